This is an optimization exercise on Yosys and OpenROAD, whose aim is small area, not a production implementation. Function was checked by simulation only, so behaviour that the tests miss may differ from the original. The runs stand in the order in which they began. Some may have run side by side, so a run need not build on the results above it, and the first need not be the original design. Some runs may be left out. An edit can pass the tests and still lose a function that they never use. In runs 12 to 20 the design's own scripts or RTL, not TritonCTS, make the clock network. The flow treats the clock pin as an ideal source. Dropping or thinning the clock tree relies on that and would not hold on a real chip. No activity file was given, so power comes from the tool's default toggle rates.

## config.mk

```make
export PLATFORM = sky130hd
export DESIGN_NAME = top_czcjj
export DESIGN_NICKNAME = top_czcjj
export VERILOG_FILES = /design/flow/design.v
export SDC_FILE = /design/flow/constraint.sdc
export NUM_CORES = 4
export LEC_CHECK = 0
export CAP_MARGIN = 20
export CORE_MARGIN = 2
export CORE_UTILIZATION = 40
export PLACE_DENSITY = 0.6
export SLEW_MARGIN = 20
```

## constraint.sdc

```tcl
create_clock -name core_clock -period 14.0 [get_ports {sys_clk}]
set_input_delay 2.8000 -clock core_clock [delete_from_list [all_inputs] [get_ports {sys_clk}]]
set_output_delay 2.8000 -clock core_clock [all_outputs]
set_load 0.01 [all_outputs]
```

## run.sh

```bash
#!/bin/bash
# synth_recipe.tcl (not shown) runs the flow's synth.tcl, then flattens the netlist and writes it again
# the make line also repeats each setting of config.mk as NAME=value (left out here)
make -C /OpenROAD-flow-scripts/flow DESIGN_CONFIG=/design/flow/config.mk WORK_HOME=/design/flow/orfs CLKGATE_MAP_FILE= SYNTH_SCRIPT=/design/flow/synth_recipe.tcl finish
```

## design.v

```verilog
module key
(
	input                   clk,        
	input                reset_n,
	input   	[2:0]           key,
	output   				change_dis,
	output					add_km,
	output					stop,
	output    sys_reset_n
);
reg[2:0] D_ff_1;           
reg[2:0] D_ff_2;     
reg[2:0] D_ff_3;   
reg D_ff_1_reset_n;
reg D_ff_2_reset_n;
reg D_ff_3_reset_n;
always@(posedge clk )
begin
	D_ff_1 <= ~key;  
   D_ff_1_reset_n<=~reset_n;	
end
always@(posedge clk )
begin
	D_ff_2 <= D_ff_1;     
	D_ff_2_reset_n<=D_ff_1_reset_n;
end
always@(posedge clk)
begin
	D_ff_3_reset_n<=D_ff_2_reset_n;
	D_ff_3 <= D_ff_2;      
end
assign change_dis = D_ff_1[2]&D_ff_2[2]&D_ff_3[2];
assign add_km	=	D_ff_1[1]&D_ff_2[1]&D_ff_3[1];
assign stop = D_ff_1[0]&D_ff_2[0]&D_ff_3[0];
assign sys_reset_n=~(D_ff_1_reset_n&D_ff_2_reset_n&D_ff_3_reset_n);
endmodule
module count_1s
(
	input clk,
	input sys_reset_n,
	input EN,
	output reg [7:0] data_s,
	output reg [7:0] data_m,
	output [3:0] point
);
parameter time_60=8'd60;
parameter MAX_NUM=5'd24;
reg [4:0] cnt;   
reg   clk_1s;   
wire  tick_s;   
assign point=4'b0100;
assign tick_s = EN && !(cnt<MAX_NUM) && clk_1s;
always @(posedge clk)
	begin
		if(!sys_reset_n)
			begin
				cnt<=1'b0;
				clk_1s<=1'b0;
		end
		else if(!EN)
			begin
				cnt<=cnt;
				clk_1s<=clk_1s;
			end
		else if(cnt<MAX_NUM)
			begin
				cnt<=cnt+1'b1;
			end
		else
			begin
				cnt<=0;
				clk_1s<=~clk_1s;
			end
	end
always @(posedge clk)	
	begin
		if(!sys_reset_n)
			begin
				data_s<=0;
			end
		else if(!tick_s)
			begin
				data_s<=data_s;
			end
		else if(data_s < time_60-1)
			begin
				data_s<=data_s+1'b1;		
			end
		else
			begin
				data_s<=0;
			end			
	end
always @(posedge clk)	
	begin
		if(!sys_reset_n)
			begin
				data_m<=0;
			end
		else if(!(tick_s && !(data_s < time_60-1)))
			begin
				data_m<=data_m;
			end
		else  
			begin
				if(data_m<time_60-1)
					begin
						data_m<=data_m+1'b1;
					end
				else
					begin
						data_m<=0;
					end
			end
	end
endmodule
module count_km(
	input clk,
	input key_dri,
	input sys_reset_n,
	input EN,
	output reg [15:0] data_km,
	output [3:0] point
);
parameter max_km=16'd9999; 
assign point=4'b0010;
reg key_dri_q;    
always @(posedge clk)
	key_dri_q<=key_dri;
always @(posedge clk)
	begin
		if(!sys_reset_n)
			begin
				data_km<=16'b0;
			end
		else if(!EN)
			data_km<=data_km;
		else if(key_dri_q && !key_dri)
			begin
				if(data_km<max_km)
					begin
						data_km<=data_km+1'b1;
					end
				else
					begin
						data_km<=16'd0;
					end
			end
	end
endmodule
module count_money(
	input [7:0] data_m,
	input [15:0] data_km,
	input sys_reset_n,
	input clk,
	output reg [15:0] data_price,
	output [3:0] point
);
assign point=4'b0010;
reg [15:0] price_km;
reg [15:0] price_time;
always @(posedge clk)
	begin
		if(!sys_reset_n)
			begin
				price_km<=16'd30;
			end
		else if(data_km < 16'd10)
			price_km<=16'd30;
		else if(data_km < 16'd15)
			price_km<=16'd40;
		else if(data_km < 16'd20)
			price_km<=16'd50;
		else if(data_km < 16'd25)
			price_km<=16'd60;
		else if(data_km < 16'd30)
			price_km<=16'd70;
		else
			begin
			price_km<=16'd80+((data_km-16'd30)/5)*4'd7;
			end			
	end
always @(posedge clk)
	begin
		if(!sys_reset_n)
			begin
				price_time<=16'd0;
			end
		else
			begin
				price_time<=(data_m/3)*4'd7;
			end
	end
always @(posedge clk)
	begin
		data_price<=price_km+price_time;
	end
endmodule
module stop_car(
	input  clk,
	input  stop_key,
	input  sys_reset_n,
	output reg  en_time,
	output reg 	en_km
);
reg stop_key_q;    
always @(posedge clk)
	stop_key_q<=stop_key;
always @(posedge clk)
	begin
		if(!sys_reset_n)
			begin
				en_time<=1'b0;
				en_km<=1'b1;
			end
		else if(stop_key && !stop_key_q)
			begin
				en_time<=~en_time;
				en_km<=~en_km;
			end
	end
endmodule
module mux(
	input             clk,
	input             key_dri,
	input 				sys_reset_n,
	input [15:0] 		data_1_kilometer,
	input [3:0]			data_1_point,
	input [15:0] 		data_2_time,
	input [3:0] 		data_2_point,
	input [15:0] 		data_3_price,
	input  [3:0]			data_3_point,
	output reg [15:0]	   dis_data,
	output reg [3:0]		dis_point
);
reg [1:0] cnt;
reg key_dri_q;    
always @(posedge clk)
	key_dri_q<=key_dri;
always @(posedge clk)
	begin
		if(!sys_reset_n)
			begin
				cnt<=0;
			end
		else if(!(key_dri && !key_dri_q))
			begin
				cnt<=cnt;
			end
		else if(cnt < 2'd2)
			begin
				cnt<=cnt +1'b1;
			end
		else
			begin
				cnt <= 0;
			end
	end
always @(*)
	begin
		case(cnt)
			2'd0: 
				begin
					dis_data = data_1_kilometer;
					dis_point = data_1_point;
				end
			2'd1:
				begin
					dis_data = data_2_time;
					dis_point = data_2_point;
				end
			default:
				begin
					dis_data = data_3_price;
					dis_point = data_3_point;
				end
		endcase
	end
endmodule
module seg
(
	input clk,   
	input sys_reset,
	input  [15:0] data,  
	input 	[3:0] point,   
	output reg [3:0] seg_sel,
	output reg [7:0] seg_led
);
localparam  CLK_DIVIDE = 4'd10     ;
localparam  MAX_NUM    = 3'd4      ;
reg [3:0] clk_cnt;
reg  dri_clk;
wire dri_en;        
reg [15:0] num;   
reg [2:0]       cnt0;
reg               flag;   
reg [4:0] num_disp;
reg  point_disp;
reg [1:0]    cnt_sel;   
wire [3:0] data0;
wire [3:0] data1;
wire [3:0] data2;
wire [3:0] data3;
assign  data0 = data % 4'd10;
assign  data1 = data /4'd10 % 4'd10;
assign  data2 = data /7'd100%4'd10;
assign  data3 = data /10'd1000%4'd10;
assign  dri_en = (clk_cnt == CLK_DIVIDE/2 - 1'd1) && !dri_clk;
always @(posedge clk) 
	begin
   if(!sys_reset) 
		begin
       clk_cnt <= 4'd0;
       dri_clk <= 1'b1;
		end
   else if(clk_cnt == CLK_DIVIDE/2 - 1'd1) 
		begin
       clk_cnt <= 4'd0;
       dri_clk <= ~dri_clk;
		end
   else 
		begin
       clk_cnt <= clk_cnt + 1'b1;
       dri_clk <= dri_clk;
		end
end
always @(posedge clk)
	begin
		if(!sys_reset)
		begin
			num<=16'd0;
		end
		else if(dri_en)
		begin
		num[15:12]<=data3;
		num[11:8]<=data2;
		num[7:4]<=data1;
		num[3:0]<=data0;
		end
	end
always @(posedge clk)
	begin
		if(!sys_reset)
			begin
			cnt0<=3'b0;
			flag<=1'b0;
			end
		else if(!dri_en)
			begin
			cnt0<=cnt0;
			flag<=flag;
			end
		else if (cnt0 < MAX_NUM - 1'b1) 
			begin
        cnt0 <= cnt0 + 1'b1;
        flag <= 1'b0;
			end
		else 
		begin
        cnt0 <= 3'b0;
        flag <= 1'b1;
		end
	end
always @(posedge clk)
	begin
		if(!sys_reset)
			begin
			 cnt_sel<=2'b0;
			end 
		else	if(dri_en && flag)
			begin
				if(cnt_sel==2'b11)
					begin
						cnt_sel<=2'b00;
					end
				else
					begin
						cnt_sel<=cnt_sel+1'b1;
					end
			end
		else
			begin
				cnt_sel<=cnt_sel;
			end
	end
always @(posedge clk)
	begin
		if(!sys_reset)
			begin
			 seg_sel<=4'b1111;
			 num_disp<=5'b00000;   
			 point_disp<=1'b1;
			end 
		else if(dri_en)
			begin
				case (cnt_sel)
					2'd0:
					begin
						seg_sel  <= 4'b1110;
						num_disp <= {1'b0,num[3:0]};
						point_disp <= ~point[0];
					end
					2'd1:
					begin
						seg_sel  <= 4'b1101;   
						num_disp <= {1'b0,num[7:4]};
						point_disp <= ~point[1];
					end
					2'd2:
					begin
						seg_sel  <= 4'b1011;
						num_disp <= {1'b0,num[11:8]} ;
						point_disp <= ~point[2];
					end
					2'd3:
					begin
						seg_sel  <= 4'b0111;
						num_disp <= {1'b0,num[15:12]} ;
						point_disp <= ~point[3];
					end
				endcase
		end
	end
always @(posedge clk)
	begin
		if(!sys_reset)
			begin
				seg_led <= 8'b1111_1111;
			end
		else if(dri_en)
			begin
				case (num_disp)
					5'd0 : seg_led <= {point_disp,7'b1000000};   
					5'd1 : seg_led <= {point_disp,7'b1111001};   
					5'd2 : seg_led <= {point_disp,7'b0100100};   
					5'd3 : seg_led <= {point_disp,7'b0110000};   
					5'd4 : seg_led <= {point_disp,7'b0011001};   
					5'd5 : seg_led <= {point_disp,7'b0010010};   
					5'd6 : seg_led <= {point_disp,7'b0000010};   
					5'd7 : seg_led <= {point_disp,7'b1111000};   
					5'd8 : seg_led <= {point_disp,7'b0000000};   
					5'd9 : seg_led <= {point_disp,7'b0010000};   
					default : seg_led <= seg_led;
				endcase
			end
	end
endmodule
module top_czcjj(
	input sys_clk,
	input reset_n,
	input   [2:0]    key,   
	output [3:0] seg_sel,
	output [7:0] seg_led
);
wire sys_reset_n;
wire [7:0] data_s;
wire [7:0] data_m;
wire [3:0] second_point;
wire [15:0] dis_data;
wire [3:0] dis_point;
wire change_dis;
wire add_km;
wire [15:0] data_km;
wire [3:0]	point_km;
wire [15:0]	data_price;
wire [3:0] point_price;
wire stop_key;
wire en_time;
wire en_km;
wire [15:0] data_time;
assign data_time = data_m*7'd100+data_s;
key u_key(
	.clk          			(sys_clk),
	.reset_n    		   (reset_n),
	.key 			         (key),
	.change_dis      		(change_dis),
	.add_km					(add_km),
	.stop						(stop_key),
	.sys_reset_n  			(sys_reset_n)
);
count_1s u_count_1(
	.clk						(sys_clk),
	.sys_reset_n			(sys_reset_n),
	.EN                  (en_time),
	.data_s					(data_s),
	.data_m					(data_m),
	.point               (second_point)
);
seg u_seg(
	.clk						(sys_clk),
	.sys_reset				(sys_reset_n),
	.data						(dis_data),
	.point					(dis_point),
	.seg_sel					(seg_sel),
	.seg_led					(seg_led)
);
mux u_mux(
	.clk						(sys_clk),
	.key_dri					(change_dis),
	.sys_reset_n 			(sys_reset_n),
	.data_1_kilometer		(data_km),
	.data_1_point			(point_km),
	.data_2_time			(data_time),
	.data_2_point			(second_point),
	.data_3_price			(data_price),
	.data_3_point			(point_price),
	.dis_data				(dis_data),
	.dis_point				(dis_point)
);
count_km u_count_km(
	.clk						(sys_clk),
	.key_dri					(add_km),
	.sys_reset_n			(sys_reset_n),
	.EN						(en_km),
	.data_km					(data_km),
	.point					(point_km)
);
count_money u_price(
	.data_m					(data_m),
	.data_km					(data_km),
	.sys_reset_n			(sys_reset_n),
	.clk						(sys_clk),
	.data_price				(data_price),
	.point					(point_price)
);
stop_car u_stop(
	.clk						(sys_clk),
	.stop_key				(stop_key),
	.sys_reset_n			(sys_reset_n),
	.en_time					(en_time),
	.en_km					(en_km)
);
endmodule
```

==> results of run 1 <==
worst max-delay path: cells and delay by family, from the launching register on:
kind	cells	cell delay, ns
flops	1	0.64
compound gates	15	3.85
fa+ha+maj	5	1.76
simple gates	17	4.62
xor+xnor	1	0.15
mux	2	0.74
buf+inv	5	0.90
cell type report:
class	instances	area share, %
Timing Repair Buffer	42	2.004
Inverter	133	2.816
Sequential cell	143	16.15
Multi-Input combinational cell	1860	71.67
Clock buffer	17	2.399
Clock inverter	15	1.207
Tap cell	532	3.754
worst max-delay path by stage:
| stage | slack [ns] | cells past startpoint | end |
|---|---|---|---|
| floorplan | 2.49 | 52 | u_price.price_km[15] |
| global placement | 1.12 | 50 | u_price.price_km[15] |
| detailed placement | 0.62 | 50 | u_price.price_km[15] |
| CTS | 0.54 | 50 | u_price.price_km[15] |
| global route | 0.11 | 50 | u_price.price_km[15] |
| finish | 1.25 | 45 | u_seg.num[13] |
cells in the final DEF (no fill, tap or decap), types with 19 or more instances in the layout:
cell type / count
o31ai_1: 22
a31oi_1: 40
fa_1: 24
o211ai_1: 25
nand2_1: 218
a21oi_1: 163
nand4_1: 22
nor3_1: 56
o22ai_1: 22
buf_4: 26
and2_1: 20
a21o_1: 28
inv_1: 129
a211oi_1: 23
ha_1: 136
nand3_1: 87
and3_1: 29
dfxtp_1: 143
xnor2_1: 120
nand2b_1: 19
o21a_1: 20
nor2_1: 240
xor2_1: 42
o21ai_0: 120
mux2i_1: 30
routing by layer:
metal  GRT usage [%]  routed length, um
met5               0                  0
met1           27.24              20890
met2           34.47              21040
met3           1.316               1864
met4           5.542                743
logic make-up after synthesis:
| group | count (synthesis) | synth area share (%) |
|---|---|---|
| DFF | 143 | 17.31 |
| other | 1 | 0.02268 |
| buffers and inverters | 248 | 5.992 |
| AOI/OAI and AO/OA | 689 | 28.71 |
| adders and majority gates | 171 | 13.86 |
| and+or+nand+nor | 790 | 22.52 |
| xor gates and xnor gates | 163 | 8.678 |
| muxes | 46 | 2.913 |
registers in the layout (all words and copies together) (netlist names), 4 cells and up:
signal	cells
u_count_km.data_km	16
u_price.data_price	16
u_price.price_km	16
u_seg.num	16
u_price.price_time	10
u_count_1.data_m	8
u_count_1.data_s	8
u_seg.seg_led	8
u_count_1.cnt	5
u_seg.clk_cnt	4
u_seg.num_disp	4
u_seg.seg_sel	4
per-stage QoR:
stage	instances	utilization [%]	instance area [um^2]	setup slack [ns]	hold WS, ns
2_1_floorplan	2251	-	16540	2.485	0.3231
3_3_place_gp	2708	41.79	17060	1.122	0.3304
3_5_place_dp	2708	41.79	17060	0.6168	0.3322
4_1_cts	2740	43.35	17700	0.5392	0.3440
5_1_grt	2742	43.42	17730	0.1068	0.3453
6_report	2742	43.42	17730	1.251	0.3429
timing repair:
action,4_1_cts,5_1_grt
setup endpoints to repair,0,5
buffers inserted,0,2
resized for setup,0,3
==> out/metrics.cfg, run 1 <==
[status]
outcome = no timing/DRC/antenna violations

[setup_path]
end_kind = flop
cp.arrival_ns = 13.11
critPathMaxStageDelay_ns = 0.78
slowest_stage = a22oi_1
crit_type = flop to flop
startpoint = u_count_1.data_m[3]
crit_required_ns = 14.36
startpoint_type = flop
r2r_slack_ns = 1.25
r2r_start = u_count_1.data_m[3]
cp_max_fo = 16
reg2reg_depth = 45
rr_endpoint = u_seg.num[13]

[global_route]
grt_pass1_vias = 15134
track_usage_pct = 20.10
antenna_found_initial = 0
grt_pass1_wl_um = 74310
gr-total-overflow = 0
grt_max_degree = 47

[detailed_routing]
ant_nets = 0
post-route-drc-count = 0
wl_um = 44540
wl_per_cell_um = 16.24
firstDrtPassIters = 7
dr.first_iter.drc_count = 1287
viasPerCell = 5.923
vias = 16241

[timing]
slew_viol_final = 0
rsz0062_at_grt = false
max_freq_mhz = 78.44
period_minus_slack_ns = 12.75
finClkSkew_ns = 0.01580
finalSetupTns_ns = 0
hold_viol = 0
worst_slew_pin_slew_ns = 0.9702
finalSetupViolCount = 0
slew_headroom_pct = 35.32
fin_crit_sh_pct = 91.06

[place]
io_buffer_count = 16
dp_hpwl_um = 33910
place_congestion = 0.9220

[cts]
clock_sinks = 143
cts-root-buf = clkbuf_16
cts_tree = yes
numCtsBuffers = 17
cts_max_path_buffers = 2
clkTransAtPathRegs_ns = 0.07
holdBufCountCts = 0
clk_latency_ns = 0.42
h-tree-depth = 4

[layout]
synthToLayoutAreaGrowth_pct = 7.210
nNetsFinal = 2362
regArea_um2 = 2863
layout-drive-gt1-share_pct = 6.425
multi_input_area_um2 = 12710
num_antenna_cells = 0
num-fill-cells = 4104

[yosys]
syn_area_um2 = 16540
ys_warn_count = 7
yosysSeqAreaShare_pct = 17.31
syn_avg_cell_area_um2 = 7.347
synthTopCellsByCount = nor2_1, nand2_1, a21oi_1
netlist.area_leader.share_pct = 17.31
synth-seq-cells = 143
synth-edff-count = 0
async_reset_ff_share_pct = 0
synth_top_cell_by_area = dfxtp_1
ys.flop_type = dfxtp_1
ys_types = 114
postSynthCellCount = 2251
synth_nets = 2416
post_synth_main_area_contributors = dfxtp_1, ha_1, xnor2_1
synth_most_common_cell = nor2_1

[hold_path]
hp-class = flop to flop
hp-start = u_key.D_ff_2[2]
whs_path_depth = 0
hold_end = u_key.D_ff_3[2]

[floorplanning]
die_x_um = 207.3
die_area_um2 = 42990
initial_core_util_pct = 40.50
die_y_um = 207.3
io_pins = 17
core_area_um2 = 40830
fp-row-count = 74

[job]
drv_cap = 0

Power of run 1 is not shown: the default activity estimate is doubtful for this run.
==> inputs of run 2 (changes only) <==
==> design.v (replaced) <==
module top_czcjj(
	input sys_clk,
	input reset_n,
	input   [2:0]    key,
	output [3:0] seg_sel,
	output [7:0] seg_led
);
reg [2:0] r_ff;                  
reg [2:0] k0_ff, k1_ff, k2_ff;   
reg k0_q, k1_q, k2_q;            
always @(posedge sys_clk) begin
	r_ff  <= {r_ff[1:0],  ~reset_n};
	k0_ff <= {k0_ff[1:0], ~key[0]};
	k1_ff <= {k1_ff[1:0], ~key[1]};
	k2_ff <= {k2_ff[1:0], ~key[2]};
end
wire rst  = &r_ff;
wire stop = &k0_ff;
wire addk = &k1_ff;
wire chd  = &k2_ff;
always @(posedge sys_clk) begin
	k0_q <= stop;
	k1_q <= addk;
	k2_q <= chd;
end
wire stop_ev = stop & ~k0_q;
wire add_ev  = k1_q & ~addk;
wire chd_ev  = chd & ~k2_q;
reg waiting;         
reg [1:0] mode;      
always @(posedge sys_clk) begin
	if (rst) waiting <= 1'b0;
	else if (stop_ev) waiting <= ~waiting;
end
always @(posedge sys_clk) begin
	if (rst) mode <= 2'd0;
	else if (chd_ev) mode <= mode[1] ? 2'd0 : mode + 2'd1;
end
reg [5:0] pre;        
wire tick = waiting & (&pre);
always @(posedge sys_clk) begin
	if (rst) pre <= 6'd14;
	else if (waiting) pre <= (&pre) ? 6'd14 : pre + 6'd1;
end
reg [2:0] s_t; reg [3:0] s_o;
reg [2:0] m_t; reg [3:0] m_o;
wire s_o9  = (s_o == 4'd9);
wire s_59  = s_o9 & (s_t == 3'd5);
wire m_o9  = (m_o == 4'd9);
wire m_59  = m_o9 & (m_t == 3'd5);
wire m_ev  = tick & s_59;
always @(posedge sys_clk) begin
	if (rst) begin
		s_o <= 4'd0; s_t <= 3'd0;
	end else if (tick) begin
		s_o <= s_o9 ? 4'd0 : s_o + 4'd1;
		if (s_o9) s_t <= (s_t == 3'd5) ? 3'd0 : s_t + 3'd1;
	end
end
always @(posedge sys_clk) begin
	if (rst) begin
		m_o <= 4'd0; m_t <= 3'd0;
	end else if (m_ev) begin
		m_o <= m_o9 ? 4'd0 : m_o + 4'd1;
		if (m_o9) m_t <= (m_t == 3'd5) ? 3'd0 : m_t + 3'd1;
	end
end
reg [15:0] km;
wire k_ev = ~waiting & add_ev;
wire [3:0] c9;
assign c9[0] = (km[3:0] == 4'd9);
assign c9[1] = c9[0] & (km[7:4] == 4'd9);
assign c9[2] = c9[1] & (km[11:8] == 4'd9);
assign c9[3] = c9[2] & (km[15:12] == 4'd9);
always @(posedge sys_clk) begin
	if (rst) km <= 16'd0;
	else if (k_ev) begin
		km[3:0]   <= c9[0] ? 4'd0 : km[3:0] + 4'd1;
		if (c9[0]) km[7:4]   <= c9[1] ? 4'd0 : km[7:4] + 4'd1;
		if (c9[1]) km[11:8]  <= c9[2] ? 4'd0 : km[11:8] + 4'd1;
		if (c9[2]) km[15:12] <= c9[3] ? 4'd0 : km[15:12] + 4'd1;
	end
end
reg kd1, kd2, md1, md2;
always @(posedge sys_clk) begin
	kd1 <= k_ev & ~rst;
	kd2 <= kd1 & ~rst;
	md1 <= m_ev & ~rst;
	md2 <= md1 & ~rst;
end
wire km_hi0   = (km[15:8] == 8'd0);
wire k_mul5   = (km[3:0] == 4'd0) | (km[3:0] == 4'd5);
wire k_zero   = km_hi0 & (km[7:0] == 8'd0);
wire k_five   = km_hi0 & (km[7:0] == 8'h05);
wire k_ten    = km_hi0 & ((km[7:4] == 4'd1) | (km[7:4] == 4'd2) | (km[7:0] == 8'h30));
wire m_zero   = (m_t == 3'd0) & (m_o == 4'd0);
wire [3:0] m_sum = {1'b0, m_t} + m_o;    
wire m_mul3   = (m_sum == 4'd0) | (m_sum == 4'd3) | (m_sum == 4'd6) | (m_sum == 4'd9) | (m_sum == 4'd12);
reg [15:0] delta;
always @(*) begin
	delta = 16'h0000;
	if (kd2) begin
		if (k_zero)                 delta = 16'h5999;
		else if (k_mul5 & ~k_five)  delta = k_ten ? 16'h0010 : 16'h0007;
	end else if (md2) begin
		if (m_zero)      delta = 16'h9867;
		else if (m_mul3) delta = 16'h0007;
	end
end
reg [15:0] fare;
reg [15:0] fare_n;
reg [4:0] dsum;
reg cy;
integer i;
always @(*) begin
	cy = 1'b0;
	for (i = 0; i < 4; i = i + 1) begin
		dsum = fare[4*i +: 4] + delta[4*i +: 4] + cy;
		if (dsum > 5'd9) begin
			fare_n[4*i +: 4] = dsum - 5'd10;
			cy = 1'b1;
		end else begin
			fare_n[4*i +: 4] = dsum[3:0];
			cy = 1'b0;
		end
	end
end
always @(posedge sys_clk) begin
	if (rst) fare <= 16'h0030;
	else fare <= fare_n;
end
reg [3:0] q;           
wire dri_en = &q;
always @(posedge sys_clk) begin
	if (rst) q <= 4'd6;
	else q <= dri_en ? 4'd6 : q + 4'd1;
end
reg [3:0] v;           
reg b;                 
always @(posedge sys_clk) begin
	if (rst) begin
		v <= 4'd0; b <= 1'b1;
	end else if (dri_en) begin
		v <= v + 4'd1;
		if (v[0]) b <= 1'b0;
	end
end
wire [3:0] vm1 = v - 4'd1;
wire [1:0] cs  = b ? 2'd0 : vm1[3:2];
reg [3:0] dig;
always @(*) begin
	case (mode)
		2'd0: case (v[3:2])
			2'd0: dig = km[3:0];
			2'd1: dig = km[7:4];
			2'd2: dig = km[11:8];
			default: dig = km[15:12];
		endcase
		2'd1: case (v[3:2])
			2'd0: dig = s_o;
			2'd1: dig = {1'b0, s_t};
			2'd2: dig = m_o;
			default: dig = {1'b0, m_t};
		endcase
		default: case (v[3:2])
			2'd0: dig = fare[3:0];
			2'd1: dig = fare[7:4];
			2'd2: dig = fare[11:8];
			default: dig = fare[15:12];
		endcase
	endcase
end
wire pt = (mode == 2'd1) ? (cs == 2'd2) : (cs == 2'd1);
reg [3:0] s0, nd, od;
reg pd, odp;
always @(posedge sys_clk) begin
	if (rst) begin
		s0 <= 4'd0; nd <= 4'd0; pd <= 1'b1; od <= 4'd15; odp <= 1'b1;
	end else if (dri_en) begin
		s0 <= dig;
		nd <= s0;
		pd <= ~pt;
		od <= nd;
		odp <= pd;
	end
end
wire [3:0] vm2 = v - 4'd2;
wire [1:0] ss = vm2[3:2];
assign seg_sel = b ? (v[0] ? 4'b1110 : 4'b1111) : ~(4'b0001 << ss);
wire [6:0] seg7 =
	(od == 4'd0) ? 7'b1000000 :
	(od == 4'd1) ? 7'b1111001 :
	(od == 4'd2) ? 7'b0100100 :
	(od == 4'd3) ? 7'b0110000 :
	(od == 4'd4) ? 7'b0011001 :
	(od == 4'd5) ? 7'b0010010 :
	(od == 4'd6) ? 7'b0000010 :
	(od == 4'd7) ? 7'b1111000 :
	(od == 4'd8) ? 7'b0000000 :
	(od == 4'd9) ? 7'b0010000 : 7'b1111111;
assign seg_led = {odp, seg7};
endmodule
==> out/metrics.cfg, run 2 <==
[timing]
max_freq_mhz = 109.5  ; +40%
fin_ws_ns = 4.868  ; +3.617 ns
worst_slew_pin_slew_ns = 0.8579  ; -0.1123 ns
period_minus_slack_ns = 9.132  ; -3.617 ns
rsz0062_at_grt = false
slew_headroom_pct = 42.68  ; +7.4 points
timing.hold.ws_ns = 0.3492  ; +0.006332 ns
slew_viol_final = 0  ; unchanged
finalSetupViolCount = 0  ; unchanged
hold_viol = 0  ; unchanged
finClkSkew_ns = 0.007461  ; -0.008342 ns
fin_crit_sh_pct = 65.23  ; -26 points
finalSetupTns_ns = 0  ; unchanged

[power_and_ir_drop]
p_seq_share_pct = 40.4
p_sw_w = 0.0003491
switching_share_pct = 34.54
p_int_w = 0.0006615
p_per_area_nw_per_um2 = 169.6
irDropWorstVdd_mv = 0.05932
pwr-share-comb_pct = 35.9
clockPowerShare_pct = 23.7
power.leakage_nw = 2.475

[layout]
layout-drive-gt1-share_pct = 6.525  ; +0.10 points
reg_top3 = fare: 16 flops, km: 16 flops, pre: 6 flops
regArea_um2 = 1943  ; -32%
final_cell_mix = dfxtp_1, nand2_1, nor2_1
num_antenna_cells = 0  ; unchanged
multi_input_area_um2 = 3256  ; -74%
utilization_pct = 45.18  ; +1.8 points
layout_commonest_cell = dfxtp_1
nNetsFinal = 659  ; -72%
synthToLayoutAreaGrowth_pct = 10.64
num-fill-cells = 1281  ; -69%
fin_area_um2 = 5959  ; -66%

[global_route]
track_usage_pct = 15.85  ; -4.3 points
grt_max_degree = 55  ; +17%
gr-total-overflow = 0  ; unchanged
grt_pass1_vias = 3962  ; -74%
antenna_found_initial = 0  ; unchanged
grt_pass1_wl_um = 18350  ; -75%

[cts]
holdBufCountCts = 0  ; unchanged
numCtsBuffers = 9  ; -8
clk_latency_ns = 0.35  ; -0.07 ns
cts_setup_buffers = 0  ; unchanged
cts-root-buf = clkbuf_16
clkTransAtPathRegs_ns = 0.06  ; about the same
cts-resized-gates = 0  ; unchanged
clock_sinks = 97  ; -32%
cts_tree = yes
cts_max_path_buffers = 2  ; unchanged
h-tree-depth = 3  ; -1

[yosys]
postSynthCellCount = 607  ; -73%
post_synth_main_area_contributors = dfxtp_1, ha_1, a21oi_1
syn_area_um2 = 5386  ; -67%
synthTopCellsByCount = dfxtp_1, nand2_1, nor2_1
synth-edff-count = 0  ; unchanged
yosysSeqAreaShare_pct = 36.05  ; +19 points
ys.flop_type = dfxtp_1
synth_top_cell_by_area = dfxtp_1
ys_types = 60  ; -47%
synth_most_common_cell = dfxtp_1
synth-seq-cells = 97  ; -32%
syn_avg_cell_area_um2 = 8.874  ; +21%
netlist.area_leader.share_pct = 36.05  ; +19 points
synth_nets = 657  ; -73%
ys_warn_count = 1  ; -6
async_reset_ff_share_pct = 0  ; unchanged

[setup_path]
crit_type = flop to flop
startpoint_type = flop
critPathTopFamily = adder cells
crit_required_ns = 14.26  ; -0.10 ns
path_depth = 33  ; -27%
cpMostUsedCell = ha_1
slowest_stage = nor4b_1
reg2reg_depth = 33  ; -27%
cp.arrival_ns = 9.39  ; -3.72 ns
critPathMaxStageDelay_ns = 0.64  ; -0.14 ns
r2r_slack_ns = 4.87  ; +3.62 ns
cp_max_fo = 5  ; -11
critPathBufInv = 0  ; -5
end_kind = flop

[floorplanning]
io_pins = 17  ; unchanged
initial_core_util_pct = 40.84  ; +0.34 points
core_area_um2 = 13190  ; -68%
die_area_um2 = 14410  ; -66%
fp-row-count = 42  ; -43%
die_y_um = 120.0  ; -42%
die_x_um = 120.0  ; -42%

[place]
post-place-ws_ns = 4.928  ; +4.311 ns
place_area_um2 = 5664  ; -67%
io_buffer_count = 16  ; unchanged
place_congestion = 0.8330  ; -9.7%
dp_hpwl_um = 7709  ; -77%

[hold_path]
whs_path_depth = 0  ; unchanged
hp-class = flop to flop

[detailed_routing]
dr.first_iter.drc_count = 234  ; -82%
post-route-drc-count = 0  ; unchanged
wl_um = 10620  ; -76%
ant_nets = 0  ; unchanged
firstDrtPassIters = 4  ; -3
wl_per_cell_um = 13.47  ; -17%
viasPerCell = 5.276  ; -11%
vias = 4163  ; -74%

[job]
drv_cap = 0  ; unchanged

[status]
outcome = no timing/DRC/antenna violations

[run 2: cell count changes after synthesis, moves of 94 or more]
cell     previous run  this run
inv_1             129        25
nand2_1           218        58
xnor2_1           120        20
o21ai_0           122        28
a21oi_1           163        44
ha_1              136        39
nor2_1            241        52
[run 2: logic make-up (layout without fill, tap and decap cells)]
logic type	Yosys count	count (layout)	synth area share [%]
and+or+nand+nor	227	227	22.32
muxes	26	26	6.132
AOI/OAI and AO/OA	122	122	14.01
adders and majority gates	45	45	11.29
DFF	97	97	36.05
xor gates and xnor gates	40	40	6.504
buffers and inverters	50	56	3.693
[run 2: worst register-to-register path, delay by kind of cell (launching register included)]
kind / cells / cell delay (ns)
XOR/XNOR: 6 / 1.60
AO/OA/AOI/OAI: 10 / 2.02
flip-flops: 1 / 0.35
AND/OR/NAND/NOR: 4 / 0.94
adder cells (fa/ha/maj): 13 / 4.15
[run 2: stage by stage]
stage,cells,total power (W)
after CTS,789,0.001024
after global routing,789,0.001088
after detailed placement,774,0.0007773
final,789,0.001011
after global placement,774,0.0007583
after floorplan,607,0.0006792
[run 2: area by class of cell]
type                       count  area share (%)
multi-input combinational    460           54.63
tap                          176           3.695
inverter                      25           1.575
sequential                    97           32.61
clock buffer                  11           3.905
timing repair buffer          16           2.687
clock inverter                 4          0.9028
[run 2: power by group through the flow]
| stage | clock [W] | sequential (W) | combinational [W] |
|---|---|---|---|
| after floorplan | 0 | 0.000381 | 0.000298 |
| after global placement | 0 | 0.000413 | 0.000345 |
| after detailed placement | 0 | 0.000414 | 0.000363 |
| after CTS | 0.000250 | 0.000408 | 0.000366 |
| after global routing | 0.000257 | 0.000419 | 0.000412 |
| final | 0.000240 | 0.000408 | 0.000363 |
[run 2: final timing paths]
| path | startpoint | end |
|---|---|---|
| setup reg to reg | m_t[0] | fare[14] |
| setup / recovery | m_t[0] | fare[14] |
| hold / removal | k0_ff[1] | k0_ff[2] |
| hold reg to reg | k0_ff[1] | k0_ff[2] |
[run 2: per-layer routing]
metal / up-vias / global-route usage, % / routed length, um
met4: 0 / 4.779 / 128
met1: 1966 / 19.96 / 5082
met2: 53 / 26.07 / 4966
li1: 2135 / - / -
met5: - / 0 / 0
met3: 9 / 4.800 / 447
==> inputs of run 3 (changes only) <==
==> flow/run.sh (new file) <==
#!/bin/bash
# Own layout flow: the standard flow (standard.sh) with an area-oriented synthesis
# (own_synth.tcl) and plain buf_1 cells as the port buffers.
set -euo pipefail
W=$(pwd)
F=$W/flow
export OWN_ABC_SCRIPT=$F/abc_area_min.script
bash "$W/standard.sh" "SYNTH_SCRIPT=$F/own_synth.tcl" "ADDER_MAP_FILE=" \
  "BUFFER_PORTS_ARGS=-buffer_cell sky130_fd_sc_hd__buf_1" finish > "$W/own_flow_make.log" 2>&1
==> flow/abc_area_min.script (new file) <==
strash
&get -n
&fraig -x
&put
dc2
strash
&get -n
&dch -f
&nf -R 1000 -a
&put
==> flow/own_synth.tcl (new file) <==
# Standard synthesis (synth_recipe.tcl) with two changes for area: full/half adder
# extraction is skipped, and ABC maps with an area-only script (no buffering or upsizing).
proc synth {args} { yosys synth -nofsm -noshare {*}$args }
proc extract_fa {args} { puts "own flow: extract_fa skipped" }
proc abc {args} {
  set out {}
  set skip 0
  foreach a $args {
    if { $skip } { set skip 0; continue }
    if { $a eq "-script" || $a eq "-constr" || $a eq "-D" } { set skip 1; continue }
    lappend out $a
  }
  puts "own flow: abc -script $::env(OWN_ABC_SCRIPT) $out"
  yosys abc -script $::env(OWN_ABC_SCRIPT) {*}$out
}
source $::env(SCRIPTS_DIR)/synth.tcl
# left out here: clear keep_hierarchy, flatten, clean up, hide names made inside functions, write 1_2_yosys.v
==> standard.sh (new file) <==
#!/bin/bash
# synth_recipe.tcl (not shown) runs the flow's synth.tcl, then flattens the netlist and writes it again
# the make line also repeats each setting of config.mk as NAME=value (left out here)
make -C /OpenROAD-flow-scripts/flow DESIGN_CONFIG=/design/flow/config.mk WORK_HOME=/design/flow/orfs CLKGATE_MAP_FILE= SYNTH_SCRIPT=/design/flow/synth_recipe.tcl "${@:-finish}"
removed: run.sh
==> out/metrics.cfg, run 3 <==
[status]
outcome = no timing/DRC/antenna violations

[place]
io_buffer_count = 16  ; unchanged
dp_hpwl_um = 6792  ; -12%
post-place-ws_ns = 6.591  ; +1.664 ns
place_area_um2 = 4599  ; -19%
place_congestion = 0.7701  ; -7.6%

[timing]
period_minus_slack_ns = 7.489  ; -1.643 ns
fin_crit_sh_pct = 53.49  ; -12 points
rsz0062_at_grt = false
hold_viol = 0  ; unchanged
finalSetupViolCount = 0  ; unchanged
max_freq_mhz = 133.5  ; +22%
finalSetupTns_ns = 0  ; unchanged
timing.hold.ws_ns = 0.3473  ; -0.001929 ns
slew_headroom_pct = 47.73  ; +5.0 points
slew_viol_final = 0  ; unchanged
finClkSkew_ns = 0.005083  ; -0.002378 ns
worst_slew_pin_slew_ns = 0.7812  ; -0.07669 ns
fin_ws_ns = 6.511  ; +1.643 ns

[setup_path]
r2r_slack_ns = 6.51  ; +1.64 ns
end_kind = flop
critPathMaxStageDelay_ns = 0.49  ; -0.15 ns
cp.arrival_ns = 7.74  ; -1.65 ns
startpoint_type = flop
slowest_stage = dfxtp_1
rr_endpoint = fare[14]
crit_type = flop to flop
cpMostUsedCell = o21ai_0
startpoint = m_o[0]
cp_max_fo = 9  ; +4
reg2reg_depth = 38  ; +15%
r2r_start = m_o[0]
crit_required_ns = 14.26  ; about the same

[cts]
clock_sinks = 97  ; unchanged
cts-resized-gates = 0  ; unchanged
numCtsBuffers = 9  ; unchanged
holdBufCountCts = 0  ; unchanged
cts_tree = yes
cts-root-buf = clkbuf_8
cts_max_path_buffers = 2  ; unchanged
clk_latency_ns = 0.36  ; about the same
clkTransAtPathRegs_ns = 0.09  ; +0.03 ns
h-tree-depth = 3  ; unchanged
cts_setup_buffers = 0  ; unchanged

[yosys]
synthTopCellsByCount = dfxtp_1, nand2_1, a21oi_1
synth-seq-cells = 97  ; unchanged
synth_most_common_cell = dfxtp_1
synth_top_cell_by_area = dfxtp_1
netlist.area_leader.share_pct = 44.65  ; +8.6 points
yosysSeqAreaShare_pct = 44.65  ; +8.6 points
synth_nets = 526  ; -20%
syn_area_um2 = 4349  ; -19%
ys.flop_type = dfxtp_1
ys_types = 39  ; -35%
async_reset_ff_share_pct = 0  ; unchanged
synth-edff-count = 0  ; unchanged
ys_warn_count = 1  ; unchanged
syn_avg_cell_area_um2 = 8.348  ; -5.9%
postSynthCellCount = 521  ; -14%
post_synth_main_area_contributors = dfxtp_1, a21oi_1, o21ai_0

[detailed_routing]
firstDrtPassIters = 5  ; +1
dr.first_iter.drc_count = 203  ; -13%
wl_per_cell_um = 13.74  ; +2.0%
post-route-drc-count = 0  ; unchanged
viasPerCell = 5.424  ; +2.8%
wl_um = 9547  ; -10%
ant_nets = 0  ; unchanged
vias = 3770  ; -9.4%

[hold_path]
hold_end = k2_ff[1]
hp-start = k2_ff[0]
whs_path_depth = 0  ; unchanged
hp-class = flop to flop

[layout]
layout-drive-gt1-share_pct = 3.423  ; -3.1 points
num_antenna_cells = 0  ; unchanged
final_cell_mix = dfxtp_1, nand2_1, a21oi_1
reg_top3 = fare: 16 flops, km: 16 flops, pre: 6 flops
fin_area_um2 = 4778  ; -20%
nNetsFinal = 555  ; -16%
synthToLayoutAreaGrowth_pct = 9.868
layout_commonest_cell = dfxtp_1

[floorplanning]
core_area_um2 = 10750  ; -19%
die_x_um = 108.3  ; -9.8%
die_area_um2 = 11720  ; -19%
initial_core_util_pct = 40.48  ; -0.36 points
io_pins = 17  ; unchanged
fp-row-count = 38  ; -9.5%
die_y_um = 108.3  ; -9.8%

[global_route]
gr-total-overflow = 0  ; unchanged
grt_max_degree = 42  ; -24%
grt_pass1_vias = 3412  ; -14%
grt_pass1_wl_um = 16030  ; -13%
track_usage_pct = 17.35  ; +1.5 points
antenna_found_initial = 0  ; unchanged

[power_and_ir_drop]
p_seq_share_pct = 49.8  ; +9.4 points
irDropWorstVdd_mv = 0.07231  ; +22%
p_int_w = 0.0005104  ; -23%
p_sw_w = 0.0002903  ; -17%
clockPowerShare_pct = 20.8  ; -2.9 points
switching_share_pct = 36.25  ; +1.7 points
p_per_area_nw_per_um2 = 167.6  ; -1.2%
power.leakage_nw = 1.813  ; -27%
pwr-share-comb_pct = 29.4  ; -6.5 points

[job]
drv_cap = 0  ; unchanged

[run 3: cell type report]
class / count / area, um^2
multi-input cells: 412 / 2359
well taps: 140 / 175.2
clock buffers: 10 / 137.6
inverters: 11 / 41.29
clock inverters: 6 / 41.29
flip-flops and latches: 97 / 1942
repair buffers: 19 / 82.58
fillers: 1095 / 5967
[run 3: cell families (layout without fill, tap and decap cells)]
kind of cell    count (synthesis)  count (layout)  synth area share (%)
compound gates                153             153                 21.03
xor+xnor                       44              44                 8.861
fa+ha+maj                       4               4                0.9206
buf+inv                        12              46                 1.122
flops                          97              97                 44.65
simple gates                  211             211                 23.42
[run 3: how the worst max path moves through the flow]
stage               endpoint  slack, ns  cells after the start
detailed placement  fare[14]       6.59                     38
global route        fare[14]       5.79                     38
CTS                 fare[14]       6.54                     38
floorplan           fare[14]       7.42                     38
global placement    fare[14]       7.01                     38
finish              fare[14]       6.51                     38
[run 3: critical path: cells and delay by family (launching register included)]
kind	cells	cell delay (ns)
AOI/OAI and AO/OA	13	2.70
and+or+nand+nor	16	2.23
xor gates and xnor gates	7	1.28
adders and majority gates	2	0.66
DFF	1	0.49
[run 3: power by group through the flow]
stage	logic, W	registers [W]	clock network [W]
2_1_floorplan	0.000192	0.000385	0
3_3_place_gp	0.000227	0.000401	0
3_5_place_dp	0.000236	0.000403	0
4_1_cts	0.000236	0.000398	0.000173
5_1_grt	0.000269	0.000407	0.000187
6_report	0.000235	0.000399	0.000167
[run 3: per-layer routing]
layer	vias to the layer above	routed length (um)	GRT usage, %
met2	60	4534	29.07
met3	14	333	4.219
li1	1931	-	-
met1	1765	4546	21.77
met4	0	132	6.136
met5	-	0	0
[run 3: through the flow]
stage	utilization [%]	std cells	power, W
2_1_floorplan	-	521	0.0005769
3_3_place_gp	42.80	679	0.0006283
3_5_place_dp	42.80	679	0.0006390
4_1_cts	44.47	695	0.0008072
5_1_grt	44.47	695	0.0008634
6_report	44.47	695	0.0008007
==> inputs of run 4 (changes only) <==
--- a/design.v
+++ b/design.v
@@ -1 +1,14 @@
+module bcd_inc(input [3:0] d, input c, output [3:0] o, output co);
+	assign co   = c & d[3] & d[0];
+	assign o[0] = d[0] ^ c;
+	assign o[1] = d[1] ^ (c & d[0] & ~d[3]);
+	assign o[2] = d[2] ^ (c & d[0] & d[1]);
+	assign o[3] = d[3] ^ (c & d[0] & (d[3] | (d[1] & d[2])));
+endmodule
+module six_inc(input [2:0] d, input c, output [2:0] o, output co);
+	assign co   = c & d[2] & d[0];
+	assign o[0] = d[0] ^ c;
+	assign o[1] = d[1] ^ (c & d[0] & ~d[2]);
+	assign o[2] = d[2] ^ (c & d[0] & (d[1] | d[2]));
+endmodule
 module top_czcjj(
@@ -7,23 +20,14 @@
 );
-reg [2:0] r_ff;                  
-reg [2:0] k0_ff, k1_ff, k2_ff;   
-reg k0_q, k1_q, k2_q;            
+reg [2:0] r_ff;
+reg [3:0] k0_ff, k1_ff, k2_ff;
 always @(posedge sys_clk) begin
 	r_ff  <= {r_ff[1:0],  ~reset_n};
-	k0_ff <= {k0_ff[1:0], ~key[0]};
-	k1_ff <= {k1_ff[1:0], ~key[1]};
-	k2_ff <= {k2_ff[1:0], ~key[2]};
+	k0_ff <= {k0_ff[2:0], ~key[0]};
+	k1_ff <= {k1_ff[2:0], ~key[1]};
+	k2_ff <= {k2_ff[2:0], ~key[2]};
 end
-wire rst  = &r_ff;
-wire stop = &k0_ff;
-wire addk = &k1_ff;
-wire chd  = &k2_ff;
-always @(posedge sys_clk) begin
-	k0_q <= stop;
-	k1_q <= addk;
-	k2_q <= chd;
-end
-wire stop_ev = stop & ~k0_q;
-wire add_ev  = k1_q & ~addk;
-wire chd_ev  = chd & ~k2_q;
+wire rst     = &r_ff;
+wire stop_ev = (&k0_ff[2:0]) & ~k0_ff[3];           
+wire add_ev  = (&k1_ff[3:1]) & ~k1_ff[0];           
+wire chd_ev  = (&k2_ff[2:0]) & ~k2_ff[3];           
 reg waiting;         
@@ -36,5 +40,6 @@
 	if (rst) mode <= 2'd0;
-	else if (chd_ev) mode <= mode[1] ? 2'd0 : mode + 2'd1;
+	else if (chd_ev) mode <= {mode[0], ~mode[1] & ~mode[0]};
 end
 reg [5:0] pre;        
+wire [5:0] pre_c = {&pre[4:0], &pre[3:0], &pre[2:0], &pre[1:0], pre[0], 1'b1};
 wire tick = waiting & (&pre);
@@ -42,25 +47,18 @@
 	if (rst) pre <= 6'd14;
-	else if (waiting) pre <= (&pre) ? 6'd14 : pre + 6'd1;
+	else if (waiting) pre <= (pre ^ pre_c) | {2'b00, {3{&pre}}, 1'b0};
 end
-reg [2:0] s_t; reg [3:0] s_o;
-reg [2:0] m_t; reg [3:0] m_o;
-wire s_o9  = (s_o == 4'd9);
-wire s_59  = s_o9 & (s_t == 3'd5);
-wire m_o9  = (m_o == 4'd9);
-wire m_59  = m_o9 & (m_t == 3'd5);
-wire m_ev  = tick & s_59;
+reg [3:0] s_o; reg [2:0] s_t;
+reg [3:0] m_o; reg [2:0] m_t;
+wire [3:0] s_o_n, m_o_n; wire [2:0] s_t_n, m_t_n;
+wire c_so, c_st, c_mo, c_mt;
+bcd_inc u_so(.d(s_o), .c(tick), .o(s_o_n), .co(c_so));
+six_inc u_st(.d(s_t), .c(c_so), .o(s_t_n), .co(c_st));
+bcd_inc u_mo(.d(m_o), .c(c_st), .o(m_o_n), .co(c_mo));
+six_inc u_mt(.d(m_t), .c(c_mo), .o(m_t_n), .co(c_mt));
+wire m_ev = c_st;
 always @(posedge sys_clk) begin
 	if (rst) begin
-		s_o <= 4'd0; s_t <= 3'd0;
-	end else if (tick) begin
-		s_o <= s_o9 ? 4'd0 : s_o + 4'd1;
-		if (s_o9) s_t <= (s_t == 3'd5) ? 3'd0 : s_t + 3'd1;
-	end
-end
-always @(posedge sys_clk) begin
-	if (rst) begin
-		m_o <= 4'd0; m_t <= 3'd0;
-	end else if (m_ev) begin
-		m_o <= m_o9 ? 4'd0 : m_o + 4'd1;
-		if (m_o9) m_t <= (m_t == 3'd5) ? 3'd0 : m_t + 3'd1;
+		s_o <= 4'd0; s_t <= 3'd0; m_o <= 4'd0; m_t <= 3'd0;
+	end else begin
+		s_o <= s_o_n; s_t <= s_t_n; m_o <= m_o_n; m_t <= m_t_n;
 	end
@@ -68,16 +66,12 @@
 reg [15:0] km;
+wire [15:0] km_n;
 wire k_ev = ~waiting & add_ev;
-wire [3:0] c9;
-assign c9[0] = (km[3:0] == 4'd9);
-assign c9[1] = c9[0] & (km[7:4] == 4'd9);
-assign c9[2] = c9[1] & (km[11:8] == 4'd9);
-assign c9[3] = c9[2] & (km[15:12] == 4'd9);
+wire ck0, ck1, ck2, ck3;
+bcd_inc u_k0(.d(km[3:0]),   .c(k_ev), .o(km_n[3:0]),   .co(ck0));
+bcd_inc u_k1(.d(km[7:4]),   .c(ck0),  .o(km_n[7:4]),   .co(ck1));
+bcd_inc u_k2(.d(km[11:8]),  .c(ck1),  .o(km_n[11:8]),  .co(ck2));
+bcd_inc u_k3(.d(km[15:12]), .c(ck2),  .o(km_n[15:12]), .co(ck3));
 always @(posedge sys_clk) begin
 	if (rst) km <= 16'd0;
-	else if (k_ev) begin
-		km[3:0]   <= c9[0] ? 4'd0 : km[3:0] + 4'd1;
-		if (c9[0]) km[7:4]   <= c9[1] ? 4'd0 : km[7:4] + 4'd1;
-		if (c9[1]) km[11:8]  <= c9[2] ? 4'd0 : km[11:8] + 4'd1;
-		if (c9[2]) km[15:12] <= c9[3] ? 4'd0 : km[15:12] + 4'd1;
-	end
+	else km <= km_n;
 end
@@ -90,8 +84,8 @@
 end
-wire km_hi0   = (km[15:8] == 8'd0);
-wire k_mul5   = (km[3:0] == 4'd0) | (km[3:0] == 4'd5);
-wire k_zero   = km_hi0 & (km[7:0] == 8'd0);
-wire k_five   = km_hi0 & (km[7:0] == 8'h05);
-wire k_ten    = km_hi0 & ((km[7:4] == 4'd1) | (km[7:4] == 4'd2) | (km[7:0] == 8'h30));
-wire m_zero   = (m_t == 3'd0) & (m_o == 4'd0);
+wire km_hi0   = ~(|km[15:8]);
+wire k_mul5   = ~km[3] & ~km[1] & (km[2] ~^ km[0]);    
+wire k_zero   = km_hi0 & ~(|km[7:0]);
+wire k_five   = km_hi0 & ~(|km[7:4]) & km[2];
+wire k_ten    = km_hi0 & ((km[7:4] == 4'd1) | (km[7:4] == 4'd2) | ((km[7:4] == 4'd3) & ~km[2]));
+wire m_zero   = ~(|m_t) & ~(|m_o);
 wire [3:0] m_sum = {1'b0, m_t} + m_o;    
@@ -135,3 +129,3 @@
 	if (rst) q <= 4'd6;
-	else q <= dri_en ? 4'd6 : q + 4'd1;
+	else q <= (q + 4'd1) | {1'b0, dri_en, dri_en, 1'b0};
 end
@@ -147,4 +141,3 @@
 end
-wire [3:0] vm1 = v - 4'd1;
-wire [1:0] cs  = b ? 2'd0 : vm1[3:2];
+wire [1:0] cs = b ? 2'd0 : (v[3:2] - {1'b0, ~|v[1:0]});
 reg [3:0] dig;
@@ -172,3 +165,3 @@
 end
-wire pt = (mode == 2'd1) ? (cs == 2'd2) : (cs == 2'd1);
+wire pt = mode[0] ? (cs == 2'd2) : (cs == 2'd1);
 reg [3:0] s0, nd, od;
@@ -186,5 +179,4 @@
 end
-wire [3:0] vm2 = v - 4'd2;
-wire [1:0] ss = vm2[3:2];
-assign seg_sel = b ? (v[0] ? 4'b1110 : 4'b1111) : ~(4'b0001 << ss);
+wire [1:0] ss = v[3:2] - {1'b0, ~v[1]};
+assign seg_sel = b ? {3'b111, ~v[0]} : ~(4'b0001 << ss);
 wire [6:0] seg7 =
==> out/metrics.cfg, run 4 <==
[status]
outcome = no timing/DRC/antenna violations

[timing]
rsz0062_at_grt = false
fin_crit_sh_pct = 55.01  ; +1.5 points
finClkSkew_ns = 0.01632  ; +0.01124 ns
slew_headroom_pct = 42.49  ; -5.2 points
finalSetupTns_ns = 0  ; unchanged
finalSetupViolCount = 0  ; unchanged
worst_slew_pin_slew_ns = 0.8609  ; +0.07971 ns
hold_viol = 0  ; unchanged
slew_viol_final = 0  ; unchanged
period_minus_slack_ns = 7.702  ; +0.2127 ns
max_freq_mhz = 129.8  ; -2.8%

[floorplanning]
die_x_um = 106.8  ; -1.4%
die_y_um = 106.8  ; -1.4%
fp-row-count = 37  ; -2.6%
initial_core_util_pct = 41.10  ; +0.63 points
core_area_um2 = 10280  ; -4.4%
io_pins = 17  ; unchanged
die_area_um2 = 11400  ; -2.8%

[yosys]
async_reset_ff_share_pct = 0  ; unchanged
netlist.area_leader.share_pct = 45.97  ; +1.3 points
synth_compound_area_share_pct = 22.13  ; +1.1 points
synth_top_family_by_area = simple AND/OR/NAND/NOR gates
yosysSeqAreaShare_pct = 45.97  ; +1.3 points
postSynthCellCount = 496  ; -4.8%
synth_mux_area_share_pct = 0.2370  ; +0.24 points
post_synth_main_area_contributors = dfxtp_1, a21oi_1, o21ai_0
syn_area_um2 = 4224  ; -2.9%
synth-seq-cells = 97  ; unchanged
synthTopCellsByCount = dfxtp_1, a21oi_1, nor2_1
synth_adder_area_share_pct = 1.422  ; +0.50 points
ys_warn_count = 1  ; unchanged
synth_top_cell_by_area = dfxtp_1
ys.flop_type = dfxtp_1
synth_most_common_cell = dfxtp_1
synth_nets = 501  ; -4.8%
ys_types = 39  ; unchanged
synth_xor_area_share_pct = 7.257  ; -1.6 points
syn_avg_cell_area_um2 = 8.516  ; +2.0%
synth-simple-area-share_pct = 22.19  ; -1.2 points
synth-edff-count = 0  ; unchanged

[hold_path]
hp-class = flop to flop

[global_route]
grt_pass1_wl_um = 15680  ; -2.2%
grt_pass1_vias = 3305  ; -3.1%
gr-total-overflow = 0  ; unchanged
grt_max_degree = 42  ; unchanged
antenna_found_initial = 0  ; unchanged
track_usage_pct = 17.08  ; -0.27 points

[layout]
layout-drive-gt1-share_pct = 3.214  ; -0.21 points
reg_top3 = fare: 16 flops, km: 16 flops, pre: 6 flops
synthToLayoutAreaGrowth_pct = 10.63
num_antenna_cells = 0  ; unchanged
num-fill-cells = 1056  ; -3.6%
regArea_um2 = 1942  ; unchanged
nNetsFinal = 529  ; -4.7%
final_cell_mix = dfxtp_1, a21oi_1, nor2_1
fin_area_um2 = 4673  ; -2.2%
layout_commonest_cell = dfxtp_1
multi_input_area_um2 = 2248  ; -4.7%

[detailed_routing]
viasPerCell = 5.379  ; -0.84%
dr.first_iter.drc_count = 189  ; -6.9%
ant_nets = 0  ; unchanged
post-route-drc-count = 0  ; unchanged
firstDrtPassIters = 4  ; -1
wl_per_cell_um = 13.74  ; about the same
vias = 3577  ; -5.1%
wl_um = 9140  ; -4.3%

[place]
dp_hpwl_um = 6381  ; -6.1%
io_buffer_count = 16  ; unchanged
place_area_um2 = 4462  ; -3.0%
place_congestion = 0.8167  ; +6.1%

[job]
drv_cap = 0  ; unchanged

[cts]
cts-resized-gates = 0  ; unchanged
cts_setup_buffers = 0  ; unchanged
clock_sinks = 97  ; unchanged
holdBufCountCts = 0  ; unchanged
h-tree-depth = 3  ; unchanged
numCtsBuffers = 9  ; unchanged
cts-root-buf = clkbuf_8
cts_max_path_buffers = 2  ; unchanged
clk_latency_ns = 0.37  ; about the same
cts_tree = yes
clkTransAtPathRegs_ns = 0.10  ; about the same

[power_and_ir_drop]
power.leakage_nw = 1.805  ; -0.45%
p_per_area_nw_per_um2 = 170.0  ; +1.4%
p_int_w = 0.0005152  ; +0.92%
clockPowerShare_pct = 24.0  ; +3.2 points
p_sw_w = 0.0002792  ; -3.8%
pwr-share-comb_pct = 27.4  ; -2.0 points
irDropWorstVdd_mv = 0.07356  ; +1.7%
switching_share_pct = 35.14  ; -1.1 points
p_seq_share_pct = 48.6  ; -1.2 points

[setup_path]
cp_max_fo = 7  ; -2
startpoint_type = flop
end_kind = flop
crit_type = flop to flop
critPathMaxStageDelay_ns = 0.43  ; -0.06 ns
cp.arrival_ns = 8.00  ; +0.26 ns
slowest_stage = maj3_1
crit_required_ns = 14.30  ; +0.04 ns

## run 4: cell types whose count changed after synthesis, sizes merged, moves of 4 or more
cell    change
a31oi       -4
nor3        -9
nor3b       -4
nand2      -17
clkinv      -4
nor2b       +8
a21oi      +10
xor2        -7
and3        +6
## run 4: worst paths after layout
check | from | end | slack, ns | depth (start not counted)
min | k2_ff[0] | k2_ff[1] | 0.35 | 0
max | m_o[1] | fare[13] | 6.30 | 35
min reg2reg | k2_ff[0] | k2_ff[1] | 0.35 | 0
max reg2reg | m_o[1] | fare[13] | 6.30 | 35
## run 4: cell families (layout without fill, tap and decap cells)
logic type	count (synthesis)	count (layout)
simple gates	190	190
compound gates	159	159
flops	97	97
xor+xnor	35	35
buf+inv	8	41
fa+ha+maj	6	6
mux	1	1
## run 4: stage by stage
step                      cells  hold slack, ns  power [W]  worst slack [ns]  util, %
after CTS                   665          0.3564  0.0008012             6.337    45.47
after detailed placement    649          0.3314  0.0006079             6.391    43.41
after floorplan             496          0.3233  0.0005510             7.103        -
after global routing        665          0.3627  0.0008503             5.566    45.47
after global placement      649          0.3300  0.0006005             6.791    43.41
final                       665          0.3529  0.0007943             6.298    45.47
## run 4: critical path: cells and delay by family (launching register included)
kind                     cells  cell delay, ns
AO/OA/AOI/OAI               11            1.74
XOR/XNOR                     5            0.86
adder cells (fa/ha/maj)      6            2.41
flip-flops                   1            0.38
AND/OR/NAND/NOR             13            2.26
## run 4: area by class of cell
cell class / count / share of cell area, %
flip-flops and latches: 97 / 41.55
well taps: 136 / 3.641
inverters: 7 / 0.5622
multi-input cells: 391 / 48.11
repair buffers: 18 / 1.606
clock buffers: 10 / 2.731
clock inverters: 6 / 1.794
## run 4: layer usage
layer / global-route usage [%] / up-vias / routed length [um]
li1: - / 1850 / -
met1: 23.62 / 1663 / 4651
met2: 26.43 / 49 / 4095
met3: 3.647 / 15 / 243
met4: 5.844 / 0 / 148
met5: 0 / - / 0
## run 4: power by group through the flow
stage / Sequential (W) / Combinational (W) / Clock [W]
floorplan: 0.000376 / 0.000175 / 0
global placement: 0.000389 / 0.000211 / 0
detailed placement: 0.000392 / 0.000216 / 0
CTS: 0.000386 / 0.000218 / 0.000198
global route: 0.000396 / 0.000248 / 0.000207
finish: 0.000386 / 0.000218 / 0.000190
==> inputs of run 5 (changes only) <==
--- a/design.v
+++ b/design.v
@@ -125,7 +125,7 @@
 end
-reg [3:0] q;           
-wire dri_en = &q;
+reg [4:0] q;
+wire dri_en = q[4] & ~q[3];
 always @(posedge sys_clk) begin
-	if (rst) q <= 4'd6;
-	else q <= (q + 4'd1) | {1'b0, dri_en, dri_en, 1'b0};
+	if (rst) q <= 5'd0;
+	else q <= {q[3:0], ~q[4]};
 end
@@ -138,3 +138,3 @@
 		v <= v + 4'd1;
-		if (v[0]) b <= 1'b0;
+		if (v[1]) b <= 1'b0;
 	end
@@ -169,5 +169,3 @@
 always @(posedge sys_clk) begin
-	if (rst) begin
-		s0 <= 4'd0; nd <= 4'd0; pd <= 1'b1; od <= 4'd15; odp <= 1'b1;
-	end else if (dri_en) begin
+	if (dri_en) begin
 		s0 <= dig;
@@ -180,3 +178,3 @@
 wire [1:0] ss = v[3:2] - {1'b0, ~v[1]};
-assign seg_sel = b ? {3'b111, ~v[0]} : ~(4'b0001 << ss);
+assign seg_sel = b ? {3'b111, ~|v[1:0]} : ~(4'b0001 << ss);
 wire [6:0] seg7 =
@@ -190,5 +188,5 @@
 	(od == 4'd7) ? 7'b1111000 :
-	(od == 4'd8) ? 7'b0000000 :
-	(od == 4'd9) ? 7'b0010000 : 7'b1111111;
-assign seg_led = {odp, seg7};
+	(od == 4'd8) ? 7'b0000000 : 7'b0010000;
+wire blank = ~|v[1:0];
+assign seg_led = b ? {2'b11, {6{blank}}} : {odp, seg7};
 endmodule
==> flow/run.sh (replaced) <==
#!/bin/bash
# Own layout flow: the standard flow (standard.sh) with an area-oriented synthesis
# (own_synth.tcl), plain buf_1 cells as the port buffers and a clock tree without dummy loads.
set -euo pipefail
W=$(pwd)
F=$W/flow
export OWN_ABC_SCRIPT=$F/abc_area_min.script
CTS="-sink_clustering_enable -repair_clock_nets -dont_use_dummy_load"
bash "$W/standard.sh" "SYNTH_SCRIPT=$F/own_synth.tcl" "ADDER_MAP_FILE=" \
  "BUFFER_PORTS_ARGS=-buffer_cell sky130_fd_sc_hd__buf_1" "CTS_ARGS=$CTS" finish > "$W/own_flow_make.log" 2>&1
==> out/metrics.cfg, run 5 <==
[timing]
slew_viol_final = 0  ; unchanged
fin_crit_sh_pct = 49.55  ; -5.5 points
finClkSkew_ns = 0.04270  ; +0.02638 ns
slew_headroom_pct = 45.00  ; +2.5 points
finalSetupTns_ns = 0  ; unchanged
worst_slew_pin_slew_ns = 0.8233  ; -0.03762 ns
max_freq_mhz = 144.2  ; +11%
hold_viol = 0  ; unchanged
finalSetupViolCount = 0  ; unchanged
rsz0062_at_grt = false
period_minus_slack_ns = 6.937  ; -0.7652 ns

[floorplanning]
core_area_um2 = 10280  ; unchanged
fp-row-count = 37  ; unchanged
die_y_um = 106.7  ; about the same
die_x_um = 106.7  ; about the same
die_area_um2 = 11380  ; -0.17%
initial_core_util_pct = 41.03  ; -0.073 points
io_pins = 17  ; unchanged

[cts]
clkTransAtPathRegs_ns = 0.10  ; about the same
cts_tree = yes
cts-root-buf = clkbuf_8
holdBufCountCts = 0  ; unchanged
h-tree-depth = 3  ; unchanged
clk_latency_ns = 0.38  ; about the same
clock_sinks = 98  ; +1.0%
numCtsBuffers = 9  ; unchanged
cts_max_path_buffers = 2  ; unchanged
cts_setup_buffers = 0  ; unchanged
cts-resized-gates = 0  ; unchanged

[yosys]
synth-simple-area-share_pct = 20.30  ; -1.9 points
synth_most_common_cell = dfxtp_1
synth_nets = 467  ; -6.8%
synth_adder_area_share_pct = 1.187  ; -0.23 points
syn_area_um2 = 4217  ; -0.18%
synth_mux_area_share_pct = 0.4748  ; +0.24 points
ys_types = 40  ; +2.6%
async_reset_ff_share_pct = 0  ; unchanged
ys.flop_type = dfxtp_1
synth_xor_area_share_pct = 7.893  ; +0.64 points
synth_top_cell_by_area = dfxtp_1
synth_compound_area_share_pct = 19.58  ; -2.5 points
post_synth_main_area_contributors = dfxtp_1, edfxtp_1, a21oi_1
syn_avg_cell_area_um2 = 9.127  ; +7.2%
synthTopCellsByCount = dfxtp_1, a21oi_1, o21ai_0
postSynthCellCount = 462  ; -6.9%
yosysSeqAreaShare_pct = 49.85  ; +3.9 points
synth_top_family_by_area = simple AND/OR/NAND/NOR gates
netlist.area_leader.share_pct = 39.88  ; -6.1 points
synth-edff-count = 14  ; +14
ys_warn_count = 1  ; unchanged
synth-seq-cells = 98  ; +1.0%

[layout]
num_antenna_cells = 0  ; unchanged
synthToLayoutAreaGrowth_pct = 8.932
layout-drive-gt1-share_pct = 2.449  ; -0.76 points
final_cell_mix = dfxtp_1, a21oi_1, o21ai_0
reg_top3 = fare: 16 flops, km: 16 flops, pre: 6 flops
num-fill-cells = 1000  ; -5.3%
fin_area_um2 = 4593  ; -1.7%
nNetsFinal = 497  ; -6.0%
layout_commonest_cell = dfxtp_1

[detailed_routing]
post-route-drc-count = 0  ; unchanged
wl_um = 8219  ; -10%
wl_per_cell_um = 13.13  ; -4.5%
dr.first_iter.drc_count = 234  ; +24%
vias = 3355  ; -6.2%
ant_nets = 0  ; unchanged
firstDrtPassIters = 5  ; +1
viasPerCell = 5.359  ; -0.36%

[power_and_ir_drop]
irDropWorstVdd_mv = 0.06577  ; -11%
p_per_area_nw_per_um2 = 161.7  ; -4.9%
power.leakage_nw = 1.741  ; -3.6%

[setup_path]
end_kind = flop
critPathMaxStageDelay_ns = 0.47  ; +0.04 ns
crit_required_ns = 14.22  ; -0.08 ns
cp_max_fo = 8  ; +1
slowest_stage = dfxtp_1
cp.arrival_ns = 7.15  ; -0.85 ns
startpoint_type = flop
critPathTopFamily = simple AND/OR/NAND/NOR gates
critPathBufInv = 0  ; unchanged
cpMostUsedCell = nor2_1
crit_type = flop to flop

[global_route]
antenna_found_initial = 0  ; unchanged
gr-total-overflow = 0  ; unchanged
grt_pass1_wl_um = 13970  ; -11%
grt_pass1_vias = 3031  ; -8.3%
track_usage_pct = 15.31  ; -1.8 points
grt_max_degree = 38  ; -9.5%

[place]
io_buffer_count = 16  ; unchanged
place_area_um2 = 4469  ; +0.17%
place_congestion = 0.8294  ; +1.6%
dp_hpwl_um = 5814  ; -8.9%

[job]
drv_cap = 0  ; unchanged

[hold_path]
hp-class = flop to flop

[status]
outcome = no timing/DRC/antenna violations

-- run 5: cells by family after synthesis --
group,Yosys count
AO/OA/AOI/OAI,140
XOR/XNOR,38
adder cells (fa/ha/maj),5
buffers and inverters,8
flip-flops,98
multiplexers,2
AND/OR/NAND/NOR,171
-- run 5: routing by layer --
metal	track usage [%]	up-vias	part of all wire [%]
met4	7.885	0	2.1
met1	19.16	1558	48
li1	-	1729	-
met2	25.02	51	47
met5	0	-	0
met3	3.040	17	2.8
-- run 5: through the flow --
stage | hold WS [ns] | utilization, % | instances | worst slack (ns) | power, W
CTS | 0.3566 | 44.69 | 626 | 7.093 | 0.0007489
global placement | 0.3297 | 43.49 | 617 | 7.373 | 0.0006018
global route | 0.3641 | 44.69 | 626 | 6.253 | 0.0007954
finish | 0.3539 | 44.69 | 626 | 7.063 | 0.0007425
detailed placement | 0.3375 | 43.49 | 617 | 7.146 | 0.0006092
floorplan | 0.3233 | - | 462 | 7.692 | 0.0005490
-- run 5: layout make-up --
| type | instances | area [um^2] | share of cell area [%] |
|---|---|---|---|
| Inverter | 8 | 30.03 | 0.6538 |
| Multi-Input combinational cell | 356 | 2085 | 45.38 |
| Timing Repair Buffer | 19 | 82.58 | 1.798 |
| Tap cell | 136 | 170.2 | 3.705 |
| Clock buffer | 9 | 123.9 | 2.697 |
| Sequential cell | 98 | 2102 | 45.76 |
-- run 5: worst reg2reg max path: cells and delay by family, from the launching register on --
family	cells	cell delay, ns
AOI/OAI and AO/OA	10	1.87
xor gates and xnor gates	4	0.68
adders and majority gates	5	1.87
DFF	1	0.47
and+or+nand+nor	14	1.94
-- run 5: worst paths after layout --
| kind | slack, ns | to | startpoint | cells past startpoint |
|---|---|---|---|---|
| worst max-delay path | 7.06 | fare[13] | m_o[1] | 33 |
| worst min-delay path | 0.35 | k2_ff[1] | k2_ff[0] | 0 |
| worst min register to register | 0.35 | k2_ff[1] | k2_ff[0] | 0 |
| worst max register to register | 7.06 | fare[13] | m_o[1] | 33 |
-- run 5: report_power, final --
part | total, W | switching (W) | internal [W]
combinational | 0.000216 | 0.000125 | 0.0000915
sequential | 0.000388 | 0.0000525 | 0.000335
clock | 0.000138 | 0.0000806 | 0.0000577
==> inputs of run 6 (changes only) <==
--- a/design.v
+++ b/design.v
@@ -90,4 +90,8 @@
 wire m_zero   = ~(|m_t) & ~(|m_o);
-wire [3:0] m_sum = {1'b0, m_t} + m_o;    
-wire m_mul3   = (m_sum == 4'd0) | (m_sum == 4'd3) | (m_sum == 4'd6) | (m_sum == 4'd9) | (m_sum == 4'd12);
+reg [1:0] r3;
+always @(posedge sys_clk) begin
+	if (rst) r3 <= 2'd0;
+	else if (m_ev) r3 <= {r3[0], ~r3[1] & ~r3[0]};
+end
+wire m_mul3 = ~|r3;
 reg [15:0] delta;
--- a/flow/run.sh
+++ b/flow/run.sh
@@ -7,3 +7,3 @@
 export OWN_ABC_SCRIPT=$F/abc_area_min.script
-CTS="-sink_clustering_enable -repair_clock_nets -dont_use_dummy_load"
+CTS="-sink_clustering_enable -repair_clock_nets -dont_use_dummy_load -buf_list sky130_fd_sc_hd__clkbuf_8 -sink_clustering_size 30 -sink_clustering_max_diameter 150"
 bash "$W/standard.sh" "SYNTH_SCRIPT=$F/own_synth.tcl" "ADDER_MAP_FILE=" \
==> out/metrics.cfg, run 6 <==
[layout]
num_antenna_cells = 0  ; unchanged
nNetsFinal = 492  ; -1.0%
utilization_pct = 44.58  ; -0.12 points
reg_top3 = fare: 16 flops, km: 16 flops, pre: 6 flops
final_cell_mix = dfxtp_1, a21oi_1, o21ai_0
synthToLayoutAreaGrowth_pct = 9.001  ; about the same
layout_commonest_cell = dfxtp_1
layout-drive-gt1-share_pct = 2.474  ; +0.025 points
layoutNonFillerInstCount = 621  ; -0.80%

[timing]
finalSetupTns_ns = 0  ; unchanged
finalSetupViolCount = 0  ; unchanged
fin_crit_sh_pct = 51.42  ; +1.9 points
slew_viol_final = 0  ; unchanged
finClkSkew_ns = 0.04068  ; -0.002024 ns
period_minus_slack_ns = 7.199  ; +0.2624 ns
max_freq_mhz = 138.9  ; -3.6%
slew_headroom_pct = 43.42  ; -1.6 points
rsz0062_at_grt = false
hold_viol = 0  ; unchanged
worst_slew_pin_slew_ns = 0.8456  ; +0.02226 ns

[place]
place_congestion = 0.8309  ; +0.18%
io_buffer_count = 16  ; unchanged
placed_cells = 612  ; -0.81%
dp_hpwl_um = 5892  ; +1.3%

[detailed_routing]
firstDrtPassIters = 4  ; -1
post-route-drc-count = 0  ; unchanged
ant_nets = 0  ; unchanged
viasPerCell = 5.325  ; -0.64%
wl_per_cell_um = 13.72  ; +4.5%
vias = 3307  ; -1.4%
dr.first_iter.drc_count = 185  ; -21%
wl_um = 8519  ; +3.7%

[cts]
h-tree-depth = 3  ; unchanged
clock_sinks = 100  ; +2.0%
cts-resized-gates = 0  ; unchanged
holdBufCountCts = 0  ; unchanged
cts_max_path_buffers = 2  ; unchanged
clkTransAtPathRegs_ns = 0.08  ; -0.02 ns
cts-root-buf = clkbuf_8
cts_setup_buffers = 0  ; unchanged
cts_tree = yes
numCtsBuffers = 9  ; unchanged
clk_latency_ns = 0.37  ; about the same

[setup_path]
cp_max_fo = 7  ; -1
cpMostUsedCell = nor2_1
critPathBufInv = 1  ; +1
reg2reg_depth = 37  ; +12%
critPathTopFamily = simple AND/OR/NAND/NOR gates
end_kind = flop
slowest_stage = maj3_1
crit_required_ns = 14.23  ; about the same
crit_type = flop to flop
startpoint_type = flop
r2r_start = km[11]
critPathMaxStageDelay_ns = 0.42  ; -0.05 ns
rr_endpoint = fare[13]
r2r_slack_ns = 6.80  ; -0.26 ns
cp.arrival_ns = 7.43  ; +0.28 ns

[global_route]
antenna_found_initial = 0  ; unchanged
grt_pass1_wl_um = 14730  ; +5.5%
grt_pass1_vias = 3096  ; +2.1%
grt_max_degree = 36  ; -5.3%
gr-total-overflow = 0  ; unchanged
track_usage_pct = 16.30  ; +0.99 points

[power_and_ir_drop]
p_per_area_nw_per_um2 = 163.8  ; +1.3%
irDropWorstVdd_mv = 0.06178  ; -6.1%
power.leakage_nw = 1.707  ; -1.9%
design_power_total_w = 0.0007469  ; +0.59%

[yosys]
synthTopCellsByCount = dfxtp_1, a21oi_1, o21ai_0
synth_xor_area_share_pct = 6.489  ; -1.4 points
synth-edff-count = 14  ; unchanged
synth-seq-cells = 100  ; +2.0%
syn_avg_cell_area_um2 = 9.155  ; +0.31%
ys_types = 40  ; unchanged
netlist.area_leader.share_pct = 41.15  ; +1.3 points
synth_adder_area_share_pct = 0.9569  ; -0.23 points
synth-simple-area-share_pct = 20.48  ; +0.19 points
async_reset_ff_share_pct = 0  ; unchanged
ys_warn_count = 1  ; unchanged
synth_mux_area_share_pct = 0.4785  ; +0.0037 points
synth_top_family_by_area = simple AND/OR/NAND/NOR gates
syn_area_um2 = 4184  ; -0.77%
post_synth_main_area_contributors = dfxtp_1, edfxtp_1, a21oi_1
yosysSeqAreaShare_pct = 51.20  ; +1.3 points
synth_most_common_cell = dfxtp_1
synth_compound_area_share_pct = 19.50  ; -0.087 points
synth_top_cell_by_area = dfxtp_1
ys.flop_type = dfxtp_1
postSynthCellCount = 457  ; -1.1%
synth_nets = 462  ; -1.1%

[hold_path]
hold_end = k2_ff[1]
hp-start = k2_ff[0]
hp-class = flop to flop
whs_path_depth = 0  ; unchanged

[floorplanning]
die_area_um2 = 11290  ; -0.74%
die_x_um = 106.3  ; -0.37%
fp-row-count = 37  ; unchanged
die_y_um = 106.3  ; -0.37%
io_pins = 17  ; unchanged
core_area_um2 = 10230  ; -0.45%
initial_core_util_pct = 40.90  ; -0.13 points

[status]
outcome = no timing/DRC/antenna violations

[job]
drv_cap = 0  ; unchanged

==> run 6: cell type report <==
class,count,area (um^2)
Clock buffer,9,123.9
Fill cell,1001,5670
Inverter,10,37.54
Multi-Input combinational cell,347,2004
Sequential cell,100,2142
Tap cell,136,170.2
Timing Repair Buffer,19,82.58
==> run 6: worst max path at each step <==
stage                     slack, ns    from  depth (start not counted)        to
final                          6.80  km[11]                         37  fare[13]
after global routing           5.95  km[11]                         37  fare[13]
after CTS                      6.82  km[11]                         37  fare[13]
after detailed placement       6.82  km[13]                         37  fare[13]
after global placement         7.18  km[13]                         37  fare[13]
after floorplan                7.50  km[13]                         37  fare[13]
==> run 6: power by group <==
group / switching [W] / total [W] / internal [W] / leakage (nW)
Combinational: 0.000123 / 0.000213 / 0.0000894 / 0.805
Sequential: 0.0000513 / 0.000392 / 0.000340 / 0.837
Clock: 0.0000848 / 0.000143 / 0.0000578 / 0.0647
Total: 0.000259 / 0.000747 / 0.000488 / 1.71
==> run 6: cell families (layout without fill, tap and decap cells) <==
kind of cell    after synthesis  count (layout)
compound gates              139             139
mux                           2               2
fa+ha+maj                     4               4
simple gates                171             171
flops                       100             100
buf+inv                      10              38
xor+xnor                     31              31
==> run 6: per-layer routing <==
metal / vias to the layer above / global-route usage [%] / routed length, um
met1: 1532 / 21.54 / 4141
met3: 11 / 4.537 / 341
met5: - / 0 / 0
met2: 55 / 25.46 / 3896
met4: 0 / 6.015 / 140
li1: 1709 / - / -
==> run 6: per-stage QoR <==
stage          hold WS [ns]  worst slack, ns  cell area, um^2
2_1_floorplan        0.3233            7.503             4184
3_3_place_gp         0.3303            7.183             4437
3_5_place_dp         0.3353            6.822             4437
4_1_cts              0.3404            6.819             4561
5_1_grt              0.3411            5.948             4561
6_report             0.3409            6.801             4561
==> inputs of run 7 (changes only) <==
--- a/flow/run.sh
+++ b/flow/run.sh
@@ -7,3 +7,3 @@
 export OWN_ABC_SCRIPT=$F/abc_area_min.script
-CTS="-sink_clustering_enable -repair_clock_nets -dont_use_dummy_load -buf_list sky130_fd_sc_hd__clkbuf_8 -sink_clustering_size 30 -sink_clustering_max_diameter 150"
+CTS="-sink_clustering_enable -repair_clock_nets -dont_use_dummy_load -sink_clustering_size 24 -sink_clustering_max_diameter 100"
 bash "$W/standard.sh" "SYNTH_SCRIPT=$F/own_synth.tcl" "ADDER_MAP_FILE=" \
==> out/metrics.cfg, run 7 <==
[status]
outcome = no timing/DRC/antenna violations

[global_route]
grt_pass1_wl_um = 14730  ; unchanged
top_usage_layer = met2
track_usage_pct = 16.30  ; unchanged
grt_pass1_vias = 3096  ; unchanged
met1_usage_pct = 21.54  ; unchanged
use_met2_pct = 25.46  ; unchanged
gr-total-overflow = 0  ; unchanged
grt_max_degree = 36  ; unchanged
grtUsageMet3_pct = 4.537  ; unchanged
antenna_found_initial = 0  ; unchanged

[yosys]
postSynthCellCount = 457  ; unchanged
synth_nets = 462  ; unchanged
yosysSeqAreaShare_pct = 51.20  ; unchanged
async_reset_ff_share_pct = 0  ; unchanged
synth-simple-area-share_pct = 20.48  ; unchanged
synth-seq-cells = 100  ; unchanged
ys_warn_count = 1  ; unchanged
synth_most_common_cell = dfxtp_1
synth_compound_area_share_pct = 19.50  ; unchanged
post_synth_main_area_contributors = dfxtp_1, edfxtp_1, a21oi_1
synth_adder_area_share_pct = 0.9569  ; unchanged
synthTopCellsByCount = dfxtp_1, a21oi_1, o21ai_0
synth_mux_area_share_pct = 0.4785  ; unchanged
syn_avg_cell_area_um2 = 9.155  ; unchanged
synth-edff-count = 14  ; unchanged
netlist.area_leader.share_pct = 41.15  ; unchanged
ys_types = 40  ; unchanged
ys.flop_type = dfxtp_1
syn_area_um2 = 4184  ; unchanged
synth_top_cell_by_area = dfxtp_1
synth_xor_area_share_pct = 6.489  ; unchanged
synth_top_family_by_area = simple AND/OR/NAND/NOR gates

[floorplanning]
fp-row-count = 37  ; unchanged
initial_core_util_pct = 40.90  ; unchanged
die_area_um2 = 11290  ; unchanged
die_x_um = 106.3  ; unchanged
core_area_um2 = 10230  ; unchanged
io_pins = 17  ; unchanged
die_y_um = 106.3  ; unchanged

[cts]
clock_sinks = 100  ; unchanged
cts_max_path_buffers = 2  ; unchanged
cts_setup_buffers = 0  ; unchanged
cts_tree = yes
h-tree-depth = 3  ; unchanged
holdBufCountCts = 0  ; unchanged
cts-root-buf = clkbuf_8
clkTransAtPathRegs_ns = 0.08  ; about the same
numCtsBuffers = 9  ; unchanged
clk_latency_ns = 0.37  ; about the same
cts-resized-gates = 0  ; unchanged

[power_and_ir_drop]
p_per_area_nw_per_um2 = 163.8  ; unchanged
irDropWorstVdd_mv = 0.06178  ; unchanged
power.leakage_nw = 1.707  ; unchanged

[timing]
period_minus_slack_ns = 7.199  ; unchanged
fin_crit_sh_pct = 51.42  ; unchanged
hold_viol = 0  ; unchanged
worst_slew_pin_slew_ns = 0.8456  ; unchanged
slew_headroom_pct = 43.42  ; unchanged
finClkSkew_ns = 0.04068  ; unchanged
slew_viol_final = 0  ; unchanged
finalSetupTns_ns = 0  ; unchanged
max_freq_mhz = 138.9  ; unchanged
fin_ws_ns = 6.801  ; unchanged
finalSetupViolCount = 0  ; unchanged
rsz0062_at_grt = false

[detailed_routing]
dr.first_iter.drc_count = 185  ; unchanged
viasPerCell = 5.325  ; unchanged
wl_per_cell_um = 13.72  ; unchanged
ant_nets = 0  ; unchanged
wl_um = 8519  ; unchanged
vias = 3307  ; unchanged
post-route-drc-count = 0  ; unchanged
firstDrtPassIters = 4  ; unchanged

[layout]
layout-drive-gt1-share_pct = 2.474  ; unchanged
num_antenna_cells = 0  ; unchanged
num-fill-cells = 1001  ; unchanged
nNetsFinal = 492  ; unchanged
multi_input_area_um2 = 2004  ; unchanged
synthToLayoutAreaGrowth_pct = 9.001  ; unchanged
layout_commonest_cell = dfxtp_1
reg_top3 = fare: 16 flops, km: 16 flops, pre: 6 flops
fin_area_um2 = 4561  ; unchanged
final_cell_mix = dfxtp_1, a21oi_1, o21ai_0
utilization_pct = 44.58  ; unchanged
regArea_um2 = 2142  ; unchanged

[place]
place_congestion = 0.8309  ; unchanged
post-place-ws_ns = 6.822  ; unchanged
place_area_um2 = 4437  ; unchanged
dp_hpwl_um = 5892  ; unchanged
io_buffer_count = 16  ; unchanged

[setup_path]
crit_required_ns = 14.23  ; about the same
crit_type = flop to flop
slowest_stage = maj3_1
end_kind = flop
cpMostUsedCell = nor2_1
cp.arrival_ns = 7.43  ; about the same
critPathMaxStageDelay_ns = 0.42  ; about the same
startpoint_type = flop
startpoint = km[11]
r2r_start = km[11]
cp_max_fo = 7  ; unchanged

[hold_path]
hp-start = k2_ff[0]
hp-class = flop to flop

[job]
drv_cap = 0  ; unchanged

[run 7: final timing paths]
path / end / slack [ns] / cells past startpoint
setup / recovery: fare[13] / 6.80 / 37
hold / removal: k2_ff[1] / 0.34 / 0
setup reg to reg: fare[13] / 6.80 / 37
hold reg to reg: k2_ff[1] / 0.34 / 0
[run 7: cells by family after synthesis]
group                      Yosys count
muxes                                2
and+or+nand+nor                    171
adders and majority gates            4
DFF                                100
buffers and inverters               10
xor gates and xnor gates            31
AOI/OAI and AO/OA                  139
[run 7: metal layers]
| layer | share of wire, % | wire length, um |
|---|---|---|
| met1 | 49 | 4141 |
| met4 | 1.6 | 140 |
| met5 | 0 | 0 |
| met3 | 4.0 | 341 |
| met2 | 46 | 3896 |
[run 7: critical path: cells and delay by family, from the launching register on]
family / cells / cell delay [ns]
AND/OR/NAND/NOR: 18 / 2.43
AO/OA/AOI/OAI: 10 / 2.07
adder cells (fa/ha/maj): 3 / 1.20
XOR/XNOR: 5 / 0.88
flip-flops: 1 / 0.37
buffers and inverters: 1 / 0.12
[run 7: through the flow]
| stage | hold slack [ns] | instances | power, W |
|---|---|---|---|
| detailed placement | 0.3353 | 612 | 0.0006094 |
| CTS | 0.3404 | 621 | 0.0007547 |
| global route | 0.3411 | 621 | 0.0008075 |
| global placement | 0.3303 | 612 | 0.0006030 |
| floorplan | 0.3233 | 457 | 0.0005502 |
| finish | 0.3409 | 621 | 0.0007469 |
[run 7: layout make-up]
type / instances / share of cell area (%)
inverter: 10 / 0.8230
multi-input combinational: 347 / 43.95
tap: 136 / 3.731
timing repair buffer: 19 / 1.811
clock buffer: 9 / 2.716
sequential: 100 / 46.97
[run 7: report_power, final]
part / internal (W) / leakage, nW / switching [W] / total (W)
clock network: 0.0000578 / 0.0647 / 0.0000848 / 0.000143
logic: 0.0000894 / 0.805 / 0.000123 / 0.000213
registers: 0.000340 / 0.837 / 0.0000513 / 0.000392
total: 0.000488 / 1.71 / 0.000259 / 0.000747
==> inputs of run 8 (changes only) <==
--- a/flow/run.sh
+++ b/flow/run.sh
@@ -7,3 +7,3 @@
 export OWN_ABC_SCRIPT=$F/abc_area_min.script
-CTS="-sink_clustering_enable -repair_clock_nets -dont_use_dummy_load -sink_clustering_size 24 -sink_clustering_max_diameter 100"
+CTS="-sink_clustering_enable -repair_clock_nets -dont_use_dummy_load -root_buf sky130_fd_sc_hd__clkbuf_16 -buf_list sky130_fd_sc_hd__clkbuf_16 -sink_clustering_size 50 -sink_clustering_max_diameter 300"
 bash "$W/standard.sh" "SYNTH_SCRIPT=$F/own_synth.tcl" "ADDER_MAP_FILE=" \
==> out/metrics.cfg, run 8 <==
[yosys]
synth_nets = 462  ; unchanged
ys_types = 40  ; unchanged
synth_top_family_by_area = simple AND/OR/NAND/NOR gates
synth_most_common_cell = dfxtp_1
synth_xor_area_share_pct = 6.489  ; unchanged
async_reset_ff_share_pct = 0  ; unchanged
synthTopCellsByCount = dfxtp_1, a21oi_1, o21ai_0
synth-simple-area-share_pct = 20.48  ; unchanged
synth_mux_area_share_pct = 0.4785  ; unchanged
ys.flop_type = dfxtp_1
syn_area_um2 = 4184  ; unchanged
synth_compound_area_share_pct = 19.50  ; unchanged
synth-edff-count = 14  ; unchanged
yosysSeqAreaShare_pct = 51.20  ; unchanged
synth_adder_area_share_pct = 0.9569  ; unchanged
postSynthCellCount = 457  ; unchanged
ys_warn_count = 1  ; unchanged
netlist.area_leader.share_pct = 41.15  ; unchanged
post_synth_main_area_contributors = dfxtp_1, edfxtp_1, a21oi_1
synth_top_cell_by_area = dfxtp_1
synth-seq-cells = 100  ; unchanged
syn_avg_cell_area_um2 = 9.155  ; unchanged

[layout]
synthToLayoutAreaGrowth_pct = 11.42
nNetsFinal = 492  ; unchanged
final_cell_mix = dfxtp_1, a21oi_1, o21ai_0
layout-drive-gt1-share_pct = 2.474  ; unchanged
layout_commonest_cell = dfxtp_1
reg_top3 = fare: 16 flops, km: 16 flops, pre: 6 flops
multi_input_area_um2 = 2004  ; unchanged
regArea_um2 = 2142  ; unchanged
utilization_pct = 45.57  ; +0.99 points
fin_area_um2 = 4662  ; +2.2%
num-fill-cells = 997  ; -0.40%
num_antenna_cells = 0  ; unchanged

[power_and_ir_drop]
irDropWorstVdd_mv = 0.06721  ; +8.8%
p_per_area_nw_per_um2 = 173.9  ; +6.2%
power.leakage_nw = 1.753  ; +2.7%

[timing]
fin_crit_sh_pct = 51.48  ; +0.060 points
max_freq_mhz = 138.7  ; -0.12%
worst_slew_pin_slew_ns = 0.8515  ; +0.005949 ns
finalSetupTns_ns = 0  ; unchanged
finalSetupViolCount = 0  ; unchanged
slew_headroom_pct = 43.02  ; -0.40 points
hold_viol = 0  ; unchanged
finClkSkew_ns = 0.02085  ; -0.01983 ns
slew_viol_final = 0  ; unchanged
rsz0062_at_grt = false
period_minus_slack_ns = 7.207  ; +0.008360 ns

[place]
place_area_um2 = 4437  ; unchanged
dp_hpwl_um = 5892  ; unchanged
place_congestion = 0.8309  ; unchanged
io_buffer_count = 16  ; unchanged

[cts]
cts_max_path_buffers = 2  ; unchanged
clock_sinks = 100  ; unchanged
holdBufCountCts = 0  ; unchanged
clk_latency_ns = 0.34  ; -0.03 ns
clkTransAtPathRegs_ns = 0.06  ; -0.02 ns
numCtsBuffers = 9  ; unchanged
h-tree-depth = 3  ; unchanged
cts-resized-gates = 0  ; unchanged
cts_tree = yes
cts-root-buf = clkbuf_16
cts_setup_buffers = 0  ; unchanged

[floorplanning]
initial_core_util_pct = 40.90  ; unchanged
fp-row-count = 37  ; unchanged
die_y_um = 106.3  ; unchanged
core_area_um2 = 10230  ; unchanged
die_x_um = 106.3  ; unchanged
io_pins = 17  ; unchanged
die_area_um2 = 11290  ; unchanged

[global_route]
grt_pass1_wl_um = 14740  ; about the same
grt_pass1_vias = 3078  ; -0.58%
grt_max_degree = 36  ; unchanged
antenna_found_initial = 0  ; unchanged
track_usage_pct = 16.29  ; about the same
gr-total-overflow = 0  ; unchanged

[status]
outcome = no timing/DRC/antenna violations

[setup_path]
cpMostUsedCell = nor2_1
startpoint_type = flop
slowest_stage = maj3_1
critPathMaxStageDelay_ns = 0.42  ; about the same
crit_required_ns = 14.21  ; -0.02 ns
cp_max_fo = 6  ; -1
crit_type = flop to flop
cp.arrival_ns = 7.42  ; about the same
end_kind = flop

[detailed_routing]
firstDrtPassIters = 4  ; unchanged
wl_per_cell_um = 13.70  ; -0.11%
ant_nets = 0  ; unchanged
post-route-drc-count = 0  ; unchanged
dr.first_iter.drc_count = 196  ; +5.9%
viasPerCell = 5.325  ; unchanged
wl_um = 8510  ; -0.11%
vias = 3307  ; unchanged

[job]
drv_cap = 0  ; unchanged

[hold_path]
hp-class = flop to flop

[run 8: changes by cell type in the layout (fill, tap and decap cells not counted)]
cell | before | now
clkbuf_16 | 0 | 9
clkbuf_8 | 9 | 0
[run 8: final cells by class]
class,count,area share [%]
timing repair buffer,19,1.771
tap,136,3.650
sequential,100,45.95
multi-input combinational,347,43.00
inverter,10,0.8052
clock buffer,9,4.831
[run 8: power breakdown]
part           total [W]  internal, W  leakage (nW)  switching, W
clock           0.000206     0.000113         0.111     0.0000929
combinational   0.000213    0.0000894         0.805      0.000123
sequential      0.000392     0.000341         0.837     0.0000515
[run 8: cells by family after synthesis]
logic type | after synthesis
buffers and inverters | 10
AO/OA/AOI/OAI | 139
adder cells (fa/ha/maj) | 4
multiplexers | 2
XOR/XNOR | 31
AND/OR/NAND/NOR | 171
flip-flops | 100
[run 8: final timing paths]
kind                                from       end  slack, ns  cells after the start
worst max-delay path              km[13]  fare[13]       6.79                     37
worst min-delay path            k2_ff[0]  k2_ff[1]       0.35                      0
worst max register to register    km[13]  fare[13]       6.79                     37
worst min register to register  k2_ff[0]  k2_ff[1]       0.35                      0
[run 8: metal layers]
layer,GRT usage [%],part of all wire [%],vias to the layer above
met4,6.485,1.1,0
met3,3.863,3.0,6
met1,21.69,50,1541
li1,-,-,1709
met2,25.50,46,51
met5,0,0,-
[run 8: stage by stage]
step                hold slack (ns)  worst slack, ns  power [W]  std cells
floorplan                    0.3233            7.503  0.0005502        457
global placement             0.3303            7.183  0.0006030        612
detailed placement           0.3353            6.822  0.0006094        612
CTS                          0.3450            6.819  0.0008177        621
global route                 0.3487            5.946  0.0008707        621
finish                       0.3453            6.793  0.0008109        621
[run 8: critical path, delay by kind of cell (launching register included)]
kind / cells / cell delay [ns]
AO/OA/AOI/OAI: 10 / 2.07
buffers and inverters: 1 / 0.12
flip-flops: 1 / 0.34
AND/OR/NAND/NOR: 18 / 2.47
adder cells (fa/ha/maj): 3 / 1.20
XOR/XNOR: 5 / 0.89
==> inputs of run 9 (changes only) <==
--- a/flow/run.sh
+++ b/flow/run.sh
@@ -7,3 +7,3 @@
 export OWN_ABC_SCRIPT=$F/abc_area_min.script
-CTS="-sink_clustering_enable -repair_clock_nets -dont_use_dummy_load -root_buf sky130_fd_sc_hd__clkbuf_16 -buf_list sky130_fd_sc_hd__clkbuf_16 -sink_clustering_size 50 -sink_clustering_max_diameter 300"
+CTS="-sink_clustering_enable -repair_clock_nets -dont_use_dummy_load -sink_clustering_levels 1"
 bash "$W/standard.sh" "SYNTH_SCRIPT=$F/own_synth.tcl" "ADDER_MAP_FILE=" \
==> out/metrics.cfg, run 9 <==
[cts]
numCtsBuffers = 9  ; unchanged
clk_latency_ns = 0.37  ; +0.03 ns
cts-resized-gates = 0  ; unchanged
cts_max_path_buffers = 2  ; unchanged
cts_setup_buffers = 0  ; unchanged
cts_tree = yes
holdBufCountCts = 0  ; unchanged
clkTransAtPathRegs_ns = 0.08  ; +0.02 ns
clock_sinks = 100  ; unchanged
cts-root-buf = clkbuf_8
h-tree-depth = 3  ; unchanged

[setup_path]
reg2reg_depth = 37  ; unchanged
slowest_stage = maj3_1
r2r_slack_ns = 6.80  ; about the same
critPathMaxStageDelay_ns = 0.42  ; about the same
crit_required_ns = 14.23  ; +0.02 ns
end_kind = flop
rr_endpoint = fare[13]
cp.arrival_ns = 7.43  ; about the same
crit_type = flop to flop
cpMostUsedCell = nor2_1
startpoint_type = flop
cp_max_fo = 7  ; +1
r2r_start = km[11]

[yosys]
async_reset_ff_share_pct = 0  ; unchanged
ys_warn_count = 1  ; unchanged
ys.flop_type = dfxtp_1
syn_area_um2 = 4184  ; unchanged
netlist.area_leader.share_pct = 41.15  ; unchanged
postSynthCellCount = 457  ; unchanged
yosysSeqAreaShare_pct = 51.20  ; unchanged
post_synth_main_area_contributors = dfxtp_1, edfxtp_1, a21oi_1
synth_nets = 462  ; unchanged
synth-edff-count = 14  ; unchanged
synth-seq-cells = 100  ; unchanged
synthTopCellsByCount = dfxtp_1, a21oi_1, o21ai_0
ys_types = 40  ; unchanged
synth_top_cell_by_area = dfxtp_1
synth_most_common_cell = dfxtp_1
syn_avg_cell_area_um2 = 9.155  ; unchanged

[timing]
hold_viol = 0  ; unchanged
finClkSkew_ns = 0.04068  ; +0.01983 ns
worst_slew_pin_slew_ns = 0.8456  ; -0.005949 ns
max_freq_mhz = 138.9  ; +0.12%
period_minus_slack_ns = 7.199  ; -0.008360 ns
slew_headroom_pct = 43.42  ; +0.40 points
finalSetupViolCount = 0  ; unchanged
slew_viol_final = 0  ; unchanged
rsz0062_at_grt = false
finalSetupTns_ns = 0  ; unchanged
fin_crit_sh_pct = 51.42  ; -0.060 points

[hold_path]
hold_end = k2_ff[1]
hp-start = k2_ff[0]
whs_path_depth = 0  ; unchanged
hp-class = flop to flop

[floorplanning]
io_pins = 17  ; unchanged
fp-row-count = 37  ; unchanged
die_x_um = 106.3  ; unchanged
initial_core_util_pct = 40.90  ; unchanged
die_y_um = 106.3  ; unchanged
die_area_um2 = 11290  ; unchanged
core_area_um2 = 10230  ; unchanged

[detailed_routing]
dr.first_iter.drc_count = 185  ; -5.6%
wl_um = 8519  ; +0.11%
ant_nets = 0  ; unchanged
viasPerCell = 5.325  ; unchanged
wl_per_cell_um = 13.72  ; +0.11%
post-route-drc-count = 0  ; unchanged
vias = 3307  ; unchanged
firstDrtPassIters = 4  ; unchanged

[layout]
nNetsFinal = 492  ; unchanged
num_antenna_cells = 0  ; unchanged
fin_area_um2 = 4561  ; -2.2%
synthToLayoutAreaGrowth_pct = 9.001
layout-drive-gt1-share_pct = 2.474  ; unchanged
reg_top3 = fare: 16 flops, km: 16 flops, pre: 6 flops
num-fill-cells = 1001  ; +0.40%
layout_commonest_cell = dfxtp_1
final_cell_mix = dfxtp_1, a21oi_1, o21ai_0
layoutNonFillerInstCount = 621  ; unchanged

[power_and_ir_drop]
switching_share_pct = 34.73  ; +1.7 points
p_sw_w = 0.0002594  ; -3.0%
irDropWorstVdd_mv = 0.06178  ; -8.1%
power.leakage_nw = 1.707  ; -2.6%
clockPowerShare_pct = 19.1  ; -6.3 points
p_per_area_nw_per_um2 = 163.8  ; -5.8%
p_int_w = 0.0004875  ; -10%
pwr-share-comb_pct = 28.5  ; +2.3 points
p_seq_share_pct = 52.4  ; +4.0 points

[job]
drv_cap = 0  ; unchanged

[global_route]
grt_pass1_vias = 3096  ; +0.58%
gr-total-overflow = 0  ; unchanged
antenna_found_initial = 0  ; unchanged
track_usage_pct = 16.30  ; about the same
grt_max_degree = 36  ; unchanged
grt_pass1_wl_um = 14730  ; about the same

[status]
outcome = no timing/DRC/antenna violations

[place]
dp_hpwl_um = 5892  ; unchanged
place_congestion = 0.8309  ; unchanged
place_area_um2 = 4437  ; unchanged
placed_cells = 612  ; unchanged
io_buffer_count = 16  ; unchanged

run 9: metrics by stage:
stage / power (W) / hold WS, ns / worst slack, ns / util (%)
final: 0.0007469 / 0.3409 / 6.801 / 44.58
after floorplan: 0.0005502 / 0.3233 / 7.503 / -
after global routing: 0.0008075 / 0.3411 / 5.948 / 44.58
after detailed placement: 0.0006094 / 0.3353 / 6.822 / 43.37
after global placement: 0.0006030 / 0.3303 / 7.183 / 43.37
after CTS: 0.0007547 / 0.3404 / 6.819 / 44.58
run 9: critical path: cells and delay by family (launching register included):
kind / cells / cell delay [ns]
AO/OA/AOI/OAI: 10 / 2.07
XOR/XNOR: 5 / 0.88
adder cells (fa/ha/maj): 3 / 1.20
buffers and inverters: 1 / 0.12
flip-flops: 1 / 0.37
AND/OR/NAND/NOR: 18 / 2.43
run 9: worst max path at each step:
stage	startpoint	cells past startpoint	endpoint	slack (ns)
after global routing	km[11]	37	fare[13]	5.95
final	km[11]	37	fare[13]	6.80
after floorplan	km[13]	37	fare[13]	7.50
after detailed placement	km[13]	37	fare[13]	6.82
after CTS	km[11]	37	fare[13]	6.82
after global placement	km[13]	37	fare[13]	7.18
run 9: final cells by class:
class / count / area [um^2] / area share [%]
inverter: 10 / 37.54 / 0.8230
tap: 136 / 170.2 / 3.731
timing repair buffer: 19 / 82.58 / 1.811
clock buffer: 9 / 123.9 / 2.716
sequential: 100 / 2142 / 46.97
multi-input combinational: 347 / 2004 / 43.95
run 9: kinds of logic after synthesis:
logic type,count (synthesis),share of synthesized area (%)
fa+ha+maj,4,0.9570
mux,2,0.4785
xor+xnor,31,6.489
flops,100,51.20
simple gates,171,20.48
compound gates,139,19.50
buf+inv,10,0.8972
run 9: power groups by stage:
stage	Combinational, W	Clock, W	Sequential [W]
6_report	0.000213	0.000143	0.000392
5_1_grt	0.000245	0.000162	0.000400
4_1_cts	0.000213	0.000150	0.000391
3_5_place_dp	0.000212	0	0.000397
3_3_place_gp	0.000207	0	0.000396
2_1_floorplan	0.000169	0	0.000381
run 9: layer usage:
layer  track usage, %  up-vias  part of all wire, %
li1                 -     1709                    -
met3            4.537       11                  4.0
met5                0        -                    0
met1            21.54     1532                   49
met2            25.46       55                   46
met4            6.015        0                  1.6
==> inputs of run 10 (changes only) <==
--- a/flow/run.sh
+++ b/flow/run.sh
@@ -7,3 +7,3 @@
 export OWN_ABC_SCRIPT=$F/abc_area_min.script
-CTS="-sink_clustering_enable -repair_clock_nets -dont_use_dummy_load -sink_clustering_levels 1"
+CTS="-sink_clustering_enable -repair_clock_nets -dont_use_dummy_load -sink_clustering_levels 2 -sink_clustering_size 30"
 bash "$W/standard.sh" "SYNTH_SCRIPT=$F/own_synth.tcl" "ADDER_MAP_FILE=" \
==> out/metrics.cfg, run 10 <==
[detailed_routing]
wl_per_cell_um = 13.72  ; unchanged
viasPerCell = 5.325  ; unchanged
post-route-drc-count = 0  ; unchanged
firstDrtPassIters = 4  ; unchanged
ant_nets = 0  ; unchanged
wl_um = 8519  ; unchanged
vias = 3307  ; unchanged
dr.first_iter.drc_count = 185  ; unchanged

[yosys]
syn_avg_cell_area_um2 = 9.155  ; unchanged
post_synth_main_area_contributors = dfxtp_1, edfxtp_1, a21oi_1
synth_most_common_cell = dfxtp_1
ys.flop_type = dfxtp_1
synth_nets = 462  ; unchanged
syn_area_um2 = 4184  ; unchanged
ys_warn_count = 1  ; unchanged
yosysSeqAreaShare_pct = 51.20  ; unchanged
ys_types = 40  ; unchanged
synth-seq-cells = 100  ; unchanged
synth_top_cell_by_area = dfxtp_1
async_reset_ff_share_pct = 0  ; unchanged
postSynthCellCount = 457  ; unchanged
synth-edff-count = 14  ; unchanged
synthTopCellsByCount = dfxtp_1, a21oi_1, o21ai_0
netlist.area_leader.share_pct = 41.15  ; unchanged

[timing]
max_freq_mhz = 138.9  ; unchanged
worst_slew_pin_slew_ns = 0.8456  ; unchanged
period_minus_slack_ns = 7.199  ; unchanged
slew_headroom_pct = 43.42  ; unchanged
rsz0062_at_grt = false
timing.hold.ws_ns = 0.3409  ; unchanged
fin_crit_sh_pct = 51.42  ; unchanged
slew_viol_final = 0  ; unchanged
finClkSkew_ns = 0.04068  ; unchanged
finalSetupTns_ns = 0  ; unchanged
hold_viol = 0  ; unchanged
finalSetupViolCount = 0  ; unchanged

[floorplanning]
fp-row-count = 37  ; unchanged
core_area_um2 = 10230  ; unchanged
die_x_um = 106.3  ; unchanged
die_area_um2 = 11290  ; unchanged
io_pins = 17  ; unchanged
die_y_um = 106.3  ; unchanged
initial_core_util_pct = 40.90  ; unchanged

[power_and_ir_drop]
irDropWorstVdd_mv = 0.06178  ; unchanged
p_per_area_nw_per_um2 = 163.8  ; unchanged
power.leakage_nw = 1.707  ; unchanged

[setup_path]
startpoint_type = flop
r2r_start = km[11]
critPathTopFamily = simple AND/OR/NAND/NOR gates
crit_required_ns = 14.23  ; about the same
cpMostUsedCell = nor2_1
cp.arrival_ns = 7.43  ; about the same
startpoint = km[11]
cp_max_fo = 7  ; unchanged
r2r_slack_ns = 6.80  ; about the same
end_kind = flop
reg2reg_depth = 37  ; unchanged
critPathMaxStageDelay_ns = 0.42  ; about the same
crit_type = flop to flop
rr_endpoint = fare[13]
critPathBufInv = 1  ; unchanged
slowest_stage = maj3_1

[cts]
cts_max_path_buffers = 2  ; unchanged
clkTransAtPathRegs_ns = 0.08  ; about the same
holdBufCountCts = 0  ; unchanged
cts_setup_buffers = 0  ; unchanged
cts-root-buf = clkbuf_8
h-tree-depth = 3  ; unchanged
clock_sinks = 100  ; unchanged
numCtsBuffers = 9  ; unchanged
cts-resized-gates = 0  ; unchanged
clk_latency_ns = 0.37  ; about the same
cts_tree = yes

[layout]
layout_commonest_cell = dfxtp_1
num_antenna_cells = 0  ; unchanged
nNetsFinal = 492  ; unchanged
final_cell_mix = dfxtp_1, a21oi_1, o21ai_0
layoutNonFillerInstCount = 621  ; unchanged
utilization_pct = 44.58  ; unchanged
synthToLayoutAreaGrowth_pct = 9.001  ; unchanged
layout-drive-gt1-share_pct = 2.474  ; unchanged
reg_top3 = fare: 16 flops, km: 16 flops, pre: 6 flops

[job]
drv_cap = 0  ; unchanged

[hold_path]
hp-class = flop to flop
hp-start = k2_ff[0]
whs_path_depth = 0  ; unchanged
hold_end = k2_ff[1]

[global_route]
grt_max_degree = 36  ; unchanged
gr-total-overflow = 0  ; unchanged
grtUsageMet3_pct = 4.537  ; unchanged
met1_usage_pct = 21.54  ; unchanged
top_usage_layer = met2
track_usage_pct = 16.30  ; unchanged
grt_pass1_vias = 3096  ; unchanged
antenna_found_initial = 0  ; unchanged
grt_pass1_wl_um = 14730  ; unchanged
use_met2_pct = 25.46  ; unchanged

[place]
io_buffer_count = 16  ; unchanged
dp_hpwl_um = 5892  ; unchanged
placed_cells = 612  ; unchanged
place_congestion = 0.8309  ; unchanged

[status]
outcome = no timing/DRC/antenna violations

-- run 10: cell counts after synthesis --
No cell type changed its count.
-- run 10: cells by family (layout without fill, tap and decap cells) --
kind of cell / after synthesis / count (layout) / synth area share (%)
AO/OA/AOI/OAI: 139 / 139 / 19.50
XOR/XNOR: 31 / 31 / 6.489
adder cells (fa/ha/maj): 4 / 4 / 0.9570
buffers and inverters: 10 / 38 / 0.8972
flip-flops: 100 / 100 / 51.20
multiplexers: 2 / 2 / 0.4785
AND/OR/NAND/NOR: 171 / 171 / 20.48
-- run 10: layout make-up --
cell class,instances,area [um^2]
Clock buffer,9,123.9
Fill cell,1001,5670
Inverter,10,37.54
Multi-Input combinational cell,347,2004
Sequential cell,100,2142
Tap cell,136,170.2
Timing Repair Buffer,19,82.58
-- run 10: worst max path at each step --
stage	endpoint	slack (ns)	depth (start not counted)
2_1_floorplan	fare[13]	7.50	37
3_3_place_gp	fare[13]	7.18	37
3_5_place_dp	fare[13]	6.82	37
4_1_cts	fare[13]	6.82	37
5_1_grt	fare[13]	5.95	37
6_report	fare[13]	6.80	37
-- run 10: where the power goes --
part           total [W]  switching, W  leakage (nW)  internal, W
Combinational   0.000213      0.000123         0.805    0.0000894
Sequential      0.000392     0.0000513         0.837     0.000340
Clock           0.000143     0.0000848        0.0647    0.0000578
Total           0.000747      0.000259          1.71     0.000488
-- run 10: stage by stage --
| stage | total power [W] | area, um^2 | setup WS (ns) |
|---|---|---|---|
| global placement | 0.0006030 | 4437 | 7.183 |
| CTS | 0.0007547 | 4561 | 6.819 |
| floorplan | 0.0005502 | 4184 | 7.503 |
| detailed placement | 0.0006094 | 4437 | 6.822 |
| finish | 0.0007469 | 4561 | 6.801 |
| global route | 0.0008075 | 4561 | 5.948 |
-- run 10: routing by layer --
| metal | part of all wire (%) | up-vias |
|---|---|---|
| met5 | 0 | - |
| met2 | 46 | 55 |
| li1 | - | 1709 |
| met3 | 4.0 | 11 |
| met1 | 49 | 1532 |
| met4 | 1.6 | 0 |
==> inputs of run 11 (changes only) <==
--- a/flow/run.sh
+++ b/flow/run.sh
@@ -7,3 +7,3 @@
 export OWN_ABC_SCRIPT=$F/abc_area_min.script
-CTS="-sink_clustering_enable -repair_clock_nets -dont_use_dummy_load -sink_clustering_levels 2 -sink_clustering_size 30"
+CTS="-sink_clustering_enable -repair_clock_nets -dont_use_dummy_load -sink_clustering_size 24 -sink_clustering_max_diameter 100"
 bash "$W/standard.sh" "SYNTH_SCRIPT=$F/own_synth.tcl" "ADDER_MAP_FILE=" \
==> flow/abc_area_min.script (replaced) <==
strash
&get -n
&fraig -x
&put
dc2
strash
&get -n
&deepsyn -T 120
&put
strash
&get -n
&dch -f
&nf -R 1000 -a
&put
==> out/metrics.cfg, run 11 <==
[status]
outcome = no timing/DRC/antenna violations

[cts]
numCtsBuffers = 9  ; unchanged
clkTransAtPathRegs_ns = 0.10  ; +0.02 ns
clock_sinks = 100  ; unchanged
cts-resized-gates = 0  ; unchanged
h-tree-depth = 3  ; unchanged
cts_setup_buffers = 0  ; unchanged
cts-root-buf = clkbuf_8
clk_latency_ns = 0.37  ; about the same
cts_tree = yes
cts_max_path_buffers = 2  ; unchanged
holdBufCountCts = 0  ; unchanged

[setup_path]
reg2reg_depth = 21  ; -43%
crit_type = flop to flop
cp_max_fo = 9  ; +2
r2r_slack_ns = 8.82  ; +2.02 ns
end_kind = flop
rr_endpoint = fare[13]
cp.arrival_ns = 5.47  ; -1.96 ns
r2r_start = km[15]
crit_required_ns = 14.29  ; +0.06 ns
startpoint_type = flop

[yosys]
synth-edff-count = 14  ; unchanged
post_synth_main_area_contributors = dfxtp_1, edfxtp_1, a21oi_1
synth-simple-area-share_pct = 24.39  ; +3.9 points
synth_adder_area_share_pct = 0.2457  ; -0.71 points
synth-seq-cells = 100  ; unchanged
ys.flop_type = dfxtp_1
syn_avg_cell_area_um2 = 8.876  ; -3.1%
async_reset_ff_share_pct = 0  ; unchanged
yosysSeqAreaShare_pct = 52.58  ; +1.4 points
synth_compound_area_share_pct = 19.23  ; -0.27 points
syn_area_um2 = 4074  ; -2.6%
ys_types = 42  ; +5.0%
synth_top_family_by_area = simple AND/OR/NAND/NOR gates
synth_top_cell_by_area = dfxtp_1
synth_mux_area_share_pct = 0  ; -0.48 points
synth_nets = 464  ; +0.43%
postSynthCellCount = 459  ; +0.44%
netlist.area_leader.share_pct = 42.26  ; +1.1 points
ys_warn_count = 1  ; unchanged
synth_most_common_cell = dfxtp_1
synthTopCellsByCount = dfxtp_1, nor2_1, nand2_1
synth_xor_area_share_pct = 2.365  ; -4.1 points

[layout]
reg_top3 = fare: 16 flops, km: 16 flops, pre: 6 flops
final_cell_mix = dfxtp_1, nor2_1, nand2_1
layout-drive-gt1-share_pct = 2.464  ; -0.010 points
synthToLayoutAreaGrowth_pct = 9.152
num_antenna_cells = 0  ; unchanged
layout_commonest_cell = dfxtp_1
num-fill-cells = 1000  ; -0.10%
nNetsFinal = 494  ; +0.41%

[power_and_ir_drop]
power.leakage_nw = 1.662  ; -2.6%
irDropWorstVdd_mv = 0.08725  ; +41%
design_power_total_w = 0.0007258  ; -2.8%
p_per_area_nw_per_um2 = 163.2  ; -0.35%

[detailed_routing]
viasPerCell = 5.416  ; +1.7%
post-route-drc-count = 0  ; unchanged
vias = 3358  ; +1.5%
wl_per_cell_um = 14.46  ; +5.4%
ant_nets = 0  ; unchanged
wl_um = 8963  ; +5.2%
dr.first_iter.drc_count = 271  ; +46%
firstDrtPassIters = 9  ; +5

[global_route]
grt_pass1_wl_um = 15070  ; +2.3%
grt_pass1_vias = 3153  ; +1.8%
grt_max_degree = 39  ; +8.3%
track_usage_pct = 17.21  ; +0.91 points
antenna_found_initial = 0  ; unchanged
gr-total-overflow = 0  ; unchanged

[timing]
slew_headroom_pct = 58.87  ; +15 points
finalSetupViolCount = 0  ; unchanged
timing.hold.ws_ns = 0.3532  ; +0.01238 ns
worst_slew_pin_slew_ns = 0.6132  ; -0.2323 ns
finalSetupTns_ns = 0  ; unchanged
period_minus_slack_ns = 5.177  ; -2.022 ns
hold_viol = 0  ; unchanged
rsz0062_at_grt = false
finClkSkew_ns = 0.02328  ; -0.01740 ns
max_freq_mhz = 193.2  ; +39%
fin_crit_sh_pct = 36.98  ; -14 points
slew_viol_final = 0  ; unchanged

[floorplanning]
initial_core_util_pct = 41.49  ; +0.59 points
die_x_um = 104.9  ; -1.3%
fp-row-count = 36  ; -2.7%
die_y_um = 104.9  ; -1.3%
die_area_um2 = 11010  ; -2.5%
io_pins = 17  ; unchanged
core_area_um2 = 9819  ; -4.0%

[place]
io_buffer_count = 16  ; unchanged
place_congestion = 0.8539  ; +2.8%
dp_hpwl_um = 6256  ; +6.2%

[hold_path]
hp-start = k1_ff[2]
hold_end = k1_ff[3]
hp-class = flop to flop
whs_path_depth = 0  ; unchanged

[job]
drv_cap = 0  ; unchanged

==> run 11: changes by cell type after synthesis, sizes merged, moves of 5 or more <==
cell    before  now
a21oi       55   46
nand2       37   47
a22oi       16    2
nor2        40   50
xor2        10    5
a222oi       0    5
xnor2       21    6
o22ai        0    6
nand3        9   20
==> run 11: power breakdown <==
group / total [W] / switching, W / internal (W) / leakage [nW]
clock: 0.000143 / 0.0000852 / 0.0000578 / 0.0647
sequential: 0.000388 / 0.0000485 / 0.000340 / 0.836
combinational: 0.000194 / 0.000117 / 0.0000772 / 0.762
total: 0.000726 / 0.000251 / 0.000475 / 1.66
==> run 11: metal layers <==
layer  GRT usage (%)  up-vias  share of wire [%]
li1                -     1729                  -
met1           22.31     1541                 47
met2           27.83       81                 46
met3           3.805        7                5.6
met4           6.857        0                1.1
met5               0        -                  0
==> run 11: worst max-delay path, cell delays in order (launching register included) <==
cell      delay [ns]
dfxtp_1         0.35
nor4_1          0.29
nand4_1         0.17
a211oi_1        0.43
and2_0          0.42
a41o_1          0.35
a211oi_1        0.17
a32oi_1         0.35
maj3_1          0.28
xor2_1          0.08
nand2_1         0.12
nand3b_1        0.10
o21ai_0         0.14
nand4_1         0.20
a21oi_1         0.26
nor3b_1         0.32
a21oi_1         0.23
a22o_1          0.28
nor2_1          0.16
nand2_1         0.10
o311ai_0        0.11
and3_1          0.19
==> run 11: cells by family after synthesis <==
group                    after synthesis
flip-flops                           100
buffers and inverters                 13
AND/OR/NAND/NOR                      203
AO/OA/AOI/OAI                        131
XOR/XNOR                              11
adder cells (fa/ha/maj)                1
==> run 11: how the worst max path moves through the flow <==
stage                start        to  slack [ns]  depth (start not counted)
CTS                 km[15]  fare[13]        8.85                         21
floorplan           km[11]  fare[14]        9.61                         21
detailed placement  km[15]  fare[14]        8.87                         21
finish              km[15]  fare[13]        8.82                         21
global route        km[11]  fare[14]        8.02                         21
global placement    km[11]  fare[14]        9.10                         21
==> run 11: final cells by class <==
| class | instances | area (um^2) | area share (%) |
|---|---|---|---|
| timing repair buffer | 19 | 82.58 | 1.857 |
| tap | 133 | 166.4 | 3.742 |
| multi-input combinational | 346 | 1883 | 42.35 |
| clock buffer | 9 | 123.9 | 2.786 |
| inverter | 13 | 48.80 | 1.097 |
| sequential | 100 | 2142 | 48.17 |
==> run 11: through the flow <==
stage | std cells | cell area (um^2) | utilization [%] | setup WS (ns)
final | 620 | 4447 | 45.29 | 8.823
after global routing | 620 | 4447 | 45.29 | 8.019
after CTS | 620 | 4447 | 45.29 | 8.851
after global placement | 611 | 4323 | 44.02 | 9.097
after detailed placement | 611 | 4323 | 44.02 | 8.866
after floorplan | 459 | 4074 | - | 9.606
==> inputs of run 12 (changes only) <==
==> flow/run.sh (replaced) <==
#!/bin/bash
# Own layout flow: the standard flow (standard.sh) with an area-oriented synthesis
# (own_synth.tcl), plain buf_1 cells as the port buffers and a small hand-built clock tree (manual_cts.tcl).
set -euo pipefail
W=$(pwd)
F=$W/flow
export OWN_ABC_SCRIPT=$F/abc_area_min.script
CTS_HOOK="PRE_CTS_TCL=$F/manual_cts.tcl"
bash "$W/standard.sh" "SYNTH_SCRIPT=$F/own_synth.tcl" "ADDER_MAP_FILE=" \
  "BUFFER_PORTS_ARGS=-buffer_cell sky130_fd_sc_hd__buf_1" "$CTS_HOOK" finish > "$W/own_flow_make.log" 2>&1
==> flow/manual_cts.tcl (new file) <==
# PRE_CTS_TCL hook: replaces clock_tree_synthesis with a small hand-built clock tree.
# The clock port drives four clkbuf_16 buffers; the flip-flops are split into four
# groups by location (median splits in x, then in y) and each group is driven by
# the buffer placed at its centre. Every flip-flop sees the same two-level path.
proc clock_tree_synthesis { args } {
  set block [ord::get_db_block]
  set db [ord::get_db]
  set clk [$block findNet sys_clk]
  set master [$db findMaster sky130_fd_sc_hd__clkbuf_16]
  set sinks {}
  foreach it [$clk getITerms] {
    set inst [$it getInst]
    set loc [$inst getLocation]
    lappend sinks [list [lindex $loc 0] [lindex $loc 1] $it]
  }
  set n [llength $sinks]
  puts "manual cts: $n clock sinks"
  set byx [lsort -integer -index 0 $sinks]
  set h [expr {$n / 2}]
  set groups {}
  foreach half [list [lrange $byx 0 [expr {$h - 1}]] [lrange $byx $h end]] {
    set byy [lsort -integer -index 1 $half]
    set m [expr {[llength $byy] / 2}]
    lappend groups [lrange $byy 0 [expr {$m - 1}]]
    lappend groups [lrange $byy $m end]
  }
  set g 0
  foreach grp $groups {
    set sx 0; set sy 0
    foreach s $grp { incr sx [lindex $s 0]; incr sy [lindex $s 1] }
    set cx [expr {$sx / [llength $grp]}]
    set cy [expr {$sy / [llength $grp]}]
    set inst [odb::dbInst_create $block $master "clkbuf_man_$g"]
    set net [odb::dbNet_create $block "clknet_man_$g"]
    $net setSigType CLOCK
    foreach s $grp {
      set it [lindex $s 2]
      $it disconnect
      $it connect $net
    }
    [$inst findITerm A] connect $clk
    [$inst findITerm X] connect $net
    $inst setLocation $cx $cy
    $inst setPlacementStatus PLACED
    puts "manual cts: buffer $g drives [llength $grp] sinks at ($cx, $cy)"
    incr g
  }
  $clk setSigType CLOCK
  global_connect
  set_propagated_clock [all_clocks]
}
==> out/metrics.cfg, run 12 <==
[yosys]
synth_mux_area_share_pct = 0  ; unchanged
yosysSeqAreaShare_pct = 52.58  ; unchanged
synth_top_cell_by_area = dfxtp_1
ys_types = 42  ; unchanged
synth_compound_area_share_pct = 19.23  ; unchanged
ys_warn_count = 1  ; unchanged
ys.flop_type = dfxtp_1
synth-simple-area-share_pct = 24.39  ; unchanged
synth_adder_area_share_pct = 0.2457  ; unchanged
synth-edff-count = 14  ; unchanged
postSynthCellCount = 459  ; unchanged
synth_nets = 464  ; unchanged
post_synth_main_area_contributors = dfxtp_1, edfxtp_1, a21oi_1
syn_area_um2 = 4074  ; unchanged
synth-seq-cells = 100  ; unchanged
synth_xor_area_share_pct = 2.365  ; unchanged
async_reset_ff_share_pct = 0  ; unchanged
synth_most_common_cell = dfxtp_1
netlist.area_leader.share_pct = 42.26  ; unchanged
syn_avg_cell_area_um2 = 8.876  ; unchanged
synthTopCellsByCount = dfxtp_1, nor2_1, nand2_1
synth_top_family_by_area = simple AND/OR/NAND/NOR gates

[place]
place_congestion = 0.8539  ; unchanged
io_buffer_count = 16  ; unchanged
place_area_um2 = 4323  ; unchanged
dp_hpwl_um = 6256  ; unchanged

[setup_path]
critPathTopFamily = compound AO/OA/AOI/OAI gates
slowest_stage = a211oi_1
startpoint_type = flop
crit_required_ns = 14.11  ; -0.18 ns
critPathBufInv = 0  ; unchanged
crit_path_cell_trace = nor4_1 -> nand4_1 -> a211oi_1 -> and2_0 -> a41o_1 -> a211oi_1 -> a32oi_1 -> maj3_1 -> xor2_1 -> nand2_1 -> nand3b_1 -> o21ai_0 -> nand4_1 -> a21oi_1 -> nor3b_1 -> a21oi_1 -> a22o_1 -> nor2_1 -> nand2_1 -> o311ai_0 -> and3_1
cp.arrival_ns = 5.24  ; -0.23 ns
cp_max_fo = 9  ; unchanged
crit_type = flop to flop
critPathMaxStageDelay_ns = 0.43  ; about the same
end_kind = flop

[detailed_routing]
vias = 3362  ; +0.12%
wl_per_cell_um = 14.27  ; -1.3%
firstDrtPassIters = 8  ; -1
viasPerCell = 5.467  ; +0.93%
dr.first_iter.drc_count = 285  ; +5.2%
post-route-drc-count = 0  ; unchanged
wl_um = 8774  ; -2.1%
ant_nets = 0  ; unchanged

[timing]
period_minus_slack_ns = 5.124  ; -0.05293 ns
finalSetupViolCount = 0  ; unchanged
worst_slew_pin_slew_ns = 0.6074  ; -0.005820 ns
finalSetupTns_ns = 0  ; unchanged
slew_headroom_pct = 59.26  ; +0.39 points
finClkSkew_ns = 0.01052  ; -0.01277 ns
hold_viol = 0  ; unchanged
rsz0062_at_grt = false
max_freq_mhz = 195.2  ; +1.0%
fin_crit_sh_pct = 36.60  ; -0.38 points
slew_viol_final = 0  ; unchanged

[layout]
num_antenna_cells = 0  ; unchanged
reg_top3 = fare: 16 flops, km: 16 flops, pre: 6 flops
layout_commonest_cell = dfxtp_1
fin_area_um2 = 4423  ; -0.53%
synthToLayoutAreaGrowth_pct = 8.569
nNetsFinal = 489  ; -1.0%
layout-drive-gt1-share_pct = 1.452  ; -1.0 points
final_cell_mix = dfxtp_1, nor2_1, nand2_1

[power_and_ir_drop]
p_sw_w = 0.0002331  ; -7.1%
p_per_area_nw_per_um2 = 158.8  ; -2.7%
p_int_w = 0.0004694  ; -1.2%
power.leakage_nw = 1.647  ; -0.93%
p_seq_share_pct = 55.1  ; +1.6 points
clockPowerShare_pct = 17.2  ; -2.5 points
switching_share_pct = 33.18  ; -1.4 points
irDropWorstVdd_mv = 0.1174  ; +35%
pwr-share-comb_pct = 27.7  ; +0.9 points

[status]
outcome = no timing/DRC/antenna violations

[floorplanning]
die_x_um = 104.9  ; unchanged
initial_core_util_pct = 41.49  ; unchanged
die_y_um = 104.9  ; unchanged
fp-row-count = 36  ; unchanged
die_area_um2 = 11010  ; unchanged
io_pins = 17  ; unchanged
core_area_um2 = 9819  ; unchanged

[hold_path]
hp-class = flop to flop

[cts]
clkTransAtPathRegs_ns = 0.10  ; about the same
holdBufCountCts = 0  ; unchanged
cts_setup_buffers = 0  ; unchanged
cts-resized-gates = 0  ; unchanged
clk_latency_ns = 0.16  ; -0.21 ns

[global_route]
gr-total-overflow = 0  ; unchanged
grt_pass1_wl_um = 14790  ; -1.9%
grt_max_degree = 39  ; unchanged
grt_pass1_vias = 3112  ; -1.3%
track_usage_pct = 15.85  ; -1.4 points
antenna_found_initial = 0  ; unchanged

[job]
drv_cap = 0  ; unchanged

-- run 12: cell counts after synthesis --
No cell type changed its count.
-- run 12: stage by stage --
step | setup WS, ns | utilization (%) | hold slack [ns] | total power, W | std cells
after floorplan | 9.606 | - | 0.3233 | 0.0005269 | 459
after global placement | 9.097 | 44.02 | 0.3303 | 0.0005822 | 611
after detailed placement | 8.866 | 44.02 | 0.3370 | 0.0005877 | 611
after CTS | 8.867 | 45.04 | 0.3553 | 0.0007090 | 615
after global routing | 8.046 | 45.04 | 0.3628 | 0.0007525 | 615
final | 8.876 | 45.04 | 0.3504 | 0.0007025 | 615
-- run 12: logic make-up after synthesis --
kind of cell,after synthesis
simple gates,203
xor+xnor,11
buf+inv,13
flops,100
fa+ha+maj,1
compound gates,131
-- run 12: layer usage --
layer  global-route usage (%)  share of wire (%)  vias to the layer above
li1                         -                  -                     1716
met1                    22.16                 48                     1578
met2                    27.69                 47                       64
met3                    1.310                4.6                        4
met4                    1.524               0.79                        0
met5                        0                  0                        -
-- run 12: cell type report --
| cell class | instances | area, um^2 |
|---|---|---|
| multi-input combinational | 346 | 1883 |
| timing repair buffer | 19 | 82.58 |
| sequential | 100 | 2142 |
| buffer | 4 | 100.1 |
| inverter | 13 | 48.80 |
| tap | 133 | 166.4 |
| fill | 1000 | 5396 |
-- run 12: power by group through the flow --
stage          clock network [W]  logic, W  registers [W]
2_1_floorplan                  0  0.000148       0.000379
3_3_place_gp                   0  0.000190       0.000392
3_5_place_dp                   0  0.000194       0.000393
4_1_cts                 0.000126  0.000195       0.000388
5_1_grt                 0.000135  0.000222       0.000395
6_report                0.000121  0.000194       0.000387
-- run 12: worst paths after layout --
check	slack, ns	cells after the start	startpoint	end
worst min register to register	0.35	0	k1_ff[2]	k1_ff[3]
worst max-delay path	8.88	21	km[15]	fare[13]
worst max register to register	8.88	21	km[15]	fare[13]
worst min-delay path	0.35	0	k1_ff[2]	k1_ff[3]
==> inputs of run 13 (changes only) <==
--- a/flow/manual_cts.tcl
+++ b/flow/manual_cts.tcl
@@ -1,3 +1,3 @@
 # PRE_CTS_TCL hook: replaces clock_tree_synthesis with a small hand-built clock tree.
-# The clock port drives four clkbuf_16 buffers; the flip-flops are split into four
+# The clock port drives four buf_12 buffers; the flip-flops are split into four
 # groups by location (median splits in x, then in y) and each group is driven by
@@ -8,3 +8,3 @@
   set clk [$block findNet sys_clk]
-  set master [$db findMaster sky130_fd_sc_hd__clkbuf_16]
+  set master [$db findMaster sky130_fd_sc_hd__buf_12]
   set sinks {}
==> out/metrics.cfg, run 13 <==
[timing]
rsz0062_at_grt = false
max_freq_mhz = 194.0  ; -0.60%
slew_viol_final = 0  ; unchanged
slew_headroom_pct = 58.97  ; -0.29 points
finClkSkew_ns = 0.01046  ; -0.00005930 ns
finalSetupTns_ns = 0  ; unchanged
hold_viol = 0  ; unchanged
period_minus_slack_ns = 5.155  ; +0.03110 ns
finalSetupViolCount = 0  ; unchanged
timing.hold.ws_ns = 0.3509  ; +0.0004770 ns
fin_crit_sh_pct = 36.82  ; +0.22 points
worst_slew_pin_slew_ns = 0.6118  ; +0.004368 ns

[layout]
num_antenna_cells = 0  ; unchanged
layout-drive-gt1-share_pct = 1.452  ; unchanged
final_cell_mix = dfxtp_1, nor2_1, nand2_1
layout_commonest_cell = dfxtp_1
nNetsFinal = 489  ; unchanged
synthToLayoutAreaGrowth_pct = 8.077
reg_top3 = fare: 16 flops, km: 16 flops, pre: 6 flops

[detailed_routing]
viasPerCell = 5.459  ; -0.15%
ant_nets = 0  ; unchanged
wl_um = 8772  ; about the same
dr.first_iter.drc_count = 281  ; -1.4%
post-route-drc-count = 0  ; unchanged
firstDrtPassIters = 5  ; -3
vias = 3357  ; -0.15%
wl_per_cell_um = 14.26  ; about the same

[global_route]
track_usage_pct = 15.85  ; unchanged
antenna_found_initial = 0  ; unchanged
grt_max_degree = 39  ; unchanged
gr-total-overflow = 0  ; unchanged
grt_pass1_vias = 3112  ; unchanged
grt_pass1_wl_um = 14790  ; unchanged

[yosys]
synth_most_common_cell = dfxtp_1
yosysSeqAreaShare_pct = 52.58  ; unchanged
ys.flop_type = dfxtp_1
postSynthCellCount = 459  ; unchanged
post_synth_main_area_contributors = dfxtp_1, edfxtp_1, a21oi_1
async_reset_ff_share_pct = 0  ; unchanged
synth_nets = 464  ; unchanged
synth-edff-count = 14  ; unchanged
ys_types = 42  ; unchanged
synthTopCellsByCount = dfxtp_1, nor2_1, nand2_1
netlist.area_leader.share_pct = 42.26  ; unchanged
syn_area_um2 = 4074  ; unchanged
syn_avg_cell_area_um2 = 8.876  ; unchanged
synth_top_cell_by_area = dfxtp_1
ys_warn_count = 1  ; unchanged
synth-seq-cells = 100  ; unchanged

[setup_path]
crit_required_ns = 14.09  ; -0.02 ns
cp.arrival_ns = 5.24  ; about the same
startpoint_type = flop
cp_max_fo = 9  ; unchanged
crit_type = flop to flop
end_kind = flop

[floorplanning]
core_area_um2 = 9819  ; unchanged
fp-row-count = 36  ; unchanged
initial_core_util_pct = 41.49  ; unchanged
io_pins = 17  ; unchanged
die_area_um2 = 11010  ; unchanged
die_y_um = 104.9  ; unchanged
die_x_um = 104.9  ; unchanged

[power_and_ir_drop]
irDropWorstVdd_mv = 0.1185  ; +0.90%
p_per_area_nw_per_um2 = 158.3  ; -0.32%
power.leakage_nw = 1.635  ; -0.71%

[place]
io_buffer_count = 16  ; unchanged
dp_hpwl_um = 6256  ; unchanged
place_congestion = 0.8539  ; unchanged

[cts]
cts-resized-gates = 0  ; unchanged
holdBufCountCts = 0  ; unchanged
clkTransAtPathRegs_ns = 0.10  ; about the same
clk_latency_ns = 0.13  ; -0.03 ns
cts_setup_buffers = 0  ; unchanged

[hold_path]
hp-class = flop to flop

[status]
outcome = no timing/DRC/antenna violations

[job]
drv_cap = 0  ; unchanged

==> run 13: final timing paths <==
| check | startpoint | end | slack, ns | cells past startpoint |
|---|---|---|---|---|
| worst max-delay path | km[15] | fare[13] | 8.84 | 21 |
| worst min-delay path | k1_ff[2] | k1_ff[3] | 0.35 | 0 |
| worst max register to register | km[15] | fare[13] | 8.84 | 21 |
| worst min register to register | k1_ff[2] | k1_ff[3] | 0.35 | 0 |
==> run 13: cell type report <==
class / count / area, um^2
multi-input combinational: 346 / 1883
inverter: 13 / 48.80
tap: 133 / 166.4
buffer: 4 / 80.08
sequential: 100 / 2142
timing repair buffer: 19 / 82.58
fill: 1004 / 5416
==> run 13: worst max-delay path, cell delays in order, from the launching register on <==
cell and delay, ns:
dfxtp_1 0.36, nor4_1 0.30, nand4_1 0.17, a211oi_1 0.43
and2_0 0.41, a41o_1 0.36, a211oi_1 0.17, a32oi_1 0.35
maj3_1 0.28, xor2_1 0.08, nand2_1 0.12, nand3b_1 0.10
o21ai_0 0.14, nand4_1 0.20, a21oi_1 0.25, nor3b_1 0.32
a21oi_1 0.23, a22o_1 0.28, nor2_1 0.16, nand2_1 0.10
o311ai_0 0.11, and3_1 0.19
==> run 13: per-stage QoR <==
stage	setup slack, ns	cell area, um^2	utilization (%)	total power (W)	std cells
after global routing	8.045	4403	44.84	0.0007460	615
final	8.845	4403	44.84	0.0006971	615
after global placement	9.097	4323	44.02	0.0005822	611
after CTS	8.866	4403	44.84	0.0007032	615
after floorplan	9.606	4074	-	0.0005269	459
after detailed placement	8.866	4323	44.02	0.0005877	611
==> run 13: kinds of logic (layout without fill, tap and decap cells) <==
kind of cell | after synthesis | after routing | synth area share, %
AOI/OAI and AO/OA | 131 | 131 | 19.23
DFF | 100 | 100 | 52.58
and+or+nand+nor | 203 | 203 | 24.39
adders and majority gates | 1 | 1 | 0.2457
xor gates and xnor gates | 11 | 11 | 2.365
buffers and inverters | 13 | 36 | 1.198
==> run 13: power breakdown <==
| group | total (W) | internal, W | switching (W) |
|---|---|---|---|
| Sequential | 0.000388 | 0.000340 | 0.0000476 |
| Clock | 0.000115 | 0.0000466 | 0.0000685 |
| Combinational | 0.000194 | 0.0000772 | 0.000117 |
==> run 13: layer usage <==
layer	track usage [%]	up-vias	share of wire, %
met1	22.16	1582	48
met4	1.524	0	0.78
met3	1.310	4	4.0
li1	-	1715	-
met5	0	-	0
met2	27.69	56	47
==> inputs of run 14 (changes only) <==
--- a/config.mk
+++ b/config.mk
@@ -9,4 +9,4 @@
 export CORE_MARGIN = 2
-export CORE_UTILIZATION = 40
-export PLACE_DENSITY = 0.6
+export CORE_UTILIZATION = 70
+export PLACE_DENSITY = 0.85
 export SLEW_MARGIN = 20
==> out/metrics.cfg, run 14 <==
[status]
outcome = no timing/DRC/antenna violations

[setup_path]
crit_type = flop to flop
crit_required_ns = 14.07  ; -0.02 ns
startpoint_type = flop
cp_max_fo = 9  ; unchanged
end_kind = flop
cp.arrival_ns = 5.46  ; +0.22 ns

[power_and_ir_drop]
irDropWorstVdd_mv = 0.1479  ; +25%
p_per_area_nw_per_um2 = 162.4  ; +2.6%
pwr-share-comb_pct = 28.4  ; +0.5 points
switching_share_pct = 34.01  ; +0.53 points
p_int_w = 0.0004637  ; about the same
p_sw_w = 0.0002390  ; +2.4%
clockPowerShare_pct = 16.2  ; -0.3 points
power.leakage_nw = 1.635  ; unchanged
p_seq_share_pct = 55.4  ; -0.2 points

[timing]
slew_headroom_pct = 51.01  ; -8.0 points
finalSetupViolCount = 0  ; unchanged
worst_slew_pin_slew_ns = 0.7305  ; +0.1187 ns
rsz0062_at_grt = false
max_freq_mhz = 185.6  ; -4.3%
slew_viol_final = 0  ; unchanged
fin_crit_sh_pct = 38.48  ; +1.7 points
finClkSkew_ns = 0.01299  ; +0.002532 ns
hold_viol = 0  ; unchanged
period_minus_slack_ns = 5.388  ; +0.2325 ns
timing.hold.ws_ns = 0.3543  ; +0.003382 ns
finalSetupTns_ns = 0  ; unchanged

[cts]
holdBufCountCts = 0  ; unchanged
cts-resized-gates = 0  ; unchanged
cts_setup_buffers = 0  ; unchanged
clk_latency_ns = 0.14  ; about the same
clkTransAtPathRegs_ns = 0.10  ; about the same

[detailed_routing]
viasPerCell = 6.477  ; +19%
wl_um = 9221  ; +5.1%
post-route-drc-count = 0  ; unchanged
dr.first_iter.drc_count = 298  ; +6.0%
ant_nets = 0  ; unchanged
vias = 3588  ; +6.9%
firstDrtPassIters = 8  ; +3
wl_per_cell_um = 16.64  ; +17%

[global_route]
gr-total-overflow = 0  ; unchanged
track_usage_pct = 28.77  ; +13 points
grt_max_degree = 30  ; -23%
grt_pass1_vias = 3295  ; +5.9%
grt_pass1_wl_um = 14990  ; +1.4%
antenna_found_initial = 0  ; unchanged

[layout]
synthToLayoutAreaGrowth_pct = 6.204
final_cell_mix = dfxtp_1, nor2_1, nand2_1
nNetsFinal = 489  ; unchanged
num-fill-cells = 394  ; -61%
layout_commonest_cell = dfxtp_1
num_antenna_cells = 0  ; unchanged
reg_top3 = fare: 16 flops, km: 16 flops, pre: 6 flops
layout-drive-gt1-share_pct = 1.452  ; unchanged

[yosys]
syn_area_um2 = 4074  ; unchanged
ys_types = 42  ; unchanged
ys.flop_type = dfxtp_1
post_synth_main_area_contributors = dfxtp_1, edfxtp_1, a21oi_1
synth-seq-cells = 100  ; unchanged
yosysSeqAreaShare_pct = 52.58  ; unchanged
synth_top_cell_by_area = dfxtp_1
synthTopCellsByCount = dfxtp_1, nor2_1, nand2_1
async_reset_ff_share_pct = 0  ; unchanged
syn_avg_cell_area_um2 = 8.876  ; unchanged
synth-edff-count = 14  ; unchanged
netlist.area_leader.share_pct = 42.26  ; unchanged
postSynthCellCount = 459  ; unchanged
synth_nets = 464  ; unchanged
ys_warn_count = 1  ; unchanged
synth_most_common_cell = dfxtp_1

[floorplanning]
die_area_um2 = 6446  ; -41%
fp-row-count = 27  ; -25%
io_pins = 17  ; unchanged
core_area_um2 = 5574  ; -43%
die_x_um = 80.29  ; -23%
initial_core_util_pct = 73.09  ; +32 points
die_y_um = 80.29  ; -23%

[place]
place_congestion = 0.9210  ; +7.9%
dp_hpwl_um = 6450  ; +3.1%
io_buffer_count = 16  ; unchanged

[job]
drv_cap = 0  ; unchanged

[hold_path]
hp-class = flop to flop

-- run 14: final timing paths --
path	start	cells after the start	slack, ns	endpoint
setup reg to reg	km[15]	21	8.61	fare[14]
hold / removal	k2_ff[0]	0	0.35	k2_ff[1]
hold reg to reg	k2_ff[0]	0	0.35	k2_ff[1]
setup / recovery	km[15]	21	8.61	fare[14]
-- run 14: kinds of logic after synthesis --
| logic type | synth area share, % |
|---|---|
| xor+xnor | 2.365 |
| fa+ha+maj | 0.2457 |
| simple gates | 24.39 |
| compound gates | 19.23 |
| flops | 52.58 |
| buf+inv | 1.198 |
-- run 14: layout make-up --
cell class,count,area [um^2],share of cell area (%)
timing repair buffer,19,82.58,1.909
buffer,4,80.08,1.851
inverter,13,48.80,1.128
tap,72,90.09,2.082
sequential,100,2142,49.51
multi-input combinational,346,1883,43.52
-- run 14: routing by layer --
| metal | routed length (um) | GRT usage (%) | share of wire, % | up-vias |
|---|---|---|---|---|
| li1 | - | - | - | 1725 |
| met1 | 3836 | 37.45 | 42 | 1664 |
| met2 | 4462 | 50.33 | 48 | 168 |
| met3 | 663 | 2.809 | 7.2 | 31 |
| met4 | 259 | 9.322 | 2.8 | 0 |
| met5 | 0 | 0 | 0 | - |
-- run 14: critical path, cell delays in order, from the launching register on --
cell      delay [ns]
dfxtp_1         0.36
nor4_1          0.31
nand4_1         0.15
a211oi_1        0.42
and2_0          0.45
a41o_1          0.36
a211oi_1        0.19
a32oi_1         0.37
maj3_1          0.30
xor2_1          0.09
nand2_1         0.12
nand3b_1        0.12
o21ai_0         0.17
nand4_1         0.20
a21oi_1         0.26
nor3b_1         0.34
a21oi_1         0.24
a22o_1          0.29
nor2_1          0.17
nand2_1         0.12
and3_1          0.18
nor3_1          0.11
-- run 14: stage by stage --
| stage | cells | worst slack, ns | total power (W) | util, % | area (um^2) |
|---|---|---|---|---|---|
| 5_1_grt | 554 | 8.092 | 0.0007424 | 77.62 | 4327 |
| 3_5_place_dp | 550 | 8.788 | 0.0005879 | 76.18 | 4247 |
| 6_report | 554 | 8.612 | 0.0007027 | 77.62 | 4327 |
| 2_1_floorplan | 459 | 9.606 | 0.0005269 | - | 4074 |
| 3_3_place_gp | 550 | 9.198 | 0.0005760 | 76.18 | 4247 |
| 4_1_cts | 554 | 8.757 | 0.0006976 | 77.62 | 4327 |
-- run 14: power by group through the flow --
stage / combinational [W] / sequential, W / clock [W]
2_1_floorplan: 0.000148 / 0.000379 / 0
3_3_place_gp: 0.000186 / 0.000390 / 0
6_report: 0.000200 / 0.000389 / 0.000114
4_1_cts: 0.000196 / 0.000387 / 0.000114
3_5_place_dp: 0.000195 / 0.000393 / 0
5_1_grt: 0.000223 / 0.000394 / 0.000124
==> inputs of run 15 (changes only) <==
--- a/flow/manual_cts.tcl
+++ b/flow/manual_cts.tcl
@@ -1,3 +1,3 @@
 # PRE_CTS_TCL hook: replaces clock_tree_synthesis with a small hand-built clock tree.
-# The clock port drives four buf_12 buffers; the flip-flops are split into four
+# The clock port drives four buffers (buf_12 for the most spread group, buf_8 for the others); the flip-flops are split into four
 # groups by location (median splits in x, then in y) and each group is driven by
@@ -8,3 +8,4 @@
   set clk [$block findNet sys_clk]
-  set master [$db findMaster sky130_fd_sc_hd__buf_12]
+  set m8 [$db findMaster sky130_fd_sc_hd__buf_8]
+  set m12 [$db findMaster sky130_fd_sc_hd__buf_12]
   set sinks {}
@@ -26,4 +27,15 @@
   }
+  # the group with the largest half-perimeter gets the stronger buffer
+  set wide 0; set wmax -1; set k 0
+  foreach grp $groups {
+    set xs {}; set ys {}
+    foreach s $grp { lappend xs [lindex $s 0]; lappend ys [lindex $s 1] }
+    set xs [lsort -integer $xs]; set ys [lsort -integer $ys]
+    set hp [expr {[lindex $xs end] - [lindex $xs 0] + [lindex $ys end] - [lindex $ys 0]}]
+    if { $hp > $wmax } { set wmax $hp; set wide $k }
+    incr k
+  }
   set g 0
   foreach grp $groups {
+    set master [expr {$g == $wide ? $m12 : $m8}]
     set sx 0; set sy 0
--- a/config.mk
+++ b/config.mk
@@ -9,4 +9,4 @@
 export CORE_MARGIN = 2
-export CORE_UTILIZATION = 70
-export PLACE_DENSITY = 0.85
+export CORE_UTILIZATION = 40
+export PLACE_DENSITY = 0.6
 export SLEW_MARGIN = 20
==> out/metrics.cfg, run 15 <==
[global_route]
antenna_found_initial = 0  ; unchanged
grt_max_degree = 39  ; +30%
grt_pass1_wl_um = 14810  ; -1.2%
grt_pass1_vias = 3105  ; -5.8%
top_usage_layer = met2
track_usage_pct = 15.86  ; -13 points
use_met2_pct = 27.64  ; -23 points
grtUsageMet3_pct = 0.8734  ; -1.9 points
gr-total-overflow = 0  ; unchanged
met1_usage_pct = 22.24  ; -15 points

[yosys]
ys_types = 42  ; unchanged
synthTopCellsByCount = dfxtp_1, nor2_1, nand2_1
synth_most_common_cell = dfxtp_1
ys.flop_type = dfxtp_1
postSynthCellCount = 459  ; unchanged
synth_mux_area_share_pct = 0  ; unchanged
syn_avg_cell_area_um2 = 8.876  ; unchanged
synth_top_family_by_area = simple AND/OR/NAND/NOR gates
synth-seq-cells = 100  ; unchanged
synth_xor_area_share_pct = 2.365  ; unchanged
async_reset_ff_share_pct = 0  ; unchanged
post_synth_main_area_contributors = dfxtp_1, edfxtp_1, a21oi_1
synth_adder_area_share_pct = 0.2457  ; unchanged
synth_compound_area_share_pct = 19.23  ; unchanged
syn_area_um2 = 4074  ; unchanged
synth-simple-area-share_pct = 24.39  ; unchanged
synth_top_cell_by_area = dfxtp_1
synth_nets = 464  ; unchanged
yosysSeqAreaShare_pct = 52.58  ; unchanged
synth-edff-count = 14  ; unchanged
ys_warn_count = 1  ; unchanged
netlist.area_leader.share_pct = 42.26  ; unchanged

[cts]
cts_setup_buffers = 0  ; unchanged
cts-resized-gates = 0  ; unchanged
clk_latency_ns = 0.15  ; about the same
clkTransAtPathRegs_ns = 0.12  ; +0.02 ns
holdBufCountCts = 0  ; unchanged

[setup_path]
end_kind = flop
crit_required_ns = 14.09  ; +0.02 ns
cp_max_fo = 9  ; unchanged
r2r_start = km[15]
crit_type = flop to flop
startpoint_type = flop
startpoint = km[15]
cp.arrival_ns = 5.29  ; -0.17 ns

[timing]
rsz0062_at_grt = false
slew_headroom_pct = 58.33  ; +7.3 points
finClkSkew_ns = 0.01213  ; -0.0008591 ns
fin_crit_sh_pct = 37.14  ; -1.3 points
period_minus_slack_ns = 5.200  ; -0.1879 ns
hold_viol = 0  ; unchanged
finalSetupViolCount = 0  ; unchanged
worst_slew_pin_slew_ns = 0.6237  ; -0.1067 ns
slew_viol_final = 0  ; unchanged
max_freq_mhz = 192.3  ; +3.6%
finalSetupTns_ns = 0  ; unchanged

[hold_path]
hp-start = k1_ff[2]
hp-class = flop to flop

[layout]
final_cell_mix = dfxtp_1, nor2_1, nand2_1
regArea_um2 = 2142  ; unchanged
num_antenna_cells = 0  ; unchanged
multi_input_area_um2 = 1883  ; unchanged
reg_top3 = fare: 16 flops, km: 16 flops, pre: 6 flops
nNetsFinal = 489  ; unchanged
layout_commonest_cell = dfxtp_1
layout-drive-gt1-share_pct = 1.452  ; unchanged
num-fill-cells = 1003  ; +150%
utilization_pct = 44.69  ; -33 points
synthToLayoutAreaGrowth_pct = 7.709

[detailed_routing]
vias = 3357  ; -6.4%
post-route-drc-count = 0  ; unchanged
ant_nets = 0  ; unchanged
dr.first_iter.drc_count = 306  ; +2.7%
wl_per_cell_um = 14.31  ; -14%
wl_um = 8799  ; -4.6%
viasPerCell = 5.459  ; -16%
firstDrtPassIters = 5  ; -3

[floorplanning]
die_y_um = 104.9  ; +31%
initial_core_util_pct = 41.49  ; -32 points
core_area_um2 = 9819  ; +76%
die_x_um = 104.9  ; +31%
fp-row-count = 36  ; +33%
die_area_um2 = 11010  ; +71%
io_pins = 17  ; unchanged

[status]
outcome = no timing/DRC/antenna violations

[place]
place_congestion = 0.8539  ; -7.3%
dp_hpwl_um = 6256  ; -3.0%
io_buffer_count = 16  ; unchanged

[power_and_ir_drop]
irDropWorstVdd_mv = 0.1150  ; -22%
power.leakage_nw = 1.629  ; -0.36%
p_per_area_nw_per_um2 = 156.5  ; -3.6%

[job]
drv_cap = 0  ; unchanged

==> run 15: cell count changes in the layout (fill, tap and decap cells not counted) <==
| cell | change |
|---|---|
| buf_12 | -3 |
| buf_8 | +3 |
==> run 15: routing by layer <==
metal	up-vias	wire (um)	share of wire (%)
met5	-	0	0
met4	0	115	1.3
met3	8	228	2.6
met2	51	4113	47
met1	1582	4341	49
li1	1716	-	-
==> run 15: path summary, 6_finish.rpt <==
check	end	slack, ns	cells past startpoint
worst max-delay path	fare[13]	8.80	21
worst min register to register	k1_ff[3]	0.35	0
worst max register to register	fare[13]	8.80	21
worst min-delay path	k1_ff[3]	0.35	0
==> run 15: cell type report <==
| class | instances | share of cell area (%) |
|---|---|---|
| plain buffers | 4 | 1.483 |
| well taps | 133 | 3.792 |
| flip-flops and latches | 100 | 48.82 |
| inverters | 13 | 1.112 |
| multi-input cells | 346 | 42.91 |
| repair buffers | 19 | 1.882 |
==> run 15: per-stage QoR <==
| step | instances | area (um^2) | power (W) | hold WS [ns] | setup WS (ns) |
|---|---|---|---|---|---|
| after global routing | 615 | 4388 | 0.0007360 | 0.3649 | 8.010 |
| final | 615 | 4388 | 0.0006868 | 0.3498 | 8.800 |
| after CTS | 615 | 4388 | 0.0006924 | 0.3608 | 8.839 |
| after global placement | 611 | 4323 | 0.0005822 | 0.3303 | 9.097 |
| after detailed placement | 611 | 4323 | 0.0005877 | 0.3370 | 8.866 |
| after floorplan | 459 | 4074 | 0.0005269 | 0.3233 | 9.606 |
==> run 15: kinds of logic after synthesis <==
family / count (synthesis)
AO/OA/AOI/OAI: 131
XOR/XNOR: 11
adder cells (fa/ha/maj): 1
buffers and inverters: 13
flip-flops: 100
AND/OR/NAND/NOR: 203
==> run 15: critical path, stage by stage, from the launching register on <==
cell	delay (ns)
dfxtp_1	0.37
nor4_1	0.31
nand4_1	0.17
a211oi_1	0.43
and2_0	0.41
a41o_1	0.36
a211oi_1	0.17
a32oi_1	0.35
maj3_1	0.28
xor2_1	0.08
nand2_1	0.12
nand3b_1	0.10
o21ai_0	0.14
nand4_1	0.20
a21oi_1	0.25
nor3b_1	0.32
a21oi_1	0.23
a22o_1	0.28
nor2_1	0.16
nand2_1	0.10
o311ai_0	0.11
and3_1	0.19
==> run 15: where the power goes <==
group | switching (W) | internal [W]
clock | 0.0000686 | 0.0000363
combinational | 0.000117 | 0.0000772
sequential | 0.0000477 | 0.000340
total | 0.000234 | 0.000453
==> inputs of run 16 (changes only) <==
--- a/flow/run.sh
+++ b/flow/run.sh
@@ -8,3 +8,5 @@
 CTS_HOOK="PRE_CTS_TCL=$F/manual_cts.tcl"
+# the platform's don't-use cells plus the larger buffers, so that repairs use small ones
+DU="sky130_fd_sc_hd__probe_p_8 sky130_fd_sc_hd__probec_p_8 sky130_fd_sc_hd__lpflow_bleeder_1 sky130_fd_sc_hd__lpflow_clkbufkapwr_1 sky130_fd_sc_hd__lpflow_clkbufkapwr_16 sky130_fd_sc_hd__lpflow_clkbufkapwr_2 sky130_fd_sc_hd__lpflow_clkbufkapwr_4 sky130_fd_sc_hd__lpflow_clkbufkapwr_8 sky130_fd_sc_hd__lpflow_clkinvkapwr_1 sky130_fd_sc_hd__lpflow_clkinvkapwr_16 sky130_fd_sc_hd__lpflow_clkinvkapwr_2 sky130_fd_sc_hd__lpflow_clkinvkapwr_4 sky130_fd_sc_hd__lpflow_clkinvkapwr_8 sky130_fd_sc_hd__lpflow_decapkapwr_12 sky130_fd_sc_hd__lpflow_decapkapwr_3 sky130_fd_sc_hd__lpflow_decapkapwr_4 sky130_fd_sc_hd__lpflow_decapkapwr_6 sky130_fd_sc_hd__lpflow_decapkapwr_8 sky130_fd_sc_hd__lpflow_inputiso0n_1 sky130_fd_sc_hd__lpflow_inputiso0p_1 sky130_fd_sc_hd__lpflow_inputiso1n_1 sky130_fd_sc_hd__lpflow_inputiso1p_1 sky130_fd_sc_hd__lpflow_inputisolatch_1 sky130_fd_sc_hd__lpflow_isobufsrc_1 sky130_fd_sc_hd__lpflow_isobufsrc_16 sky130_fd_sc_hd__lpflow_isobufsrc_2 sky130_fd_sc_hd__lpflow_isobufsrc_4 sky130_fd_sc_hd__lpflow_isobufsrc_8 sky130_fd_sc_hd__lpflow_isobufsrckapwr_16 sky130_fd_sc_hd__lpflow_lsbuf_lh_hl_isowell_tap_1 sky130_fd_sc_hd__lpflow_lsbuf_lh_hl_isowell_tap_2 sky130_fd_sc_hd__lpflow_lsbuf_lh_hl_isowell_tap_4 sky130_fd_sc_hd__lpflow_lsbuf_lh_isowell_4 sky130_fd_sc_hd__lpflow_lsbuf_lh_isowell_tap_1 sky130_fd_sc_hd__lpflow_lsbuf_lh_isowell_tap_2 sky130_fd_sc_hd__lpflow_lsbuf_lh_isowell_tap_4 sky130_fd_sc_hd__buf_4 sky130_fd_sc_hd__buf_6 sky130_fd_sc_hd__buf_8 sky130_fd_sc_hd__buf_12 sky130_fd_sc_hd__buf_16 sky130_fd_sc_hd__bufbuf_8 sky130_fd_sc_hd__bufbuf_16 sky130_fd_sc_hd__clkbuf_4 sky130_fd_sc_hd__clkbuf_8 sky130_fd_sc_hd__clkbuf_16"
 bash "$W/standard.sh" "SYNTH_SCRIPT=$F/own_synth.tcl" "ADDER_MAP_FILE=" \
-  "BUFFER_PORTS_ARGS=-buffer_cell sky130_fd_sc_hd__buf_1" "$CTS_HOOK" finish > "$W/own_flow_make.log" 2>&1
+  "BUFFER_PORTS_ARGS=-buffer_cell sky130_fd_sc_hd__buf_1" "$CTS_HOOK" "DONT_USE_CELLS=$DU" finish > "$W/own_flow_make.log" 2>&1
--- a/flow/manual_cts.tcl
+++ b/flow/manual_cts.tcl
@@ -1,3 +1,3 @@
 # PRE_CTS_TCL hook: replaces clock_tree_synthesis with a small hand-built clock tree.
-# The clock port drives four buffers (buf_12 for the most spread group, buf_8 for the others); the flip-flops are split into four
+# The clock port drives four buf_12 buffers; the flip-flops are split into four
 # groups by location (median splits in x, then in y) and each group is driven by
@@ -8,4 +8,3 @@
   set clk [$block findNet sys_clk]
-  set m8 [$db findMaster sky130_fd_sc_hd__buf_8]
-  set m12 [$db findMaster sky130_fd_sc_hd__buf_12]
+  set master [$db findMaster sky130_fd_sc_hd__buf_12]
   set sinks {}
@@ -27,15 +26,4 @@
   }
-  # the group with the largest half-perimeter gets the stronger buffer
-  set wide 0; set wmax -1; set k 0
-  foreach grp $groups {
-    set xs {}; set ys {}
-    foreach s $grp { lappend xs [lindex $s 0]; lappend ys [lindex $s 1] }
-    set xs [lsort -integer $xs]; set ys [lsort -integer $ys]
-    set hp [expr {[lindex $xs end] - [lindex $xs 0] + [lindex $ys end] - [lindex $ys 0]}]
-    if { $hp > $wmax } { set wmax $hp; set wide $k }
-    incr k
-  }
   set g 0
   foreach grp $groups {
-    set master [expr {$g == $wide ? $m12 : $m8}]
     set sx 0; set sy 0
==> out/metrics.cfg, run 16 <==
[status]
outcome = no timing/DRC/antenna violations

[hold_path]
hp-class = flop to flop
hold_end = k2_ff[2]
hp-start = k2_ff[1]
whs_path_depth = 0  ; unchanged

[power_and_ir_drop]
power.leakage_nw = 1.624  ; -0.33%
p_seq_share_pct = 55.5  ; -0.9 points
switching_share_pct = 33.61  ; -0.40 points
p_sw_w = 0.0002345  ; +0.40%
irDropWorstVdd_mv = 0.09094  ; -21%
design_power_total_w = 0.0006978  ; +1.6%
pwr-share-comb_pct = 27.9  ; -0.4 points
p_int_w = 0.0004633  ; +2.2%
clockPowerShare_pct = 16.6  ; +1.3 points
p_per_area_nw_per_um2 = 158.9  ; +1.5%

[timing]
finalSetupTns_ns = 0  ; unchanged
max_freq_mhz = 191.6  ; -0.35%
finalSetupViolCount = 0  ; unchanged
slew_headroom_pct = 39.63  ; -19 points
timing.hold.ws_ns = 0.3531  ; +0.003313 ns
hold_viol = 0  ; unchanged
fin_crit_sh_pct = 37.27  ; +0.13 points
period_minus_slack_ns = 5.218  ; +0.01806 ns
worst_slew_pin_slew_ns = 0.9056  ; +0.2819 ns
finClkSkew_ns = 0.01357  ; +0.001441 ns
fin_ws_ns = 8.782  ; -0.01806 ns
slew_viol_final = 0  ; unchanged
rsz0062_at_grt = false

[yosys]
async_reset_ff_share_pct = 0  ; unchanged
ys.flop_type = dfxtp_1
synth-edff-count = 14  ; unchanged
post_synth_main_area_contributors = dfxtp_1, edfxtp_1, a21oi_1
postSynthCellCount = 459  ; unchanged
ys_types = 42  ; unchanged
syn_area_um2 = 4074  ; unchanged
yosysSeqAreaShare_pct = 52.58  ; unchanged
synth-seq-cells = 100  ; unchanged
ys_warn_count = 1  ; unchanged
netlist.area_leader.share_pct = 42.26  ; unchanged
synthTopCellsByCount = dfxtp_1, nor2_1, nand2_1
syn_avg_cell_area_um2 = 8.876  ; unchanged
synth_nets = 464  ; unchanged
synth_top_cell_by_area = dfxtp_1
synth_most_common_cell = dfxtp_1

[setup_path]
slowest_stage = a211oi_1
critPathMaxStageDelay_ns = 0.45  ; +0.02 ns
crit_required_ns = 14.06  ; -0.03 ns
rr_endpoint = fare[14]
critPathTopFamily = compound AO/OA/AOI/OAI gates
crit_path_cell_trace = nor4_1 -> nand4_1 -> a211oi_1 -> and2_0 -> a41o_1 -> a211oi_1 -> a32oi_1 -> maj3_1 -> xor2_1 -> nand2_1 -> nand3b_1 -> o21ai_0 -> nand4_1 -> a21oi_1 -> nor3b_1 -> a21oi_1 -> a22o_1 -> nor2_1 -> nand2_1 -> and3_1 -> nor3_1
startpoint = km[11]
r2r_start = km[11]
crit_type = flop to flop
critPathBufInv = 0  ; unchanged
startpoint_type = flop
cp.arrival_ns = 5.28  ; about the same
end_kind = flop
cp_max_fo = 9  ; unchanged
r2r_slack_ns = 8.78  ; -0.02 ns
reg2reg_depth = 21  ; unchanged

[floorplanning]
core_area_um2 = 9819  ; unchanged
initial_core_util_pct = 41.49  ; unchanged
io_pins = 17  ; unchanged
die_x_um = 104.9  ; unchanged
die_y_um = 104.9  ; unchanged
fp-row-count = 36  ; unchanged
die_area_um2 = 11010  ; unchanged

[detailed_routing]
vias = 3362  ; +0.15%
dr.first_iter.drc_count = 258  ; -16%
wl_um = 8689  ; -1.3%
viasPerCell = 5.467  ; +0.15%
post-route-drc-count = 0  ; unchanged
firstDrtPassIters = 5  ; unchanged
wl_per_cell_um = 14.13  ; -1.3%
ant_nets = 0  ; unchanged

[layout]
layout_commonest_cell = dfxtp_1
reg_top3 = fare: 16 flops, km: 16 flops, pre: 6 flops
synthToLayoutAreaGrowth_pct = 7.801  ; about the same
layoutNonFillerInstCount = 615  ; unchanged
layout-drive-gt1-share_pct = 0.8299  ; -0.62 points
num_antenna_cells = 0  ; unchanged
final_cell_mix = dfxtp_1, nor2_1, nand2_1
nNetsFinal = 489  ; unchanged

[global_route]
grt_pass1_wl_um = 14860  ; +0.32%
gr-total-overflow = 0  ; unchanged
antenna_found_initial = 0  ; unchanged
grt_pass1_vias = 3171  ; +2.1%
grt_max_degree = 26  ; -33%
track_usage_pct = 15.80  ; -0.067 points

[cts]
holdBufCountCts = 0  ; unchanged
clkTransAtPathRegs_ns = 0.10  ; -0.02 ns
clk_latency_ns = 0.14  ; about the same
cts_setup_buffers = 0  ; unchanged
cts-resized-gates = 0  ; unchanged

[place]
io_buffer_count = 16  ; unchanged
post-place-ws_ns = 8.755  ; -0.1113 ns
placed_cells = 611  ; unchanged
place_congestion = 0.8648  ; +1.3%
dp_hpwl_um = 6341  ; +1.4%

[job]
drv_cap = 0  ; unchanged

## run 16: changes by cell type in the layout (fill, tap and decap cells not counted)
cell and delta:
buf_12 +3, buf_4 -3, buf_8 -3, buf_1 +3
## run 16: kinds of logic after synthesis
| logic type | Yosys count | synth area share, % |
|---|---|---|
| AND/OR/NAND/NOR | 203 | 24.39 |
| AO/OA/AOI/OAI | 131 | 19.23 |
| flip-flops | 100 | 52.58 |
| buffers and inverters | 13 | 1.198 |
| XOR/XNOR | 11 | 2.365 |
| adder cells (fa/ha/maj) | 1 | 0.2457 |
## run 16: worst max path at each step
stage,endpoint,slack (ns),cells past startpoint
4_1_cts,fare[14],8.76,21
2_1_floorplan,fare[14],9.61,21
3_5_place_dp,fare[14],8.76,21
3_3_place_gp,fare[14],9.09,21
6_report,fare[14],8.78,21
5_1_grt,fare[14],8.21,21
## run 16: cell type report
class	instances	area [um^2]
Timing Repair Buffer	19	71.32
Inverter	13	48.80
Fill cell	1010	5428
Tap cell	133	166.4
Sequential cell	100	2142
Multi-Input combinational cell	346	1883
Buffer	4	80.08
## run 16: power by group through the flow
stage	logic, W	registers, W	clock network (W)
after floorplan	0.000148	0.000379	0
after global placement	0.000190	0.000393	0
after detailed placement	0.000195	0.000392	0
after CTS	0.000195	0.000387	0.000120
after global routing	0.000220	0.000394	0.000129
final	0.000195	0.000387	0.000116
## run 16: layer usage
metal / GRT usage [%] / share of wire, % / vias to the layer above
met5: 0 / 0 / -
met4: 1.429 / 0.76 / 0
met3: 1.310 / 3.7 / 6
met2: 27.97 / 47 / 66
met1: 21.82 / 48 / 1557
li1: - / - / 1733
## run 16: through the flow
stage | util (%) | area [um^2]
after floorplan | - | 4074
after global placement | 43.91 | 4312
after detailed placement | 43.91 | 4312
after CTS | 44.72 | 4392
after global routing | 44.72 | 4392
final | 44.72 | 4392
==> inputs of run 17 (changes only) <==
--- a/flow/run.sh
+++ b/flow/run.sh
@@ -11,2 +11,2 @@
 bash "$W/standard.sh" "SYNTH_SCRIPT=$F/own_synth.tcl" "ADDER_MAP_FILE=" \
-  "BUFFER_PORTS_ARGS=-buffer_cell sky130_fd_sc_hd__buf_1" "$CTS_HOOK" "DONT_USE_CELLS=$DU" finish > "$W/own_flow_make.log" 2>&1
+  "BUFFER_PORTS_ARGS=-buffer_cell sky130_fd_sc_hd__buf_1" "$CTS_HOOK" "DONT_USE_CELLS=$DU" "SYNTH_OPERATIONS_ARGS=-noabc" finish > "$W/own_flow_make.log" 2>&1
==> out/metrics.cfg, run 17 <==
[layout]
utilization_pct = 44.59  ; -0.14 points
num-fill-cells = 975  ; -3.5%
final_cell_mix = dfxtp_1, a21oi_1, nand2_1
synthToLayoutAreaGrowth_pct = 8.067
layout-drive-gt1-share_pct = 1.288  ; +0.46 points
reg_top3 = fare: 16 flops, km: 16 flops, pre: 6 flops
nNetsFinal = 473  ; -3.3%
num_antenna_cells = 0  ; unchanged
layout_commonest_cell = dfxtp_1

[floorplanning]
core_area_um2 = 9774  ; -0.46%
die_y_um = 104.4  ; -0.49%
initial_core_util_pct = 41.26  ; -0.23 points
die_x_um = 104.4  ; -0.49%
die_area_um2 = 10900  ; -0.98%
io_pins = 17  ; unchanged
fp-row-count = 36  ; unchanged

[cts]
cts-resized-gates = 0  ; unchanged
clk_latency_ns = 0.13  ; about the same
cts_setup_buffers = 0  ; unchanged
clkTransAtPathRegs_ns = 0.10  ; about the same
holdBufCountCts = 0  ; unchanged

[timing]
worst_slew_pin_slew_ns = 0.8167  ; -0.08885 ns
max_freq_mhz = 180.6  ; -5.7%
fin_crit_sh_pct = 39.54  ; +2.3 points
rsz0062_at_grt = false
hold_viol = 0  ; unchanged
finalSetupViolCount = 0  ; unchanged
slew_headroom_pct = 45.55  ; +5.9 points
finClkSkew_ns = 0.008534  ; -0.005035 ns
period_minus_slack_ns = 5.536  ; +0.3175 ns
slew_viol_final = 0  ; unchanged
finalSetupTns_ns = 0  ; unchanged

[detailed_routing]
met2_length_um = 3753  ; -8.3%
dr_wl_met3_um = 327  ; +2.2%
viasPerCell = 5.462  ; about the same
post-route-drc-count = 0  ; unchanged
top_layer_used = met4
wl_um = 8441  ; -2.9%
vias = 3272  ; -2.7%
dr.first_iter.drc_count = 214  ; -17%
firstDrtPassIters = 7  ; +2
m1WireLength_um = 4117  ; -2.2%
ant_nets = 0  ; unchanged
wl_per_cell_um = 14.09  ; -0.26%

[yosys]
synth-edff-count = 14  ; unchanged
postSynthCellCount = 441  ; -3.9%
synth_adder_area_share_pct = 0.2482  ; +0.0025 points
yosysSeqAreaShare_pct = 53.12  ; +0.54 points
synth_mux_area_share_pct = 1.365  ; +1.4 points
synth_top_cell_by_area = dfxtp_1
synth_top_family_by_area = simple AND/OR/NAND/NOR gates
synth-simple-area-share_pct = 21.41  ; -3.0 points
netlist.area_leader.share_pct = 42.69  ; +0.43 points
post_synth_main_area_contributors = dfxtp_1, edfxtp_1, a21oi_1
ys.flop_type = dfxtp_1
syn_avg_cell_area_um2 = 9.144  ; +3.0%
synthTopCellsByCount = dfxtp_1, a21oi_1, nand2_1
synth-seq-cells = 100  ; unchanged
synth_most_common_cell = dfxtp_1
ys_types = 40  ; -4.8%
synth_nets = 446  ; -3.9%
async_reset_ff_share_pct = 0  ; unchanged
synth_xor_area_share_pct = 3.909  ; +1.5 points
syn_area_um2 = 4033  ; -1.0%
ys_warn_count = 1  ; unchanged
synth_compound_area_share_pct = 18.74  ; -0.49 points

[power_and_ir_drop]
irDropWorstVdd_mv = 0.08726  ; -4.0%
power.leakage_nw = 1.645  ; +1.3%
design_power_total_w = 0.0006903  ; -1.1%
p_per_area_nw_per_um2 = 158.4  ; -0.31%

[global_route]
grt_pass1_vias = 3033  ; -4.4%
track_usage_pct = 15.05  ; -0.75 points
antenna_found_initial = 0  ; unchanged
grt_pass1_wl_um = 14180  ; -4.6%
gr-total-overflow = 0  ; unchanged
grt_max_degree = 26  ; unchanged

[setup_path]
cp.arrival_ns = 5.55  ; +0.27 ns
critPathTopFamily = simple AND/OR/NAND/NOR gates
r2r_slack_ns = 8.46  ; -0.32 ns
cpMostUsedCell = a21oi_1
slowest_stage = dfxtp_1
cp_max_fo = 7  ; -2
reg2reg_depth = 25  ; +19%
critPathMaxStageDelay_ns = 0.38  ; -0.07 ns
startpoint_type = flop
crit_required_ns = 14.01  ; -0.05 ns
crit_type = flop to flop
end_kind = flop
rr_endpoint = fare[14]
critPathBufInv = 2  ; +2
r2r_start = km[7]

[hold_path]
hp-class = flop to flop
hold_end = k1_ff[2]
hp-start = k1_ff[1]
whs_path_depth = 0  ; unchanged

[job]
drv_cap = 0  ; unchanged

[status]
outcome = no timing/DRC/antenna violations

[place]
dp_hpwl_um = 6016  ; -5.1%
io_buffer_count = 16  ; unchanged
place_congestion = 0.8982  ; +3.9%

run 17: cell types whose count changed in the layout (fill, tap and decap cells not counted), sizes merged, moves of 4 or more:
| cell | delta |
|---|---|
| a22o | -4 |
| o22ai | -6 |
| a21oi | +18 |
| xnor2 | +7 |
| nor3 | -5 |
| nand3 | -11 |
| a222oi | +4 |
| o221ai | -5 |
| nor2 | -8 |
run 17: logic make-up (layout without fill, tap and decap cells):
kind of cell,count (synthesis),after routing
simple gates,175,175
compound gates,131,131
flops,100,100
xor+xnor,18,18
buf+inv,13,38
mux,3,3
fa+ha+maj,1,1
run 17: final cells by class:
class                           count  area, um^2  share of cell area [%]
Buffer                              4       80.08                   1.837
Inverter                           13       48.80                   1.120
Multi-Input combinational cell    328        1842                   42.26
Sequential cell                   100        2142                   49.15
Tap cell                          133       166.4                   3.819
Timing Repair Buffer               21       78.83                   1.809
run 17: stage by stage:
| step | instances | hold WS [ns] | cell area [um^2] | setup slack [ns] |
|---|---|---|---|---|
| floorplan | 441 | 0.3233 | 4033 | 9.023 |
| global placement | 595 | 0.3295 | 4278 | 8.857 |
| detailed placement | 595 | 0.3326 | 4278 | 8.616 |
| CTS | 599 | 0.3485 | 4358 | 8.576 |
| global route | 599 | 0.3675 | 4358 | 7.822 |
| finish | 599 | 0.3483 | 4358 | 8.464 |
run 17: worst reg2reg max path, delay by kind of cell, from the launching register on:
kind | cells | cell delay (ns)
adders and majority gates | 1 | 0.31
buffers and inverters | 2 | 0.45
xor gates and xnor gates | 1 | 0.32
and+or+nand+nor | 13 | 2.28
DFF | 1 | 0.38
AOI/OAI and AO/OA | 8 | 1.68
run 17: power by group:
part           internal [W]  switching (W)
clock             0.0000466      0.0000691
sequential         0.000337      0.0000512
combinational     0.0000764       0.000110
run 17: worst max path at each step:
stage,cells after the start,slack [ns],from,to
2_1_floorplan,25,9.02,m_o[3],fare[14]
3_3_place_gp,26,8.86,m_o[3],fare[14]
3_5_place_dp,25,8.62,km[7],fare[14]
4_1_cts,25,8.58,km[7],fare[14]
5_1_grt,26,7.82,m_o[3],fare[14]
6_report,25,8.46,km[7],fare[14]
run 17: layer usage:
metal	up-vias	global-route usage (%)
met5	-	0
met1	1539	21.11
met4	0	4.440
met2	72	24.65
li1	1644	-
met3	17	1.378
==> inputs of run 18 (changes only) <==
--- a/flow/abc_area_min.script
+++ b/flow/abc_area_min.script
@@ -14 +14,6 @@
 &put
+strash
+&get -n
+&dch -f
+&nf -R 1000 -a
+&put
==> out/metrics.cfg, run 18 <==
[status]
outcome = no timing/DRC/antenna violations

[power_and_ir_drop]
p_per_area_nw_per_um2 = 155.9  ; -1.6%
p_int_w = 0.0004525  ; -1.7%
switching_share_pct = 33.04  ; -0.31 points
irDropWorstVdd_mv = 0.07309  ; -16%
design_power_total_w = 0.0006757  ; -2.1%
clockPowerShare_pct = 17.1  ; +0.4 points
pwr-share-comb_pct = 26.7  ; -0.3 points
p_sw_w = 0.0002232  ; -3.0%
p_seq_share_pct = 56.2  ; about the same
power.leakage_nw = 1.673  ; +1.7%

[setup_path]
crit_type = flop to flop
startpoint_type = flop
critPathMaxStageDelay_ns = 0.52  ; +0.14 ns
reg2reg_depth = 26  ; +4.0%
r2r_slack_ns = 8.16  ; -0.31 ns
cpMostUsedCell = nand2_1
cp_max_fo = 7  ; unchanged
end_kind = flop
rr_endpoint = fare[13]
slowest_stage = or4_1
crit_required_ns = 14.03  ; +0.02 ns
critPathTopFamily = simple AND/OR/NAND/NOR gates
critPathBufInv = 1  ; -1
cp.arrival_ns = 5.87  ; +0.32 ns
r2r_start = km[7]

[timing]
slew_viol_final = 0  ; unchanged
fin_ws_ns = 8.157  ; -0.3070 ns
finClkSkew_ns = 0.005110  ; -0.003424 ns
hold_viol = 0  ; unchanged
finalSetupTns_ns = 0  ; unchanged
max_freq_mhz = 171.2  ; -5.3%
period_minus_slack_ns = 5.843  ; +0.3070 ns
rsz0062_at_grt = false
fin_crit_sh_pct = 41.73  ; +2.2 points
worst_slew_pin_slew_ns = 0.9292  ; +0.1124 ns
slew_headroom_pct = 37.83  ; -7.7 points
finalSetupViolCount = 0  ; unchanged

[layout]
nNetsFinal = 479  ; +1.3%
num_antenna_cells = 0  ; unchanged
reg_top3 = fare: 16 flops, km: 16 flops, pre: 6 flops
layout-drive-gt1-share_pct = 1.059  ; -0.23 points
synthToLayoutAreaGrowth_pct = 7.946
layout_commonest_cell = dfxtp_1
final_cell_mix = dfxtp_1, a21oi_1, nor2_1

[job]
drv_cap = 0  ; unchanged

[detailed_routing]
post-route-drc-count = 0  ; unchanged
ant_nets = 0  ; unchanged
dr.first_iter.drc_count = 263  ; +23%
wl_per_cell_um = 13.62  ; -3.3%
wl_um = 8240  ; -2.4%
viasPerCell = 5.327  ; -2.5%
vias = 3223  ; -1.5%
firstDrtPassIters = 5  ; -2

[yosys]
ys_warn_count = 1  ; unchanged
async_reset_ff_share_pct = 0  ; unchanged
syn_area_um2 = 4015  ; -0.43%
netlist.area_leader.share_pct = 42.88  ; +0.19 points
ys.flop_type = dfxtp_1
synth_nets = 454  ; +1.8%
syn_avg_cell_area_um2 = 8.942  ; -2.2%
ys_types = 36  ; -10%
synth-seq-cells = 100  ; unchanged
synthTopCellsByCount = dfxtp_1, a21oi_1, nor2_1
synth-edff-count = 14  ; unchanged
post_synth_main_area_contributors = dfxtp_1, edfxtp_1, a21oi_1
synth_most_common_cell = dfxtp_1
yosysSeqAreaShare_pct = 53.35  ; +0.23 points
postSynthCellCount = 449  ; +1.8%
synth_top_cell_by_area = dfxtp_1

[cts]
cts_setup_buffers = 0  ; unchanged
cts-resized-gates = 0  ; unchanged
clk_latency_ns = 0.13  ; about the same
holdBufCountCts = 0  ; unchanged
clkTransAtPathRegs_ns = 0.10  ; about the same

[global_route]
grt_max_degree = 28  ; +7.7%
grt_pass1_vias = 3079  ; +1.5%
gr-total-overflow = 0  ; unchanged
grt_pass1_wl_um = 14190  ; about the same
antenna_found_initial = 0  ; unchanged
track_usage_pct = 15.04  ; about the same

[place]
dp_hpwl_um = 5840  ; -2.9%
place_congestion = 0.8395  ; -6.5%
post-place-ws_ns = 8.311  ; -0.3056 ns
io_buffer_count = 16  ; unchanged

[hold_path]
hold_end = k1_ff[1]
hp-class = flop to flop
hp-start = k1_ff[0]
whs_path_depth = 0  ; unchanged

[floorplanning]
initial_core_util_pct = 41.08  ; -0.18 points
core_area_um2 = 9774  ; unchanged
io_pins = 17  ; unchanged
die_x_um = 104.2  ; -0.21%
die_y_um = 104.2  ; -0.21%
fp-row-count = 36  ; unchanged
die_area_um2 = 10860  ; -0.41%

==> run 18: cell count changes after synthesis, sizes merged, moves of 3 or more <==
cell,previous run,this run
nor2,42,51
nand3,9,14
nand2,44,48
xnor2,13,9
a21oi,64,61
a22oi,0,3
mux2i,1,4
nand2b,4,1
or3,3,0
==> run 18: area by class of cell <==
class | count | area, um^2
Multi-Input combinational cell | 335 | 1822
Sequential cell | 100 | 2142
Inverter | 14 | 52.55
Fill cell | 943 | 5440
Buffer | 4 | 80.08
Tap cell | 133 | 166.4
Timing Repair Buffer | 19 | 71.32
==> run 18: worst max-delay path by stage <==
| stage | to | from | slack [ns] | depth (start not counted) |
|---|---|---|---|---|
| floorplan | fare[13] | km[7] | 8.81 | 27 |
| global placement | fare[13] | km[7] | 8.59 | 28 |
| detailed placement | fare[13] | km[7] | 8.31 | 27 |
| CTS | fare[13] | km[7] | 8.21 | 26 |
| global route | fare[13] | km[7] | 7.35 | 27 |
| finish | fare[13] | km[7] | 8.16 | 26 |
==> run 18: through the flow <==
stage                     cell area, um^2  instances  util [%]  hold slack (ns)
after detailed placement             4253        601     43.51           0.3352
after global routing                 4334        605     44.34           0.3670
final                                4334        605     44.34           0.3527
after CTS                            4333        605     44.33           0.3567
after global placement               4253        601     43.51           0.3327
after floorplan                      4015        449         -           0.3304
==> run 18: power by group through the flow <==
stage	logic (W)	clock network, W	registers (W)
2_1_floorplan	0.000138	0	0.000373
3_3_place_gp	0.000176	0	0.000385
3_5_place_dp	0.000179	0	0.000386
4_1_cts	0.000181	0.000118	0.000379
5_1_grt	0.000208	0.000130	0.000387
6_report	0.000180	0.000115	0.000380
==> run 18: kinds of logic after synthesis <==
kind of cell,after synthesis,share of synthesized area (%)
xor+xnor,16,3.490
buf+inv,14,1.309
compound gates,133,19.29
fa+ha+maj,1,0.2493
simple gates,181,21.32
mux,4,0.9972
flops,100,53.35
==> run 18: metal layers <==
metal | vias to the layer above | routed length (um) | track usage, %
met2 | 55 | 3696 | 25.70
li1 | 1666 | - | -
met1 | 1492 | 4096 | 21.07
met4 | 0 | 144 | 3.185
met3 | 10 | 303 | 0.8772
met5 | - | 0 | 0
==> inputs of run 19 (changes only) <==
==> flow/abc_area_min.script (replaced) <==
strash
&get -n
&fraig -x
&put
dc2
strash
&get -n
&deepsyn -T 240
&put
strash
&get -n
&dch -f
&nf -R 1000 -a
&put
==> out/metrics.cfg, run 19 <==
[floorplanning]
io_pins = 17  ; unchanged
core_area_um2 = 9774  ; unchanged
initial_core_util_pct = 41.26  ; +0.18 points
die_x_um = 104.4  ; +0.21%
die_area_um2 = 10900  ; +0.41%
fp-row-count = 36  ; unchanged
die_y_um = 104.4  ; +0.21%

[setup_path]
slowest_stage = nor4_2
critPathMaxStageDelay_ns = 0.54  ; +0.02 ns
end_kind = flop
startpoint_type = flop
cp_max_fo = 7  ; unchanged
cp.arrival_ns = 5.44  ; -0.43 ns
crit_required_ns = 14.07  ; +0.04 ns
crit_path_cell_trace = nor4_1 -> nand2_1 -> nor4_2 -> a221oi_1 -> nor2_1 -> nor2b_1 -> nor3b_1 -> a21oi_1 -> nor2b_1 -> o21a_1 -> nor2_1 -> a21oi_1 -> o21ai_0 -> and2_0 -> nor2_1 -> or3_1 -> nor2_1 -> nand2_1 -> o21ai_0 -> o21ai_0 -> nor4_1 -> a31o_1 -> o21ai_0 -> a21oi_1
crit_type = flop to flop

[timing]
slew_headroom_pct = 31.49  ; -6.3 points
timing.hold.ws_ns = 0.3539  ; +0.001147 ns
fin_ws_ns = 8.633  ; +0.4761 ns
slew_viol_final = 0  ; unchanged
hold_viol = 0  ; unchanged
max_freq_mhz = 186.3  ; +8.9%
fin_crit_sh_pct = 38.33  ; -3.4 points
period_minus_slack_ns = 5.367  ; -0.4761 ns
rsz0062_at_grt = false
worst_slew_pin_slew_ns = 1.028  ; +0.09854 ns
finClkSkew_ns = 0.007249  ; +0.002139 ns
finalSetupTns_ns = 0  ; unchanged
finalSetupViolCount = 0  ; unchanged

[global_route]
grt_pass1_wl_um = 14280  ; +0.63%
grt_max_degree = 26  ; -7.1%
track_usage_pct = 15.21  ; +0.17 points
grt_pass1_vias = 2960  ; -3.9%
antenna_found_initial = 0  ; unchanged
gr-total-overflow = 0  ; unchanged

[yosys]
ys_warn_count = 1  ; unchanged
syn_avg_cell_area_um2 = 9.062  ; +1.3%
postSynthCellCount = 445  ; -0.89%
synthTopCellsByCount = dfxtp_1, a21oi_1, nor2_1
async_reset_ff_share_pct = 0  ; unchanged
synth_mux_area_share_pct = 0  ; -1.0 points
synth_top_family_by_area = simple AND/OR/NAND/NOR gates
syn_area_um2 = 4033  ; +0.44%
synth-simple-area-share_pct = 23.24  ; +1.9 points
yosysSeqAreaShare_pct = 53.12  ; -0.23 points
synth_xor_area_share_pct = 2.389  ; -1.1 points
synth_nets = 450  ; -0.88%
synth_most_common_cell = dfxtp_1
netlist.area_leader.share_pct = 42.69  ; -0.19 points
synth_top_cell_by_area = dfxtp_1
post_synth_main_area_contributors = dfxtp_1, edfxtp_1, a21oi_1
synth_compound_area_share_pct = 20.23  ; +0.94 points
ys.flop_type = dfxtp_1
synth-seq-cells = 100  ; unchanged
synth_adder_area_share_pct = 0  ; -0.25 points
ys_types = 41  ; +14%
synth-edff-count = 14  ; unchanged

[place]
place_congestion = 0.8995  ; +7.1%
dp_hpwl_um = 6132  ; +5.0%
place_area_um2 = 4274  ; +0.50%
post-place-ws_ns = 8.348  ; +0.03698 ns
placed_cells = 598  ; -0.50%
io_buffer_count = 16  ; unchanged

[detailed_routing]
vias = 3297  ; +2.3%
wl_um = 8591  ; +4.3%
firstDrtPassIters = 7  ; +2
wl_per_cell_um = 14.27  ; +4.8%
ant_nets = 0  ; unchanged
dr.first_iter.drc_count = 275  ; +4.6%
post-route-drc-count = 0  ; unchanged
viasPerCell = 5.477  ; +2.8%

[layout]
layout-drive-gt1-share_pct = 1.066  ; +0.0068 points
nNetsFinal = 476  ; -0.63%
synthToLayoutAreaGrowth_pct = 8.129
fin_area_um2 = 4360  ; +0.61%
final_cell_mix = dfxtp_1, a21oi_1, nor2_1
reg_top3 = fare: 16 flops, km: 16 flops, pre: 6 flops
num_antenna_cells = 0  ; unchanged
layoutNonFillerInstCount = 602  ; -0.50%
num-fill-cells = 965  ; +2.3%
layout_commonest_cell = dfxtp_1

[cts]
clk_latency_ns = 0.13  ; about the same
cts-resized-gates = 0  ; unchanged
holdBufCountCts = 0  ; unchanged
cts_setup_buffers = 0  ; unchanged
clkTransAtPathRegs_ns = 0.10  ; about the same

[power_and_ir_drop]
power.leakage_nw = 1.613  ; -3.6%
irDropWorstVdd_mv = 0.09793  ; +34%
p_per_area_nw_per_um2 = 158.7  ; +1.8%

[status]
outcome = no timing/DRC/antenna violations

[hold_path]
hp-class = flop to flop

[job]
drv_cap = 0  ; unchanged

## run 19: worst paths after layout
path	from	end	slack (ns)	cells after the start
worst max-delay path	m_o[3]	fare[14]	8.63	24
worst min-delay path	k2_ff[1]	k2_ff[2]	0.35	0
worst max register to register	m_o[3]	fare[14]	8.63	24
worst min register to register	k2_ff[1]	k2_ff[2]	0.35	0
## run 19: final cells by class
class | instances | area [um^2] | area share, %
Sequential cell | 100 | 2142 | 49.12
Multi-Input combinational cell | 334 | 1856 | 42.55
Tap cell | 133 | 166.4 | 3.816
Buffer | 4 | 80.08 | 1.836
Timing Repair Buffer | 20 | 75.07 | 1.722
Inverter | 11 | 41.29 | 0.9469
## run 19: worst max-delay path, delay by kind of cell, from the launching register on
| kind | cells | cell delay, ns |
|---|---|---|
| and+or+nand+nor | 14 | 3.19 |
| DFF | 1 | 0.37 |
| AOI/OAI and AO/OA | 10 | 1.75 |
## run 19: power breakdown
group	switching [W]	internal [W]	leakage (nW)	total (W)
registers	0.0000433	0.000338	0.836	0.000381
clock network	0.0000705	0.0000466	0.0376	0.000117
logic	0.000120	0.0000735	0.739	0.000194
total	0.000234	0.000458	1.61	0.000692
## run 19: cell families after synthesis
kind of cell / count (synthesis)
DFF: 100
AOI/OAI and AO/OA: 136
xor gates and xnor gates: 11
and+or+nand+nor: 187
buffers and inverters: 11
## run 19: per-layer routing
metal  up-vias  global-route usage (%)  part of all wire, %
met2        94                   24.79                   44
met1      1513                   22.57                   49
met3        11                   1.128                  5.6
met5         -                       0                    0
met4         0                   2.124                  1.3
li1       1679                       -                    -
## run 19: metrics by stage
step	power [W]	util [%]
after floorplan	0.0005182	-
after detailed placement	0.0005796	43.73
after CTS	0.0006962	44.55
final	0.0006920	44.61
after global placement	0.0005759	43.73
after global routing	0.0007383	44.61
==> inputs of run 20 (changes only) <==
--- a/flow/abc_area_min.script
+++ b/flow/abc_area_min.script
@@ -14 +14,6 @@
 &put
+strash
+&get -n
+&dch -f
+&nf -R 1000 -a
+&put
==> out/metrics.cfg, run 20 <==
[status]
outcome = no timing/DRC/antenna violations

[layout]
reg_top3 = fare: 16 flops, km: 16 flops, pre: 6 flops
layout-drive-gt1-share_pct = 0.8511  ; -0.22 points
num_antenna_cells = 0  ; unchanged
final_cell_mix = dfxtp_1, a21oi_1, nand2_1
synthToLayoutAreaGrowth_pct = 7.974
fin_area_um2 = 4354  ; -0.14%
utilization_pct = 44.55  ; -0.064 points
layout_commonest_cell = dfxtp_1
layoutNonFillerInstCount = 603  ; +0.17%
num-fill-cells = 964  ; -0.10%
nNetsFinal = 477  ; +0.21%

[global_route]
grt_pass1_wl_um = 14300  ; +0.14%
gr-total-overflow = 0  ; unchanged
track_usage_pct = 15.25  ; +0.041 points
grt_pass1_vias = 3032  ; +2.4%
antenna_found_initial = 0  ; unchanged
grt_max_degree = 26  ; unchanged

[place]
dp_hpwl_um = 6175  ; +0.70%
placed_cells = 599  ; +0.17%
place_congestion = 0.8706  ; -3.2%
place_area_um2 = 4274  ; unchanged
io_buffer_count = 16  ; unchanged

[cts]
holdBufCountCts = 0  ; unchanged
cts_setup_buffers = 0  ; unchanged
cts-resized-gates = 0  ; unchanged
clkTransAtPathRegs_ns = 0.10  ; about the same
clk_latency_ns = 0.14  ; about the same

[setup_path]
crit_required_ns = 14.07  ; about the same
cp_max_fo = 6  ; -1
crit_path_cell_trace = or4_1 -> nor4_1 -> nor2b_1 -> a311oi_1 -> nand2_1 -> or2_0 -> nand2_1 -> nand2_1 -> nor2b_1 -> o21a_1 -> nor2_1 -> a21oi_1 -> o22ai_1 -> a21oi_1 -> or3_1 -> nor2_1 -> a21oi_1 -> maj3_1 -> or3_1 -> o21ai_0 -> o21ai_0 -> a21oi_1
cpMostUsedCell = a21oi_1
end_kind = flop
cp.arrival_ns = 5.47  ; +0.03 ns
crit_type = flop to flop
slowest_stage = or4_1
critPathMaxStageDelay_ns = 0.51  ; -0.03 ns
startpoint_type = flop

[timing]
finalSetupViolCount = 0  ; unchanged
fin_crit_sh_pct = 38.59  ; +0.26 points
slew_headroom_pct = 32.45  ; +0.96 points
rsz0062_at_grt = false
worst_slew_pin_slew_ns = 1.013  ; -0.01443 ns
finClkSkew_ns = 0.01496  ; +0.007706 ns
hold_viol = 0  ; unchanged
period_minus_slack_ns = 5.402  ; +0.03575 ns
finalSetupTns_ns = 0  ; unchanged
slew_viol_final = 0  ; unchanged
max_freq_mhz = 185.1  ; -0.66%

[power_and_ir_drop]
p_per_area_nw_per_um2 = 162.6  ; +2.5%
irDropWorstVdd_mv = 0.06338  ; -35%
power.leakage_nw = 1.632  ; +1.2%

[floorplanning]
initial_core_util_pct = 41.26  ; unchanged
io_pins = 17  ; unchanged
fp-row-count = 36  ; unchanged
core_area_um2 = 9774  ; unchanged
die_area_um2 = 10900  ; unchanged
die_x_um = 104.4  ; unchanged
die_y_um = 104.4  ; unchanged

[detailed_routing]
ant_nets = 0  ; unchanged
viasPerCell = 5.504  ; +0.50%
wl_per_cell_um = 14.34  ; +0.52%
dr.first_iter.drc_count = 267  ; -2.9%
firstDrtPassIters = 6  ; -1
vias = 3319  ; +0.67%
wl_um = 8650  ; +0.69%
post-route-drc-count = 0  ; unchanged

[yosys]
ys_types = 45  ; +9.8%
syn_area_um2 = 4033  ; unchanged
postSynthCellCount = 446  ; +0.22%
synth-edff-count = 14  ; unchanged
syn_avg_cell_area_um2 = 9.042  ; -0.22%
synth_nets = 451  ; +0.22%
synth_most_common_cell = dfxtp_1
ys_warn_count = 1  ; unchanged
synth-seq-cells = 100  ; unchanged
async_reset_ff_share_pct = 0  ; unchanged
ys.flop_type = dfxtp_1
post_synth_main_area_contributors = dfxtp_1, edfxtp_1, a21oi_1
yosysSeqAreaShare_pct = 53.12  ; unchanged
synthTopCellsByCount = dfxtp_1, a21oi_1, nand2_1
synth_top_cell_by_area = dfxtp_1
netlist.area_leader.share_pct = 42.69  ; unchanged

[hold_path]
hp-class = flop to flop

[job]
drv_cap = 0  ; unchanged

## run 20: cell count changes in the layout (fill, tap and decap cells not counted), moves of 2 or more
| cell | delta |
|---|---|
| a211oi_1 | +2 |
| a21oi_1 | +3 |
| a222oi_1 | -2 |
| a22oi_1 | +3 |
| a311oi_1 | +2 |
| and2_0 | -8 |
| nand2_1 | +8 |
| nand2b_1 | -2 |
| nand4_1 | +2 |
| nor2_1 | -2 |
| o211ai_1 | -3 |
| o21ai_0 | -6 |
| or3_1 | -2 |
| xor2_1 | +2 |
## run 20: worst paths after layout
check / startpoint / endpoint / slack, ns / cells after the start
setup / recovery: km[13] / fare[14] / 8.60 / 22
hold / removal: k2_ff[1] / k2_ff[2] / 0.36 / 0
setup reg to reg: km[13] / fare[14] / 8.60 / 22
hold reg to reg: k2_ff[1] / k2_ff[2] / 0.36 / 0
## run 20: layout make-up
type / instances / area, um^2 / area share, %
buffer: 4 / 80.08 / 1.839
inverter: 11 / 41.29 / 0.9483
multi-input combinational: 335 / 1849 / 42.47
sequential: 100 / 2142 / 49.20
tap: 133 / 166.4 / 3.822
timing repair buffer: 20 / 75.07 / 1.724
## run 20: worst max-delay path, delay by kind of cell, from the launching register on
family | cells | cell delay (ns)
flip-flops | 1 | 0.36
AO/OA/AOI/OAI | 9 | 1.72
adder cells (fa/ha/maj) | 1 | 0.44
AND/OR/NAND/NOR | 12 | 2.82
## run 20: cells by family (layout without fill, tap and decap cells)
family          after synthesis  in the layout  share of synthesized area, %
simple gates                185            185                         22.49
compound gates              136            136                         20.26
flops                       100            100                         53.12
xor+xnor                     12             12                         2.606
buf+inv                      11             35                         1.024
fa+ha+maj                     1              1                        0.2482
mux                           1              1                        0.2482
## run 20: through the flow
stage                     power [W]  worst slack [ns]  hold slack, ns
after CTS                 0.0007106             8.625          0.3567
after floorplan           0.0005330             9.201          0.3233
final                     0.0007081             8.598          0.3556
after global routing      0.0007500             8.091          0.3692
after global placement    0.0005899             8.809          0.3322
after detailed placement  0.0005944             8.648          0.3352
## run 20: power by group
part           switching (W)  internal [W]  total (W)
Sequential         0.0000483      0.000341   0.000389
Clock              0.0000706     0.0000466   0.000117
Combinational       0.000123     0.0000789   0.000202
## run 20: routing by layer
metal	vias to the layer above	wire length (um)	GRT usage [%]
li1	1690	-	-
met1	1535	4192	21.73
met2	82	3929	25.91
met3	12	364	0.6892
met4	0	163	2.799
met5	-	0	0

[re-timing with driven ports]
In the flow no input, the clock included, has a driving cell. The finished layouts below were timed again as built, in two steps. Step 1: set_driving_cell puts a clkbuf_16 on sys_clk and a buf_2 on each other input, an assumption about the parent block. Step 2, shift: input delay + t, output delay - t, t = (earliest + latest rising clock arrival at the registers) / 2. This alone moves slack from input paths to output paths. Slacks: ideal / step 1 / step 2; pairs: ideal / step 1.
run | t (ns) | setup WS [ns] | worst hold slack (ns) | clock arrival spread, ns | cell pins on the clock port's net
run 1 | 0.466 | 1.251 / 1.251 / 1.251 | 0.343 / 0.343 / 0.343 | 0.016 / 0.017 | 1
run 2 | 0.384 | 4.868 / 4.868 / 4.868 | 0.349 / 0.349 / 0.349 | 0.008 / 0.007 | 1
run 3 | 0.393 | 6.511 / 6.511 / 6.511 | 0.347 / 0.347 / 0.347 | 0.006 / 0.006 | 1
run 4 | 0.394 | 6.298 / 6.298 / 6.298 | 0.353 / 0.353 / 0.353 | 0.017 / 0.016 | 1
run 5 | 0.383 | 7.063 / 7.063 / 7.063 | 0.354 / 0.354 / 0.354 | 0.043 / 0.044 | 1
run 6 | 0.385 | 6.801 / 6.801 / 6.801 | 0.341 / 0.341 / 0.341 | 0.041 / 0.041 | 1
run 7 | 0.385 | 6.801 / 6.801 / 6.801 | 0.341 / 0.341 / 0.341 | 0.041 / 0.041 | 1
run 8 | 0.367 | 6.793 / 6.793 / 6.793 | 0.345 / 0.345 / 0.345 | 0.021 / 0.021 | 1
run 9 | 0.385 | 6.801 / 6.801 / 6.801 | 0.341 / 0.341 / 0.341 | 0.041 / 0.041 | 1
run 10 | 0.385 | 6.801 / 6.801 / 6.801 | 0.341 / 0.341 / 0.341 | 0.041 / 0.041 | 1
run 11 | 0.391 | 8.823 / 8.823 / 8.823 | 0.353 / 0.353 / 0.353 | 0.024 / 0.023 | 1
run 12 | 0.231 | 8.876 / 8.876 / 8.876 | 0.350 / 0.350 / 0.350 | 0.013 / 0.013 | 4
run 13 | 0.214 | 8.845 / 8.845 / 8.845 | 0.351 / 0.351 / 0.351 | 0.013 / 0.012 | 4
run 14 | 0.212 | 8.612 / 8.612 / 8.612 | 0.354 / 0.354 / 0.354 | 0.015 / 0.015 | 4
run 15 | 0.220 | 8.800 / 8.800 / 8.800 | 0.350 / 0.350 / 0.350 | 0.012 / 0.012 | 4
run 16 | 0.219 | 8.782 / 8.782 / 8.782 | 0.353 / 0.353 / 0.353 | 0.014 / 0.014 | 4
run 17 | 0.218 | 8.464 / 8.464 / 8.464 | 0.348 / 0.348 / 0.348 | 0.008 / 0.009 | 4
run 18 | 0.216 | 8.157 / 8.158 / 8.158 | 0.353 / 0.353 / 0.353 | 0.005 / 0.005 | 4
run 19 | 0.216 | 8.633 / 8.634 / 8.634 | 0.354 / 0.354 / 0.354 | 0.007 / 0.007 | 4
run 20 | 0.220 | 8.598 / 8.598 / 8.598 | 0.356 / 0.356 / 0.356 | 0.016 / 0.016 | 4
After both steps setup and hold are still met in every run listed.
